This is an optimization exercise on Yosys and OpenROAD, whose aim is small area, not a production implementation. Where RTL was checked, it was by simulation tests only, not by an equivalence proof against the original. Order is by start time. A run may have started before the one above it ended, and the first run may already hold edits. Some runs may be left out. An edit can pass the tests and still lose a function that they never use. Only the layout flow was run in runs 3 to 5, 9 and 23; the RTL was not checked for function there. No driver is modelled on the clock port, so clocking that relies on it looks cheaper here than on a real chip. No activity file was given, so power comes from the tool's default toggle rates.

**run.sh**
```bash
#!/bin/bash
# synth_recipe.tcl (not shown) runs the flow's synth.tcl, then flattens the netlist and writes it again
# the make line also repeats each setting of config.mk as NAME=value (left out here)
make -C /OpenROAD-flow-scripts/flow DESIGN_CONFIG=/design/flow/config.mk WORK_HOME=/design/flow/orfs CLKGATE_MAP_FILE= SYNTH_SCRIPT=/design/flow/synth_recipe.tcl finish
```
**design.v**
```verilog
`timescale 1ns/10ps
module fifo (data_i, write_i, read_i, full_o, empty_o, data_o, clk, rst_n);
parameter DWIDTH = 8, FDEPTH = 5;
input wire [DWIDTH-1:0] data_i;
input wire write_i, read_i;
output full_o, empty_o;
output reg [DWIDTH-1:0] data_o;
input wire clk, rst_n;
reg [2:0]j, n_j;
reg [DWIDTH-1:0] n_data;
reg [DWIDTH-1:0] mem [FDEPTH-1:0];
reg [DWIDTH-1:0] n_mem [FDEPTH-1:0];
assign empty_o = j == 0 ? 1 : 0;
assign full_o = j >= (FDEPTH) ? 1 : 0;
always@(*) begin
	n_j = j;
	data_o = 0;
	n_mem[0] = mem[0];
	n_mem[1] = mem[1];
	n_mem[2] = mem[2];
	n_mem[3] = mem[3];
	n_mem[4] = mem[4];
	if(write_i && read_i)begin
		data_o = mem[0];
		case(j)
			1:begin
				n_mem[0] = data_i;
				n_mem[1] = 0;
				n_mem[2] = 0;
				n_mem[3] = 0;
				n_mem[4] = 0;
			end
			2:begin
				n_mem[0] = mem[1];
				n_mem[1] = data_i;
				n_mem[2] = 0;
				n_mem[3] = 0;
				n_mem[4] = 0;
			end
			3:begin
				n_mem[0] = mem[1];
				n_mem[1] = mem[2];
				n_mem[2] = data_i;
				n_mem[3] = 0;
				n_mem[4] = 0;
			end
			4:begin
				n_mem[0] = mem[1];
				n_mem[1] = mem[2];
				n_mem[2] = mem[3];
				n_mem[3] = data_i;
				n_mem[4] = 0;
			end
			5:begin
				n_mem[0] = mem[1];
				n_mem[1] = mem[2];
				n_mem[2] = mem[3];
				n_mem[3] = mem[4];
				n_mem[4] = data_i;
			end
		endcase
		n_j = j;
	end
	else if(!write_i && read_i)begin
		data_o = mem[0];
		n_mem[0] = mem[1];
		n_mem[1] = mem[2];
		n_mem[2] = mem[3];
		n_mem[3] = mem[4];
		n_mem[4] = 0;
		n_j = j - 1;
	end
	else if(write_i && !read_i)begin
		data_o = 0;
		n_mem[j] = data_i;
		n_j = j + 1;
	end
end
always @(posedge clk, negedge rst_n) begin
	if(!rst_n) begin
		j <= 0;
		mem[0] <= 0;
		mem[1] <= 0;
		mem[2] <= 0;
		mem[3] <= 0;
		mem[4] <= 0;
	end
	else begin
		j <= n_j;
		mem[0] <= n_mem[0];
		mem[1] <= n_mem[1];
		mem[2] <= n_mem[2];
		mem[3] <= n_mem[3];
		mem[4] <= n_mem[4];
	end
end
endmodule
`timescale 1ns/10ps
module path(clk, rst_n, data1_i, data2_i, valid1_i, valid2_i, data_o, req_o, gnt_i, stop1_o, stop2_o, valid_o);
parameter DWIDTH = 8;
parameter FDEPTH = 5;
input clk;
input rst_n;
input [DWIDTH-1:0] data1_i;
input [DWIDTH-1:0] data2_i;
input valid1_i;
input valid2_i;
input gnt_i;
output req_o;
output reg stop1_o;
output reg stop2_o;
output reg [DWIDTH-1:0] data_o;
output reg valid_o;
wire [DWIDTH-1:0] fifo_o;
wire full, empty, valid_i, almost_full;
wire bypass;
wire read_i;
wire write_i;
wire [DWIDTH-1:0] data_i;
reg n_req_o;
reg n_stop1_o;
reg n_stop2_o;
reg [DWIDTH-1:0] n_data_o;
reg n_valid_o; 
reg [3:0]count;
reg [3:0]n_count;
reg switch,n_switch;
reg [DWIDTH-1:0]n_data_i;
assign valid_i = valid1_i || valid2_i;
assign bypass = empty && gnt_i && valid_i;
assign data_i = n_data_i;
assign read_i = !empty && gnt_i;
assign write_i = !bypass && ((!switch && valid1_i && !stop1_o) || (switch && valid2_i && !stop2_o));
assign req_o = !empty || bypass;
always@(*) begin
	n_data_o =  data_o;
	n_valid_o = valid_o;
	n_count = count;
	n_switch = switch;
	if(full && !read_i) begin
		stop1_o = 1;
		stop2_o = 1;
	end
	else begin
		if(switch)begin
			stop1_o = 1;
			stop2_o = 0;
		end
		else begin
			stop1_o = 0;
			stop2_o = 1;
		end
	end
	if(!switch && valid1_i && !stop1_o)begin
		n_data_i = data1_i;
		if(count == 9)begin
			n_count = 0;
			n_switch = 1;
		end
		else begin
			n_count = count + 1;
			n_switch = 0;
		end
	end
	else if(switch && valid2_i && !stop2_o)begin
		n_data_i = data2_i;
		if(count == 9)begin
			n_count = 0;
			n_switch = 0;
		end
		else begin
			n_count = count + 1;
			n_switch = 1;
		end
	end
	else begin
		n_data_i = 0;
		n_count = count;
		n_switch = switch;
	end
	if(bypass)begin
		n_data_o =  n_data_i;
		n_valid_o = 1;
	end
	else if(read_i)begin
		n_data_o = fifo_o;
		n_valid_o = 1;
	end
	else begin
		n_data_o = data_o;
		n_valid_o = 0;
	end
end
always@(posedge clk, negedge rst_n)	begin
    if (!rst_n) begin
		data_o <= 0;
		valid_o <= 0;
		count <= 0;
		switch <= 0;
	end else begin
		data_o <=  n_data_o;
		valid_o <= n_valid_o;
		count <= n_count;
		switch <= n_switch;
	end
end
fifo fifo_inst (.data_i(data_i), .write_i(write_i), .read_i(read_i),
                .full_o(full), .empty_o(empty),
                .data_o(fifo_o), .clk(clk), .rst_n(rst_n));
endmodule
```
**config.mk**
```make
export PLATFORM = sky130hd
export DESIGN_NAME = path
export DESIGN_NICKNAME = path
export VERILOG_FILES = /design/flow/design.v
export SDC_FILE = /design/flow/constraint.sdc
export NUM_CORES = 4
export LEC_CHECK = 0
export CAP_MARGIN = 20
export CORE_MARGIN = 2
export CORE_UTILIZATION = 40
export SLEW_MARGIN = 20
```
**constraint.sdc**
```tcl
create_clock -name core_clock -period 5.0 [get_ports {clk}]
set_input_delay 1.0000 -clock core_clock [delete_from_list [all_inputs] [get_ports {clk}]]
set_output_delay 1.0000 -clock core_clock [all_outputs]
set_load 0.01 [all_outputs]
```
==> run_summary.xml, run 1 <==
<?xml version="1.0" encoding="UTF-8"?>
<metrics>
  <group name="pwr">
    <metric name="leakage_power_summed_over_all_cells" unit="nW">1.59</metric>
    <metric name="max-vdd-ir-drop" unit="mV">0.247</metric>
    <metric name="cellPowerDensity" unit="nW/um^2">679</metric>
  </group>
  <group name="hold_path">
    <metric name="timing.hold.worst.class" unit="">register to register</metric>
  </group>
  <group name="global_route">
    <metric name="grt_first_pass_wirelength" unit="microns">13700</metric>
    <metric name="grt.overflow.total" unit="">0</metric>
    <metric name="grt_start_max_net_pins" unit="">40</metric>
    <metric name="grt_pass1_vias" unit="">2605</metric>
    <metric name="overall_global_routing_resource_usage" unit="%">19.7</metric>
    <metric name="antenna_found_initial" unit="">0</metric>
  </group>
  <group name="timing">
    <metric name="timing_hold_violations_final" unit="">0</metric>
    <metric name="setup_viol_count_final" unit="">0</metric>
    <metric name="fmax" unit="MHz">241</metric>
    <metric name="layout_min_cycle_time" unit="ns">4.15</metric>
    <metric name="grt_setup_unrepaired" unit="">no</metric>
    <metric name="drv_slew" unit="">0</metric>
    <metric name="finalClockSkew" unit="ns">0.00861</metric>
    <metric name="timing.hold.ws" unit="ns">0.492</metric>
    <metric name="total_negative_setup_slack" unit="ns">0</metric>
    <metric name="worst_slew_pin_slew" unit="ns">0.755</metric>
    <metric name="fin_crit_sh" unit="%">83.0</metric>
    <metric name="relSlewSlack" unit="%">49.6</metric>
  </group>
  <group name="layout">
    <metric name="syn2layout_area_growth" unit="%">14.5</metric>
    <metric name="drive_above_1_share" unit="%">12.1</metric>
    <metric name="multi_input_comb_area" unit="sq um">1820</metric>
    <metric name="ff_latch_area" unit="sq um">1430</metric>
    <metric name="antenna-diode-count" unit="">0</metric>
    <metric name="layout.cell_area.non_filler" unit="sq um">3910</metric>
    <metric name="final_nets" unit="">414</metric>
    <metric name="nFillCells" unit="">828</metric>
  </group>
  <group name="place">
    <metric name="port-buffer-count" unit="">32</metric>
    <metric name="post-dp-hpwl" unit="microns">6100</metric>
    <metric name="place_congestion" unit="">0.874</metric>
    <metric name="post_dp_cell_area" unit="sq um">3740</metric>
  </group>
  <group name="cts">
    <metric name="worst_skew_pair.late_latency" unit="ns">0.34</metric>
    <metric name="ctsHtreeMaxLevel" unit="">3</metric>
    <metric name="ctsHoldBuffers" unit="">0</metric>
    <metric name="clkTransAtPathRegs" unit="ns">0.06</metric>
    <metric name="tritoncts" unit="">built</metric>
    <metric name="cts-buffers-inserted" unit="">9</metric>
    <metric name="cts_buffer_depth" unit="">2</metric>
    <metric name="cts_num_sinks" unit="">57</metric>
    <metric name="cts_resized" unit="">0</metric>
    <metric name="root_buffer" unit="">sky130_fd_sc_hd__clkbuf_8</metric>
    <metric name="post-cts-setup-buffer-count" unit="">0</metric>
  </group>
  <group name="status">
    <metric name="status" unit="">complete, no violations</metric>
  </group>
  <group name="logic_synthesis">
    <metric name="synth_edf_count" unit="">0</metric>
    <metric name="synth.most_common_cell" unit="">sky130_fd_sc_hd__dfrtp_1</metric>
    <metric name="yosys-top-cells-area" unit="">sky130_fd_sc_hd__dfrtp_1, sky130_fd_sc_hd__nand3_1, sky130_fd_sc_hd__a22oi_4</metric>
    <metric name="ys_async_sr_fraction" unit="%">100</metric>
    <metric name="sequential_element_share_of_the_synthesized_area" unit="%">41.7</metric>
    <metric name="netlist_cell_types" unit="">52</metric>
    <metric name="synth_top_cell_by_area" unit="">sky130_fd_sc_hd__dfrtp_1</metric>
    <metric name="netlist_top_cells_count" unit="">sky130_fd_sc_hd__dfrtp_1, sky130_fd_sc_hd__nand2_1, sky130_fd_sc_hd__nand3_1</metric>
    <metric name="synthesis.instances" unit="">358</metric>
    <metric name="synth_seq_cells" unit="">57</metric>
    <metric name="ys_warn_count" unit="">4</metric>
    <metric name="post_synth_instance_area" unit="sq um">3420</metric>
    <metric name="synth-main-ff-cell" unit="">sky130_fd_sc_hd__dfrtp_1</metric>
    <metric name="synth_top_area_share" unit="%">41.7</metric>
    <metric name="synth.avg_cell_area" unit="sq um">9.55</metric>
  </group>
  <group name="floorplanning">
    <metric name="die_area" unit="sq um">9300</metric>
    <metric name="initial_core_utilization" unit="%">41.4</metric>
    <metric name="floorplan.die.width" unit="microns">96.4</metric>
    <metric name="core" unit="sq um">8260</metric>
    <metric name="placement_rows" unit="">33</metric>
    <metric name="io-pin-count" unit="">33</metric>
    <metric name="floorplan.die.height" unit="microns">96.4</metric>
  </group>
  <group name="setup_path">
    <metric name="worst-path-max-fanout" unit="">16</metric>
    <metric name="critical_path.slowest_cell" unit="">sky130_fd_sc_hd__clkdlybuf4s50_1</metric>
    <metric name="timing.critical_path.cells" unit="">clkdlybuf4s50_1, o21ai_0, or2_0, nand2_1, inv_1, ha_1, nor2_2, o21ai_1, and2_1, a31oi_1</metric>
    <metric name="timing.critical_path.to_type" unit="">register</metric>
    <metric name="timing.critical_path.required" unit="ns">5.20</metric>
    <metric name="critical_path_buf_inv_count" unit="">2</metric>
    <metric name="timing.setup.critical_path_class" unit="">input port to register</metric>
    <metric name="worst_setup_path_start_kind" unit="">input port</metric>
    <metric name="cp_top_family" unit="">simple AND/OR/NAND/NOR gates</metric>
    <metric name="critical-path-max-stage-delay" unit="ns">0.61</metric>
    <metric name="critical_path_arrival" unit="ns">4.35</metric>
  </group>
  <group name="route">
    <metric name="route.antenna.remaining_nets" unit="">0</metric>
    <metric name="detail_route.wl_per_cell" unit="microns">16.7</metric>
    <metric name="dr.first_iter.drc_count" unit="">272</metric>
    <metric name="drc_errors" unit="">0</metric>
    <metric name="drt-vias-per-instance" unit="">5.50</metric>
    <metric name="drt_pre_antenna_iters" unit="">5</metric>
    <metric name="num_vias" unit="">2718</metric>
    <metric name="drt-total-wl" unit="microns">8230</metric>
  </group>
  <group name="run">
    <metric name="max_cap_violations" unit="">0</metric>
  </group>
</metrics>
[cell families (layout without fill, tap and decap cells)]
family / after synthesis / count (layout) / synth area share (%)
compound gates: 114 / 114 / 26.8
buf+inv: 27 / 58 / 5.05
simple gates: 144 / 144 / 21.0
xor+xnor: 4 / 4 / 1.03
flops: 57 / 57 / 41.7
mux: 3 / 3 / 1.02
fa+ha+maj: 9 / 9 / 3.29
[sequential cells by signal, indices dropped and copies added, names as in the netlist]
register       flops
count              4
data_o             8
fifo_inst.j        3
fifo_inst.mem     40
switch             1
valid_o            1
[through the flow]
step	total power [mW]	cells	setup slack, ns	util [%]
2_1_floorplan	1.97	358	1.92	-
3_3_place_gp	2.25	478	0.746	45.3
3_5_place_dp	2.28	478	0.562	45.3
4_1_cts	2.67	494	0.889	47.4
5_1_grt	2.90	494	0.416	47.4
6_report	2.66	494	0.848	47.4
[path summary, 6_finish.rpt]
kind	startpoint	to	slack (ns)	cells after the start
worst max-delay path	valid1_i	fifo_inst.mem[1][4]	0.85	10
worst max register to register	fifo_inst.j[1]	fifo_inst.mem[1][4]	1.26	11
worst min-delay path	fifo_inst.mem[0][0]	data_o[0]	0.49	2
min in group asynchronous	rst_n	count[0]	0.59	1
max in group asynchronous	rst_n	fifo_inst.mem[2][2]	3.55	2
worst min register to register	fifo_inst.mem[0][0]	data_o[0]	0.49	2
[worst register-to-register path, delay by kind of cell (launching register included)]
kind	cells	cell delay [ns]
buf+inv	2	0.21
fa+ha+maj	2	0.78
flops	1	0.46
simple gates	4	1.26
compound gates	3	0.89
[area by class of cell]
type                    instances  share of cell area, %
clock buffers                  11                   3.61
well taps                     105                   3.36
inverters                       7                  0.671
multi-input cells             274                   46.5
clock inverters                 5                  0.799
flip-flops and latches         57                   36.4
repair buffers                 35                   8.63
[report_power, final]
part,internal [mW],total (mW),switching [mW]
Sequential,0.694,0.875,0.182
Combinational,0.565,1.41,0.840
Clock,0.191,0.379,0.187
[routing by layer]
layer	vias to the layer above	part of all wire (%)	wire length [microns]	track usage, %
met2	79	43	3530	29.1
met4	0	2.4	195	6.46
li1	1356	-	-	-
met1	1269	48	3990	28.3
met5	-	0	0	0
met3	14	6.2	508	5.04
[layout by cell type (no fill, tap or decap), types with 3 or more instances in the layout]
| cell | n |
|---|---|
| sky130_fd_sc_hd__dfrtp_1 | 57 |
| sky130_fd_sc_hd__nand2_1 | 38 |
| sky130_fd_sc_hd__nand3_1 | 37 |
| sky130_fd_sc_hd__clkdlybuf4s50_1 | 31 |
| sky130_fd_sc_hd__nor2_1 | 28 |
| sky130_fd_sc_hd__a21oi_1 | 26 |
| sky130_fd_sc_hd__a31oi_1 | 18 |
| sky130_fd_sc_hd__o21ai_1 | 16 |
| sky130_fd_sc_hd__a22oi_1 | 16 |
| sky130_fd_sc_hd__nand2b_1 | 14 |
| sky130_fd_sc_hd__clkbuf_8 | 10 |
| sky130_fd_sc_hd__a22o_1 | 9 |
| sky130_fd_sc_hd__ha_1 | 9 |
| sky130_fd_sc_hd__nand3b_1 | 8 |
| sky130_fd_sc_hd__a22oi_4 | 7 |
| sky130_fd_sc_hd__inv_1 | 6 |
| sky130_fd_sc_hd__a21oi_2 | 5 |
| sky130_fd_sc_hd__o21ai_0 | 5 |
| sky130_fd_sc_hd__xnor2_1 | 3 |
| sky130_fd_sc_hd__clkinv_2 | 3 |
| sky130_fd_sc_hd__buf_4 | 3 |
==> run 2, diff against run 1 <==
==> design.v (replaced) <==
`timescale 1ns/10ps
module path(clk, rst_n, data1_i, data2_i, valid1_i, valid2_i, data_o, req_o, gnt_i, stop1_o, stop2_o, valid_o);
input clk;
input rst_n;
input [7:0] data1_i;
input [7:0] data2_i;
input valid1_i;
input valid2_i;
input gnt_i;
output req_o;
output stop1_o;
output stop2_o;
output reg [7:0] data_o;
output reg valid_o;
reg [2:0] n;         
reg [3:0] count;     
reg sel;             
reg [7:0] mem0, mem1, mem2, mem3, mem4;
wire empty   = (n == 3'd0);
wire full    = (n == 3'd5);
wire read    = !empty && gnt_i;
wire blocked = full && !gnt_i;
wire vsel    = sel ? valid2_i : valid1_i;
wire accept  = vsel && !blocked;
wire bypass  = empty && gnt_i && (valid1_i || valid2_i);
wire write   = accept && !bypass;
wire [7:0] din = sel ? data2_i : data1_i;
assign stop1_o = blocked || sel;
assign stop2_o = blocked || !sel;
assign req_o   = !empty || bypass;
wire r1 = (n == 3'd1);
wire r2 = (n == 3'd2);
wire r3 = (n == 3'd3);
wire r4 = (n == 3'd4);
wire [7:0] oldest = ({8{r1}} & mem0) | ({8{r2}} & mem1) | ({8{r3}} & mem2)
                  | ({8{r4}} & mem3) | ({8{full}} & mem4);
always @(posedge clk) begin
	if (write) begin
		mem0 <= din;
		mem1 <= mem0;
		mem2 <= mem1;
		mem3 <= mem2;
		mem4 <= mem3;
	end
end
always @(posedge clk, negedge rst_n) begin
	if (!rst_n) begin
		n <= 3'd0;
		count <= 4'd0;
		sel <= 1'b0;
		data_o <= 8'd0;
		valid_o <= 1'b0;
	end else begin
		if (write && !read)
			n <= n + 3'd1;
		else if (read && !write)
			n <= n - 3'd1;
		if (accept) begin
			if (count == 4'd9) begin
				count <= 4'd0;
				sel <= !sel;
			end else
				count <= count + 4'd1;
		end
		valid_o <= bypass || read;
		if (bypass)
			data_o <= accept ? din : 8'd0;
		else if (read)
			data_o <= oldest;
	end
end
endmodule
==> run 2 against run 1 <==
Against the previous run: clock power is 35% higher; core utilization is 4.2 points higher; routed wire length is 38% lower; synthesized cell count is 49% lower; via count is 43% lower; die area is 26% lower; combinational power is 52% lower; largest cell class is now registers; largest power group is now registers; highest routed layer unchanged.
==> run_summary.xml, run 2 <==
<?xml version="1.0" encoding="UTF-8"?>
<metrics>
  <group name="global_route">
    <metric name="grt_start_max_net_pins" unit="">33</metric>
    <metric name="overall_global_routing_resource_usage" unit="%">16.3</metric>
    <metric name="grt_pass1_vias" unit="">1647</metric>
    <metric name="grt_first_pass_wirelength" unit="microns">8560</metric>
    <metric name="antenna_found_initial" unit="">0</metric>
    <metric name="grt.overflow.total" unit="">0</metric>
  </group>
  <group name="status">
    <metric name="status" unit="">complete, no violations</metric>
  </group>
  <group name="timing">
    <metric name="relSlewSlack" unit="%">42.5</metric>
    <metric name="worst_slew_pin_slew" unit="ns">0.859</metric>
    <metric name="grt_setup_unrepaired" unit="">no</metric>
    <metric name="layout_min_cycle_time" unit="ns">3.59</metric>
    <metric name="timing_hold_violations_final" unit="">0</metric>
    <metric name="fin_crit_sh" unit="%">71.8</metric>
    <metric name="finalClockSkew" unit="ns">0.00569</metric>
    <metric name="total_negative_setup_slack" unit="ns">0</metric>
    <metric name="setup_viol_count_final" unit="">0</metric>
    <metric name="timing.hold.ws" unit="ns">0.448</metric>
    <metric name="drv_slew" unit="">0</metric>
    <metric name="fmax" unit="MHz">279</metric>
  </group>
  <group name="setup_path">
    <metric name="ff_to_ff_start" unit="">n[1]</metric>
    <metric name="timing.critical_path.to_type" unit="">output pin</metric>
    <metric name="timing.critical_path.required" unit="ns">4.00</metric>
    <metric name="worst_setup_path_start_kind" unit="">input port</metric>
    <metric name="ff2ff_path_depth" unit="">8</metric>
    <metric name="reg2reg_setup_slack" unit="ns">2.42</metric>
    <metric name="rr_endpoint" unit="">n[2]</metric>
    <metric name="timing.setup.critical_path_class" unit="">input port to output pin</metric>
    <metric name="worst-path-max-fanout" unit="">7</metric>
    <metric name="critical_path_arrival" unit="ns">2.59</metric>
  </group>
  <group name="floorplanning">
    <metric name="placement_rows" unit="">28</metric>
    <metric name="core" unit="sq um">5990</metric>
    <metric name="die_area" unit="sq um">6900</metric>
    <metric name="floorplan.die.height" unit="microns">83.1</metric>
    <metric name="floorplan.die.width" unit="microns">83.1</metric>
    <metric name="io-pin-count" unit="">33</metric>
    <metric name="initial_core_utilization" unit="%">41.7</metric>
  </group>
  <group name="logic_synthesis">
    <metric name="synthesis.instances" unit="">183</metric>
    <metric name="ys_warn_count" unit="">1</metric>
    <metric name="synth_top_area_share" unit="%">48.0</metric>
    <metric name="synth-main-ff-cell" unit="">sky130_fd_sc_hd__edfxtp_1</metric>
    <metric name="netlist_cell_types" unit="">37</metric>
    <metric name="synth.avg_cell_area" unit="sq um">13.7</metric>
    <metric name="ys_async_sr_fraction" unit="%">29.8</metric>
    <metric name="synth_seq_cells" unit="">57</metric>
    <metric name="synth.most_common_cell" unit="">sky130_fd_sc_hd__edfxtp_1</metric>
    <metric name="yosys-top-cells-area" unit="">sky130_fd_sc_hd__edfxtp_1, sky130_fd_sc_hd__dfrtp_1, sky130_fd_sc_hd__ha_1</metric>
    <metric name="synth_edf_count" unit="">40</metric>
    <metric name="sequential_element_share_of_the_synthesized_area" unit="%">65.1</metric>
    <metric name="netlist_top_cells_count" unit="">sky130_fd_sc_hd__edfxtp_1, sky130_fd_sc_hd__a21oi_1, sky130_fd_sc_hd__dfrtp_1</metric>
    <metric name="synth_top_cell_by_area" unit="">sky130_fd_sc_hd__edfxtp_1</metric>
    <metric name="post_synth_instance_area" unit="sq um">2500</metric>
  </group>
  <group name="route">
    <metric name="drc_errors" unit="">0</metric>
    <metric name="dr.first_iter.drc_count" unit="">106</metric>
    <metric name="drt-vias-per-instance" unit="">5.24</metric>
    <metric name="num_vias" unit="">1557</metric>
    <metric name="drt-total-wl" unit="microns">5070</metric>
    <metric name="route.antenna.remaining_nets" unit="">0</metric>
    <metric name="drt_pre_antenna_iters" unit="">5</metric>
    <metric name="detail_route.wl_per_cell" unit="microns">17.1</metric>
  </group>
  <group name="layout">
    <metric name="nFillCells" unit="">527</metric>
    <metric name="drive_above_1_share" unit="%">11.7</metric>
    <metric name="antenna-diode-count" unit="">0</metric>
    <metric name="layout_commonest_cell" unit="">sky130_fd_sc_hd__edfxtp_1</metric>
    <metric name="syn2layout_area_growth" unit="%">23.7</metric>
    <metric name="layout_common_cells" unit="">sky130_fd_sc_hd__edfxtp_1, sky130_fd_sc_hd__clkdlybuf4s50_1, sky130_fd_sc_hd__a21oi_1, sky130_fd_sc_hd__dfrtp_1, sky130_fd_sc_hd__nand2_1</metric>
    <metric name="final_nets" unit="">245</metric>
  </group>
  <group name="cts">
    <metric name="cts_num_sinks" unit="">57</metric>
    <metric name="ctsHtreeMaxLevel" unit="">3</metric>
    <metric name="clkTransAtPathRegs" unit="ns">0.06</metric>
    <metric name="ctsHoldBuffers" unit="">0</metric>
    <metric name="post-cts-setup-buffer-count" unit="">0</metric>
    <metric name="cts_buffer_depth" unit="">2</metric>
    <metric name="root_buffer" unit="">sky130_fd_sc_hd__clkbuf_8</metric>
    <metric name="cts_resized" unit="">0</metric>
    <metric name="tritoncts" unit="">built</metric>
    <metric name="worst_skew_pair.late_latency" unit="ns">0.34</metric>
    <metric name="cts-buffers-inserted" unit="">9</metric>
  </group>
  <group name="hold_path">
    <metric name="timing.hold.worst.class" unit="">register to register</metric>
    <metric name="start_point_of_the_worst_hold_path" unit="">mem3[1]</metric>
    <metric name="holdPathEnd" unit="">mem4[1]</metric>
    <metric name="whs_path_cells" unit="">0</metric>
  </group>
  <group name="pwr">
    <metric name="seq_power_share" unit="%">43.8</metric>
    <metric name="switchingPower" unit="mW">0.704</metric>
    <metric name="clkPwrFrac" unit="%">24.1</metric>
    <metric name="cellPowerDensity" unit="nW/um^2">682</metric>
    <metric name="comb_power_share" unit="%">32.0</metric>
    <metric name="max-vdd-ir-drop" unit="mV">0.430</metric>
    <metric name="internal_power" unit="mW">1.41</metric>
    <metric name="leakage_power_summed_over_all_cells" unit="nW">1.20</metric>
    <metric name="switching_share" unit="%">33.4</metric>
  </group>
  <group name="place">
    <metric name="place_congestion" unit="">0.755</metric>
    <metric name="post-dp-hpwl" unit="microns">3310</metric>
    <metric name="port-buffer-count" unit="">32</metric>
  </group>
  <group name="run">
    <metric name="max_cap_violations" unit="">0</metric>
  </group>
</metrics>
[run 2: cell types whose count changed in the layout (fill, tap and decap cells not counted), moves of 24 or more]
cell / change
sky130_fd_sc_hd__edfxtp_1: +40
sky130_fd_sc_hd__nand3_1: -35
sky130_fd_sc_hd__nand2_1: -24
sky130_fd_sc_hd__dfrtp_1: -40
sky130_fd_sc_hd__nor2_1: -24
[run 2: how the worst max path moves through the flow]
| stage | start | endpoint | cells after the start |
|---|---|---|---|
| global placement | gnt_i | stop2_o | 4 |
| CTS | gnt_i | stop1_o | 4 |
| finish | gnt_i | stop1_o | 4 |
| detailed placement | gnt_i | stop1_o | 4 |
| global route | gnt_i | stop1_o | 4 |
| floorplan | gnt_i | n[2] | 7 |
[run 2: power groups by stage]
stage                     registers [mW]  clock network [mW]  logic (mW)
after detailed placement           0.935                   0       0.685
after global routing               0.959               0.539       0.763
after floorplan                    0.882                   0       0.505
after CTS                          0.927               0.520       0.688
final                              0.925               0.510       0.676
after global placement             0.927                   0       0.678
[run 2: metal layers]
layer | vias to the layer above | GRT usage, % | wire (microns)
met5 | - | 0 | 0
met4 | 0 | 5.37 | 40
met3 | 6 | 6.36 | 282
met2 | 45 | 25.7 | 2430
met1 | 746 | 20.8 | 2320
li1 | 760 | - | -
[run 2: layout make-up]
class | count | area, sq um | area share [%]
inverters | 13 | 48.8 | 1.58
clock inverters | 7 | 109 | 3.52
flip-flops and latches | 57 | 1630 | 52.6
repair buffers | 33 | 328 | 10.6
multi-input cells | 103 | 763 | 24.7
well taps | 75 | 93.8 | 3.03
clock buffers | 9 | 124 | 4.00
[run 2: through the flow]
stage | area, sq um | worst slack (ns) | instances | power [mW] | utilization [%]
global route | 3090 | 1.32 | 297 | 2.26 | 51.6
detailed placement | 2860 | 1.41 | 281 | 1.62 | 47.7
global placement | 2860 | 1.43 | 281 | 1.60 | 47.7
finish | 3090 | 1.41 | 297 | 2.11 | 51.6
floorplan | 2500 | 0.566 | 183 | 1.39 | -
CTS | 3090 | 1.40 | 297 | 2.14 | 51.6
[run 2: worst max-delay path, cell delays in order]
cell,delay [ns]
sky130_fd_sc_hd__clkdlybuf4s50_1,0.56
sky130_fd_sc_hd__nand3b_2,0.36
sky130_fd_sc_hd__nand2b_1,0.13
sky130_fd_sc_hd__clkdlybuf4s50_1,0.53
[run 2: cell families (layout without fill, tap and decap cells)]
group / Yosys count / after routing / synth area share, %
simple gates: 30 / 30 / 6.46
xor+xnor: 5 / 5 / 1.75
mux: 9 / 9 / 3.85
fa+ha+maj: 7 / 7 / 3.50
flops: 57 / 57 / 65.1
compound gates: 52 / 52 / 14.4
buf+inv: 23 / 62 / 5.00
==> run 3, diff against run 2 <==
--- a/design.v
+++ b/design.v
@@ -12,13 +12,13 @@
 output stop2_o;
 output reg [7:0] data_o;
 output reg valid_o;
-reg [2:0] n;         
+reg [4:0] v;         
 reg [3:0] count;     
 reg sel;             
 reg [7:0] mem0, mem1, mem2, mem3, mem4;
-wire empty   = (n == 3'd0);
-wire full    = (n == 3'd5);
-wire read    = !empty && gnt_i;
+wire empty   = !v[0];
+wire full    = v[4];
+wire read    = v[0] && gnt_i;
 wire blocked = full && !gnt_i;
 wire vsel    = sel ? valid2_i : valid1_i;
 wire accept  = vsel && !blocked;
@@ -27,13 +27,10 @@
 wire [7:0] din = sel ? data2_i : data1_i;
 assign stop1_o = blocked || sel;
 assign stop2_o = blocked || !sel;
-assign req_o   = !empty || bypass;
-wire r1 = (n == 3'd1);
-wire r2 = (n == 3'd2);
-wire r3 = (n == 3'd3);
-wire r4 = (n == 3'd4);
-wire [7:0] oldest = ({8{r1}} & mem0) | ({8{r2}} & mem1) | ({8{r3}} & mem2)
-                  | ({8{r4}} & mem3) | ({8{full}} & mem4);
+assign req_o   = v[0] || bypass;
+wire [7:0] oldest = ({8{v[0] & !v[1]}} & mem0) | ({8{v[1] & !v[2]}} & mem1)
+                  | ({8{v[2] & !v[3]}} & mem2) | ({8{v[3] & !v[4]}} & mem3)
+                  | ({8{v[4]}} & mem4);
 always @(posedge clk) begin
 	if (write) begin
 		mem0 <= din;
@@ -45,16 +42,16 @@
 end
 always @(posedge clk, negedge rst_n) begin
 	if (!rst_n) begin
-		n <= 3'd0;
+		v <= 5'd0;
 		count <= 4'd0;
 		sel <= 1'b0;
 		data_o <= 8'd0;
 		valid_o <= 1'b0;
 	end else begin
 		if (write && !read)
-			n <= n + 3'd1;
+			v <= {v[3:0], 1'b1};
 		else if (read && !write)
-			n <= n - 3'd1;
+			v <= {1'b0, v[4:1]};
 		if (accept) begin
 			if (count == 4'd9) begin
 				count <= 4'd0;
==> run 3 against run 2 <==
Against the previous run: critical path depth unchanged; core utilization down 0.99 points; via count down 4.4%; routed wire length down 1.8%; critical endpoint unchanged; sequential power shrank 5.9%; critical path type unchanged; highest routed layer unchanged; design area fell by 4.2%; count of clock-buffer cells in the layout grew 2; combinational power decreased by 28%; worst hold slack lost 0.0085 ns; largest power group unchanged.
==> run_summary.xml, run 3 <==
<?xml version="1.0" encoding="UTF-8"?>
<metrics>
  <group name="status">
    <metric name="status" unit="">complete, no violations</metric>
  </group>
  <group name="timing">
    <metric name="grt_setup_unrepaired" unit="">no</metric>
    <metric name="drv_slew" unit="">0</metric>
    <metric name="finalWorstSetupSlack" unit="ns">1.53</metric>
    <metric name="timing.hold.ws" unit="ns">0.440</metric>
    <metric name="layout_min_cycle_time" unit="ns">3.47</metric>
    <metric name="fmax" unit="MHz">288</metric>
    <metric name="relSlewSlack" unit="%">37.3</metric>
    <metric name="fin_crit_sh" unit="%">69.5</metric>
    <metric name="total_negative_setup_slack" unit="ns">0</metric>
    <metric name="finalClockSkew" unit="ns">0.00568</metric>
    <metric name="setup_viol_count_final" unit="">0</metric>
    <metric name="timing_hold_violations_final" unit="">0</metric>
    <metric name="worst_slew_pin_slew" unit="ns">0.938</metric>
  </group>
  <group name="cts">
    <metric name="worst_skew_pair.late_latency" unit="ns">0.33</metric>
    <metric name="root_buffer" unit="">sky130_fd_sc_hd__clkbuf_8</metric>
    <metric name="clkTransAtPathRegs" unit="ns">0.06</metric>
    <metric name="post-cts-setup-buffer-count" unit="">0</metric>
    <metric name="cts_resized" unit="">0</metric>
    <metric name="ctsHoldBuffers" unit="">0</metric>
    <metric name="cts_num_sinks" unit="">59</metric>
    <metric name="cts_buffer_depth" unit="">2</metric>
    <metric name="cts-buffers-inserted" unit="">9</metric>
    <metric name="ctsHtreeMaxLevel" unit="">3</metric>
    <metric name="tritoncts" unit="">built</metric>
  </group>
  <group name="route">
    <metric name="num_vias" unit="">1489</metric>
    <metric name="drt_pre_antenna_iters" unit="">5</metric>
    <metric name="drc_errors" unit="">0</metric>
    <metric name="dr.first_iter.drc_count" unit="">112</metric>
    <metric name="drt-vias-per-instance" unit="">5.34</metric>
    <metric name="route.antenna.remaining_nets" unit="">0</metric>
    <metric name="detail_route.wl_per_cell" unit="microns">17.8</metric>
    <metric name="drt-total-wl" unit="microns">4970</metric>
  </group>
  <group name="pwr">
    <metric name="cellPowerDensity" unit="nW/um^2">597</metric>
    <metric name="total_power" unit="mW">1.77</metric>
    <metric name="max-vdd-ir-drop" unit="mV">0.270</metric>
    <metric name="leakage_power_summed_over_all_cells" unit="nW">1.09</metric>
  </group>
  <group name="logic_synthesis">
    <metric name="synth_top_area_share" unit="%">50.1</metric>
    <metric name="synth.most_common_cell" unit="">sky130_fd_sc_hd__edfxtp_1</metric>
    <metric name="synthesis.instances" unit="">164</metric>
    <metric name="synth_seq_cells" unit="">59</metric>
    <metric name="yosys-top-cells-area" unit="">sky130_fd_sc_hd__edfxtp_1, sky130_fd_sc_hd__dfrtp_1, sky130_fd_sc_hd__mux2_2</metric>
    <metric name="synth-main-ff-cell" unit="">sky130_fd_sc_hd__edfxtp_1</metric>
    <metric name="post_synth_instance_area" unit="sq um">2400</metric>
    <metric name="netlist_top_cells_count" unit="">sky130_fd_sc_hd__edfxtp_1, sky130_fd_sc_hd__dfrtp_1, sky130_fd_sc_hd__nand2_1</metric>
    <metric name="sequential_element_share_of_the_synthesized_area" unit="%">69.9</metric>
    <metric name="synth_top_cell_by_area" unit="">sky130_fd_sc_hd__edfxtp_1</metric>
    <metric name="netlist_cell_types" unit="">28</metric>
    <metric name="synth_edf_count" unit="">40</metric>
    <metric name="ys_warn_count" unit="">1</metric>
    <metric name="ys_async_sr_fraction" unit="%">32.2</metric>
    <metric name="synth.avg_cell_area" unit="sq um">14.6</metric>
  </group>
  <group name="layout">
    <metric name="final_util" unit="%">50.6</metric>
    <metric name="layout.cell_area.non_filler" unit="sq um">2960</metric>
    <metric name="drive_above_1_share" unit="%">13.2</metric>
    <metric name="layout_common_cells" unit="">sky130_fd_sc_hd__edfxtp_1, sky130_fd_sc_hd__clkdlybuf4s50_1, sky130_fd_sc_hd__dfrtp_1</metric>
    <metric name="fin_cells" unit="">279</metric>
    <metric name="layout_commonest_cell" unit="">sky130_fd_sc_hd__edfxtp_1</metric>
    <metric name="syn2layout_area_growth" unit="%">23.5</metric>
    <metric name="antenna-diode-count" unit="">0</metric>
    <metric name="nFillCells" unit="">490</metric>
    <metric name="final_nets" unit="">221</metric>
  </group>
  <group name="global_route">
    <metric name="grt_pass1_vias" unit="">1569</metric>
    <metric name="grt.overflow.total" unit="">0</metric>
    <metric name="grt_start_max_net_pins" unit="">24</metric>
    <metric name="antenna_found_initial" unit="">0</metric>
    <metric name="overall_global_routing_resource_usage" unit="%">16.3</metric>
    <metric name="grt_first_pass_wirelength" unit="microns">7690</metric>
  </group>
  <group name="floorplanning">
    <metric name="io-pin-count" unit="">33</metric>
    <metric name="initial_core_utilization" unit="%">41.0</metric>
    <metric name="floorplan.die.height" unit="microns">81.4</metric>
    <metric name="placement_rows" unit="">28</metric>
    <metric name="core" unit="sq um">5850</metric>
    <metric name="die_area" unit="sq um">6630</metric>
    <metric name="floorplan.die.width" unit="microns">81.4</metric>
  </group>
  <group name="place">
    <metric name="post_dp_cell_area" unit="sq um">2780</metric>
    <metric name="post-place-cells" unit="">263</metric>
    <metric name="place_congestion" unit="">0.782</metric>
    <metric name="port-buffer-count" unit="">32</metric>
    <metric name="post-dp-hpwl" unit="microns">3350</metric>
    <metric name="post-place-ws" unit="ns">1.54</metric>
  </group>
  <group name="setup_path">
    <metric name="timing.critical_path.to_type" unit="">output pin</metric>
    <metric name="worst-path-max-fanout" unit="">6</metric>
    <metric name="critical_path_arrival" unit="ns">2.47</metric>
    <metric name="timing.setup.critical_path_class" unit="">input port to output pin</metric>
    <metric name="timing.critical_path.required" unit="ns">4.00</metric>
    <metric name="worst_setup_path_start_kind" unit="">input port</metric>
  </group>
  <group name="hold_path">
    <metric name="timing.hold.worst.class" unit="">register to register</metric>
  </group>
  <group name="run">
    <metric name="max_cap_violations" unit="">0</metric>
  </group>
</metrics>
-- run 3: cell types whose count changed after synthesis, sizes merged, moves of 5 or more --
cell    before  now
ha           7    1
a221o        0    8
a21oi       17   12
nor2b        2    9
a222oi       0    5
o221ai       7    0
mux2         2    9
a221oi       8    0
inv         13    3
-- run 3: per-layer routing --
layer / vias up / wire [microns] / track usage [%]
met5: - / 0 / 0
met4: 0 / 19 / 6.95
met3: 2 / 257 / 6.04
met2: 36 / 2530 / 26.0
met1: 746 / 2170 / 19.9
li1: 705 / - / -
-- run 3: where the power goes --
part	total, mW	leakage (nW)	internal [mW]	switching [mW]
Sequential	0.870	0.623	0.743	0.127
Clock	0.408	0.0971	0.228	0.179
Combinational	0.490	0.365	0.240	0.251
-- run 3: layout make-up --
| class | count | area, sq um | share of cell area (%) |
|---|---|---|---|
| Multi-Input combinational cell | 93 | 668 | 22.6 |
| Inverter | 3 | 11.3 | 0.380 |
| Sequential cell | 59 | 1680 | 56.6 |
| Clock buffer | 11 | 131 | 4.43 |
| Timing Repair Buffer | 33 | 328 | 11.1 |
| Tap cell | 75 | 93.8 | 3.17 |
| Clock inverter | 5 | 53.8 | 1.82 |
-- run 3: path summary, 6_finish.rpt --
kind	from	to	slack, ns	cells after the start
max in group asynchronous	rst_n	v[4]	3.24	1
max reg2reg	sel	v[2]	2.50	6
min in group asynchronous	rst_n	count[1]	1.19	1
min reg2reg	mem0[0]	mem1[0]	0.44	0
min	mem0[0]	mem1[0]	0.44	0
max	gnt_i	stop1_o	1.53	4
-- run 3: critical path: stages --
cell	delay (ns)
sky130_fd_sc_hd__clkdlybuf4s50_1	0.54
sky130_fd_sc_hd__nand2b_1	0.28
sky130_fd_sc_hd__nand2b_1	0.12
sky130_fd_sc_hd__clkdlybuf4s50_1	0.53
-- run 3: kinds of logic after synthesis --
group                    share of synthesized area, %
AO/OA/AOI/OAI                                    13.1
XOR/XNOR                                         1.10
adder cells (fa/ha/maj)                         0.522
buffers and inverters                            2.71
flip-flops                                       69.9
multiplexers                                     5.63
AND/OR/NAND/NOR                                  6.99
==> run 4, diff against run 3 <==
--- a/config.mk
+++ b/config.mk
@@ -8,4 +8,7 @@
 export CAP_MARGIN = 20
 export CORE_MARGIN = 2
 export CORE_UTILIZATION = 40
+export CTS_BUF_LIST = sky130_fd_sc_hd__clkbuf_4
+export CTS_CLUSTER_DIAMETER = 100
+export CTS_CLUSTER_SIZE = 30
 export SLEW_MARGIN = 20
==> run 4 against run 3 <==
Against the previous run: critical endpoint unchanged; clock skew grew 0.0075 ns; via count down 0.20%; largest cell class unchanged; still clean; combinational power is essentially flat.
==> run_summary.xml, run 4 <==
<?xml version="1.0" encoding="UTF-8"?>
<metrics>
  <group name="status">
    <metric name="status" unit="">complete, no violations</metric>
  </group>
  <group name="floorplanning">
    <metric name="core" unit="sq um">5850</metric>
    <metric name="placement_rows" unit="">28</metric>
    <metric name="floorplan.die.height" unit="microns">81.4</metric>
    <metric name="initial_core_utilization" unit="%">41.0</metric>
    <metric name="die_area" unit="sq um">6630</metric>
    <metric name="floorplan.die.width" unit="microns">81.4</metric>
    <metric name="io-pin-count" unit="">33</metric>
  </group>
  <group name="layout">
    <metric name="layout_common_cells" unit="">sky130_fd_sc_hd__edfxtp_1, sky130_fd_sc_hd__clkdlybuf4s50_1, sky130_fd_sc_hd__dfrtp_1</metric>
    <metric name="antenna-diode-count" unit="">0</metric>
    <metric name="syn2layout_area_growth" unit="%">21.5</metric>
    <metric name="final_nets" unit="">221</metric>
    <metric name="ff_latch_area" unit="sq um">1680</metric>
    <metric name="drive_above_1_share" unit="%">14.2</metric>
    <metric name="layout_commonest_cell" unit="">sky130_fd_sc_hd__edfxtp_1</metric>
    <metric name="nFillCells" unit="">488</metric>
    <metric name="multi_input_comb_area" unit="sq um">668</metric>
  </group>
  <group name="timing">
    <metric name="fin_crit_sh" unit="%">69.5</metric>
    <metric name="grt_setup_unrepaired" unit="">no</metric>
    <metric name="drv_slew" unit="">0</metric>
    <metric name="relSlewSlack" unit="%">36.7</metric>
    <metric name="worst_slew_pin_slew" unit="ns">0.947</metric>
    <metric name="total_negative_setup_slack" unit="ns">0</metric>
    <metric name="timing_hold_violations_final" unit="">0</metric>
    <metric name="timing.hold.ws" unit="ns">0.446</metric>
    <metric name="setup_viol_count_final" unit="">0</metric>
    <metric name="fmax" unit="MHz">288</metric>
    <metric name="finalClockSkew" unit="ns">0.0132</metric>
    <metric name="layout_min_cycle_time" unit="ns">3.47</metric>
  </group>
  <group name="cts">
    <metric name="worst_skew_pair.late_latency" unit="ns">0.39</metric>
    <metric name="ctsHtreeMaxLevel" unit="">3</metric>
    <metric name="cts_buffer_depth" unit="">2</metric>
    <metric name="post-cts-setup-buffer-count" unit="">0</metric>
    <metric name="cts-buffers-inserted" unit="">9</metric>
    <metric name="clkTransAtPathRegs" unit="ns">0.09</metric>
    <metric name="root_buffer" unit="">sky130_fd_sc_hd__clkbuf_4</metric>
    <metric name="cts_num_sinks" unit="">59</metric>
    <metric name="tritoncts" unit="">built</metric>
    <metric name="cts_resized" unit="">0</metric>
    <metric name="ctsHoldBuffers" unit="">0</metric>
  </group>
  <group name="setup_path">
    <metric name="rr_endpoint" unit="">v[2]</metric>
    <metric name="crit_start" unit="">gnt_i</metric>
    <metric name="timing.critical_path.required" unit="ns">4.00</metric>
    <metric name="worst-path-max-fanout" unit="">6</metric>
    <metric name="timing.setup.critical_path_class" unit="">input port to output pin</metric>
    <metric name="reg2reg_setup_slack" unit="ns">2.52</metric>
    <metric name="timing.critical_path.to_type" unit="">output pin</metric>
    <metric name="worst_setup_path_endpoint" unit="">stop1_o</metric>
    <metric name="ff_to_ff_start" unit="">sel</metric>
    <metric name="worst_setup_path_start_kind" unit="">input port</metric>
    <metric name="critical_path_arrival" unit="ns">2.47</metric>
    <metric name="ff2ff_path_depth" unit="">6</metric>
  </group>
  <group name="global_route">
    <metric name="grt.overflow.total" unit="">0</metric>
    <metric name="antenna_found_initial" unit="">0</metric>
    <metric name="grt_first_pass_wirelength" unit="microns">7670</metric>
    <metric name="grt_start_max_net_pins" unit="">24</metric>
    <metric name="overall_global_routing_resource_usage" unit="%">16.2</metric>
    <metric name="grt_pass1_vias" unit="">1569</metric>
  </group>
  <group name="pwr">
    <metric name="leakage_power_summed_over_all_cells" unit="nW">1.07</metric>
    <metric name="max-vdd-ir-drop" unit="mV">0.326</metric>
    <metric name="cellPowerDensity" unit="nW/um^2">579</metric>
  </group>
  <group name="logic_synthesis">
    <metric name="synth.avg_cell_area" unit="sq um">14.6</metric>
    <metric name="synth.most_common_cell" unit="">sky130_fd_sc_hd__edfxtp_1</metric>
    <metric name="yosys-top-cells-area" unit="">sky130_fd_sc_hd__edfxtp_1, sky130_fd_sc_hd__dfrtp_1, sky130_fd_sc_hd__mux2_2</metric>
    <metric name="ys_warn_count" unit="">1</metric>
    <metric name="netlist_top_cells_count" unit="">sky130_fd_sc_hd__edfxtp_1, sky130_fd_sc_hd__dfrtp_1, sky130_fd_sc_hd__nand2_1</metric>
    <metric name="synth_seq_cells" unit="">59</metric>
    <metric name="synth_top_cell_by_area" unit="">sky130_fd_sc_hd__edfxtp_1</metric>
    <metric name="synth_top_area_share" unit="%">50.1</metric>
    <metric name="synth-main-ff-cell" unit="">sky130_fd_sc_hd__edfxtp_1</metric>
    <metric name="sequential_element_share_of_the_synthesized_area" unit="%">69.9</metric>
    <metric name="ys_async_sr_fraction" unit="%">32.2</metric>
    <metric name="netlist_cell_types" unit="">28</metric>
    <metric name="synth_edf_count" unit="">40</metric>
    <metric name="synthesis.instances" unit="">164</metric>
    <metric name="post_synth_instance_area" unit="sq um">2400</metric>
  </group>
  <group name="place">
    <metric name="post-dp-hpwl" unit="microns">3350</metric>
    <metric name="port-buffer-count" unit="">32</metric>
    <metric name="place_congestion" unit="">0.782</metric>
  </group>
  <group name="route">
    <metric name="dr.first_iter.drc_count" unit="">102</metric>
    <metric name="num_vias" unit="">1486</metric>
    <metric name="drt_pre_antenna_iters" unit="">4</metric>
    <metric name="detail_route.wl_per_cell" unit="microns">17.8</metric>
    <metric name="route.antenna.remaining_nets" unit="">0</metric>
    <metric name="drc_errors" unit="">0</metric>
    <metric name="drt-vias-per-instance" unit="">5.33</metric>
    <metric name="drt-total-wl" unit="microns">4970</metric>
  </group>
  <group name="hold_path">
    <metric name="start_point_of_the_worst_hold_path" unit="">mem0[0]</metric>
    <metric name="timing.hold.worst.class" unit="">register to register</metric>
  </group>
  <group name="run">
    <metric name="max_cap_violations" unit="">0</metric>
  </group>
</metrics>
## run 4: cell count changes in the layout (fill, tap and decap cells not counted)
cell	change
sky130_fd_sc_hd__clkbuf_1	-2
sky130_fd_sc_hd__clkbuf_4	+11
sky130_fd_sc_hd__clkbuf_8	-9
## run 4: critical path, stage by stage
cell and delay [ns]:
sky130_fd_sc_hd__clkdlybuf4s50_1 0.54, sky130_fd_sc_hd__nand2b_1 0.28, sky130_fd_sc_hd__nand2b_1 0.12, sky130_fd_sc_hd__clkdlybuf4s50_1 0.53
## run 4: cell type report
cell class / instances / share of cell area, %
clock buffer: 11 / 2.83
clock inverter: 5 / 1.85
inverter: 3 / 0.386
tap: 75 / 3.22
timing repair buffer: 33 / 11.2
sequential: 59 / 57.5
multi-input combinational: 93 / 22.9
## run 4: how the worst min path moves through the flow
stage / endpoint / slack [ns] / depth (start not counted)
6_report: mem1[0] / 0.45 / 0
5_1_grt: mem1[0] / 0.46 / 0
4_1_cts: mem1[0] / 0.45 / 0
3_5_place_dp: mem1[0] / 0.43 / 0
3_3_place_gp: mem1[7] / 0.43 / 0
2_1_floorplan: mem1[0] / 0.42 / 0
## run 4: cell families after synthesis
group	synth area share, %
AND/OR/NAND/NOR	6.99
adder cells (fa/ha/maj)	0.522
multiplexers	5.63
buffers and inverters	2.71
XOR/XNOR	1.10
AO/OA/AOI/OAI	13.1
flip-flops	69.9
## run 4: where the power goes
part           internal, mW  leakage (nW)  total [mW]  switching, mW
logic                 0.240         0.365       0.490          0.251
registers             0.741         0.623       0.867          0.126
clock network         0.162        0.0806       0.330          0.168
total                  1.14          1.07        1.69          0.544
## run 4: per-layer routing
metal | vias up | share of wire, % | track usage (%)
li1 | 708 | - | -
met1 | 736 | 43 | 19.4
met2 | 40 | 51 | 26.1
met3 | 2 | 4.9 | 6.04
met4 | 0 | 0.42 | 6.78
met5 | - | 0 | 0
## run 4: per-stage QoR
stage / utilization [%] / cells / instance area (sq um) / worst slack [ns] / power [mW]
CTS: 49.8 / 279 / 2910 / 1.53 / 1.70
global route: 49.8 / 279 / 2910 / 1.47 / 1.79
floorplan: - / 164 / 2400 / 0.724 / 1.17
detailed placement: 47.5 / 263 / 2780 / 1.54 / 1.37
global placement: 47.5 / 263 / 2780 / 1.59 / 1.34
finish: 49.8 / 279 / 2910 / 1.53 / 1.69
==> run 5, diff against run 4 <==
==> flow/run.sh (new file) <==
#!/bin/bash
# The standard ORFS layout (standard.sh), with two changes to what it inserts:
#  - port buffers are the smallest buffer cell (buf_1) instead of clkdlybuf4s50_1;
#  - clock tree synthesis uses small clock buffers and inserts no dummy loads.
# The full make output goes to standard.log in this folder; ORFS's per-step
# logs stay under orfs/logs/.
set -euo pipefail
export BUFFER_PORTS_ARGS="-buffer_cell sky130_fd_sc_hd__buf_1"
export CTS_ARGS="-sink_clustering_enable -repair_clock_nets -dont_use_dummy_load -buf_list sky130_fd_sc_hd__clkbuf_4"
bash standard.sh > standard.log 2>&1
==> standard.sh (new file) <==
#!/bin/bash
# synth_recipe.tcl (not shown) runs the flow's synth.tcl, then flattens the netlist and writes it again
# the make line also repeats each setting of config.mk as NAME=value (left out here)
make -C /OpenROAD-flow-scripts/flow DESIGN_CONFIG=/design/flow/config.mk WORK_HOME=/design/flow/orfs CLKGATE_MAP_FILE= SYNTH_SCRIPT=/design/flow/synth_recipe.tcl "${@:-finish}"
--- a/config.mk
+++ b/config.mk
@@ -8,7 +8,4 @@
 export CAP_MARGIN = 20
 export CORE_MARGIN = 2
 export CORE_UTILIZATION = 40
-export CTS_BUF_LIST = sky130_fd_sc_hd__clkbuf_4
-export CTS_CLUSTER_DIAMETER = 100
-export CTS_CLUSTER_SIZE = 30
 export SLEW_MARGIN = 20
removed: run.sh
==> run 5 against run 4 <==
Against the previous run: design area shrank 9.2%; via count shrank 2.1%; synthesized cell count is the same; global-route usage grew 0.15 points; clock skew grew 0.0082 ns; largest cell class unchanged.
==> run_summary.xml, run 5 <==
<?xml version="1.0" encoding="UTF-8"?>
<metrics>
  <group name="logic_synthesis">
    <metric name="post_synth_instance_area" unit="sq um">2400</metric>
    <metric name="sequential_element_share_of_the_synthesized_area" unit="%">69.9</metric>
    <metric name="ys_warn_count" unit="">1</metric>
    <metric name="synth-main-ff-cell" unit="">sky130_fd_sc_hd__edfxtp_1</metric>
    <metric name="synthesis.instances" unit="">164</metric>
    <metric name="netlist_cell_types" unit="">28</metric>
    <metric name="synth_top_cell_by_area" unit="">sky130_fd_sc_hd__edfxtp_1</metric>
    <metric name="yosys-top-cells-area" unit="">sky130_fd_sc_hd__edfxtp_1, sky130_fd_sc_hd__dfrtp_1, sky130_fd_sc_hd__mux2_2</metric>
    <metric name="synth_edf_count" unit="">40</metric>
    <metric name="netlist_top_cells_count" unit="">sky130_fd_sc_hd__edfxtp_1, sky130_fd_sc_hd__dfrtp_1, sky130_fd_sc_hd__nand2_1</metric>
    <metric name="synth_top_area_share" unit="%">50.1</metric>
    <metric name="synth_seq_cells" unit="">59</metric>
    <metric name="ys_async_sr_fraction" unit="%">32.2</metric>
    <metric name="synth.avg_cell_area" unit="sq um">14.6</metric>
    <metric name="synth.most_common_cell" unit="">sky130_fd_sc_hd__edfxtp_1</metric>
  </group>
  <group name="cts">
    <metric name="worst_skew_pair.late_latency" unit="ns">0.38</metric>
    <metric name="cts-buffers-inserted" unit="">9</metric>
    <metric name="post-cts-setup-buffer-count" unit="">0</metric>
    <metric name="tritoncts" unit="">built</metric>
    <metric name="cts_resized" unit="">0</metric>
    <metric name="ctsHoldBuffers" unit="">0</metric>
    <metric name="cts_num_sinks" unit="">59</metric>
    <metric name="root_buffer" unit="">sky130_fd_sc_hd__clkbuf_4</metric>
    <metric name="ctsHtreeMaxLevel" unit="">3</metric>
    <metric name="clkTransAtPathRegs" unit="ns">0.09</metric>
    <metric name="cts_buffer_depth" unit="">2</metric>
  </group>
  <group name="floorplanning">
    <metric name="core" unit="sq um">5850</metric>
    <metric name="floorplan.die.width" unit="microns">81.4</metric>
    <metric name="die_area" unit="sq um">6630</metric>
    <metric name="placement_rows" unit="">28</metric>
    <metric name="io-pin-count" unit="">33</metric>
    <metric name="initial_core_utilization" unit="%">41.0</metric>
    <metric name="floorplan.die.height" unit="microns">81.4</metric>
  </group>
  <group name="layout">
    <metric name="syn2layout_area_growth" unit="%">10.3</metric>
    <metric name="final_nets" unit="">221</metric>
    <metric name="antenna-diode-count" unit="">0</metric>
    <metric name="layout_commonest_cell" unit="">sky130_fd_sc_hd__edfxtp_1</metric>
    <metric name="layout.cell_area.non_filler" unit="sq um">2650</metric>
    <metric name="final_util" unit="%">45.2</metric>
    <metric name="drive_above_1_share" unit="%">11.7</metric>
    <metric name="fin_cells" unit="">272</metric>
    <metric name="layout_common_cells" unit="">sky130_fd_sc_hd__edfxtp_1, sky130_fd_sc_hd__buf_1, sky130_fd_sc_hd__dfrtp_1</metric>
  </group>
  <group name="global_route">
    <metric name="overall_global_routing_resource_usage" unit="%">16.3</metric>
    <metric name="grt.overflow.total" unit="">0</metric>
    <metric name="antenna_found_initial" unit="">0</metric>
    <metric name="grt_first_pass_wirelength" unit="microns">7620</metric>
    <metric name="grt_pass1_vias" unit="">1483</metric>
    <metric name="grt_start_max_net_pins" unit="">41</metric>
  </group>
  <group name="timing">
    <metric name="finalWorstSetupSlack" unit="ns">2.28</metric>
    <metric name="relSlewSlack" unit="%">46.2</metric>
    <metric name="worst_slew_pin_slew" unit="ns">0.803</metric>
    <metric name="grt_setup_unrepaired" unit="">no</metric>
    <metric name="fin_crit_sh" unit="%">54.4</metric>
    <metric name="total_negative_setup_slack" unit="ns">0</metric>
    <metric name="drv_slew" unit="">0</metric>
    <metric name="setup_viol_count_final" unit="">0</metric>
    <metric name="finalClockSkew" unit="ns">0.0214</metric>
    <metric name="layout_min_cycle_time" unit="ns">2.72</metric>
    <metric name="timing.hold.ws" unit="ns">0.442</metric>
    <metric name="fmax" unit="MHz">368</metric>
    <metric name="timing_hold_violations_final" unit="">0</metric>
  </group>
  <group name="pwr">
    <metric name="max-vdd-ir-drop" unit="mV">0.282</metric>
    <metric name="total_power" unit="mW">1.51</metric>
    <metric name="leakage_power_summed_over_all_cells" unit="nW">0.947</metric>
    <metric name="cellPowerDensity" unit="nW/um^2">571</metric>
  </group>
  <group name="place">
    <metric name="port-buffer-count" unit="">32</metric>
    <metric name="post-place-ws" unit="ns">2.28</metric>
    <metric name="post_dp_cell_area" unit="sq um">2580</metric>
    <metric name="place_congestion" unit="">0.763</metric>
    <metric name="post-dp-hpwl" unit="microns">2970</metric>
    <metric name="post-place-cells" unit="">263</metric>
  </group>
  <group name="route">
    <metric name="route.antenna.remaining_nets" unit="">0</metric>
    <metric name="num_vias" unit="">1455</metric>
    <metric name="drc_errors" unit="">0</metric>
    <metric name="detail_route.wl_per_cell" unit="microns">16.7</metric>
    <metric name="dr.first_iter.drc_count" unit="">97</metric>
    <metric name="drt_pre_antenna_iters" unit="">4</metric>
    <metric name="drt-vias-per-instance" unit="">5.35</metric>
    <metric name="drt-total-wl" unit="microns">4530</metric>
  </group>
  <group name="setup_path">
    <metric name="timing.critical_path.required" unit="ns">4.00</metric>
    <metric name="ff2ff_path_depth" unit="">4</metric>
    <metric name="critical_path_arrival" unit="ns">1.72</metric>
    <metric name="reg2reg_setup_slack" unit="ns">2.93</metric>
    <metric name="worst-path-max-fanout" unit="">6</metric>
    <metric name="timing.setup.critical_path_class" unit="">input port to output pin</metric>
    <metric name="worst_setup_path_start_kind" unit="">input port</metric>
    <metric name="rr_endpoint" unit="">mem3[0]</metric>
    <metric name="timing.critical_path.to_type" unit="">output pin</metric>
    <metric name="ff_to_ff_start" unit="">sel</metric>
    <metric name="crit_start" unit="">gnt_i</metric>
  </group>
  <group name="status">
    <metric name="status" unit="">complete, no violations</metric>
  </group>
  <group name="hold_path">
    <metric name="timing.hold.worst.class" unit="">register to register</metric>
    <metric name="whs_path_cells" unit="">0</metric>
    <metric name="start_point_of_the_worst_hold_path" unit="">mem2[1]</metric>
    <metric name="holdPathEnd" unit="">mem3[1]</metric>
  </group>
  <group name="run">
    <metric name="max_cap_violations" unit="">0</metric>
  </group>
</metrics>
## run 5: cell counts after synthesis
No cell type changed its count.
## run 5: layout make-up
cell class / count / area, sq um
timing repair buffer: 33 / 129
tap: 75 / 93.8
sequential: 59 / 1680
clock buffer: 9 / 67.6
fill: 519 / 3200
inverter: 3 / 11.3
multi-input combinational: 93 / 668
## run 5: worst max-delay path by stage
stage                          to  slack, ns  cells after the start
after floorplan              v[1]       0.72                      7
after global placement    stop2_o       2.31                      4
after detailed placement  stop2_o       2.28                      4
after CTS                 stop2_o       2.28                      4
after global routing      stop2_o       2.19                      4
final                     stop2_o       2.28                      4
## run 5: cells by family (layout without fill, tap and decap cells)
| kind of cell | after synthesis | count (layout) | synth area share (%) |
|---|---|---|---|
| xor gates and xnor gates | 3 | 3 | 1.10 |
| AOI/OAI and AO/OA | 44 | 44 | 13.1 |
| muxes | 12 | 12 | 5.63 |
| DFF | 59 | 59 | 69.9 |
| buffers and inverters | 12 | 45 | 2.71 |
| adders and majority gates | 1 | 1 | 0.522 |
| and+or+nand+nor | 33 | 33 | 6.99 |
## run 5: worst max-delay path: stages
cell	delay, ns
sky130_fd_sc_hd__buf_1	0.26
sky130_fd_sc_hd__nand2b_1	0.24
sky130_fd_sc_hd__nand2_1	0.07
sky130_fd_sc_hd__buf_1	0.15
## run 5: routing by layer
metal	vias up	share of wire (%)	track usage, %
met5	-	0	0
met4	0	1.3	8.14
met3	6	3.3	4.62
met2	30	47	23.1
met1	723	49	23.0
li1	696	-	-
## run 5: power by group
part / internal (mW) / switching, mW / total [mW]
Clock: 0.0835 / 0.140 / 0.223
Combinational: 0.179 / 0.245 / 0.424
Sequential: 0.742 / 0.121 / 0.863
Total: 1.00 / 0.506 / 1.51
==> run 6, diff against run 5 <==
--- a/design.v
+++ b/design.v
@@ -31,6 +31,7 @@
 wire [7:0] oldest = ({8{v[0] & !v[1]}} & mem0) | ({8{v[1] & !v[2]}} & mem1)
                   | ({8{v[2] & !v[3]}} & mem2) | ({8{v[3] & !v[4]}} & mem3)
                   | ({8{v[4]}} & mem4);
+wire a0 = accept & count[0];
 always @(posedge clk) begin
 	if (write) begin
 		mem0 <= din;
@@ -52,13 +53,11 @@
 			v <= {v[3:0], 1'b1};
 		else if (read && !write)
 			v <= {1'b0, v[4:1]};
-		if (accept) begin
-			if (count == 4'd9) begin
-				count <= 4'd0;
-				sel <= !sel;
-			end else
-				count <= count + 4'd1;
-		end
+		count[0] <= count[0] ^ accept;
+		count[1] <= count[1] ^ (a0 & !count[3]);
+		count[2] <= count[2] ^ (a0 & count[1]);
+		count[3] <= count[3] ^ (a0 & ((count[1] & count[2]) | count[3]));
+		sel <= sel ^ (a0 & count[3]);
 		valid_o <= bypass || read;
 		if (bypass)
 			data_o <= accept ? din : 8'd0;
==> flow/run.sh (replaced) <==
#!/bin/bash
# The standard ORFS layout (standard.sh), with changes to what it inserts and sizes:
#  - port buffers are the smallest buffer cell (buf_1) instead of clkdlybuf4s50_1;
#  - clock tree synthesis uses small clock buffers and inserts no dummy loads;
#  - buffers from synthesis are removed, and gates off the critical paths downsized.
# The full make output goes to standard.log in this folder; ORFS's per-step
# logs stay under orfs/logs/.
set -euo pipefail
export BUFFER_PORTS_ARGS="-buffer_cell sky130_fd_sc_hd__buf_1"
export CTS_ARGS="-sink_clustering_enable -repair_clock_nets -dont_use_dummy_load -buf_list sky130_fd_sc_hd__clkbuf_4 -sink_clustering_size 30 -sink_clustering_max_diameter 200"
export REMOVE_ABC_BUFFERS=1
export RECOVER_POWER=100
bash standard.sh > standard.log 2>&1
==> run 6 against run 5 <==
Against the previous run: the layout now fails its checks (max-capacitance violations, max-slew violations); first-iteration DRC count rose by 27%; core utilization rose by 0.95 points; synthesized cell count fell by 6.7%; clock skew rose by 0.0043 ns; area after synthesis fell by 1.6%; die area fell by 1.5%; largest power group unchanged.
==> run_summary.xml, run 6 <==
<?xml version="1.0" encoding="UTF-8"?>
<metrics>
  <group name="status">
    <metric name="status" unit="">complete, but fails checks</metric>
    <metric name="check.faults" unit="">max-capacitance violations, max-slew violations</metric>
  </group>
  <group name="timing">
    <metric name="grt_setup_unrepaired" unit="">no</metric>
    <metric name="relSlewSlack" unit="%">-5.24</metric>
    <metric name="drv_slew" unit="">10</metric>
    <metric name="fmax" unit="MHz">310</metric>
    <metric name="finalWorstSetupSlack" unit="ns">1.77</metric>
    <metric name="timing.hold.ws" unit="ns">0.448</metric>
    <metric name="timing_hold_violations_final" unit="">0</metric>
    <metric name="total_negative_setup_slack" unit="ns">0</metric>
    <metric name="fin_crit_sh" unit="%">64.6</metric>
    <metric name="layout_min_cycle_time" unit="ns">3.23</metric>
    <metric name="finalClockSkew" unit="ns">0.0257</metric>
    <metric name="worst_slew_pin_slew" unit="ns">1.57</metric>
    <metric name="setup_viol_count_final" unit="">0</metric>
  </group>
  <group name="route">
    <metric name="dr.first_iter.drc_count" unit="">123</metric>
    <metric name="num_vias" unit="">1440</metric>
    <metric name="detail_route.wl_per_cell" unit="microns">19.2</metric>
    <metric name="drt-vias-per-instance" unit="">5.56</metric>
    <metric name="route.antenna.remaining_nets" unit="">0</metric>
    <metric name="drc_errors" unit="">0</metric>
    <metric name="drt_pre_antenna_iters" unit="">5</metric>
    <metric name="drt-total-wl" unit="microns">4980</metric>
  </group>
  <group name="pwr">
    <metric name="switchingPower" unit="mW">0.479</metric>
    <metric name="max-vdd-ir-drop" unit="mV">0.233</metric>
    <metric name="comb_power_share" unit="%">25.3</metric>
    <metric name="leakage_power_summed_over_all_cells" unit="nW">0.906</metric>
    <metric name="total_power" unit="mW">1.44</metric>
    <metric name="switching_share" unit="%">33.3</metric>
    <metric name="cellPowerDensity" unit="nW/um^2">556</metric>
    <metric name="seq_power_share" unit="%">58.6</metric>
    <metric name="clkPwrFrac" unit="%">16.1</metric>
    <metric name="internal_power" unit="mW">0.960</metric>
  </group>
  <group name="logic_synthesis">
    <metric name="synth.avg_cell_area" unit="sq um">15.4</metric>
    <metric name="ys_async_sr_fraction" unit="%">32.2</metric>
    <metric name="post_synth_instance_area" unit="sq um">2360</metric>
    <metric name="sequential_element_share_of_the_synthesized_area" unit="%">71.0</metric>
    <metric name="synth_seq_cells" unit="">59</metric>
    <metric name="synth_top_cell_by_area" unit="">sky130_fd_sc_hd__edfxtp_1</metric>
    <metric name="synth-main-ff-cell" unit="">sky130_fd_sc_hd__edfxtp_1</metric>
    <metric name="synth_edf_count" unit="">40</metric>
    <metric name="yosys-top-cells-area" unit="">sky130_fd_sc_hd__edfxtp_1, sky130_fd_sc_hd__dfrtp_1, sky130_fd_sc_hd__mux2_2</metric>
    <metric name="synth.most_common_cell" unit="">sky130_fd_sc_hd__edfxtp_1</metric>
    <metric name="netlist_cell_types" unit="">25</metric>
    <metric name="netlist_top_cells_count" unit="">sky130_fd_sc_hd__edfxtp_1, sky130_fd_sc_hd__dfrtp_1, sky130_fd_sc_hd__nand2_1</metric>
    <metric name="synthesis.instances" unit="">153</metric>
    <metric name="ys_warn_count" unit="">1</metric>
    <metric name="synth_top_area_share" unit="%">50.9</metric>
  </group>
  <group name="place">
    <metric name="post_dp_cell_area" unit="sq um">2530</metric>
    <metric name="post-place-ws" unit="ns">1.94</metric>
    <metric name="port-buffer-count" unit="">32</metric>
    <metric name="post-place-cells" unit="">250</metric>
    <metric name="place_congestion" unit="">0.709</metric>
    <metric name="post-dp-hpwl" unit="microns">3140</metric>
  </group>
  <group name="setup_path">
    <metric name="timing.critical_path.required" unit="ns">4.99</metric>
    <metric name="rr_endpoint" unit="">mem2[4]</metric>
    <metric name="ff_to_ff_start" unit="">sel</metric>
    <metric name="critical_path_arrival" unit="ns">3.22</metric>
    <metric name="timing.setup.critical_path_class" unit="">register to register</metric>
    <metric name="worst_setup_path_start_kind" unit="">register</metric>
    <metric name="timing.critical_path.to_type" unit="">register</metric>
    <metric name="reg2reg_setup_slack" unit="ns">1.77</metric>
    <metric name="ff2ff_path_depth" unit="">4</metric>
    <metric name="crit_start" unit="">sel</metric>
    <metric name="worst_setup_path_endpoint" unit="">mem2[4]</metric>
    <metric name="worst-path-max-fanout" unit="">25</metric>
  </group>
  <group name="cts">
    <metric name="worst_skew_pair.late_latency" unit="ns">0.40</metric>
    <metric name="ctsHoldBuffers" unit="">0</metric>
    <metric name="tritoncts" unit="">built</metric>
    <metric name="post-cts-setup-buffer-count" unit="">0</metric>
    <metric name="cts-buffers-inserted" unit="">9</metric>
    <metric name="cts_buffer_depth" unit="">2</metric>
    <metric name="clkTransAtPathRegs" unit="ns">0.09</metric>
    <metric name="cts_resized" unit="">0</metric>
    <metric name="cts_num_sinks" unit="">59</metric>
    <metric name="ctsHtreeMaxLevel" unit="">3</metric>
    <metric name="root_buffer" unit="">sky130_fd_sc_hd__clkbuf_4</metric>
  </group>
  <group name="global_route">
    <metric name="antenna_found_initial" unit="">0</metric>
    <metric name="overall_global_routing_resource_usage" unit="%">17.4</metric>
    <metric name="grt_first_pass_wirelength" unit="microns">7900</metric>
    <metric name="grt_pass1_vias" unit="">1511</metric>
    <metric name="grt_start_max_net_pins" unit="">26</metric>
    <metric name="grt.overflow.total" unit="">0</metric>
  </group>
  <group name="layout">
    <metric name="antenna-diode-count" unit="">0</metric>
    <metric name="syn2layout_area_growth" unit="%">9.70</metric>
    <metric name="final_nets" unit="">212</metric>
    <metric name="multi_input_comb_area" unit="sq um">621</metric>
    <metric name="fin_cells" unit="">259</metric>
    <metric name="layout_common_cells" unit="">sky130_fd_sc_hd__edfxtp_1, sky130_fd_sc_hd__buf_1, sky130_fd_sc_hd__dfrtp_1</metric>
    <metric name="final_util" unit="%">46.2</metric>
    <metric name="layout.cell_area.non_filler" unit="sq um">2590</metric>
    <metric name="drive_above_1_share" unit="%">6.95</metric>
    <metric name="layout_commonest_cell" unit="">sky130_fd_sc_hd__edfxtp_1</metric>
    <metric name="nFillCells" unit="">537</metric>
    <metric name="ff_latch_area" unit="sq um">1680</metric>
  </group>
  <group name="floorplanning">
    <metric name="core" unit="sq um">5610</metric>
    <metric name="die_area" unit="sq um">6530</metric>
    <metric name="placement_rows" unit="">27</metric>
    <metric name="io-pin-count" unit="">33</metric>
    <metric name="floorplan.die.height" unit="microns">80.8</metric>
    <metric name="floorplan.die.width" unit="microns">80.8</metric>
    <metric name="initial_core_utilization" unit="%">42.1</metric>
  </group>
  <group name="run">
    <metric name="max_cap_violations" unit="">1</metric>
  </group>
  <group name="hold_path">
    <metric name="timing.hold.worst.class" unit="">register to register</metric>
  </group>
</metrics>
## run 6: cell types whose count changed after synthesis, moves of 2 or more
| cell | previous run | this run |
|---|---|---|
| sky130_fd_sc_hd__buf_2 | 4 | 2 |
| sky130_fd_sc_hd__a21oi_1 | 12 | 7 |
| sky130_fd_sc_hd__a22oi_1 | 6 | 10 |
| sky130_fd_sc_hd__nor2b_1 | 9 | 3 |
| sky130_fd_sc_hd__nor3_1 | 2 | 0 |
| sky130_fd_sc_hd__nand2_1 | 16 | 13 |
## run 6: area by class of cell
type,count,area share (%)
multi-input cells,83,24.0
flip-flops and latches,59,64.7
well taps,72,3.48
repair buffers,33,4.78
clock buffers,9,2.61
inverters,3,0.435
## run 6: critical path, cell delays in order (launching register included)
cell and delay [ns]:
sky130_fd_sc_hd__dfrtp_1 0.76, sky130_fd_sc_hd__mux2i_1 0.21, sky130_fd_sc_hd__a21oi_1 0.21, sky130_fd_sc_hd__o21a_1 0.63, sky130_fd_sc_hd__clkbuf_1 1.02
## run 6: cells by family after synthesis
group	Yosys count	synth area share [%]
compound gates	42	13.5
flops	59	71.0
fa+ha+maj	2	1.06
mux	12	5.51
simple gates	24	5.35
xor+xnor	3	1.11
buf+inv	11	2.49
## run 6: power by group through the flow
stage | combinational [mW] | sequential, mW | clock, mW
floorplan | 0.255 | 0.824 | 0
global placement | 0.366 | 0.841 | 0
detailed placement | 0.380 | 0.850 | 0
CTS | 0.381 | 0.843 | 0.242
global route | 0.412 | 0.863 | 0.261
finish | 0.364 | 0.844 | 0.231
## run 6: per-layer routing
metal | wire [microns] | up-vias | GRT usage (%)
met4 | 53 | 0 | 6.27
met3 | 357 | 6 | 7.44
li1 | - | 665 | -
met1 | 2220 | 705 | 22.7
met2 | 2350 | 64 | 25.9
met5 | 0 | - | 0
## run 6: worst min path at each step
stage / endpoint / depth (start not counted) / startpoint
floorplan: mem1[6] / 0 / mem0[6]
global placement: mem3[7] / 0 / mem2[7]
detailed placement: mem3[7] / 0 / mem2[7]
CTS: mem3[7] / 0 / mem2[7]
global route: mem3[4] / 0 / mem2[4]
finish: mem3[1] / 0 / mem2[1]
==> run 7, diff against run 6 <==
--- a/flow/run.sh
+++ b/flow/run.sh
@@ -7,7 +7,7 @@
 # logs stay under orfs/logs/.
 set -euo pipefail
 export BUFFER_PORTS_ARGS="-buffer_cell sky130_fd_sc_hd__buf_1"
-export CTS_ARGS="-sink_clustering_enable -repair_clock_nets -dont_use_dummy_load -buf_list sky130_fd_sc_hd__clkbuf_4 -sink_clustering_size 30 -sink_clustering_max_diameter 200"
+export CTS_ARGS="-sink_clustering_enable -repair_clock_nets -dont_use_dummy_load -buf_list sky130_fd_sc_hd__clkbuf_8 -sink_clustering_size 64 -sink_clustering_max_diameter 500"
 export REMOVE_ABC_BUFFERS=1
 export RECOVER_POWER=100
 bash standard.sh > standard.log 2>&1
==> run 7 against run 6 <==
Against the previous run: still fails the layout checks on max-capacitance violations, max-slew violations; final cell count unchanged; worst hold slack better by 0.0012 ns; clock power is 37% higher; largest cell class unchanged; area after synthesis is the same; total power is 6.2% higher; via count rose by 1.7%; maximum frequency shrank 0.55%; register-to-register slack got worse by 0.02 ns; critical path depth stayed put; combinational power barely moved; synthesized cell count unchanged.
==> run_summary.xml, run 7 <==
<?xml version="1.0" encoding="UTF-8"?>
<metrics>
  <group name="floorplanning">
    <metric name="io-pin-count" unit="">33</metric>
    <metric name="core" unit="sq um">5610</metric>
    <metric name="floorplan.die.width" unit="microns">80.8</metric>
    <metric name="placement_rows" unit="">27</metric>
    <metric name="initial_core_utilization" unit="%">42.1</metric>
    <metric name="die_area" unit="sq um">6530</metric>
    <metric name="floorplan.die.height" unit="microns">80.8</metric>
  </group>
  <group name="timing">
    <metric name="grt_setup_unrepaired" unit="">no</metric>
    <metric name="total_negative_setup_slack" unit="ns">0</metric>
    <metric name="fmax" unit="MHz">308</metric>
    <metric name="fin_crit_sh" unit="%">64.9</metric>
    <metric name="setup_viol_count_final" unit="">0</metric>
    <metric name="relSlewSlack" unit="%">-9.33</metric>
    <metric name="layout_min_cycle_time" unit="ns">3.25</metric>
    <metric name="worst_slew_pin_slew" unit="ns">1.63</metric>
    <metric name="timing_hold_violations_final" unit="">0</metric>
    <metric name="finalClockSkew" unit="ns">0.0167</metric>
    <metric name="drv_slew" unit="">10</metric>
  </group>
  <group name="layout">
    <metric name="final_nets" unit="">212</metric>
    <metric name="nFillCells" unit="">530</metric>
    <metric name="layout.cell_area.non_filler" unit="sq um">2650</metric>
    <metric name="syn2layout_area_growth" unit="%">12.1</metric>
    <metric name="drive_above_1_share" unit="%">6.95</metric>
    <metric name="layout_common_cells" unit="">sky130_fd_sc_hd__edfxtp_1, sky130_fd_sc_hd__buf_1, sky130_fd_sc_hd__dfrtp_1</metric>
    <metric name="antenna-diode-count" unit="">0</metric>
    <metric name="layout_commonest_cell" unit="">sky130_fd_sc_hd__edfxtp_1</metric>
  </group>
  <group name="cts">
    <metric name="cts-buffers-inserted" unit="">9</metric>
    <metric name="root_buffer" unit="">sky130_fd_sc_hd__clkbuf_8</metric>
    <metric name="cts_num_sinks" unit="">59</metric>
    <metric name="cts_resized" unit="">0</metric>
    <metric name="cts_buffer_depth" unit="">2</metric>
    <metric name="clkTransAtPathRegs" unit="ns">0.07</metric>
    <metric name="post-cts-setup-buffer-count" unit="">0</metric>
    <metric name="tritoncts" unit="">built</metric>
    <metric name="ctsHoldBuffers" unit="">0</metric>
    <metric name="ctsHtreeMaxLevel" unit="">3</metric>
    <metric name="worst_skew_pair.late_latency" unit="ns">0.33</metric>
  </group>
  <group name="logic_synthesis">
    <metric name="synth_top_cell_by_area" unit="">sky130_fd_sc_hd__edfxtp_1</metric>
    <metric name="synth_top_area_share" unit="%">50.9</metric>
    <metric name="synth.avg_cell_area" unit="sq um">15.4</metric>
    <metric name="sequential_element_share_of_the_synthesized_area" unit="%">71.0</metric>
    <metric name="post_synth_instance_area" unit="sq um">2360</metric>
    <metric name="synthesis.instances" unit="">153</metric>
    <metric name="yosys-top-cells-area" unit="">sky130_fd_sc_hd__edfxtp_1, sky130_fd_sc_hd__dfrtp_1, sky130_fd_sc_hd__mux2_2</metric>
    <metric name="ys_async_sr_fraction" unit="%">32.2</metric>
    <metric name="netlist_cell_types" unit="">25</metric>
    <metric name="synth.most_common_cell" unit="">sky130_fd_sc_hd__edfxtp_1</metric>
    <metric name="netlist_top_cells_count" unit="">sky130_fd_sc_hd__edfxtp_1, sky130_fd_sc_hd__dfrtp_1, sky130_fd_sc_hd__nand2_1</metric>
    <metric name="synth_seq_cells" unit="">59</metric>
    <metric name="synth_edf_count" unit="">40</metric>
    <metric name="synth-main-ff-cell" unit="">sky130_fd_sc_hd__edfxtp_1</metric>
    <metric name="ys_warn_count" unit="">1</metric>
  </group>
  <group name="hold_path">
    <metric name="whs_path_cells" unit="">0</metric>
    <metric name="start_point_of_the_worst_hold_path" unit="">mem2[4]</metric>
    <metric name="timing.hold.worst.class" unit="">register to register</metric>
    <metric name="holdPathEnd" unit="">mem3[4]</metric>
  </group>
  <group name="setup_path">
    <metric name="ff2ff_path_depth" unit="">4</metric>
    <metric name="critical_path.slowest_cell" unit="">sky130_fd_sc_hd__clkbuf_1</metric>
    <metric name="critical-path-max-stage-delay" unit="ns">1.04</metric>
    <metric name="timing.critical_path.cells" unit="">mux2i_1, a21oi_1, o21a_1, clkbuf_1</metric>
    <metric name="ff_to_ff_start" unit="">sel</metric>
    <metric name="critical_path_arrival" unit="ns">3.17</metric>
    <metric name="reg2reg_setup_slack" unit="ns">1.75</metric>
    <metric name="timing.setup.critical_path_class" unit="">register to register</metric>
    <metric name="rr_endpoint" unit="">mem4[4]</metric>
    <metric name="worst-path-max-fanout" unit="">25</metric>
    <metric name="worst_setup_path_start_kind" unit="">register</metric>
    <metric name="timing.critical_path.required" unit="ns">4.93</metric>
    <metric name="timing.critical_path.to_type" unit="">register</metric>
  </group>
  <group name="route">
    <metric name="drt-vias-per-instance" unit="">5.65</metric>
    <metric name="detail_route.wl_per_cell" unit="microns">19.3</metric>
    <metric name="num_vias" unit="">1464</metric>
    <metric name="drt_pre_antenna_iters" unit="">5</metric>
    <metric name="drt-total-wl" unit="microns">5000</metric>
    <metric name="drc_errors" unit="">0</metric>
    <metric name="dr.first_iter.drc_count" unit="">130</metric>
    <metric name="route.antenna.remaining_nets" unit="">0</metric>
  </group>
  <group name="pwr">
    <metric name="leakage_power_summed_over_all_cells" unit="nW">0.929</metric>
    <metric name="clkPwrFrac" unit="%">20.7</metric>
    <metric name="internal_power" unit="mW">1.04</metric>
    <metric name="max-vdd-ir-drop" unit="mV">0.305</metric>
    <metric name="comb_power_share" unit="%">24.0</metric>
    <metric name="switchingPower" unit="mW">0.491</metric>
    <metric name="cellPowerDensity" unit="nW/um^2">578</metric>
    <metric name="total_power" unit="mW">1.53</metric>
    <metric name="seq_power_share" unit="%">55.3</metric>
    <metric name="switching_share" unit="%">32.1</metric>
  </group>
  <group name="global_route">
    <metric name="antenna_found_initial" unit="">0</metric>
    <metric name="grt_start_max_net_pins" unit="">26</metric>
    <metric name="grt_first_pass_wirelength" unit="microns">7910</metric>
    <metric name="grt.overflow.total" unit="">0</metric>
    <metric name="grt_pass1_vias" unit="">1527</metric>
    <metric name="overall_global_routing_resource_usage" unit="%">17.3</metric>
  </group>
  <group name="status">
    <metric name="check.faults" unit="">max-capacitance violations, max-slew violations</metric>
    <metric name="status" unit="">complete, but fails checks</metric>
  </group>
  <group name="place">
    <metric name="port-buffer-count" unit="">32</metric>
    <metric name="post_dp_cell_area" unit="sq um">2530</metric>
    <metric name="post-dp-hpwl" unit="microns">3140</metric>
    <metric name="place_congestion" unit="">0.709</metric>
  </group>
  <group name="run">
    <metric name="max_cap_violations" unit="">1</metric>
  </group>
</metrics>
-- run 7: power groups by stage --
stage,combinational [mW],clock [mW],sequential (mW)
floorplan,0.255,0,0.824
global placement,0.366,0,0.841
detailed placement,0.380,0,0.850
CTS,0.381,0.327,0.845
global route,0.411,0.348,0.865
finish,0.366,0.317,0.846
-- run 7: critical path: cells and delay by family, from the launching register on --
| family | cells | cell delay [ns] |
|---|---|---|
| AO/OA/AOI/OAI | 2 | 0.83 |
| buffers and inverters | 1 | 1.04 |
| flip-flops | 1 | 0.75 |
| multiplexers | 1 | 0.21 |
-- run 7: how the worst max path moves through the flow --
stage                     endpoint      from  slack [ns]  cells past startpoint
after global placement        v[3]     gnt_i        2.17                      7
after floorplan               v[3]  valid2_i        1.93                      6
after detailed placement      v[2]     gnt_i        1.94                      7
after CTS                     v[2]       sel        2.30                      6
after global routing       mem2[4]       sel        1.44                      4
final                      mem4[4]       sel        1.75                      4
-- run 7: kinds of logic (layout without fill, tap and decap cells) --
family                   Yosys count  in the layout  synth area share, %
adder cells (fa/ha/maj)            2              2                 1.06
flip-flops                        59             59                 71.0
XOR/XNOR                           3              3                 1.11
AO/OA/AOI/OAI                     42             42                 13.5
AND/OR/NAND/NOR                   24             24                 5.35
buffers and inverters             11             45                 2.49
multiplexers                      12             12                 5.51
-- run 7: metrics by stage --
stage,cells,utilization [%],hold slack [ns],setup WS [ns]
global route,259,47.2,0.450,1.44
finish,259,47.2,0.450,1.75
global placement,250,45.1,0.435,2.17
detailed placement,250,45.2,0.436,1.94
floorplan,145,-,0.425,1.93
CTS,259,47.4,0.443,2.30
-- run 7: metal layers --
| metal | up-vias | global-route usage [%] | part of all wire, % |
|---|---|---|---|
| met5 | - | 0 | 0 |
| met4 | 0 | 5.93 | 0.72 |
| met3 | 4 | 7.11 | 7.7 |
| met2 | 71 | 25.8 | 47 |
| met1 | 724 | 22.8 | 45 |
| li1 | 665 | - | - |
-- run 7: cell type report --
class                   instances  area, sq um  share of cell area, %
multi-input cells              83          621                   23.5
well taps                      72         90.1                   3.40
repair buffers                 33          124                   4.68
clock buffers                   9          124                   4.68
flip-flops and latches         59         1680                   63.4
inverters                       3         11.3                  0.426
==> run 8, diff against run 7 <==
==> flow/run.sh (replaced) <==
#!/bin/bash
# The standard ORFS layout (standard.sh), with changes to what it inserts:
#  - port buffers are the smallest buffer cell (buf_1) instead of clkdlybuf4s50_1;
#  - clock tree synthesis uses clkbuf_4 buffers and inserts no dummy loads;
#  - buffers that synthesis (ABC) inserted are removed at floorplan; the
#    resizer's repair_design puts back what slew and capacitance need.
# The full make output goes to standard.log in this folder; ORFS's per-step
# logs stay under orfs/logs/.
set -euo pipefail
export BUFFER_PORTS_ARGS="-buffer_cell sky130_fd_sc_hd__buf_1"
export CTS_ARGS="-sink_clustering_enable -repair_clock_nets -dont_use_dummy_load -buf_list sky130_fd_sc_hd__clkbuf_4"
export REMOVE_ABC_BUFFERS=1
bash standard.sh > standard.log 2>&1
==> run 8 against run 7 <==
Against the previous run: design area shrank 1.7%; via count decreased by 1.4%; the run now finishes clean; routed wire length fell by 0.44%; sequential power hardly changed; die area stayed put; register-to-register slack gained 0.58 ns; maximum frequency rose by 22%; largest power group unchanged; worst hold slack worse by 0.0013 ns; total power down 5.4%; non-clock buffer count unchanged; highest routed layer unchanged; count of clock-buffer cells in the layout did not move; first-iteration DRC count grew 3.1%.
==> run_summary.xml, run 8 <==
<?xml version="1.0" encoding="UTF-8"?>
<metrics>
  <group name="hold_path">
    <metric name="timing.hold.worst.class" unit="">register to register</metric>
  </group>
  <group name="floorplanning">
    <metric name="io-pin-count" unit="">33</metric>
    <metric name="placement_rows" unit="">27</metric>
    <metric name="floorplan.die.width" unit="microns">80.8</metric>
    <metric name="floorplan.die.height" unit="microns">80.8</metric>
    <metric name="initial_core_utilization" unit="%">42.1</metric>
    <metric name="die_area" unit="sq um">6530</metric>
    <metric name="core" unit="sq um">5610</metric>
  </group>
  <group name="logic_synthesis">
    <metric name="sequential_element_share_of_the_synthesized_area" unit="%">71.0</metric>
    <metric name="synth_top_cell_by_area" unit="">sky130_fd_sc_hd__edfxtp_1</metric>
    <metric name="synth.most_common_cell" unit="">sky130_fd_sc_hd__edfxtp_1</metric>
    <metric name="netlist_cell_types" unit="">25</metric>
    <metric name="ys_async_sr_fraction" unit="%">32.2</metric>
    <metric name="synth.avg_cell_area" unit="sq um">15.4</metric>
    <metric name="netlist_top_cells_count" unit="">sky130_fd_sc_hd__edfxtp_1, sky130_fd_sc_hd__dfrtp_1, sky130_fd_sc_hd__nand2_1</metric>
    <metric name="synth-main-ff-cell" unit="">sky130_fd_sc_hd__edfxtp_1</metric>
    <metric name="synth_edf_count" unit="">40</metric>
    <metric name="ys_warn_count" unit="">1</metric>
    <metric name="synth_seq_cells" unit="">59</metric>
    <metric name="yosys-top-cells-area" unit="">sky130_fd_sc_hd__edfxtp_1, sky130_fd_sc_hd__dfrtp_1, sky130_fd_sc_hd__mux2_2</metric>
    <metric name="post_synth_instance_area" unit="sq um">2360</metric>
    <metric name="synthesis.instances" unit="">153</metric>
    <metric name="synth_top_area_share" unit="%">50.9</metric>
  </group>
  <group name="timing">
    <metric name="setup_viol_count_final" unit="">0</metric>
    <metric name="fin_crit_sh" unit="%">53.4</metric>
    <metric name="layout_min_cycle_time" unit="ns">2.67</metric>
    <metric name="drv_slew" unit="">0</metric>
    <metric name="finalClockSkew" unit="ns">0.0268</metric>
    <metric name="worst_slew_pin_slew" unit="ns">0.947</metric>
    <metric name="timing_hold_violations_final" unit="">0</metric>
    <metric name="grt_setup_unrepaired" unit="">no</metric>
    <metric name="fmax" unit="MHz">375</metric>
    <metric name="relSlewSlack" unit="%">36.5</metric>
    <metric name="total_negative_setup_slack" unit="ns">0</metric>
  </group>
  <group name="setup_path">
    <metric name="timing.critical_path.to_type" unit="">register</metric>
    <metric name="timing.setup.critical_path_class" unit="">register to register</metric>
    <metric name="timing.critical_path.required" unit="ns">5.26</metric>
    <metric name="critical_path_arrival" unit="ns">2.93</metric>
    <metric name="worst-path-max-fanout" unit="">17</metric>
    <metric name="reg2reg_setup_slack" unit="ns">2.33</metric>
    <metric name="worst_setup_path_start_kind" unit="">register</metric>
  </group>
  <group name="pwr">
    <metric name="leakage_power_summed_over_all_cells" unit="nW">0.912</metric>
    <metric name="max-vdd-ir-drop" unit="mV">0.236</metric>
    <metric name="cellPowerDensity" unit="nW/um^2">556</metric>
  </group>
  <group name="layout">
    <metric name="drive_above_1_share" unit="%">12.3</metric>
    <metric name="final_nets" unit="">212</metric>
    <metric name="final_util" unit="%">46.4</metric>
    <metric name="syn2layout_area_growth" unit="%">10.1</metric>
    <metric name="antenna-diode-count" unit="">0</metric>
    <metric name="layout_common_cells" unit="">sky130_fd_sc_hd__edfxtp_1, sky130_fd_sc_hd__buf_1, sky130_fd_sc_hd__dfrtp_1</metric>
    <metric name="layout_commonest_cell" unit="">sky130_fd_sc_hd__edfxtp_1</metric>
  </group>
  <group name="global_route">
    <metric name="grt_pass1_vias" unit="">1511</metric>
    <metric name="antenna_found_initial" unit="">0</metric>
    <metric name="overall_global_routing_resource_usage" unit="%">17.4</metric>
    <metric name="grt_first_pass_wirelength" unit="microns">7900</metric>
    <metric name="grt.overflow.total" unit="">0</metric>
    <metric name="grt_start_max_net_pins" unit="">26</metric>
  </group>
  <group name="cts">
    <metric name="cts_resized" unit="">0</metric>
    <metric name="root_buffer" unit="">sky130_fd_sc_hd__clkbuf_4</metric>
    <metric name="cts_buffer_depth" unit="">2</metric>
    <metric name="clkTransAtPathRegs" unit="ns">0.09</metric>
    <metric name="worst_skew_pair.late_latency" unit="ns">0.40</metric>
    <metric name="cts-buffers-inserted" unit="">9</metric>
    <metric name="ctsHoldBuffers" unit="">0</metric>
    <metric name="post-cts-setup-buffer-count" unit="">0</metric>
    <metric name="cts_num_sinks" unit="">59</metric>
    <metric name="tritoncts" unit="">built</metric>
    <metric name="ctsHtreeMaxLevel" unit="">3</metric>
  </group>
  <group name="place">
    <metric name="port-buffer-count" unit="">32</metric>
    <metric name="place_congestion" unit="">0.709</metric>
    <metric name="post-dp-hpwl" unit="microns">3140</metric>
  </group>
  <group name="route">
    <metric name="num_vias" unit="">1443</metric>
    <metric name="wl_met1" unit="microns">2250</metric>
    <metric name="route.antenna.remaining_nets" unit="">0</metric>
    <metric name="drt-total-wl" unit="microns">4980</metric>
    <metric name="drt_pre_antenna_iters" unit="">5</metric>
    <metric name="met3_length" unit="microns">345</metric>
    <metric name="dr.first_iter.drc_count" unit="">134</metric>
    <metric name="drt-vias-per-instance" unit="">5.57</metric>
    <metric name="detail_route.wl_per_cell" unit="microns">19.2</metric>
    <metric name="drc_errors" unit="">0</metric>
    <metric name="wl_met2" unit="microns">2310</metric>
    <metric name="routed.top_layer" unit="">met4</metric>
  </group>
  <group name="status">
    <metric name="status" unit="">complete, no violations</metric>
  </group>
  <group name="run">
    <metric name="max_cap_violations" unit="">0</metric>
  </group>
</metrics>
==> run 8: changes by cell type in the layout (fill, tap and decap cells not counted), sizes merged <==
cell,before,now
clkbuf,11,9
buf,31,33
==> run 8: per-layer routing <==
layer,up-vias,track usage [%]
li1,665,-
met1,708,22.7
met2,61,25.9
met3,9,7.44
met4,0,6.27
met5,-,0
==> run 8: cell type report <==
| cell class | count | area, sq um |
|---|---|---|
| fillers | 535 | 3010 |
| flip-flops and latches | 59 | 1680 |
| clock buffers | 9 | 67.6 |
| multi-input cells | 83 | 626 |
| well taps | 72 | 90.1 |
| inverters | 3 | 11.3 |
| repair buffers | 33 | 129 |
==> run 8: logic make-up (layout without fill, tap and decap cells) <==
| kind of cell | after synthesis | count (layout) | share of synthesized area [%] |
|---|---|---|---|
| AOI/OAI and AO/OA | 42 | 42 | 13.5 |
| xor gates and xnor gates | 3 | 3 | 1.11 |
| adders and majority gates | 2 | 2 | 1.06 |
| buffers and inverters | 11 | 45 | 2.49 |
| DFF | 59 | 59 | 71.0 |
| muxes | 12 | 12 | 5.51 |
| and+or+nand+nor | 24 | 24 | 5.35 |
==> run 8: through the flow <==
step	hold slack (ns)	worst slack [ns]	power [mW]	cell area, sq um	instances
after floorplan	0.425	1.93	1.08	2310	145
after global placement	0.435	2.17	1.21	2530	250
after detailed placement	0.436	1.94	1.23	2530	250
after CTS	0.445	2.30	1.47	2600	259
after global routing	0.449	2.03	1.54	2600	259
final	0.448	2.33	1.45	2600	259
==> run 8: path summary, 6_finish.rpt <==
kind	start	end	cells past startpoint
worst min register to register	mem2[1]	mem3[1]	0
worst max-delay path	sel	v[1]	6
min in group asynchronous	rst_n	data_o[4]	1
max in group asynchronous	rst_n	data_o[6]	1
worst min-delay path	mem2[1]	mem3[1]	0
worst max register to register	sel	v[1]	6
==> run 8: critical path: stages, from the launching register on <==
cell	delay, ns
sky130_fd_sc_hd__dfrtp_1	0.76
sky130_fd_sc_hd__mux2i_1	0.21
sky130_fd_sc_hd__a21oi_1	0.21
sky130_fd_sc_hd__o21a_1	0.64
sky130_fd_sc_hd__ha_1	0.41
sky130_fd_sc_hd__mux2i_1	0.22
sky130_fd_sc_hd__o21ai_0	0.09
==> run 8: where the power goes <==
group / switching, mW / internal (mW) / leakage [nW] / total (mW)
Sequential: 0.119 / 0.723 / 0.626 / 0.843
Combinational: 0.213 / 0.160 / 0.245 / 0.372
Clock: 0.148 / 0.0835 / 0.0414 / 0.232
==> run 9, diff against run 8 <==
==> design.v (replaced) <==
`timescale 1ns/10ps
module path(clk, rst_n, data1_i, data2_i, valid1_i, valid2_i, data_o, req_o, gnt_i, stop1_o, stop2_o, valid_o);
input clk;
input rst_n;
input [7:0] data1_i;
input [7:0] data2_i;
input valid1_i;
input valid2_i;
input gnt_i;
output req_o;
output stop1_o;
output stop2_o;
output reg [7:0] data_o;
output reg valid_o;
reg [4:0] v;         
reg [3:0] count;     
reg sel;             
reg [7:0] mem0, mem1, mem2, mem3, mem4;
wire blocked = v[4] && !gnt_i;
wire vsel    = sel ? valid2_i : valid1_i;
wire accept  = vsel && !blocked;
wire anyv    = valid1_i || valid2_i;
wire [7:0] din = sel ? data2_i : data1_i;
assign stop1_o = blocked || sel;
assign stop2_o = blocked || !sel;
assign req_o   = v[0] || (gnt_i && anyv);
wire write = vsel && (v[0] ? (!v[4] || gnt_i) : !gnt_i);
wire up    = vsel && !gnt_i && !v[4];
wire down  = v[0] && gnt_i && !vsel;
wire s0 = gnt_i & v[0] & !v[1];
wire s1 = gnt_i & v[1] & !v[2];
wire s2 = gnt_i & v[2] & !v[3];
wire s3 = gnt_i & v[3] & !v[4];
wire s4 = gnt_i & v[4];
wire sb = gnt_i & !v[0] & vsel;
wire go = gnt_i && (v[0] || anyv);
wire [7:0] data_d = ({8{s0}} & mem0) | ({8{s1}} & mem1) | ({8{s2}} & mem2)
                  | ({8{s3}} & mem3) | ({8{s4}} & mem4) | ({8{sb}} & din)
                  | ({8{!go}} & data_o);
wire a0 = accept & count[0];
always @(posedge clk) begin
	if (write) begin
		mem0 <= din;
		mem1 <= mem0;
		mem2 <= mem1;
		mem3 <= mem2;
		mem4 <= mem3;
	end
end
always @(posedge clk, negedge rst_n) begin
	if (!rst_n) begin
		v <= 5'd0;
		count <= 4'd0;
		sel <= 1'b0;
		data_o <= 8'd0;
		valid_o <= 1'b0;
	end else begin
		v[0] <= (v[0] & !(down & !v[1])) | up;
		v[1] <= (v[1] & !(down & !v[2])) | (up & v[0]);
		v[2] <= (v[2] & !(down & !v[3])) | (up & v[1]);
		v[3] <= (v[3] & !(down & !v[4])) | (up & v[2]);
		v[4] <= (v[4] & !down) | (up & v[3]);
		count[0] <= count[0] ^ accept;
		count[1] <= count[1] ^ (a0 & !count[3]);
		count[2] <= count[2] ^ (a0 & count[1]);
		count[3] <= count[3] ^ (a0 & ((count[1] & count[2]) | count[3]));
		sel <= sel ^ (a0 & count[3]);
		valid_o <= go;
		data_o <= data_d;
	end
end
endmodule
==> flow/run.sh (replaced) <==
#!/bin/bash
# The standard ORFS layout (standard.sh), with changes to what it inserts and sizes:
#  - port buffers are the smallest buffer cell (buf_1) instead of clkdlybuf4s50_1;
#  - clock tree synthesis uses clkbuf_4 buffers and inserts no dummy loads;
#  - buffers that synthesis (ABC) inserted are removed at floorplan;
#  - before repair_design (3_4_place_resized), every gate is swapped for its
#    smallest drive strength (flow/downsize.tcl); repair_design and the later
#    timing repair size up what slew, capacitance and timing need.
# The full make output goes to standard.log in this folder; ORFS's per-step
# logs stay under orfs/logs/.
set -euo pipefail
export BUFFER_PORTS_ARGS="-buffer_cell sky130_fd_sc_hd__buf_1"
export CTS_ARGS="-sink_clustering_enable -repair_clock_nets -dont_use_dummy_load -buf_list sky130_fd_sc_hd__clkbuf_4"
export REMOVE_ABC_BUFFERS=1
export PRE_RESIZE_TCL="$PWD/flow/downsize.tcl"
bash standard.sh > standard.log 2>&1
==> flow/downsize.tcl (new file) <==
# PRE_RESIZE hook: swap every standard cell for the smallest-area cell of the
# same kind (the same name up to the drive-strength suffix), so that repair_design,
# which runs next, and the later timing repair size up only what needs it.
set ds_lib [lindex [get_libs *] 0]
set ds_block [ord::get_db_block]
set ds_db [ord::get_db]
set ds_swapped 0
foreach inst [$ds_block getInsts] {
  set master [$inst getMaster]
  if {[$master getType] ne "CORE"} { continue }
  set name [$master getName]
  if {![regexp {^(sky130_fd_sc_hd__.+)_([0-9]+)$} $name -> base drive]} { continue }
  if {[string match "*dfxtp*" $base] || [string match "*df*" $base] || [string match "*edf*" $base]} { continue }
  set best $name
  set best_area [expr {[$master getWidth] * [$master getHeight]}]
  foreach cand [$ds_db getLibs] {
    foreach m [$cand getMasters] {
      set mn [$m getName]
      if {![regexp "^[string map {+ \\+} $base]_(\[0-9\]+)\$" $mn]} { continue }
      set lc [get_lib_cells -quiet */$mn]
      if {$lc eq "" || [get_property $lc dont_use]} { continue }
      set a [expr {[$m getWidth] * [$m getHeight]}]
      if {$a < $best_area} { set best $mn; set best_area $a }
    }
  }
  if {$best ne $name} {
    replace_cell [$inst getName] $best
    incr ds_swapped
  }
}
puts "downsize.tcl: swapped $ds_swapped cells to smaller ones"
==> run 9 against run 8 <==
Against the previous run: global-route usage down 0.52 points; clock skew down 0.0020 ns; synthesized cell count up 5.9%; first-iteration DRC count up 31%; critical path type is now input port to output pin.
==> run_summary.xml, run 9 <==
<?xml version="1.0" encoding="UTF-8"?>
<metrics>
  <group name="layout">
    <metric name="layout_common_cells" unit="">sky130_fd_sc_hd__edfxtp_1, sky130_fd_sc_hd__buf_1, sky130_fd_sc_hd__dfrtp_1</metric>
    <metric name="nFillCells" unit="">535</metric>
    <metric name="layout_commonest_cell" unit="">sky130_fd_sc_hd__edfxtp_1</metric>
    <metric name="multi_input_comb_area" unit="sq um">633</metric>
    <metric name="final_util" unit="%">45.2</metric>
    <metric name="layout.cell_area.non_filler" unit="sq um">2640</metric>
    <metric name="ff_latch_area" unit="sq um">1680</metric>
    <metric name="fin_cells" unit="">274</metric>
    <metric name="antenna-diode-count" unit="">0</metric>
    <metric name="syn2layout_area_growth" unit="%">10.6</metric>
    <metric name="drive_above_1_share" unit="%">8.54</metric>
    <metric name="final_nets" unit="">223</metric>
  </group>
  <group name="timing">
    <metric name="grt_setup_unrepaired" unit="">no</metric>
    <metric name="total_negative_setup_slack" unit="ns">0</metric>
    <metric name="timing_hold_violations_final" unit="">0</metric>
    <metric name="finalClockSkew" unit="ns">0.0247</metric>
    <metric name="setup_viol_count_final" unit="">0</metric>
    <metric name="relSlewSlack" unit="%">26.9</metric>
    <metric name="finalWorstSetupSlack" unit="ns">1.72</metric>
    <metric name="worst_slew_pin_slew" unit="ns">1.09</metric>
    <metric name="drv_slew" unit="">0</metric>
    <metric name="fmax" unit="MHz">305</metric>
    <metric name="layout_min_cycle_time" unit="ns">3.28</metric>
    <metric name="fin_crit_sh" unit="%">65.6</metric>
    <metric name="timing.hold.ws" unit="ns">0.429</metric>
  </group>
  <group name="global_route">
    <metric name="grt_first_pass_wirelength" unit="microns">7870</metric>
    <metric name="overall_global_routing_resource_usage" unit="%">16.8</metric>
    <metric name="grt_pass1_vias" unit="">1465</metric>
    <metric name="antenna_found_initial" unit="">0</metric>
    <metric name="grt.overflow.total" unit="">0</metric>
    <metric name="grt_start_max_net_pins" unit="">24</metric>
  </group>
  <group name="pwr">
    <metric name="switching_share" unit="%">33.2</metric>
    <metric name="switchingPower" unit="mW">0.509</metric>
    <metric name="internal_power" unit="mW">1.02</metric>
    <metric name="seq_power_share" unit="%">58.9</metric>
    <metric name="cellPowerDensity" unit="nW/um^2">579</metric>
    <metric name="leakage_power_summed_over_all_cells" unit="nW">0.937</metric>
    <metric name="comb_power_share" unit="%">26.3</metric>
    <metric name="max-vdd-ir-drop" unit="mV">0.367</metric>
    <metric name="total_power" unit="mW">1.53</metric>
    <metric name="clkPwrFrac" unit="%">14.7</metric>
  </group>
  <group name="setup_path">
    <metric name="reg2reg_setup_slack" unit="ns">2.71</metric>
    <metric name="critical_path.slowest_cell" unit="">sky130_fd_sc_hd__buf_1</metric>
    <metric name="critical-path-max-stage-delay" unit="ns">0.68</metric>
    <metric name="critical_path_arrival" unit="ns">2.28</metric>
    <metric name="timing.setup.critical_path_class" unit="">input port to output pin</metric>
    <metric name="ff2ff_path_depth" unit="">5</metric>
    <metric name="timing.critical_path.cells" unit="">buf_1, nor2b_1, or2_2, buf_1</metric>
    <metric name="rr_endpoint" unit="">mem2[0]</metric>
    <metric name="cp_top_family" unit="">buffers and inverters</metric>
    <metric name="worst-path-max-fanout" unit="">19</metric>
    <metric name="timing.critical_path.required" unit="ns">4.00</metric>
    <metric name="critical_path_buf_inv_count" unit="">2</metric>
    <metric name="ff_to_ff_start" unit="">sel</metric>
    <metric name="worst_path_most_repeated_cell" unit="">sky130_fd_sc_hd__buf_1</metric>
    <metric name="timing.critical_path.to_type" unit="">output pin</metric>
    <metric name="worst_setup_path_start_kind" unit="">input port</metric>
  </group>
  <group name="hold_path">
    <metric name="whs_path_cells" unit="">0</metric>
    <metric name="start_point_of_the_worst_hold_path" unit="">mem1[2]</metric>
    <metric name="holdPathEnd" unit="">mem2[2]</metric>
    <metric name="timing.hold.worst.class" unit="">register to register</metric>
  </group>
  <group name="floorplanning">
    <metric name="floorplan.die.width" unit="microns">81.3</metric>
    <metric name="floorplan.die.height" unit="microns">81.3</metric>
    <metric name="core" unit="sq um">5850</metric>
    <metric name="die_area" unit="sq um">6610</metric>
    <metric name="initial_core_utilization" unit="%">40.9</metric>
    <metric name="placement_rows" unit="">28</metric>
    <metric name="io-pin-count" unit="">33</metric>
  </group>
  <group name="cts">
    <metric name="tritoncts" unit="">built</metric>
    <metric name="worst_skew_pair.late_latency" unit="ns">0.40</metric>
    <metric name="cts_buffer_depth" unit="">2</metric>
    <metric name="cts_num_sinks" unit="">59</metric>
    <metric name="cts-buffers-inserted" unit="">9</metric>
    <metric name="ctsHtreeMaxLevel" unit="">3</metric>
    <metric name="post-cts-setup-buffer-count" unit="">0</metric>
    <metric name="clkTransAtPathRegs" unit="ns">0.10</metric>
    <metric name="root_buffer" unit="">sky130_fd_sc_hd__clkbuf_4</metric>
    <metric name="cts_resized" unit="">0</metric>
    <metric name="ctsHoldBuffers" unit="">0</metric>
  </group>
  <group name="place">
    <metric name="post_dp_cell_area" unit="sq um">2580</metric>
    <metric name="post-place-ws" unit="ns">1.71</metric>
    <metric name="port-buffer-count" unit="">32</metric>
    <metric name="place_congestion" unit="">0.746</metric>
    <metric name="post-dp-hpwl" unit="microns">3110</metric>
    <metric name="post-place-cells" unit="">265</metric>
  </group>
  <group name="logic_synthesis">
    <metric name="synth.avg_cell_area" unit="sq um">14.8</metric>
    <metric name="post_synth_instance_area" unit="sq um">2390</metric>
    <metric name="synth.most_common_cell" unit="">sky130_fd_sc_hd__edfxtp_1</metric>
    <metric name="synth_compound_gate_area_share" unit="%">12.7</metric>
    <metric name="synth_top_cell_by_area" unit="">sky130_fd_sc_hd__edfxtp_1</metric>
    <metric name="synth_top_family_by_area" unit="">compound AO/OA/AOI/OAI gates</metric>
    <metric name="post_synth_fa_ha_maj_area_fraction" unit="%">0.523</metric>
    <metric name="netlist_cell_types" unit="">34</metric>
    <metric name="netlist_top_cells_count" unit="">sky130_fd_sc_hd__edfxtp_1, sky130_fd_sc_hd__dfrtp_1, sky130_fd_sc_hd__nand2_1</metric>
    <metric name="sequential_element_share_of_the_synthesized_area" unit="%">70.1</metric>
    <metric name="synth_xor_area_share" unit="%">1.10</metric>
    <metric name="synth_top_area_share" unit="%">50.2</metric>
    <metric name="synthesis.instances" unit="">162</metric>
    <metric name="synth-main-ff-cell" unit="">sky130_fd_sc_hd__edfxtp_1</metric>
    <metric name="synthMuxAreaShare" unit="%">5.29</metric>
    <metric name="synth_edf_count" unit="">40</metric>
    <metric name="post_synthesis_share_of_cell_area_spent_on_and_or_nand_and_nor_gates" unit="%">8.32</metric>
    <metric name="ys_async_sr_fraction" unit="%">32.2</metric>
    <metric name="ys_warn_count" unit="">1</metric>
    <metric name="synth_seq_cells" unit="">59</metric>
    <metric name="yosys-top-cells-area" unit="">sky130_fd_sc_hd__edfxtp_1, sky130_fd_sc_hd__dfrtp_1, sky130_fd_sc_hd__mux2_4</metric>
  </group>
  <group name="status">
    <metric name="status" unit="">complete, no violations</metric>
  </group>
  <group name="route">
    <metric name="num_vias" unit="">1507</metric>
    <metric name="drc_errors" unit="">0</metric>
    <metric name="route.antenna.remaining_nets" unit="">0</metric>
    <metric name="drt-total-wl" unit="microns">4870</metric>
    <metric name="dr.first_iter.drc_count" unit="">175</metric>
    <metric name="detail_route.wl_per_cell" unit="microns">17.8</metric>
    <metric name="drt_pre_antenna_iters" unit="">5</metric>
    <metric name="drt-vias-per-instance" unit="">5.50</metric>
  </group>
  <group name="run">
    <metric name="max_cap_violations" unit="">0</metric>
  </group>
</metrics>
[run 9: cell types whose count changed in the layout (fill, tap and decap cells not counted), sizes merged, moves of 2 or more]
cell	before	now
a21oi	7	5
nand2	14	16
a32oi	0	2
a32o	0	2
buf	33	35
nor2	1	4
mux2i	4	1
and3	0	2
a221o	8	0
nand3	0	7
a22o	0	7
a31oi	2	0
a22oi	10	6
[run 9: per-layer routing]
metal  share of wire (%)  wire (microns)  track usage (%)
met1                  47            2270             24.6
met5                   0               0                0
met2                  46            2250             23.1
met3                 4.8             232             3.44
met4                 2.3             114             9.83
[run 9: cell type report]
type / instances / area share (%)
inverters: 4 / 0.568
repair buffers: 35 / 5.96
clock buffers: 9 / 2.56
well taps: 75 / 3.55
multi-input cells: 92 / 23.9
flip-flops and latches: 59 / 63.4
[run 9: worst max-delay path by stage]
stage | depth (start not counted) | startpoint | slack (ns) | to
detailed placement | 4 | gnt_i | 1.71 | stop1_o
global placement | 4 | gnt_i | 1.71 | stop1_o
CTS | 4 | gnt_i | 1.71 | stop1_o
global route | 4 | gnt_i | 1.60 | stop1_o
floorplan | 3 | valid1_i | 2.40 | mem0[0]
finish | 4 | gnt_i | 1.72 | stop1_o
[run 9: cells by family after synthesis]
family,count (synthesis)
multiplexers,9
AO/OA/AOI/OAI,39
XOR/XNOR,3
adder cells (fa/ha/maj),1
buffers and inverters,11
flip-flops,59
AND/OR/NAND/NOR,40
[run 9: power by group through the flow]
stage               combinational (mW)  sequential (mW)  clock (mW)
floorplan                        0.277            0.886           0
detailed placement               0.406            0.914           0
finish                           0.403            0.902       0.226
CTS                              0.409            0.904       0.236
global route                     0.454            0.928       0.252
global placement                 0.402            0.918           0
==> run 10, diff against run 9 <==
==> design.v (replaced) <==
`timescale 1ns/10ps
module path(clk, rst_n, data1_i, data2_i, valid1_i, valid2_i, data_o, req_o, gnt_i, stop1_o, stop2_o, valid_o);
input clk;
input rst_n;
input [7:0] data1_i;
input [7:0] data2_i;
input valid1_i;
input valid2_i;
input gnt_i;
output req_o;
output stop1_o;
output stop2_o;
output reg [7:0] data_o;
output reg valid_o;
reg [4:0] v;         
reg [3:0] count;     
reg sel;             
reg [7:0] mem0, mem1, mem2, mem3, mem4;
wire empty   = !v[0];
wire full    = v[4];
wire read    = v[0] && gnt_i;
wire blocked = full && !gnt_i;
wire vsel    = sel ? valid2_i : valid1_i;
wire accept  = vsel && !blocked;
wire bypass  = empty && gnt_i && (valid1_i || valid2_i);
wire write   = accept && !bypass;
wire [7:0] din = sel ? data2_i : data1_i;
assign stop1_o = blocked || sel;
assign stop2_o = blocked || !sel;
assign req_o   = v[0] || bypass;
wire [7:0] oldest = ({8{v[0] & !v[1]}} & mem0) | ({8{v[1] & !v[2]}} & mem1)
                  | ({8{v[2] & !v[3]}} & mem2) | ({8{v[3] & !v[4]}} & mem3)
                  | ({8{v[4]}} & mem4);
wire a0 = accept & count[0];
always @(posedge clk) begin
	if (write) begin
		mem0 <= din;
		mem1 <= mem0;
		mem2 <= mem1;
		mem3 <= mem2;
		mem4 <= mem3;
	end
end
always @(posedge clk, negedge rst_n) begin
	if (!rst_n) begin
		v <= 5'd0;
		count <= 4'd0;
		sel <= 1'b0;
		data_o <= 8'd0;
		valid_o <= 1'b0;
	end else begin
		if (write && !read)
			v <= {v[3:0], 1'b1};
		else if (read && !write)
			v <= {1'b0, v[4:1]};
		count[0] <= count[0] ^ accept;
		count[1] <= count[1] ^ (a0 & !count[3]);
		count[2] <= count[2] ^ (a0 & count[1]);
		count[3] <= count[3] ^ (a0 & ((count[1] & count[2]) | count[3]));
		sel <= sel ^ (a0 & count[3]);
		valid_o <= bypass || read;
		if (bypass)
			data_o <= accept ? din : 8'd0;
		else if (read)
			data_o <= oldest;
	end
end
endmodule
==> flow/run.sh (replaced) <==
#!/bin/bash
# The standard ORFS layout (standard.sh), with changes to what it inserts:
#  - port buffers are the smallest buffer cell (buf_1) instead of clkdlybuf4s50_1;
#  - clock tree synthesis uses clkbuf_4 buffers and inserts no dummy loads;
#  - buffers that synthesis (ABC) inserted are removed at floorplan; the
#    resizer's repair_design puts back what slew and capacitance need.
# The full make output goes to standard.log in this folder; ORFS's per-step
# logs stay under orfs/logs/.
set -euo pipefail
export BUFFER_PORTS_ARGS="-buffer_cell sky130_fd_sc_hd__buf_1"
export CTS_ARGS="-sink_clustering_enable -repair_clock_nets -dont_use_dummy_load -buf_list sky130_fd_sc_hd__clkbuf_4"
export REMOVE_ABC_BUFFERS=1
bash standard.sh > standard.log 2>&1
--- a/config.mk
+++ b/config.mk
@@ -7,5 +7,5 @@
 export LEC_CHECK = 0
 export CAP_MARGIN = 20
 export CORE_MARGIN = 2
-export CORE_UTILIZATION = 40
+export CORE_UTILIZATION = 65
 export SLEW_MARGIN = 20
removed: flow/downsize.tcl
==> run 10 against run 9 <==
Against the previous run: count of clock-buffer cells in the layout did not move; synthesized cell count fell by 5.6%; first-iteration DRC count rose by 19%; design area fell by 2.9%; flip-flop and latch count did not move; register-to-register slack got worse by 0.57 ns; setup slack improved by 0.42 ns; non-clock buffer count fell by 2; die area fell by 38%; maximum frequency rose by 15%; routed wire length fell by 3.1%; critical endpoint is now v[3]; largest power group unchanged; highest routed layer unchanged.
==> run_summary.xml, run 10 <==
<?xml version="1.0" encoding="UTF-8"?>
<metrics>
  <group name="timing">
    <metric name="fmax" unit="MHz">350</metric>
    <metric name="total_negative_setup_slack" unit="ns">0</metric>
    <metric name="timing_hold_violations_final" unit="">0</metric>
    <metric name="finalClockSkew" unit="ns">0.0146</metric>
    <metric name="worst_slew_pin_slew" unit="ns">1.00</metric>
    <metric name="layout_min_cycle_time" unit="ns">2.86</metric>
    <metric name="relSlewSlack" unit="%">33.1</metric>
    <metric name="grt_setup_unrepaired" unit="">no</metric>
    <metric name="drv_slew" unit="">0</metric>
    <metric name="fin_crit_sh" unit="%">57.2</metric>
    <metric name="timing.hold.ws" unit="ns">0.461</metric>
    <metric name="setup_viol_count_final" unit="">0</metric>
  </group>
  <group name="floorplanning">
    <metric name="initial_core_utilization" unit="%">69.1</metric>
    <metric name="floorplan.die.width" unit="microns">64.3</metric>
    <metric name="core" unit="sq um">3420</metric>
    <metric name="io-pin-count" unit="">33</metric>
    <metric name="die_area" unit="sq um">4130</metric>
    <metric name="placement_rows" unit="">21</metric>
    <metric name="floorplan.die.height" unit="microns">64.3</metric>
  </group>
  <group name="layout">
    <metric name="fin_cells" unit="">233</metric>
    <metric name="layout_commonest_cell" unit="">sky130_fd_sc_hd__edfxtp_1</metric>
    <metric name="nFillCells" unit="">219</metric>
    <metric name="antenna-diode-count" unit="">0</metric>
    <metric name="syn2layout_area_growth" unit="%">8.74</metric>
    <metric name="layout_common_cells" unit="">sky130_fd_sc_hd__edfxtp_1, sky130_fd_sc_hd__buf_1, sky130_fd_sc_hd__dfrtp_1</metric>
    <metric name="drive_above_1_share" unit="%">12.3</metric>
    <metric name="final_nets" unit="">212</metric>
    <metric name="ff_latch_area" unit="sq um">1680</metric>
    <metric name="layout.cell_area.non_filler" unit="sq um">2570</metric>
    <metric name="multi_input_comb_area" unit="sq um">626</metric>
  </group>
  <group name="cts">
    <metric name="post-cts-setup-buffer-count" unit="">0</metric>
    <metric name="cts-buffers-inserted" unit="">9</metric>
    <metric name="root_buffer" unit="">sky130_fd_sc_hd__clkbuf_4</metric>
    <metric name="tritoncts" unit="">built</metric>
    <metric name="cts_buffer_depth" unit="">2</metric>
    <metric name="clkTransAtPathRegs" unit="ns">0.09</metric>
    <metric name="cts_num_sinks" unit="">59</metric>
    <metric name="ctsHoldBuffers" unit="">0</metric>
    <metric name="ctsHtreeMaxLevel" unit="">3</metric>
    <metric name="worst_skew_pair.late_latency" unit="ns">0.39</metric>
    <metric name="cts_resized" unit="">0</metric>
  </group>
  <group name="global_route">
    <metric name="grt_first_pass_wirelength" unit="microns">7670</metric>
    <metric name="grt_start_max_net_pins" unit="">23</metric>
    <metric name="grt_pass1_vias" unit="">1549</metric>
    <metric name="antenna_found_initial" unit="">0</metric>
    <metric name="overall_global_routing_resource_usage" unit="%">26.2</metric>
    <metric name="grt.overflow.total" unit="">0</metric>
  </group>
  <group name="logic_synthesis">
    <metric name="synth.avg_cell_area" unit="sq um">15.4</metric>
    <metric name="synthesis.instances" unit="">153</metric>
    <metric name="ys_warn_count" unit="">1</metric>
    <metric name="sequential_element_share_of_the_synthesized_area" unit="%">71.0</metric>
    <metric name="post_synth_instance_area" unit="sq um">2360</metric>
    <metric name="synth_seq_cells" unit="">59</metric>
    <metric name="netlist_cell_types" unit="">25</metric>
    <metric name="ys_async_sr_fraction" unit="%">32.2</metric>
    <metric name="netlist_top_cells_count" unit="">sky130_fd_sc_hd__edfxtp_1, sky130_fd_sc_hd__dfrtp_1, sky130_fd_sc_hd__nand2_1</metric>
    <metric name="synth.most_common_cell" unit="">sky130_fd_sc_hd__edfxtp_1</metric>
    <metric name="synth_edf_count" unit="">40</metric>
    <metric name="synth_top_area_share" unit="%">50.9</metric>
    <metric name="synth_top_cell_by_area" unit="">sky130_fd_sc_hd__edfxtp_1</metric>
    <metric name="yosys-top-cells-area" unit="">sky130_fd_sc_hd__edfxtp_1, sky130_fd_sc_hd__dfrtp_1, sky130_fd_sc_hd__mux2_2</metric>
    <metric name="synth-main-ff-cell" unit="">sky130_fd_sc_hd__edfxtp_1</metric>
  </group>
  <group name="route">
    <metric name="drc_errors" unit="">0</metric>
    <metric name="num_vias" unit="">1500</metric>
    <metric name="drt_pre_antenna_iters" unit="">5</metric>
    <metric name="route.antenna.remaining_nets" unit="">0</metric>
    <metric name="drt-vias-per-instance" unit="">6.44</metric>
    <metric name="dr.first_iter.drc_count" unit="">208</metric>
    <metric name="detail_route.wl_per_cell" unit="microns">20.3</metric>
    <metric name="drt-total-wl" unit="microns">4720</metric>
  </group>
  <group name="pwr">
    <metric name="max-vdd-ir-drop" unit="mV">0.317</metric>
    <metric name="cellPowerDensity" unit="nW/um^2">562</metric>
    <metric name="leakage_power_summed_over_all_cells" unit="nW">0.913</metric>
  </group>
  <group name="setup_path">
    <metric name="timing.critical_path.to_type" unit="">register</metric>
    <metric name="timing.setup.critical_path_class" unit="">register to register</metric>
    <metric name="critical_path_arrival" unit="ns">3.11</metric>
    <metric name="worst_setup_path_start_kind" unit="">register</metric>
    <metric name="timing.critical_path.required" unit="ns">5.25</metric>
    <metric name="worst-path-max-fanout" unit="">22</metric>
  </group>
  <group name="run">
    <metric name="max_cap_violations" unit="">0</metric>
  </group>
  <group name="place">
    <metric name="post-dp-hpwl" unit="microns">3060</metric>
    <metric name="place_congestion" unit="">0.734</metric>
    <metric name="port-buffer-count" unit="">32</metric>
    <metric name="post_dp_cell_area" unit="sq um">2500</metric>
    <metric name="post-place-cells" unit="">224</metric>
  </group>
  <group name="status">
    <metric name="status" unit="">complete, no violations</metric>
  </group>
  <group name="hold_path">
    <metric name="timing.hold.worst.class" unit="">register to register</metric>
  </group>
</metrics>
==> run 10: critical path, stage by stage (launching register included) <==
cell                      delay [ns]
sky130_fd_sc_hd__dfrtp_1        0.71
sky130_fd_sc_hd__mux2i_1        0.21
sky130_fd_sc_hd__a21oi_1        0.21
sky130_fd_sc_hd__o21a_1         0.83
sky130_fd_sc_hd__ha_1           0.43
sky130_fd_sc_hd__mux2i_1        0.21
sky130_fd_sc_hd__o21ai_0        0.10
==> run 10: final cells by class <==
type / count / share of cell area, %
Sequential cell: 59 / 65.3
Multi-Input combinational cell: 83 / 24.4
Timing Repair Buffer: 33 / 5.02
Clock buffer: 9 / 2.63
Tap cell: 46 / 2.24
Inverter: 3 / 0.439
==> run 10: per-layer routing <==
| metal | GRT usage [%] | wire [microns] | vias up |
|---|---|---|---|
| li1 | - | - | 669 |
| met1 | 33.5 | 1970 | 763 |
| met2 | 41.5 | 2420 | 63 |
| met3 | 10.6 | 285 | 5 |
| met4 | 7.98 | 48 | 0 |
| met5 | 0 | 0 | - |
==> run 10: cells by family (layout without fill, tap and decap cells) <==
group | Yosys count | in the layout | synth area share (%)
AOI/OAI and AO/OA | 42 | 42 | 13.5
buffers and inverters | 11 | 45 | 2.49
muxes | 12 | 12 | 5.51
adders and majority gates | 2 | 2 | 1.06
xor gates and xnor gates | 3 | 3 | 1.11
DFF | 59 | 59 | 71.0
and+or+nand+nor | 24 | 24 | 5.35
==> run 10: final timing paths <==
kind / start / endpoint / slack, ns / cells past startpoint
max in group asynchronous: rst_n / v[3] / 4.09 / 1
max: sel / v[3] / 2.14 / 6
min in group asynchronous: rst_n / count[1] / 0.56 / 1
min: mem0[3] / mem1[3] / 0.46 / 0
min reg2reg: mem0[3] / mem1[3] / 0.46 / 0
max reg2reg: sel / v[3] / 2.14 / 6
==> run 10: where the power goes <==
part | switching (mW) | internal (mW) | total (mW)
logic | 0.214 | 0.159 | 0.374
clock network | 0.143 | 0.0834 | 0.227
registers | 0.119 | 0.724 | 0.843
==> run 10: stage by stage <==
stage	total power, mW	setup WS, ns	utilization (%)
after floorplan	1.08	1.93	-
after global placement	1.20	1.98	73.2
after detailed placement	1.22	1.78	73.2
after CTS	1.45	2.17	75.1
after global routing	1.52	2.02	75.2
final	1.44	2.14	75.2
==> run 11, diff against run 10 <==
--- a/design.v
+++ b/design.v
@@ -1,3 +1,15 @@
+`timescale 1ns/10ps
+module dsel(s, m, d);
+input [6:0] s;
+input [6:0] m;
+output d;
+assign d = |(s & m);
+endmodule
+module vsel(up, down, hold, below, above, self, d);
+input up, down, hold, below, above, self;
+output d;
+assign d = (up & below) | (down & above) | (hold & self);
+endmodule
 `timescale 1ns/10ps
 module path(clk, rst_n, data1_i, data2_i, valid1_i, valid2_i, data_o, req_o, gnt_i, stop1_o, stop2_o, valid_o);
 input clk;
@@ -28,9 +40,30 @@
 assign stop1_o = blocked || sel;
 assign stop2_o = blocked || !sel;
 assign req_o   = v[0] || bypass;
-wire [7:0] oldest = ({8{v[0] & !v[1]}} & mem0) | ({8{v[1] & !v[2]}} & mem1)
-                  | ({8{v[2] & !v[3]}} & mem2) | ({8{v[3] & !v[4]}} & mem3)
-                  | ({8{v[4]}} & mem4);
+wire go = bypass || read;
+wire [6:0] dsel_s = {read & v[4], read & v[3] & !v[4], read & v[2] & !v[3],
+                     read & v[1] & !v[2], read & v[0] & !v[1], bypass & accept, !go};
+wire [7:0] data_d;
+genvar b;
+generate
+	for (b = 0; b < 8; b = b + 1) begin : bit_
+		dsel u_dsel (.s(dsel_s),
+		             .m({mem4[b], mem3[b], mem2[b], mem1[b], mem0[b], din[b], data_o[b]}),
+		             .d(data_d[b]));
+	end
+endgenerate
+wire up = write & !read;
+wire down = read & !write;
+wire hold = !(up | down);
+wire [4:0] v_d;
+assign v_d[0] = up | (down & v[1]) | (hold & v[0]);
+assign v_d[4] = (up & v[3]) | (hold & v[4]);
+generate
+	for (b = 1; b < 4; b = b + 1) begin : vbit_
+		vsel u_vsel (.up(up), .down(down), .hold(hold), .below(v[b - 1]),
+		             .above(v[b + 1]), .self(v[b]), .d(v_d[b]));
+	end
+endgenerate
 wire a0 = accept & count[0];
 always @(posedge clk) begin
 	if (write) begin
@@ -49,20 +82,14 @@
 		data_o <= 8'd0;
 		valid_o <= 1'b0;
 	end else begin
-		if (write && !read)
-			v <= {v[3:0], 1'b1};
-		else if (read && !write)
-			v <= {1'b0, v[4:1]};
+		v <= v_d;
 		count[0] <= count[0] ^ accept;
 		count[1] <= count[1] ^ (a0 & !count[3]);
 		count[2] <= count[2] ^ (a0 & count[1]);
 		count[3] <= count[3] ^ (a0 & ((count[1] & count[2]) | count[3]));
 		sel <= sel ^ (a0 & count[3]);
-		valid_o <= bypass || read;
-		if (bypass)
-			data_o <= accept ? din : 8'd0;
-		else if (read)
-			data_o <= oldest;
+		valid_o <= go;
+		data_o <= data_d;
 	end
 end
 endmodule
==> flow/run.sh (replaced) <==
#!/bin/bash
# The standard ORFS layout (standard.sh), with changes to what it inserts:
#  - port buffers are the smallest buffer cell (buf_1) instead of clkdlybuf4s50_1;
#  - clock tree synthesis uses clkbuf_4 buffers and inserts no dummy loads;
#    after CTS, flow/shrink.tcl shrinks clock buffers that can be smaller
#    while every flip-flop clock pin stays well under the slew limit;
#  - buffers that synthesis (ABC) inserted are removed at floorplan; the
#    resizer's repair_design puts back what slew and capacitance need.
# The full make output goes to standard.log in this folder; ORFS's per-step
# logs stay under orfs/logs/.
set -euo pipefail
export BUFFER_PORTS_ARGS="-buffer_cell sky130_fd_sc_hd__buf_1"
export CTS_ARGS="-sink_clustering_enable -repair_clock_nets -dont_use_dummy_load -buf_list sky130_fd_sc_hd__clkbuf_4"
export REMOVE_ABC_BUFFERS=1
export POST_CTS_TCL="$PWD/flow/shrink.tcl"
export CLK_SHRINK_CELLS="sky130_fd_sc_hd__clkbuf_1 sky130_fd_sc_hd__clkbuf_2"
export CLK_SHRINK_SLEW_PS=105
bash standard.sh > standard.log 2>&1
==> flow/shrink.tcl (new file) <==
# POST_CTS hook: shrink the clock buffers that CTS placed. Each clock buffer is
# tried at the smaller sizes in CLK_SHRINK_CELLS (smallest first); a size is kept
# if, with placement parasitics, every flip-flop clock pin stays under
# CLK_SHRINK_SLEW_PS and timing stays met.
set_propagated_clock [all_clocks]
proc cs_worst_clk_slew {} {
  estimate_parasitics -placement
  set w 0
  foreach pin [all_registers -clock_pins -edge_triggered] {
    foreach edge {rise fall} {
      foreach an {min max} {
        set sl [get_property $pin slew_${an}_$edge]
        set ps [expr {[sta::time_ui_sta $sl] * 1e12}]
        if {$ps > $w} { set w $ps }
      }
    }
  }
  return $w
}
proc cs_ok {} {
  if {[cs_worst_clk_slew] > $::env(CLK_SHRINK_SLEW_PS)} { return 0 }
  if {[sta::worst_slack_cmd max] < 0 || [sta::worst_slack_cmd min] < 0} { return 0 }
  if {[sta::max_slew_violation_count] > 0 || [sta::max_capacitance_violation_count] > 0} { return 0 }
  return 1
}
set cs_block [ord::get_db_block]
set cs_bufs {}
foreach inst [$cs_block getInsts] {
  if {[string match "clkbuf_*" [$inst getName]] && [string match "*clkbuf*" [[$inst getMaster] getName]]} {
    lappend cs_bufs $inst
  }
}
# leaves first, the root (clkbuf_0_*) last
set cs_bufs [lsort -decreasing -command {apply {{a b} {string compare [$a getName] [$b getName]}}} $cs_bufs]
puts "shrink.tcl: worst clock-pin slew before: [cs_worst_clk_slew] ps"
set cs_n 0
foreach inst $cs_bufs {
  set orig [[$inst getMaster] getName]
  foreach cell $::env(CLK_SHRINK_CELLS) {
    if {$cell eq $orig} { break }
    replace_cell [$inst getName] $cell
    if {[cs_ok]} {
      puts "shrink.tcl: [$inst getName] $orig -> $cell"
      incr cs_n
      break
    }
    replace_cell [$inst getName] $orig
  }
}
puts "shrink.tcl: shrank $cs_n of [llength $cs_bufs] clock buffers; worst clock-pin slew now [cs_worst_clk_slew] ps"
detailed_placement
--- a/config.mk
+++ b/config.mk
@@ -7,5 +7,6 @@
 export LEC_CHECK = 0
 export CAP_MARGIN = 20
 export CORE_MARGIN = 2
-export CORE_UTILIZATION = 65
+export CORE_UTILIZATION = 40
 export SLEW_MARGIN = 20
+export SYNTH_HIERARCHICAL = 1
==> run 11 against run 10 <==
Against the previous run: synthesized cell count shrank 8.5%; sequential share of layout area shrank 0.63 points; clock skew grew 0.041 ns; die area grew 54%; core utilization shrank 28 points; routed wire length grew 0.38%; critical endpoint is now stop1_o; non-clock buffer count grew 4; first-iteration DRC count shrank 31%.
==> run_summary.xml, run 11 <==
<?xml version="1.0" encoding="UTF-8"?>
<metrics>
  <group name="status">
    <metric name="status" unit="">complete, no violations</metric>
  </group>
  <group name="timing">
    <metric name="setup_viol_count_final" unit="">0</metric>
    <metric name="layout_min_cycle_time" unit="ns">2.73</metric>
    <metric name="fin_crit_sh" unit="%">54.6</metric>
    <metric name="finalWorstSetupSlack" unit="ns">2.27</metric>
    <metric name="worst_slew_pin_slew" unit="ns">0.777</metric>
    <metric name="fmax" unit="MHz">366</metric>
    <metric name="timing_hold_violations_final" unit="">0</metric>
    <metric name="total_negative_setup_slack" unit="ns">0</metric>
    <metric name="grt_setup_unrepaired" unit="">no</metric>
    <metric name="drv_slew" unit="">0</metric>
    <metric name="relSlewSlack" unit="%">48.0</metric>
    <metric name="finalClockSkew" unit="ns">0.0552</metric>
  </group>
  <group name="logic_synthesis">
    <metric name="ys_warn_count" unit="">7</metric>
    <metric name="post_synth_fa_ha_maj_area_fraction" unit="%">1.64</metric>
    <metric name="yosys-top-cells-area" unit="">sky130_fd_sc_hd__edfxtp_1, sky130_fd_sc_hd__dfrtp_1, sky130_fd_sc_hd__a22oi_1</metric>
    <metric name="netlist_cell_types" unit="">24</metric>
    <metric name="ys_async_sr_fraction" unit="%">32.2</metric>
    <metric name="synth_seq_cells" unit="">59</metric>
    <metric name="synth_top_cell_by_area" unit="">sky130_fd_sc_hd__edfxtp_1</metric>
    <metric name="synth_compound_gate_area_share" unit="%">11.7</metric>
    <metric name="synth_xor_area_share" unit="%">1.15</metric>
    <metric name="synth-main-ff-cell" unit="">sky130_fd_sc_hd__edfxtp_1</metric>
    <metric name="sequential_element_share_of_the_synthesized_area" unit="%">73.1</metric>
    <metric name="synth.avg_cell_area" unit="sq um">16.4</metric>
    <metric name="synthesis.instances" unit="">140</metric>
    <metric name="synth_edf_count" unit="">40</metric>
    <metric name="synth_top_area_share" unit="%">52.3</metric>
    <metric name="synth.most_common_cell" unit="">sky130_fd_sc_hd__edfxtp_1</metric>
    <metric name="post_synthesis_share_of_cell_area_spent_on_and_or_nand_and_nor_gates" unit="%">6.82</metric>
    <metric name="synthMuxAreaShare" unit="%">4.36</metric>
    <metric name="synth_top_family_by_area" unit="">compound AO/OA/AOI/OAI gates</metric>
    <metric name="post_synth_instance_area" unit="sq um">2290</metric>
    <metric name="netlist_top_cells_count" unit="">sky130_fd_sc_hd__edfxtp_1, sky130_fd_sc_hd__dfrtp_1, sky130_fd_sc_hd__a22oi_1</metric>
  </group>
  <group name="layout">
    <metric name="final_nets" unit="">211</metric>
    <metric name="multi_input_comb_area" unit="sq um">588</metric>
    <metric name="layout_commonest_cell" unit="">sky130_fd_sc_hd__edfxtp_1</metric>
    <metric name="antenna-diode-count" unit="">0</metric>
    <metric name="drive_above_1_share" unit="%">11.4</metric>
    <metric name="nFillCells" unit="">516</metric>
    <metric name="syn2layout_area_growth" unit="%">13.0</metric>
    <metric name="ff_latch_area" unit="sq um">1680</metric>
    <metric name="layout_common_cells" unit="">sky130_fd_sc_hd__edfxtp_1, sky130_fd_sc_hd__buf_1, sky130_fd_sc_hd__dfrtp_1</metric>
    <metric name="layout.cell_area.non_filler" unit="sq um">2590</metric>
  </group>
  <group name="setup_path">
    <metric name="worst_setup_path_start_kind" unit="">register</metric>
    <metric name="worst-path-max-fanout" unit="">12</metric>
    <metric name="reg2reg_setup_slack" unit="ns">2.43</metric>
    <metric name="ff_to_ff_start" unit="">sel</metric>
    <metric name="critical_path_buf_inv_count" unit="">1</metric>
    <metric name="timing.critical_path.to_type" unit="">output pin</metric>
    <metric name="critical_path_arrival" unit="ns">1.73</metric>
    <metric name="timing.critical_path.required" unit="ns">4.00</metric>
    <metric name="critical_path.slowest_cell" unit="">sky130_fd_sc_hd__dfrtp_1</metric>
    <metric name="timing.setup.critical_path_class" unit="">register to output pin</metric>
    <metric name="rr_endpoint" unit="">v[3]</metric>
    <metric name="cp_top_family" unit="">flip-flops</metric>
    <metric name="ff2ff_path_depth" unit="">6</metric>
    <metric name="timing.critical_path.cells" unit="">nand2b_1, buf_1</metric>
    <metric name="critical-path-max-stage-delay" unit="ns">0.76</metric>
  </group>
  <group name="floorplanning">
    <metric name="placement_rows" unit="">27</metric>
    <metric name="initial_core_utilization" unit="%">41.4</metric>
    <metric name="core" unit="sq um">5540</metric>
    <metric name="floorplan.die.height" unit="microns">79.7</metric>
    <metric name="die_area" unit="sq um">6360</metric>
    <metric name="floorplan.die.width" unit="microns">79.7</metric>
    <metric name="io-pin-count" unit="">33</metric>
  </group>
  <group name="route">
    <metric name="drt-total-wl" unit="microns">4740</metric>
    <metric name="drt-vias-per-instance" unit="">5.64</metric>
    <metric name="detail_route.wl_per_cell" unit="microns">18.4</metric>
    <metric name="drc_errors" unit="">0</metric>
    <metric name="drt_pre_antenna_iters" unit="">5</metric>
    <metric name="dr.first_iter.drc_count" unit="">144</metric>
    <metric name="route.antenna.remaining_nets" unit="">0</metric>
    <metric name="num_vias" unit="">1450</metric>
  </group>
  <group name="global_route">
    <metric name="overall_global_routing_resource_usage" unit="%">16.4</metric>
    <metric name="grt_first_pass_wirelength" unit="microns">7420</metric>
    <metric name="grt_pass1_vias" unit="">1449</metric>
    <metric name="antenna_found_initial" unit="">0</metric>
    <metric name="grt_start_max_net_pins" unit="">42</metric>
    <metric name="grt.overflow.total" unit="">0</metric>
  </group>
  <group name="place">
    <metric name="port-buffer-count" unit="">32</metric>
    <metric name="post_dp_cell_area" unit="sq um">2530</metric>
    <metric name="post-dp-hpwl" unit="microns">3070</metric>
    <metric name="post-place-ws" unit="ns">2.19</metric>
    <metric name="place_congestion" unit="">0.748</metric>
  </group>
  <group name="pwr">
    <metric name="cellPowerDensity" unit="nW/um^2">590</metric>
    <metric name="leakage_power_summed_over_all_cells" unit="nW">0.948</metric>
    <metric name="max-vdd-ir-drop" unit="mV">0.314</metric>
  </group>
  <group name="hold_path">
    <metric name="timing.hold.worst.class" unit="">input port to asynchronous set/reset pin</metric>
  </group>
  <group name="cts">
    <metric name="worst_skew_pair.late_latency" unit="ns">0.64</metric>
    <metric name="cts_num_sinks" unit="">59</metric>
    <metric name="tritoncts" unit="">built</metric>
    <metric name="clkTransAtPathRegs" unit="ns">0.10</metric>
  </group>
  <group name="run">
    <metric name="max_cap_violations" unit="">0</metric>
  </group>
</metrics>
-- run 11: cell count changes after synthesis, sizes merged, moves of 3 or more --
cell and change:
a222oi +5, a21oi -7, nand2 -9, nor2b -3
o21ai -5, nand3 +8, buf -3, mux2i -3
clkbuf -4, a22oi +6, a221o -7, nor3b +3
-- run 11: cell families after synthesis --
group,Yosys count
buffers and inverters,6
adders and majority gates,3
AOI/OAI and AO/OA,32
muxes,9
DFF,59
and+or+nand+nor,28
xor gates and xnor gates,3
-- run 11: through the flow --
step                std cells  hold slack [ns]  utilization [%]  power [mW]
floorplan                 139            0.426                -        1.16
global placement          248            0.430             45.7        1.29
detailed placement        248            0.441             45.7        1.33
global route              257            0.252             46.8        1.64
finish                    257            0.310             46.8        1.53
-- run 11: power breakdown --
group / internal, mW / switching [mW]
combinational: 0.174 / 0.229
clock: 0.0720 / 0.140
sequential: 0.776 / 0.138
total: 1.02 / 0.506
-- run 11: per-layer routing --
| metal | GRT usage [%] | vias up | part of all wire, % |
|---|---|---|---|
| li1 | - | 664 | - |
| met1 | 22.5 | 701 | 45 |
| met2 | 23.9 | 75 | 47 |
| met3 | 3.85 | 10 | 6.4 |
| met4 | 9.66 | 0 | 2.0 |
| met5 | 0 | - | 0 |
-- run 11: per-module statistics from Yosys, one instance, submodules excluded --
module | cells | copies in the design | cell area, sq um | flops+latches
dsel | 4 | 8 | 30.0 | 0
path | 102 | 1 | 2010 | 59
vsel | 2 | 3 | 13.8 | 0
-- run 11: worst max-delay path by stage --
stage	cells after the start	slack [ns]	from	endpoint
after global placement	7	2.32	gnt_i	v[1]
after detailed placement	7	2.19	gnt_i	v[2]
after global routing	2	2.13	sel	stop1_o
final	2	2.27	sel	stop1_o
after floorplan	5	2.18	valid2_i	v[1]
-- run 11: worst reg2reg max path: stages (launching register included) --
cell                       delay (ns)
sky130_fd_sc_hd__dfrtp_1         0.76
sky130_fd_sc_hd__mux2i_1         0.38
sky130_fd_sc_hd__and3b_1         0.22
sky130_fd_sc_hd__buf_4           0.28
sky130_fd_sc_hd__ha_1            0.34
sky130_fd_sc_hd__a222oi_1        0.36
sky130_fd_sc_hd__inv_1           0.07
-- run 11: cell type report --
| type | count | area share (%) |
|---|---|---|
| flip-flops and latches | 59 | 64.7 |
| well taps | 72 | 3.47 |
| repair buffers | 37 | 6.08 |
| inverters | 5 | 0.724 |
| clock buffers | 9 | 2.36 |
| multi-input cells | 75 | 22.7 |
==> run 12, diff against run 11 <==
--- a/design.v
+++ b/design.v
@@ -24,25 +24,30 @@
 output stop2_o;
 output reg [7:0] data_o;
 output reg valid_o;
-reg [4:0] v;         
+reg [2:0] j;         
 reg [3:0] count;     
 reg sel;             
 reg [7:0] mem0, mem1, mem2, mem3, mem4;
-wire empty   = !v[0];
-wire full    = v[4];
-wire read    = v[0] && gnt_i;
+wire n1 = j[0] & !j[1];
+wire n2 = j[1] & !j[2];
+wire n3 = j[2] & j[0];
+wire n4 = j[1] & !j[0];
+wire n5 = j[2] & !j[1];
+wire nz      = j[0] | j[2];
+wire full    = n5;
+wire read    = nz && gnt_i;
 wire blocked = full && !gnt_i;
 wire vsel    = sel ? valid2_i : valid1_i;
 wire accept  = vsel && !blocked;
-wire bypass  = empty && gnt_i && (valid1_i || valid2_i);
+wire bypass  = !nz && gnt_i && (valid1_i || valid2_i);
 wire write   = accept && !bypass;
 wire [7:0] din = sel ? data2_i : data1_i;
 assign stop1_o = blocked || sel;
 assign stop2_o = blocked || !sel;
-assign req_o   = v[0] || bypass;
+assign req_o   = nz || bypass;
 wire go = bypass || read;
-wire [6:0] dsel_s = {read & v[4], read & v[3] & !v[4], read & v[2] & !v[3],
-                     read & v[1] & !v[2], read & v[0] & !v[1], bypass & accept, !go};
+wire [6:0] dsel_s = {read & n5, read & n4, read & n3, read & n2, read & n1,
+                     bypass & accept, !go};
 wire [7:0] data_d;
 genvar b;
 generate
@@ -55,13 +60,13 @@
 wire up = write & !read;
 wire down = read & !write;
 wire hold = !(up | down);
-wire [4:0] v_d;
-assign v_d[0] = up | (down & v[1]) | (hold & v[0]);
-assign v_d[4] = (up & v[3]) | (hold & v[4]);
+wire [2:0] j_up = {j[1:0], !j[2]};
+wire [2:0] j_down = {!j[0], j[2:1]};
+wire [2:0] j_d;
 generate
-	for (b = 1; b < 4; b = b + 1) begin : vbit_
-		vsel u_vsel (.up(up), .down(down), .hold(hold), .below(v[b - 1]),
-		             .above(v[b + 1]), .self(v[b]), .d(v_d[b]));
+	for (b = 0; b < 3; b = b + 1) begin : jbit_
+		vsel u_vsel (.up(up), .down(down), .hold(hold), .below(j_up[b]),
+		             .above(j_down[b]), .self(j[b]), .d(j_d[b]));
 	end
 endgenerate
 wire a0 = accept & count[0];
@@ -76,13 +81,13 @@
 end
 always @(posedge clk, negedge rst_n) begin
 	if (!rst_n) begin
-		v <= 5'd0;
+		j <= 3'd0;
 		count <= 4'd0;
 		sel <= 1'b0;
 		data_o <= 8'd0;
 		valid_o <= 1'b0;
 	end else begin
-		v <= v_d;
+		j <= j_d;
 		count[0] <= count[0] ^ accept;
 		count[1] <= count[1] ^ (a0 & !count[3]);
 		count[2] <= count[2] ^ (a0 & count[1]);
==> run 12 against run 11 <==
Against the previous run: still clean; core utilization shrank 0.11 points; first-iteration DRC count rose by 11%; design area shrank 1.4%; via count down 0.55%; sequential power decreased by 3.5%; clock skew fell by 0.028 ns; global-route usage up 0.80 points; count of clock-buffer cells in the layout is the same; non-clock buffer count shrank 2; critical path type is now input port to output pin; critical endpoint is now stop2_o; largest power group unchanged.
==> run_summary.xml, run 12 <==
<?xml version="1.0" encoding="UTF-8"?>
<metrics>
  <group name="setup_path">
    <metric name="critical_path.slowest_cell" unit="">sky130_fd_sc_hd__nor3b_4</metric>
    <metric name="timing.critical_path.required" unit="ns">4.00</metric>
    <metric name="critical_path_buf_inv_count" unit="">2</metric>
    <metric name="worst-path-max-fanout" unit="">7</metric>
    <metric name="critical-path-max-stage-delay" unit="ns">0.35</metric>
    <metric name="worst_setup_path_start_kind" unit="">input port</metric>
    <metric name="timing.critical_path.cells" unit="">buf_1, nor3b_4, nand2b_1, buf_1</metric>
    <metric name="timing.setup.critical_path_class" unit="">input port to output pin</metric>
    <metric name="worst_path_most_repeated_cell" unit="">sky130_fd_sc_hd__buf_1</metric>
    <metric name="critical_path_arrival" unit="ns">1.85</metric>
    <metric name="cp_top_family" unit="">simple AND/OR/NAND/NOR gates</metric>
    <metric name="timing.critical_path.to_type" unit="">output pin</metric>
  </group>
  <group name="timing">
    <metric name="relSlewSlack" unit="%">40.3</metric>
    <metric name="finalClockSkew" unit="ns">0.0270</metric>
    <metric name="fin_crit_sh" unit="%">57.1</metric>
    <metric name="worst_slew_pin_slew" unit="ns">0.893</metric>
    <metric name="timing_hold_violations_final" unit="">0</metric>
    <metric name="layout_min_cycle_time" unit="ns">2.85</metric>
    <metric name="setup_viol_count_final" unit="">0</metric>
    <metric name="drv_slew" unit="">0</metric>
    <metric name="fmax" unit="MHz">350</metric>
    <metric name="grt_setup_unrepaired" unit="">no</metric>
    <metric name="total_negative_setup_slack" unit="ns">0</metric>
  </group>
  <group name="route">
    <metric name="drt_pre_antenna_iters" unit="">5</metric>
    <metric name="num_vias" unit="">1442</metric>
    <metric name="drt-total-wl" unit="microns">4760</metric>
    <metric name="drc_errors" unit="">0</metric>
    <metric name="route.antenna.remaining_nets" unit="">0</metric>
    <metric name="detail_route.wl_per_cell" unit="microns">18.6</metric>
    <metric name="dr.first_iter.drc_count" unit="">160</metric>
    <metric name="drt-vias-per-instance" unit="">5.63</metric>
  </group>
  <group name="floorplanning">
    <metric name="floorplan.die.height" unit="microns">79.1</metric>
    <metric name="floorplan.die.width" unit="microns">79.1</metric>
    <metric name="placement_rows" unit="">27</metric>
    <metric name="initial_core_utilization" unit="%">41.2</metric>
    <metric name="io-pin-count" unit="">33</metric>
    <metric name="core" unit="sq um">5470</metric>
    <metric name="die_area" unit="sq um">6250</metric>
  </group>
  <group name="logic_synthesis">
    <metric name="post_synth_instance_area" unit="sq um">2250</metric>
    <metric name="synth.most_common_cell" unit="">sky130_fd_sc_hd__edfxtp_1</metric>
    <metric name="synth_edf_count" unit="">40</metric>
    <metric name="synth_top_cell_by_area" unit="">sky130_fd_sc_hd__edfxtp_1</metric>
    <metric name="netlist_cell_types" unit="">25</metric>
    <metric name="ys_async_sr_fraction" unit="%">29.8</metric>
    <metric name="synth.avg_cell_area" unit="sq um">16.0</metric>
    <metric name="yosys-top-cells-area" unit="">sky130_fd_sc_hd__edfxtp_1, sky130_fd_sc_hd__dfrtp_1, sky130_fd_sc_hd__a22oi_1</metric>
    <metric name="synthesis.instances" unit="">141</metric>
    <metric name="ys_warn_count" unit="">7</metric>
    <metric name="synth_top_area_share" unit="%">53.3</metric>
    <metric name="netlist_top_cells_count" unit="">sky130_fd_sc_hd__edfxtp_1, sky130_fd_sc_hd__dfrtp_1, sky130_fd_sc_hd__a22oi_1</metric>
    <metric name="sequential_element_share_of_the_synthesized_area" unit="%">72.2</metric>
    <metric name="synth_seq_cells" unit="">57</metric>
    <metric name="synth-main-ff-cell" unit="">sky130_fd_sc_hd__edfxtp_1</metric>
  </group>
  <group name="place">
    <metric name="port-buffer-count" unit="">32</metric>
    <metric name="post-place-cells" unit="">247</metric>
    <metric name="post-dp-hpwl" unit="microns">3120</metric>
    <metric name="place_congestion" unit="">0.799</metric>
  </group>
  <group name="global_route">
    <metric name="antenna_found_initial" unit="">0</metric>
    <metric name="grt.overflow.total" unit="">0</metric>
    <metric name="grt_start_max_net_pins" unit="">26</metric>
    <metric name="grt_pass1_vias" unit="">1492</metric>
    <metric name="grt_first_pass_wirelength" unit="microns">7730</metric>
    <metric name="overall_global_routing_resource_usage" unit="%">17.2</metric>
  </group>
  <group name="pwr">
    <metric name="max-vdd-ir-drop" unit="mV">0.253</metric>
    <metric name="leakage_power_summed_over_all_cells" unit="nW">0.922</metric>
    <metric name="cellPowerDensity" unit="nW/um^2">591</metric>
    <metric name="total_power" unit="mW">1.51</metric>
  </group>
  <group name="layout">
    <metric name="ff_latch_area" unit="sq um">1630</metric>
    <metric name="syn2layout_area_growth" unit="%">13.4</metric>
    <metric name="nFillCells" unit="">517</metric>
    <metric name="final_util" unit="%">46.7</metric>
    <metric name="antenna-diode-count" unit="">0</metric>
    <metric name="final_nets" unit="">210</metric>
    <metric name="drive_above_1_share" unit="%">13.6</metric>
    <metric name="multi_input_comb_area" unit="sq um">609</metric>
    <metric name="layout_common_cells" unit="">sky130_fd_sc_hd__edfxtp_1, sky130_fd_sc_hd__buf_1, sky130_fd_sc_hd__dfrtp_1</metric>
    <metric name="fin_cells" unit="">256</metric>
    <metric name="layout_commonest_cell" unit="">sky130_fd_sc_hd__edfxtp_1</metric>
  </group>
  <group name="hold_path">
    <metric name="timing.hold.worst.class" unit="">register to register</metric>
  </group>
  <group name="cts">
    <metric name="cts_num_sinks" unit="">57</metric>
    <metric name="tritoncts" unit="">built</metric>
    <metric name="clkTransAtPathRegs" unit="ns">0.09</metric>
    <metric name="worst_skew_pair.late_latency" unit="ns">0.37</metric>
  </group>
  <group name="run">
    <metric name="max_cap_violations" unit="">0</metric>
  </group>
  <group name="status">
    <metric name="status" unit="">complete, no violations</metric>
  </group>
</metrics>
## run 12: changes by cell type in the layout (fill, tap and decap cells not counted), moves of 2 or more
cell	change
sky130_fd_sc_hd__nor2_1	+4
sky130_fd_sc_hd__buf_4	-2
sky130_fd_sc_hd__clkbuf_2	+2
sky130_fd_sc_hd__dfrtp_1	-2
sky130_fd_sc_hd__nand2b_1	-2
sky130_fd_sc_hd__nor3b_1	-2
sky130_fd_sc_hd__o21ai_2	+2
## run 12: path summary, 6_finish.rpt
path                               from  endpoint  slack, ns  cells after the start
worst min-delay path            mem3[0]   mem4[0]       0.45                      0
min in group asynchronous         rst_n  count[3]       0.58                      1
worst min register to register  mem3[0]   mem4[0]       0.45                      0
worst max-delay path              gnt_i   stop2_o       2.15                      4
max in group asynchronous         rst_n      j[0]       4.07                      1
worst max register to register      sel   mem1[0]       2.32                      3
## run 12: cell type report
class / count / share of cell area (%)
clock buffers: 9 / 2.45
repair buffers: 35 / 5.63
flip-flops and latches: 57 / 63.7
well taps: 72 / 3.53
inverters: 6 / 0.881
multi-input cells: 77 / 23.8
## run 12: layer usage
layer,track usage (%),up-vias,wire (microns)
met1,22.8,716,1950
met5,0,-,0
li1,-,656,-
met2,26.4,68,2370
met3,6.48,2,406
met4,5.34,0,24
## run 12: power breakdown
| group | total [mW] | internal [mW] | leakage, nW | switching, mW |
|---|---|---|---|---|
| clock | 0.212 | 0.0757 | 0.0405 | 0.136 |
| sequential | 0.881 | 0.746 | 0.592 | 0.135 |
| combinational | 0.416 | 0.175 | 0.290 | 0.241 |
| total | 1.51 | 0.997 | 0.922 | 0.512 |
## run 12: kinds of logic (layout without fill, tap and decap cells)
| group | Yosys count | count (layout) | share of synthesized area [%] |
|---|---|---|---|
| buf+inv | 7 | 50 | 1.33 |
| fa+ha+maj | 3 | 3 | 1.67 |
| flops | 57 | 57 | 72.2 |
| mux | 9 | 9 | 4.44 |
| xor+xnor | 3 | 3 | 1.17 |
| compound gates | 34 | 34 | 12.6 |
| simple gates | 28 | 28 | 6.61 |
## run 12: stage by stage
step | setup WS, ns | area (sq um) | hold WS (ns)
2_1_floorplan | -0.0679 | 2250 | 0.426
3_3_place_gp | 2.14 | 2490 | 0.434
3_5_place_dp | 2.00 | 2490 | 0.436
5_1_grt | 2.05 | 2550 | 0.467
6_report | 2.15 | 2550 | 0.449
## run 12: Yosys stat by module (local to each module, per instance)
| module | cells | cell area (sq um) |
|---|---|---|
| path | 103 | 1970 |
| vsel | 2 | 13.8 |
| dsel | 4 | 30.0 |
==> run 13, diff against run 12 <==
--- a/config.mk
+++ b/config.mk
@@ -8,5 +8,6 @@
 export CAP_MARGIN = 20
 export CORE_MARGIN = 2
 export CORE_UTILIZATION = 40
+export GPL_TIMING_DRIVEN = 0
 export SLEW_MARGIN = 20
 export SYNTH_HIERARCHICAL = 1
==> run 13 against run 12 <==
Against the previous run: die area stayed put; global-route usage rose by 0.22 points; critical path depth unchanged; total power increased by 1.2%; first-iteration DRC count fell by 28%; count of clock-buffer cells in the layout is the same; flip-flop and latch count did not move; highest routed layer unchanged.
==> run_summary.xml, run 13 <==
<?xml version="1.0" encoding="UTF-8"?>
<metrics>
  <group name="route">
    <metric name="drt_pre_antenna_iters" unit="">4</metric>
    <metric name="route.antenna.remaining_nets" unit="">0</metric>
    <metric name="drt-vias-per-instance" unit="">5.61</metric>
    <metric name="drt-total-wl" unit="microns">4800</metric>
    <metric name="detail_route.wl_per_cell" unit="microns">18.7</metric>
    <metric name="drc_errors" unit="">0</metric>
    <metric name="dr.first_iter.drc_count" unit="">116</metric>
    <metric name="num_vias" unit="">1436</metric>
  </group>
  <group name="floorplanning">
    <metric name="floorplan.die.width" unit="microns">79.1</metric>
    <metric name="initial_core_utilization" unit="%">41.2</metric>
    <metric name="io-pin-count" unit="">33</metric>
    <metric name="core" unit="sq um">5470</metric>
    <metric name="placement_rows" unit="">27</metric>
    <metric name="floorplan.die.height" unit="microns">79.1</metric>
    <metric name="die_area" unit="sq um">6250</metric>
  </group>
  <group name="setup_path">
    <metric name="ff_to_ff_start" unit="">sel</metric>
    <metric name="timing.critical_path.required" unit="ns">4.00</metric>
    <metric name="reg2reg_setup_slack" unit="ns">2.62</metric>
    <metric name="worst_setup_path_start_kind" unit="">input port</metric>
    <metric name="worst-path-max-fanout" unit="">7</metric>
    <metric name="timing.setup.critical_path_class" unit="">input port to output pin</metric>
    <metric name="timing.critical_path.to_type" unit="">output pin</metric>
    <metric name="rr_endpoint" unit="">j[2]</metric>
    <metric name="ff2ff_path_depth" unit="">5</metric>
    <metric name="crit_start" unit="">gnt_i</metric>
    <metric name="worst_setup_path_endpoint" unit="">stop2_o</metric>
    <metric name="critical_path_arrival" unit="ns">1.89</metric>
  </group>
  <group name="timing">
    <metric name="layout_min_cycle_time" unit="ns">2.89</metric>
    <metric name="fin_crit_sh" unit="%">57.8</metric>
    <metric name="worst_slew_pin_slew" unit="ns">0.740</metric>
    <metric name="drv_slew" unit="">0</metric>
    <metric name="finalWorstSetupSlack" unit="ns">2.11</metric>
    <metric name="finalClockSkew" unit="ns">0.0150</metric>
    <metric name="timing.hold.ws" unit="ns">0.277</metric>
    <metric name="fmax" unit="MHz">346</metric>
    <metric name="relSlewSlack" unit="%">50.5</metric>
    <metric name="grt_setup_unrepaired" unit="">no</metric>
    <metric name="timing_hold_violations_final" unit="">0</metric>
    <metric name="setup_viol_count_final" unit="">0</metric>
  </group>
  <group name="pwr">
    <metric name="total_power" unit="mW">1.53</metric>
    <metric name="cellPowerDensity" unit="nW/um^2">592</metric>
    <metric name="leakage_power_summed_over_all_cells" unit="nW">0.925</metric>
    <metric name="max-vdd-ir-drop" unit="mV">0.237</metric>
  </group>
  <group name="logic_synthesis">
    <metric name="synth_top_cell_by_area" unit="">sky130_fd_sc_hd__edfxtp_1</metric>
    <metric name="sequential_element_share_of_the_synthesized_area" unit="%">72.2</metric>
    <metric name="synth_seq_cells" unit="">57</metric>
    <metric name="netlist_cell_types" unit="">25</metric>
    <metric name="synth_edf_count" unit="">40</metric>
    <metric name="synth.avg_cell_area" unit="sq um">16.0</metric>
    <metric name="synth_top_area_share" unit="%">53.3</metric>
    <metric name="synth-main-ff-cell" unit="">sky130_fd_sc_hd__edfxtp_1</metric>
    <metric name="yosys-top-cells-area" unit="">sky130_fd_sc_hd__edfxtp_1, sky130_fd_sc_hd__dfrtp_1, sky130_fd_sc_hd__a22oi_1</metric>
    <metric name="post_synth_instance_area" unit="sq um">2250</metric>
    <metric name="ys_async_sr_fraction" unit="%">29.8</metric>
    <metric name="synthesis.instances" unit="">141</metric>
    <metric name="ys_warn_count" unit="">7</metric>
    <metric name="netlist_top_cells_count" unit="">sky130_fd_sc_hd__edfxtp_1, sky130_fd_sc_hd__dfrtp_1, sky130_fd_sc_hd__a22oi_1</metric>
    <metric name="synth.most_common_cell" unit="">sky130_fd_sc_hd__edfxtp_1</metric>
  </group>
  <group name="layout">
    <metric name="drive_above_1_share" unit="%">14.1</metric>
    <metric name="layout_common_cells" unit="">sky130_fd_sc_hd__edfxtp_1, sky130_fd_sc_hd__buf_1, sky130_fd_sc_hd__dfrtp_1</metric>
    <metric name="antenna-diode-count" unit="">0</metric>
    <metric name="layout_commonest_cell" unit="">sky130_fd_sc_hd__edfxtp_1</metric>
    <metric name="nFillCells" unit="">516</metric>
    <metric name="multi_input_comb_area" unit="sq um">621</metric>
    <metric name="syn2layout_area_growth" unit="%">14.4</metric>
    <metric name="ff_latch_area" unit="sq um">1630</metric>
    <metric name="final_nets" unit="">210</metric>
  </group>
  <group name="cts">
    <metric name="tritoncts" unit="">built</metric>
    <metric name="cts_num_sinks" unit="">57</metric>
    <metric name="clkTransAtPathRegs" unit="ns">0.09</metric>
    <metric name="worst_skew_pair.late_latency" unit="ns">0.67</metric>
  </group>
  <group name="place">
    <metric name="place_congestion" unit="">0.798</metric>
    <metric name="post-dp-hpwl" unit="microns">3220</metric>
    <metric name="port-buffer-count" unit="">32</metric>
    <metric name="post-place-ws" unit="ns">2.13</metric>
  </group>
  <group name="global_route">
    <metric name="antenna_found_initial" unit="">0</metric>
    <metric name="gr-usage-met2" unit="%">26.2</metric>
    <metric name="grtUsageMet3" unit="%">6.82</metric>
    <metric name="grt.overflow.total" unit="">0</metric>
    <metric name="grt_pass1_vias" unit="">1515</metric>
    <metric name="grt_first_pass_wirelength" unit="microns">7910</metric>
    <metric name="grt-busiest-layer" unit="">met2</metric>
    <metric name="grt_start_max_net_pins" unit="">18</metric>
    <metric name="overall_global_routing_resource_usage" unit="%">17.4</metric>
    <metric name="grt.met1_usage" unit="%">23.3</metric>
  </group>
  <group name="hold_path">
    <metric name="timing.hold.worst.class" unit="">input port to asynchronous set/reset pin</metric>
  </group>
  <group name="run">
    <metric name="max_cap_violations" unit="">0</metric>
  </group>
  <group name="status">
    <metric name="status" unit="">complete, no violations</metric>
  </group>
</metrics>
==> run 13: final cells by class <==
| class | instances | area share, % |
|---|---|---|
| clock buffers | 9 | 2.47 |
| inverters | 6 | 0.873 |
| multi-input cells | 77 | 24.1 |
| repair buffers | 35 | 6.02 |
| well taps | 72 | 3.49 |
| flip-flops and latches | 57 | 63.1 |
==> run 13: kinds of logic after synthesis <==
| family | after synthesis | synth area share, % |
|---|---|---|
| and+or+nand+nor | 28 | 6.61 |
| buffers and inverters | 7 | 1.33 |
| xor gates and xnor gates | 3 | 1.17 |
| AOI/OAI and AO/OA | 34 | 12.6 |
| adders and majority gates | 3 | 1.67 |
| muxes | 9 | 4.44 |
| DFF | 57 | 72.2 |
==> run 13: Yosys stat by module (local to each module, per instance) <==
module,cell area (sq um),cells,flip-flops and latches,times used
path,1970,103,57,1
dsel,30.0,4,0,8
vsel,13.8,2,0,3
==> run 13: metrics by stage <==
| stage | area (sq um) | std cells | setup TNS [ns] | utilization [%] |
|---|---|---|---|---|
| floorplan | 2250 | 140 | -0.202 | - |
| global placement | 2460 | 244 | -45.25 | 44.9 |
| detailed placement | 2510 | 247 | 0 | 45.9 |
| global route | 2580 | 256 | 0 | 47.1 |
| finish | 2580 | 256 | 0 | 47.1 |
==> run 13: how the worst min path moves through the flow <==
stage,cells past startpoint,start,end,slack [ns]
floorplan,0,mem1[0],mem2[0],0.43
global placement,0,mem1[3],mem2[3],0.43
detailed placement,0,mem0[0],mem1[0],0.44
global route,1,rst_n,count[3],0.19
finish,1,rst_n,count[0],0.28
==> run 13: layer usage <==
| layer | vias to the layer above | part of all wire (%) | routed length [microns] |
|---|---|---|---|
| met5 | - | 0 | 0 |
| met4 | 0 | 1.3 | 62 |
| met3 | 6 | 6.5 | 311 |
| met2 | 55 | 48 | 2320 |
| met1 | 717 | 44 | 2110 |
| li1 | 658 | - | - |
==> run 13: critical path, stage by stage <==
cell	delay, ns
sky130_fd_sc_hd__buf_1	0.20
sky130_fd_sc_hd__nor3b_4	0.37
sky130_fd_sc_hd__nand2b_1	0.15
sky130_fd_sc_hd__buf_1	0.16
==> run 13: power by group <==
part	switching [mW]	leakage [nW]	internal [mW]
Sequential	0.136	0.592	0.745
Clock	0.137	0.0380	0.0757
Combinational	0.248	0.295	0.185
==> run 14, diff against run 13 <==
==> config.mk (replaced) <==
export PLATFORM = sky130hd
export DESIGN_NAME = path
export DESIGN_NICKNAME = path
export VERILOG_FILES = /design/flow/design.v
export SDC_FILE = /design/flow/constraint.sdc
export NUM_CORES = 4
export LEC_CHECK = 0
export CAP_MARGIN = 10
export CORE_MARGIN = 2
export CORE_UTILIZATION = 40
export SLEW_MARGIN = 10
export SYNTH_HIERARCHICAL = 1
==> run 14 against run 13 <==
Against the previous run: sequential share of layout area is 0.62 points higher; combinational power shrank 4%; die area unchanged; still clean; synthesized cell count unchanged.
==> run_summary.xml, run 14 <==
<?xml version="1.0" encoding="UTF-8"?>
<metrics>
  <group name="status">
    <metric name="status" unit="">complete, no violations</metric>
  </group>
  <group name="layout">
    <metric name="nFillCells" unit="">518</metric>
    <metric name="layout_commonest_cell" unit="">sky130_fd_sc_hd__edfxtp_1</metric>
    <metric name="layout_common_cells" unit="">sky130_fd_sc_hd__edfxtp_1, sky130_fd_sc_hd__buf_1, sky130_fd_sc_hd__dfrtp_1</metric>
    <metric name="syn2layout_area_growth" unit="%">13.3</metric>
    <metric name="layout.cell_area.non_filler" unit="sq um">2550</metric>
    <metric name="drive_above_1_share" unit="%">13.0</metric>
    <metric name="antenna-diode-count" unit="">0</metric>
    <metric name="final_nets" unit="">210</metric>
  </group>
  <group name="floorplanning">
    <metric name="core" unit="sq um">5470</metric>
    <metric name="die_area" unit="sq um">6250</metric>
    <metric name="floorplan.die.width" unit="microns">79.1</metric>
    <metric name="placement_rows" unit="">27</metric>
    <metric name="floorplan.die.height" unit="microns">79.1</metric>
    <metric name="initial_core_utilization" unit="%">41.2</metric>
    <metric name="io-pin-count" unit="">33</metric>
  </group>
  <group name="timing">
    <metric name="fmax" unit="MHz">350</metric>
    <metric name="finalClockSkew" unit="ns">0.0270</metric>
    <metric name="worst_slew_pin_slew" unit="ns">1.05</metric>
    <metric name="drv_slew" unit="">0</metric>
    <metric name="grt_setup_unrepaired" unit="">no</metric>
    <metric name="relSlewSlack" unit="%">29.7</metric>
    <metric name="setup_viol_count_final" unit="">0</metric>
    <metric name="timing_hold_violations_final" unit="">0</metric>
    <metric name="finalWorstSetupSlack" unit="ns">2.15</metric>
    <metric name="fin_crit_sh" unit="%">57.1</metric>
    <metric name="layout_min_cycle_time" unit="ns">2.85</metric>
  </group>
  <group name="logic_synthesis">
    <metric name="synth_xor_area_share" unit="%">1.17</metric>
    <metric name="sequential_element_share_of_the_synthesized_area" unit="%">72.2</metric>
    <metric name="synth_top_area_share" unit="%">53.3</metric>
    <metric name="synth.most_common_cell" unit="">sky130_fd_sc_hd__edfxtp_1</metric>
    <metric name="synthesis.instances" unit="">141</metric>
    <metric name="synth_seq_cells" unit="">57</metric>
    <metric name="post_synth_fa_ha_maj_area_fraction" unit="%">1.67</metric>
    <metric name="netlist_top_cells_count" unit="">sky130_fd_sc_hd__edfxtp_1, sky130_fd_sc_hd__dfrtp_1, sky130_fd_sc_hd__a22oi_1</metric>
    <metric name="synth_compound_gate_area_share" unit="%">12.6</metric>
    <metric name="synthMuxAreaShare" unit="%">4.44</metric>
    <metric name="synth_top_family_by_area" unit="">compound AO/OA/AOI/OAI gates</metric>
    <metric name="post_synthesis_share_of_cell_area_spent_on_and_or_nand_and_nor_gates" unit="%">6.61</metric>
    <metric name="synth.avg_cell_area" unit="sq um">16.0</metric>
    <metric name="synth_top_cell_by_area" unit="">sky130_fd_sc_hd__edfxtp_1</metric>
    <metric name="ys_warn_count" unit="">7</metric>
    <metric name="post_synth_instance_area" unit="sq um">2250</metric>
    <metric name="synth_edf_count" unit="">40</metric>
    <metric name="netlist_cell_types" unit="">25</metric>
    <metric name="yosys-top-cells-area" unit="">sky130_fd_sc_hd__edfxtp_1, sky130_fd_sc_hd__dfrtp_1, sky130_fd_sc_hd__a22oi_1</metric>
    <metric name="synth-main-ff-cell" unit="">sky130_fd_sc_hd__edfxtp_1</metric>
    <metric name="ys_async_sr_fraction" unit="%">29.8</metric>
  </group>
  <group name="setup_path">
    <metric name="ff2ff_path_depth" unit="">3</metric>
    <metric name="reg2reg_setup_slack" unit="ns">2.32</metric>
    <metric name="rr_endpoint" unit="">mem1[0]</metric>
    <metric name="critical_path.slowest_cell" unit="">sky130_fd_sc_hd__nor3b_4</metric>
    <metric name="worst_setup_path_start_kind" unit="">input port</metric>
    <metric name="timing.critical_path.cells" unit="">buf_1, nor3b_4, nand2b_1, buf_1</metric>
    <metric name="ff_to_ff_start" unit="">sel</metric>
    <metric name="critical-path-max-stage-delay" unit="ns">0.35</metric>
    <metric name="critical_path_arrival" unit="ns">1.85</metric>
    <metric name="timing.setup.critical_path_class" unit="">input port to output pin</metric>
    <metric name="worst_path_most_repeated_cell" unit="">sky130_fd_sc_hd__buf_1</metric>
    <metric name="timing.critical_path.to_type" unit="">output pin</metric>
    <metric name="worst-path-max-fanout" unit="">7</metric>
    <metric name="timing.critical_path.required" unit="ns">4.00</metric>
  </group>
  <group name="hold_path">
    <metric name="start_point_of_the_worst_hold_path" unit="">mem3[0]</metric>
    <metric name="timing.hold.worst.class" unit="">register to register</metric>
    <metric name="holdPathEnd" unit="">mem4[0]</metric>
    <metric name="whs_path_cells" unit="">0</metric>
  </group>
  <group name="cts">
    <metric name="worst_skew_pair.late_latency" unit="ns">0.37</metric>
    <metric name="tritoncts" unit="">built</metric>
    <metric name="clkTransAtPathRegs" unit="ns">0.09</metric>
    <metric name="cts_num_sinks" unit="">57</metric>
  </group>
  <group name="global_route">
    <metric name="antenna_found_initial" unit="">0</metric>
    <metric name="overall_global_routing_resource_usage" unit="%">17.2</metric>
    <metric name="grt_start_max_net_pins" unit="">26</metric>
    <metric name="grt_first_pass_wirelength" unit="microns">7730</metric>
    <metric name="grt.overflow.total" unit="">0</metric>
    <metric name="grt_pass1_vias" unit="">1492</metric>
  </group>
  <group name="pwr">
    <metric name="max-vdd-ir-drop" unit="mV">0.253</metric>
    <metric name="cellPowerDensity" unit="nW/um^2">591</metric>
    <metric name="leakage_power_summed_over_all_cells" unit="nW">0.919</metric>
    <metric name="total_power" unit="mW">1.51</metric>
  </group>
  <group name="route">
    <metric name="drc_errors" unit="">0</metric>
    <metric name="drt-vias-per-instance" unit="">5.63</metric>
    <metric name="num_vias" unit="">1442</metric>
    <metric name="dr.first_iter.drc_count" unit="">160</metric>
    <metric name="drt_pre_antenna_iters" unit="">5</metric>
    <metric name="drt-total-wl" unit="microns">4760</metric>
    <metric name="route.antenna.remaining_nets" unit="">0</metric>
    <metric name="detail_route.wl_per_cell" unit="microns">18.6</metric>
  </group>
  <group name="place">
    <metric name="post_dp_cell_area" unit="sq um">2490</metric>
    <metric name="post-dp-hpwl" unit="microns">3120</metric>
    <metric name="port-buffer-count" unit="">32</metric>
    <metric name="place_congestion" unit="">0.799</metric>
    <metric name="post-place-ws" unit="ns">2.00</metric>
  </group>
  <group name="run">
    <metric name="max_cap_violations" unit="">0</metric>
  </group>
</metrics>
-- run 14: cell counts after synthesis --
No cell type changed its count.
-- run 14: how the worst max path moves through the flow --
stage	endpoint	slack, ns	startpoint	cells past startpoint
2_1_floorplan	j[1]	-0.07	valid2_i	5
3_3_place_gp	mem4[4]	2.14	gnt_i	4
3_5_place_dp	mem0[4]	2.00	gnt_i	4
5_1_grt	stop2_o	2.05	gnt_i	4
6_report	stop2_o	2.15	gnt_i	4
-- run 14: report_power, final --
part | switching, mW | internal (mW)
combinational | 0.241 | 0.175
sequential | 0.135 | 0.746
clock | 0.136 | 0.0757
total | 0.512 | 0.996
-- run 14: modules after synthesis (local to each module, per instance) --
module | flops+latches | cells inside | copies in the design
dsel | 0 | 4 | 8
path | 57 | 103 | 1
vsel | 0 | 2 | 3
-- run 14: stage by stage --
step | std cells | setup TNS (ns) | hold WS, ns | utilization (%)
floorplan | 140 | -0.202 | 0.426 | -
global placement | 247 | 0 | 0.434 | 45.5
detailed placement | 247 | 0 | 0.436 | 45.5
global route | 256 | 0 | 0.467 | 46.7
finish | 256 | 0 | 0.449 | 46.7
-- run 14: final cells by class --
type / count / area [sq um] / share of cell area (%)
well taps: 72 / 90.1 / 3.53
inverters: 6 / 22.5 / 0.882
repair buffers: 35 / 143 / 5.59
multi-input cells: 77 / 609 / 23.9
clock buffers: 9 / 62.6 / 2.45
flip-flops and latches: 57 / 1630 / 63.7
-- run 14: per-layer routing --
metal | global-route usage (%) | vias to the layer above | wire, microns | share of wire, %
met2 | 26.4 | 68 | 2370 | 50
met1 | 22.8 | 716 | 1960 | 41
li1 | - | 656 | - | -
met5 | 0 | - | 0 | 0
met4 | 5.34 | 0 | 24 | 0.50
met3 | 6.48 | 2 | 406 | 8.5
-- run 14: worst max-delay path, delay by kind of cell --
kind,cells,cell delay (ns)
buffers and inverters,2,0.35
and+or+nand+nor,2,0.50
-- run 14: cells by family after synthesis --
| kind of cell | Yosys count |
|---|---|
| adder cells (fa/ha/maj) | 3 |
| XOR/XNOR | 3 |
| multiplexers | 9 |
| flip-flops | 57 |
| buffers and inverters | 7 |
| AO/OA/AOI/OAI | 34 |
| AND/OR/NAND/NOR | 28 |
==> run 15, diff against run 14 <==
--- a/config.mk
+++ b/config.mk
@@ -5,8 +5,8 @@
 export SDC_FILE = /design/flow/constraint.sdc
 export NUM_CORES = 4
 export LEC_CHECK = 0
-export CAP_MARGIN = 10
+export CAP_MARGIN = 5
 export CORE_MARGIN = 2
 export CORE_UTILIZATION = 40
-export SLEW_MARGIN = 10
+export SLEW_MARGIN = 5
 export SYNTH_HIERARCHICAL = 1
==> run 15 against run 14 <==
Against the previous run: flip-flop and latch count stayed put; count of clock-buffer cells in the layout did not move; via count is the same; area after synthesis is the same; worst hold slack is the same; routed wire length unchanged; combinational power about the same; first-iteration DRC count did not move; critical path depth did not move; design area unchanged; global-route usage stayed put; critical endpoint unchanged; highest routed layer unchanged.
==> run_summary.xml, run 15 <==
<?xml version="1.0" encoding="UTF-8"?>
<metrics>
  <group name="route">
    <metric name="dr.first_iter.drc_count" unit="">160</metric>
    <metric name="drc_errors" unit="">0</metric>
    <metric name="drt-vias-per-instance" unit="">5.63</metric>
    <metric name="num_vias" unit="">1442</metric>
    <metric name="drt_pre_antenna_iters" unit="">5</metric>
    <metric name="detail_route.wl_per_cell" unit="microns">18.6</metric>
    <metric name="route.antenna.remaining_nets" unit="">0</metric>
    <metric name="drt-total-wl" unit="microns">4760</metric>
  </group>
  <group name="timing">
    <metric name="fmax" unit="MHz">350</metric>
    <metric name="relSlewSlack" unit="%">29.7</metric>
    <metric name="layout_min_cycle_time" unit="ns">2.85</metric>
    <metric name="setup_viol_count_final" unit="">0</metric>
    <metric name="drv_slew" unit="">0</metric>
    <metric name="grt_setup_unrepaired" unit="">no</metric>
    <metric name="finalClockSkew" unit="ns">0.0270</metric>
    <metric name="finalWorstSetupSlack" unit="ns">2.15</metric>
    <metric name="worst_slew_pin_slew" unit="ns">1.05</metric>
    <metric name="fin_crit_sh" unit="%">57.1</metric>
    <metric name="total_negative_setup_slack" unit="ns">0</metric>
    <metric name="timing_hold_violations_final" unit="">0</metric>
  </group>
  <group name="logic_synthesis">
    <metric name="post_synth_instance_area" unit="sq um">2250</metric>
    <metric name="netlist_cell_types" unit="">25</metric>
    <metric name="sequential_element_share_of_the_synthesized_area" unit="%">72.2</metric>
    <metric name="synth.most_common_cell" unit="">sky130_fd_sc_hd__edfxtp_1</metric>
    <metric name="synth_top_area_share" unit="%">53.3</metric>
    <metric name="ys_async_sr_fraction" unit="%">29.8</metric>
    <metric name="yosys-top-cells-area" unit="">sky130_fd_sc_hd__edfxtp_1, sky130_fd_sc_hd__dfrtp_1, sky130_fd_sc_hd__a22oi_1</metric>
    <metric name="ys_warn_count" unit="">7</metric>
    <metric name="synth_top_cell_by_area" unit="">sky130_fd_sc_hd__edfxtp_1</metric>
    <metric name="synth-main-ff-cell" unit="">sky130_fd_sc_hd__edfxtp_1</metric>
    <metric name="synth_edf_count" unit="">40</metric>
    <metric name="synth_seq_cells" unit="">57</metric>
    <metric name="synth.avg_cell_area" unit="sq um">16.0</metric>
    <metric name="netlist_top_cells_count" unit="">sky130_fd_sc_hd__edfxtp_1, sky130_fd_sc_hd__dfrtp_1, sky130_fd_sc_hd__a22oi_1</metric>
    <metric name="synthesis.instances" unit="">141</metric>
  </group>
  <group name="global_route">
    <metric name="overall_global_routing_resource_usage" unit="%">17.2</metric>
    <metric name="antenna_found_initial" unit="">0</metric>
    <metric name="grt.overflow.total" unit="">0</metric>
    <metric name="grt_start_max_net_pins" unit="">26</metric>
    <metric name="grt_first_pass_wirelength" unit="microns">7730</metric>
    <metric name="grt_pass1_vias" unit="">1492</metric>
  </group>
  <group name="setup_path">
    <metric name="worst_setup_path_start_kind" unit="">input port</metric>
    <metric name="rr_endpoint" unit="">mem1[0]</metric>
    <metric name="timing.critical_path.required" unit="ns">4.00</metric>
    <metric name="timing.setup.critical_path_class" unit="">input port to output pin</metric>
    <metric name="ff_to_ff_start" unit="">sel</metric>
    <metric name="worst_path_most_repeated_cell" unit="">sky130_fd_sc_hd__buf_1</metric>
    <metric name="critical_path_buf_inv_count" unit="">2</metric>
    <metric name="timing.critical_path.to_type" unit="">output pin</metric>
    <metric name="worst_setup_path_endpoint" unit="">stop2_o</metric>
    <metric name="critical_path_arrival" unit="ns">1.85</metric>
    <metric name="reg2reg_setup_slack" unit="ns">2.32</metric>
    <metric name="cp_top_family" unit="">simple AND/OR/NAND/NOR gates</metric>
    <metric name="cp_num_cells" unit="">4</metric>
    <metric name="worst-path-max-fanout" unit="">7</metric>
    <metric name="critical_path.slowest_cell" unit="">sky130_fd_sc_hd__nor3b_4</metric>
    <metric name="crit_start" unit="">gnt_i</metric>
    <metric name="ff2ff_path_depth" unit="">3</metric>
    <metric name="timing.critical_path.cells" unit="">buf_1, nor3b_4, nand2b_1, buf_1</metric>
    <metric name="critical-path-max-stage-delay" unit="ns">0.35</metric>
  </group>
  <group name="cts">
    <metric name="clkTransAtPathRegs" unit="ns">0.09</metric>
    <metric name="worst_skew_pair.late_latency" unit="ns">0.37</metric>
    <metric name="cts_num_sinks" unit="">57</metric>
    <metric name="tritoncts" unit="">built</metric>
  </group>
  <group name="run">
    <metric name="max_cap_violations" unit="">0</metric>
  </group>
  <group name="layout">
    <metric name="layout_commonest_cell" unit="">sky130_fd_sc_hd__edfxtp_1</metric>
    <metric name="final_nets" unit="">210</metric>
    <metric name="drive_above_1_share" unit="%">13.0</metric>
    <metric name="syn2layout_area_growth" unit="%">13.3</metric>
    <metric name="layout_common_cells" unit="">sky130_fd_sc_hd__edfxtp_1, sky130_fd_sc_hd__buf_1, sky130_fd_sc_hd__dfrtp_1</metric>
    <metric name="nFillCells" unit="">518</metric>
    <metric name="antenna-diode-count" unit="">0</metric>
  </group>
  <group name="floorplanning">
    <metric name="io-pin-count" unit="">33</metric>
    <metric name="die_area" unit="sq um">6250</metric>
    <metric name="core" unit="sq um">5470</metric>
    <metric name="initial_core_utilization" unit="%">41.2</metric>
    <metric name="placement_rows" unit="">27</metric>
    <metric name="floorplan.die.width" unit="microns">79.1</metric>
    <metric name="floorplan.die.height" unit="microns">79.1</metric>
  </group>
  <group name="pwr">
    <metric name="cellPowerDensity" unit="nW/um^2">591</metric>
    <metric name="leakage_power_summed_over_all_cells" unit="nW">0.919</metric>
    <metric name="max-vdd-ir-drop" unit="mV">0.253</metric>
    <metric name="total_power" unit="mW">1.51</metric>
  </group>
  <group name="place">
    <metric name="post-dp-hpwl" unit="microns">3120</metric>
    <metric name="port-buffer-count" unit="">32</metric>
    <metric name="place_congestion" unit="">0.799</metric>
    <metric name="post-place-ws" unit="ns">2.00</metric>
  </group>
  <group name="status">
    <metric name="status" unit="">complete, no violations</metric>
  </group>
  <group name="hold_path">
    <metric name="timing.hold.worst.class" unit="">register to register</metric>
  </group>
</metrics>
## run 15: cell counts after synthesis
No cell type changed its count.
## run 15: routing by layer
layer  track usage, %  part of all wire [%]
met5                0                     0
met4             5.34                  0.50
met2             26.4                    50
met3             6.48                   8.5
met1             22.8                    41
## run 15: cell families (layout without fill, tap and decap cells)
logic type | Yosys count | count (layout) | synth area share (%)
simple gates | 28 | 28 | 6.61
fa+ha+maj | 3 | 3 | 1.67
compound gates | 34 | 34 | 12.6
flops | 57 | 57 | 72.2
mux | 9 | 9 | 4.44
buf+inv | 7 | 50 | 1.33
xor+xnor | 3 | 3 | 1.17
## run 15: cell type report
class | count | area, sq um | area share (%)
Clock buffer | 9 | 62.6 | 2.45
Inverter | 6 | 22.5 | 0.882
Multi-Input combinational cell | 77 | 609 | 23.9
Sequential cell | 57 | 1630 | 63.7
Tap cell | 72 | 90.1 | 3.53
Timing Repair Buffer | 35 | 143 | 5.59
## run 15: metrics by stage
stage / hold slack (ns) / area [sq um] / utilization [%] / std cells
final: 0.449 / 2550 / 46.7 / 256
after global routing: 0.467 / 2550 / 46.7 / 256
after detailed placement: 0.436 / 2490 / 45.5 / 247
after global placement: 0.434 / 2490 / 45.5 / 247
after floorplan: 0.426 / 2250 / - / 140
## run 15: worst min path at each step
| stage | slack, ns | start | cells past startpoint | endpoint |
|---|---|---|---|---|
| detailed placement | 0.44 | mem2[4] | 0 | mem3[4] |
| global placement | 0.43 | mem2[0] | 0 | mem3[0] |
| floorplan | 0.43 | mem1[0] | 0 | mem2[0] |
| global route | 0.47 | mem0[7] | 0 | mem1[7] |
| finish | 0.45 | mem3[0] | 0 | mem4[0] |
## run 15: power by group
group          internal, mW  total [mW]  switching [mW]
Clock                0.0757       0.212           0.136
Combinational         0.175       0.416           0.241
Sequential            0.746       0.881           0.135
## run 15: Yosys stat by module, one instance, submodules excluded
module | copies in the design | flops+latches | cells inside | area (sq um)
path | 1 | 57 | 103 | 1970
dsel | 8 | 0 | 4 | 30.0
vsel | 3 | 0 | 2 | 13.8
==> run 16, diff against run 15 <==
--- a/flow/run.sh
+++ b/flow/run.sh
@@ -5,13 +5,16 @@
 #    after CTS, flow/shrink.tcl shrinks clock buffers that can be smaller
 #    while every flip-flop clock pin stays well under the slew limit;
 #  - buffers that synthesis (ABC) inserted are removed at floorplan; the
-#    resizer's repair_design puts back what slew and capacitance need.
+#    resizer's repair_design puts back what slew and capacitance need;
+#  - before CTS, flow/recover.tcl downsizes gates with timing slack to spare
+#    and repairs slew and capacitance again.
 # The full make output goes to standard.log in this folder; ORFS's per-step
 # logs stay under orfs/logs/.
 set -euo pipefail
 export BUFFER_PORTS_ARGS="-buffer_cell sky130_fd_sc_hd__buf_1"
 export CTS_ARGS="-sink_clustering_enable -repair_clock_nets -dont_use_dummy_load -buf_list sky130_fd_sc_hd__clkbuf_4"
 export REMOVE_ABC_BUFFERS=1
+export PRE_CTS_TCL="$PWD/flow/recover.tcl"
 export POST_CTS_TCL="$PWD/flow/shrink.tcl"
 export CLK_SHRINK_CELLS="sky130_fd_sc_hd__clkbuf_1 sky130_fd_sc_hd__clkbuf_2"
 export CLK_SHRINK_SLEW_PS=105
==> flow/recover.tcl (new file) <==
# PRE_CTS hook: area recovery after placement. The resizer downsizes gates
# that have timing slack to spare (repair_timing -recover_power), then
# repair_design fixes any slew or capacitance this leaves over the usual margins,
# and detailed placement legalises the result.
set_dont_use $::env(DONT_USE_CELLS)
estimate_parasitics -placement
repair_timing -recover_power 100 -verbose
set rc_slew 20
set rc_cap 20
if {[info exists ::env(SLEW_MARGIN)] && $::env(SLEW_MARGIN) ne ""} { set rc_slew $::env(SLEW_MARGIN) }
if {[info exists ::env(CAP_MARGIN)] && $::env(CAP_MARGIN) ne ""} { set rc_cap $::env(CAP_MARGIN) }
repair_design -verbose -slew_margin $rc_slew -cap_margin $rc_cap
detailed_placement
estimate_parasitics -placement
--- a/config.mk
+++ b/config.mk
@@ -5,8 +5,8 @@
 export SDC_FILE = /design/flow/constraint.sdc
 export NUM_CORES = 4
 export LEC_CHECK = 0
-export CAP_MARGIN = 5
+export CAP_MARGIN = 20
 export CORE_MARGIN = 2
 export CORE_UTILIZATION = 40
-export SLEW_MARGIN = 5
+export SLEW_MARGIN = 20
 export SYNTH_HIERARCHICAL = 1
==> run 16 against run 15 <==
Against the previous run: still clean; routed wire length is essentially flat; sequential share of layout area grew 0.38 points; flip-flop and latch count is the same; total power shrank 0.94%; core utilization shrank 0.27 points; setup slack lost 0.27 ns; critical endpoint unchanged.
==> run_summary.xml, run 16 <==
<?xml version="1.0" encoding="UTF-8"?>
<metrics>
  <group name="timing">
    <metric name="drv_slew" unit="">0</metric>
    <metric name="worst_slew_pin_slew" unit="ns">0.918</metric>
    <metric name="timing.hold.ws" unit="ns">0.334</metric>
    <metric name="fin_crit_sh" unit="%">62.5</metric>
    <metric name="layout_min_cycle_time" unit="ns">3.13</metric>
    <metric name="fmax" unit="MHz">320</metric>
    <metric name="finalClockSkew" unit="ns">0.0217</metric>
    <metric name="relSlewSlack" unit="%">38.6</metric>
    <metric name="grt_setup_unrepaired" unit="">no</metric>
    <metric name="timing_hold_violations_final" unit="">0</metric>
    <metric name="total_negative_setup_slack" unit="ns">0</metric>
    <metric name="setup_viol_count_final" unit="">0</metric>
  </group>
  <group name="layout">
    <metric name="drive_above_1_share" unit="%">10.3</metric>
    <metric name="antenna-diode-count" unit="">0</metric>
    <metric name="final_nets" unit="">210</metric>
    <metric name="layout_common_cells" unit="">sky130_fd_sc_hd__edfxtp_1, sky130_fd_sc_hd__buf_1, sky130_fd_sc_hd__dfrtp_1</metric>
    <metric name="syn2layout_area_growth" unit="%">12.7</metric>
    <metric name="layout_commonest_cell" unit="">sky130_fd_sc_hd__edfxtp_1</metric>
    <metric name="fin_cells" unit="">256</metric>
  </group>
  <group name="place">
    <metric name="port-buffer-count" unit="">32</metric>
    <metric name="post-place-cells" unit="">247</metric>
    <metric name="place_congestion" unit="">0.799</metric>
    <metric name="post-dp-hpwl" unit="microns">3120</metric>
  </group>
  <group name="logic_synthesis">
    <metric name="synth-main-ff-cell" unit="">sky130_fd_sc_hd__edfxtp_1</metric>
    <metric name="synth_edf_count" unit="">40</metric>
    <metric name="yosys-top-cells-area" unit="">sky130_fd_sc_hd__edfxtp_1, sky130_fd_sc_hd__dfrtp_1, sky130_fd_sc_hd__a22oi_1</metric>
    <metric name="ys_warn_count" unit="">7</metric>
    <metric name="netlist_top_cells_count" unit="">sky130_fd_sc_hd__edfxtp_1, sky130_fd_sc_hd__dfrtp_1, sky130_fd_sc_hd__a22oi_1</metric>
    <metric name="synth_top_cell_by_area" unit="">sky130_fd_sc_hd__edfxtp_1</metric>
    <metric name="synthesis.instances" unit="">141</metric>
    <metric name="synth.most_common_cell" unit="">sky130_fd_sc_hd__edfxtp_1</metric>
    <metric name="netlist_cell_types" unit="">25</metric>
    <metric name="synth_top_area_share" unit="%">53.3</metric>
    <metric name="post_synth_instance_area" unit="sq um">2250</metric>
    <metric name="synth.avg_cell_area" unit="sq um">16.0</metric>
    <metric name="ys_async_sr_fraction" unit="%">29.8</metric>
    <metric name="sequential_element_share_of_the_synthesized_area" unit="%">72.2</metric>
    <metric name="synth_seq_cells" unit="">57</metric>
  </group>
  <group name="setup_path">
    <metric name="critical_path_buf_inv_count" unit="">2</metric>
    <metric name="timing.setup.critical_path_class" unit="">input port to output pin</metric>
    <metric name="critical_path_arrival" unit="ns">2.13</metric>
    <metric name="cp_top_family" unit="">simple AND/OR/NAND/NOR gates</metric>
    <metric name="timing.critical_path.cells" unit="">clkbuf_1, nor3b_1, nand2b_1, buf_1</metric>
    <metric name="critical_path.slowest_cell" unit="">sky130_fd_sc_hd__nor3b_1</metric>
    <metric name="worst-path-max-fanout" unit="">7</metric>
    <metric name="worst_setup_path_start_kind" unit="">input port</metric>
    <metric name="critical-path-max-stage-delay" unit="ns">0.61</metric>
    <metric name="timing.critical_path.required" unit="ns">4.00</metric>
    <metric name="timing.critical_path.to_type" unit="">output pin</metric>
  </group>
  <group name="cts">
    <metric name="worst_skew_pair.late_latency" unit="ns">0.61</metric>
    <metric name="tritoncts" unit="">built</metric>
    <metric name="clkTransAtPathRegs" unit="ns">0.10</metric>
    <metric name="cts_num_sinks" unit="">57</metric>
  </group>
  <group name="route">
    <metric name="num_vias" unit="">1426</metric>
    <metric name="dr.first_iter.drc_count" unit="">130</metric>
    <metric name="drc_errors" unit="">0</metric>
    <metric name="drt-total-wl" unit="microns">4750</metric>
    <metric name="drt-vias-per-instance" unit="">5.57</metric>
    <metric name="route.antenna.remaining_nets" unit="">0</metric>
    <metric name="drt_pre_antenna_iters" unit="">4</metric>
    <metric name="detail_route.wl_per_cell" unit="microns">18.6</metric>
  </group>
  <group name="floorplanning">
    <metric name="core" unit="sq um">5470</metric>
    <metric name="floorplan.die.height" unit="microns">79.1</metric>
    <metric name="placement_rows" unit="">27</metric>
    <metric name="initial_core_utilization" unit="%">41.2</metric>
    <metric name="floorplan.die.width" unit="microns">79.1</metric>
    <metric name="die_area" unit="sq um">6250</metric>
    <metric name="io-pin-count" unit="">33</metric>
  </group>
  <group name="pwr">
    <metric name="max-vdd-ir-drop" unit="mV">0.298</metric>
    <metric name="total_power" unit="mW">1.49</metric>
    <metric name="clkPwrFrac" unit="%">13.8</metric>
    <metric name="cellPowerDensity" unit="nW/um^2">589</metric>
    <metric name="switching_share" unit="%">33.8</metric>
    <metric name="switchingPower" unit="mW">0.505</metric>
    <metric name="comb_power_share" unit="%">27.3</metric>
    <metric name="leakage_power_summed_over_all_cells" unit="nW">0.914</metric>
    <metric name="internal_power" unit="mW">0.990</metric>
    <metric name="seq_power_share" unit="%">58.9</metric>
  </group>
  <group name="global_route">
    <metric name="grt_pass1_vias" unit="">1471</metric>
    <metric name="grt.overflow.total" unit="">0</metric>
    <metric name="overall_global_routing_resource_usage" unit="%">17.4</metric>
    <metric name="grt_start_max_net_pins" unit="">26</metric>
    <metric name="antenna_found_initial" unit="">0</metric>
    <metric name="grt_first_pass_wirelength" unit="microns">7760</metric>
  </group>
  <group name="run">
    <metric name="max_cap_violations" unit="">0</metric>
  </group>
  <group name="hold_path">
    <metric name="timing.hold.worst.class" unit="">input port to asynchronous set/reset pin</metric>
  </group>
  <group name="status">
    <metric name="status" unit="">complete, no violations</metric>
  </group>
</metrics>
-- run 16: area by class of cell --
cell class | count | area, sq um
Inverter | 6 | 22.5
Multi-Input combinational cell | 77 | 594
Tap cell | 72 | 90.1
Clock buffer | 9 | 63.8
Timing Repair Buffer | 35 | 141
Sequential cell | 57 | 1630
Fill cell | 530 | 2930
-- run 16: modules after synthesis (local to each module, per instance) --
module | cell area, sq um | times used | cells | flip-flops and latches
dsel | 30.0 | 8 | 4 | 0
path | 1970 | 1 | 103 | 57
vsel | 13.8 | 3 | 2 | 0
-- run 16: power by group through the flow --
stage | registers [mW] | logic [mW] | clock network, mW
3_3_place_gp | 0.878 | 0.405 | 0
6_report | 0.881 | 0.408 | 0.206
2_1_floorplan | 0.870 | 0.272 | 0
5_1_grt | 0.908 | 0.455 | 0.248
3_5_place_dp | 0.891 | 0.421 | 0
-- run 16: through the flow --
stage / utilization (%) / setup slack, ns / instance area [sq um]
floorplan: - / -0.0679 / 2250
global placement: 45.5 / 2.14 / 2490
detailed placement: 45.5 / 2.00 / 2490
global route: 46.4 / 1.56 / 2540
finish: 46.4 / 1.87 / 2540
-- run 16: worst reg2reg max path, stage by stage (launching register included) --
cell	delay, ns
sky130_fd_sc_hd__dfrtp_1	0.77
sky130_fd_sc_hd__mux2i_1	0.31
sky130_fd_sc_hd__a211oi_4	0.83
sky130_fd_sc_hd__clkbuf_2	0.63
-- run 16: worst paths after layout --
| kind | endpoint | slack, ns | cells after the start | start |
|---|---|---|---|---|
| min in group core_clock | mem4[6] | 0.45 | 0 | mem3[6] |
| max in group asynchronous | j[0] | 4.30 | 1 | rst_n |
| worst min-delay path | count[2] | 0.33 | 1 | rst_n |
| worst max-delay path | stop2_o | 1.87 | 4 | gnt_i |
| worst min register to register | mem4[6] | 0.45 | 0 | mem3[6] |
| worst max register to register | mem4[3] | 2.07 | 3 | sel |
-- run 16: cells by family after synthesis --
| kind of cell | count (synthesis) | synth area share [%] |
|---|---|---|
| AND/OR/NAND/NOR | 28 | 6.61 |
| buffers and inverters | 7 | 1.33 |
| AO/OA/AOI/OAI | 34 | 12.6 |
| XOR/XNOR | 3 | 1.17 |
| multiplexers | 9 | 4.44 |
| adder cells (fa/ha/maj) | 3 | 1.67 |
| flip-flops | 57 | 72.2 |
-- run 16: layer usage --
layer	part of all wire [%]	global-route usage, %
met5	0	0
met4	0.46	6.90
met3	5.9	6.48
met2	50	26.0
met1	43	23.2
==> run 17, diff against run 16 <==
--- a/config.mk
+++ b/config.mk
@@ -7,6 +7,6 @@
 export LEC_CHECK = 0
 export CAP_MARGIN = 20
 export CORE_MARGIN = 2
-export CORE_UTILIZATION = 40
+export CORE_UTILIZATION = 60
 export SLEW_MARGIN = 20
 export SYNTH_HIERARCHICAL = 1
==> run 17 against run 16 <==
Against the previous run: still clean on timing, DRC and antenna; sequential share of layout area rose by 0.64 points; die area fell by 32%; via count rose by 1.6%; worst hold slack gained 0.12 ns; total power is essentially flat; core utilization is 23 points higher; combinational power grew 2%; sequential power is 0.6% lower; critical path depth did not move; global-route usage up 6.5 points; routed wire length decreased by 7.2%; maximum frequency down 2.0%; critical path type unchanged; largest power group unchanged.
==> run_summary.xml, run 17 <==
<?xml version="1.0" encoding="UTF-8"?>
<metrics>
  <group name="layout">
    <metric name="antenna-diode-count" unit="">0</metric>
    <metric name="layout_common_cells" unit="">sky130_fd_sc_hd__edfxtp_1, sky130_fd_sc_hd__buf_1, sky130_fd_sc_hd__dfrtp_1</metric>
    <metric name="layout.cell_area.non_filler" unit="sq um">2510</metric>
    <metric name="multi_input_comb_area" unit="sq um">594</metric>
    <metric name="drive_above_1_share" unit="%">10.3</metric>
    <metric name="final_nets" unit="">210</metric>
    <metric name="syn2layout_area_growth" unit="%">11.5</metric>
    <metric name="layout_commonest_cell" unit="">sky130_fd_sc_hd__edfxtp_1</metric>
    <metric name="fin_cells" unit="">232</metric>
    <metric name="final_util" unit="%">69.2</metric>
    <metric name="nFillCells" unit="">266</metric>
    <metric name="ff_latch_area" unit="sq um">1630</metric>
  </group>
  <group name="hold_path">
    <metric name="holdPathEnd" unit="">mem4[7]</metric>
    <metric name="whs_path_cells" unit="">0</metric>
    <metric name="start_point_of_the_worst_hold_path" unit="">mem3[7]</metric>
    <metric name="timing.hold.worst.class" unit="">register to register</metric>
  </group>
  <group name="floorplanning">
    <metric name="floorplan.die.height" unit="microns">65.3</metric>
    <metric name="floorplan.die.width" unit="microns">65.3</metric>
    <metric name="io-pin-count" unit="">33</metric>
    <metric name="initial_core_utilization" unit="%">62.0</metric>
    <metric name="die_area" unit="sq um">4260</metric>
    <metric name="placement_rows" unit="">22</metric>
    <metric name="core" unit="sq um">3630</metric>
  </group>
  <group name="setup_path">
    <metric name="crit_start" unit="">gnt_i</metric>
    <metric name="reg2reg_setup_slack" unit="ns">2.50</metric>
    <metric name="rr_endpoint" unit="">data_o[5]</metric>
    <metric name="worst_setup_path_start_kind" unit="">input port</metric>
    <metric name="timing.critical_path.to_type" unit="">output pin</metric>
    <metric name="worst-path-max-fanout" unit="">7</metric>
    <metric name="timing.critical_path.cells" unit="">clkbuf_1, nor3b_1, nand2b_1, buf_1</metric>
    <metric name="timing.setup.critical_path_class" unit="">input port to output pin</metric>
    <metric name="critical_path.slowest_cell" unit="">sky130_fd_sc_hd__nor3b_1</metric>
    <metric name="timing.critical_path.required" unit="ns">4.00</metric>
    <metric name="cp_top_family" unit="">simple AND/OR/NAND/NOR gates</metric>
    <metric name="critical_path_buf_inv_count" unit="">2</metric>
    <metric name="critical_path_arrival" unit="ns">2.19</metric>
    <metric name="critical-path-max-stage-delay" unit="ns">0.69</metric>
    <metric name="ff2ff_path_depth" unit="">5</metric>
    <metric name="ff_to_ff_start" unit="">sel</metric>
  </group>
  <group name="route">
    <metric name="drc_errors" unit="">0</metric>
    <metric name="drt-total-wl" unit="microns">4410</metric>
    <metric name="detail_route.wl_per_cell" unit="microns">19.0</metric>
    <metric name="num_vias" unit="">1449</metric>
    <metric name="drt_pre_antenna_iters" unit="">6</metric>
    <metric name="route.antenna.remaining_nets" unit="">0</metric>
    <metric name="drt-vias-per-instance" unit="">6.25</metric>
    <metric name="dr.first_iter.drc_count" unit="">160</metric>
    <metric name="met3_length" unit="microns">292</metric>
    <metric name="wl_met2" unit="microns">2160</metric>
    <metric name="routed.top_layer" unit="">met4</metric>
    <metric name="wl_met1" unit="microns">1870</metric>
  </group>
  <group name="timing">
    <metric name="grt_setup_unrepaired" unit="">no</metric>
    <metric name="finalClockSkew" unit="ns">0.0282</metric>
    <metric name="fmax" unit="MHz">314</metric>
    <metric name="drv_slew" unit="">0</metric>
    <metric name="setup_viol_count_final" unit="">0</metric>
    <metric name="finalWorstSetupSlack" unit="ns">1.81</metric>
    <metric name="worst_slew_pin_slew" unit="ns">1.09</metric>
    <metric name="fin_crit_sh" unit="%">63.8</metric>
    <metric name="timing_hold_violations_final" unit="">0</metric>
    <metric name="layout_min_cycle_time" unit="ns">3.19</metric>
    <metric name="relSlewSlack" unit="%">27.3</metric>
  </group>
  <group name="logic_synthesis">
    <metric name="ys_warn_count" unit="">7</metric>
    <metric name="ys_async_sr_fraction" unit="%">29.8</metric>
    <metric name="synth.most_common_cell" unit="">sky130_fd_sc_hd__edfxtp_1</metric>
    <metric name="synth_top_area_share" unit="%">53.3</metric>
    <metric name="synth.avg_cell_area" unit="sq um">16.0</metric>
    <metric name="netlist_cell_types" unit="">25</metric>
    <metric name="synth-main-ff-cell" unit="">sky130_fd_sc_hd__edfxtp_1</metric>
    <metric name="synth_seq_cells" unit="">57</metric>
    <metric name="synthesis.instances" unit="">141</metric>
    <metric name="netlist_top_cells_count" unit="">sky130_fd_sc_hd__edfxtp_1, sky130_fd_sc_hd__dfrtp_1, sky130_fd_sc_hd__a22oi_1</metric>
    <metric name="synth_edf_count" unit="">40</metric>
    <metric name="yosys-top-cells-area" unit="">sky130_fd_sc_hd__edfxtp_1, sky130_fd_sc_hd__dfrtp_1, sky130_fd_sc_hd__a22oi_1</metric>
    <metric name="post_synth_instance_area" unit="sq um">2250</metric>
    <metric name="sequential_element_share_of_the_synthesized_area" unit="%">72.2</metric>
    <metric name="synth_top_cell_by_area" unit="">sky130_fd_sc_hd__edfxtp_1</metric>
  </group>
  <group name="global_route">
    <metric name="grt_start_max_net_pins" unit="">31</metric>
    <metric name="grt_first_pass_wirelength" unit="microns">7250</metric>
    <metric name="antenna_found_initial" unit="">0</metric>
    <metric name="overall_global_routing_resource_usage" unit="%">23.9</metric>
    <metric name="grt.overflow.total" unit="">0</metric>
    <metric name="grt_pass1_vias" unit="">1452</metric>
  </group>
  <group name="pwr">
    <metric name="total_power" unit="mW">1.49</metric>
    <metric name="max-vdd-ir-drop" unit="mV">0.286</metric>
    <metric name="leakage_power_summed_over_all_cells" unit="nW">0.916</metric>
    <metric name="cellPowerDensity" unit="nW/um^2">594</metric>
  </group>
  <group name="place">
    <metric name="post-dp-hpwl" unit="microns">2970</metric>
    <metric name="post-place-cells" unit="">222</metric>
    <metric name="port-buffer-count" unit="">32</metric>
    <metric name="place_congestion" unit="">0.739</metric>
    <metric name="post-place-ws" unit="ns">2.14</metric>
    <metric name="post_dp_cell_area" unit="sq um">2450</metric>
  </group>
  <group name="cts">
    <metric name="tritoncts" unit="">built</metric>
    <metric name="worst_skew_pair.late_latency" unit="ns">0.43</metric>
    <metric name="cts_num_sinks" unit="">57</metric>
    <metric name="clkTransAtPathRegs" unit="ns">0.09</metric>
  </group>
  <group name="status">
    <metric name="status" unit="">complete, no violations</metric>
  </group>
  <group name="run">
    <metric name="max_cap_violations" unit="">0</metric>
  </group>
</metrics>
## run 17: cell counts after synthesis
No cell type changed its count.
## run 17: worst reg2reg max path, cell delays in order (launching register included)
cell and delay (ns):
sky130_fd_sc_hd__dfrtp_1 0.70, sky130_fd_sc_hd__mux2i_1 0.29, sky130_fd_sc_hd__nor4_1 0.92, sky130_fd_sc_hd__clkbuf_1 0.30, sky130_fd_sc_hd__a222oi_1 0.10, sky130_fd_sc_hd__nand3_1 0.11
## run 17: how the worst max path moves through the flow
stage,endpoint,cells past startpoint
2_1_floorplan,j[1],5
3_3_place_gp,stop2_o,4
3_5_place_dp,stop2_o,4
5_1_grt,stop2_o,4
6_report,stop2_o,4
## run 17: final cells by class
type | count | area share [%]
Inverter | 6 | 0.896
Clock buffer | 9 | 2.39
Multi-Input combinational cell | 77 | 23.6
Sequential cell | 57 | 64.7
Timing Repair Buffer | 35 | 5.97
Tap cell | 48 | 2.39
## run 17: cells by family after synthesis
logic type	Yosys count	synth area share, %
flip-flops	57	72.2
multiplexers	9	4.44
XOR/XNOR	3	1.17
buffers and inverters	7	1.33
AND/OR/NAND/NOR	28	6.61
AO/OA/AOI/OAI	34	12.6
adder cells (fa/ha/maj)	3	1.67
## run 17: Yosys stat by module (local to each module, per instance)
module | cells | area, sq um | copies in the design
vsel | 2 | 13.8 | 3
dsel | 4 | 30.0 | 8
path | 103 | 1970 | 1
## run 17: power breakdown
group          leakage [nW]  total (mW)  internal [mW]  switching [mW]
clock network        0.0401       0.201         0.0706           0.130
registers             0.592       0.876          0.745           0.131
logic                 0.284       0.416          0.176           0.240
total                 0.916        1.49          0.991           0.502
## run 17: routing by layer
metal,track usage (%),vias up
met4,13.3,0
met2,37.4,59
met5,0,-
li1,-,660
met1,31.6,722
met3,4.97,8
## run 17: per-stage QoR
stage / setup TNS (ns) / hold WS (ns)
final: 0 / 0.451
after detailed placement: 0 / 0.442
after global routing: 0 / 0.472
after global placement: 0 / 0.433
after floorplan: -0.202 / 0.426
==> run 18, diff against run 17 <==
--- a/design.v
+++ b/design.v
@@ -3,7 +3,16 @@
 input [6:0] s;
 input [6:0] m;
 output d;
-assign d = |(s & m);
+wire lo_n, hi_n;
+aoi3 u_lo (.s(s[2:0]), .m(m[2:0]), .y_n(lo_n));
+aoi3 u_hi (.s(s[5:3]), .m(m[5:3]), .y_n(hi_n));
+assign d = !(lo_n & hi_n) | (s[6] & m[6]);
+endmodule
+module aoi3(s, m, y_n);
+input [2:0] s;
+input [2:0] m;
+output y_n;
+assign y_n = !(|(s & m));
 endmodule
 module vsel(up, down, hold, below, above, self, d);
 input up, down, hold, below, above, self;
--- a/config.mk
+++ b/config.mk
@@ -7,6 +7,6 @@
 export LEC_CHECK = 0
 export CAP_MARGIN = 20
 export CORE_MARGIN = 2
-export CORE_UTILIZATION = 60
+export CORE_UTILIZATION = 40
 export SLEW_MARGIN = 20
 export SYNTH_HIERARCHICAL = 1
==> run 18 against run 17 <==
Against the previous run: critical path depth is the same; combinational power is essentially flat; still clean on timing, DRC and antenna; largest power group unchanged; global-route usage shrank 6.7 points.
==> run_summary.xml, run 18 <==
<?xml version="1.0" encoding="UTF-8"?>
<metrics>
  <group name="status">
    <metric name="status" unit="">complete, no violations</metric>
  </group>
  <group name="setup_path">
    <metric name="rr_endpoint" unit="">mem2[1]</metric>
    <metric name="timing.critical_path.required" unit="ns">4.00</metric>
    <metric name="timing.setup.critical_path_class" unit="">input port to output pin</metric>
    <metric name="worst_setup_path_start_kind" unit="">input port</metric>
    <metric name="timing.critical_path.to_type" unit="">output pin</metric>
    <metric name="critical_path_buf_inv_count" unit="">2</metric>
    <metric name="worst-path-max-fanout" unit="">7</metric>
    <metric name="critical_path.slowest_cell" unit="">sky130_fd_sc_hd__nor3b_1</metric>
    <metric name="critical_path_arrival" unit="ns">2.19</metric>
    <metric name="cp_top_family" unit="">simple AND/OR/NAND/NOR gates</metric>
    <metric name="timing.critical_path.cells" unit="">clkbuf_1, nor3b_1, nand2b_1, buf_1</metric>
    <metric name="ff2ff_path_depth" unit="">3</metric>
    <metric name="reg2reg_setup_slack" unit="ns">2.09</metric>
    <metric name="ff_to_ff_start" unit="">sel</metric>
    <metric name="critical-path-max-stage-delay" unit="ns">0.68</metric>
  </group>
  <group name="logic_synthesis">
    <metric name="synthMuxAreaShare" unit="%">4.46</metric>
    <metric name="synth_top_cell_by_area" unit="">sky130_fd_sc_hd__edfxtp_1</metric>
    <metric name="netlist_top_cells_count" unit="">sky130_fd_sc_hd__edfxtp_1, sky130_fd_sc_hd__a222oi_1, sky130_fd_sc_hd__dfrtp_1</metric>
    <metric name="synth.avg_cell_area" unit="sq um">15.9</metric>
    <metric name="yosys-top-cells-area" unit="">sky130_fd_sc_hd__edfxtp_1, sky130_fd_sc_hd__dfrtp_1, sky130_fd_sc_hd__a222oi_1</metric>
    <metric name="synth.most_common_cell" unit="">sky130_fd_sc_hd__edfxtp_1</metric>
    <metric name="synth_seq_cells" unit="">57</metric>
    <metric name="synth_edf_count" unit="">40</metric>
    <metric name="ys_async_sr_fraction" unit="%">29.8</metric>
    <metric name="post_synth_fa_ha_maj_area_fraction" unit="%">1.67</metric>
    <metric name="sequential_element_share_of_the_synthesized_area" unit="%">72.5</metric>
    <metric name="post_synthesis_share_of_cell_area_spent_on_and_or_nand_and_nor_gates" unit="%">7.98</metric>
    <metric name="post_synth_instance_area" unit="sq um">2240</metric>
    <metric name="synth-main-ff-cell" unit="">sky130_fd_sc_hd__edfxtp_1</metric>
    <metric name="ys_warn_count" unit="">7</metric>
    <metric name="synth_xor_area_share" unit="%">1.17</metric>
    <metric name="netlist_cell_types" unit="">24</metric>
    <metric name="synth_top_family_by_area" unit="">compound AO/OA/AOI/OAI gates</metric>
    <metric name="synthesis.instances" unit="">141</metric>
    <metric name="synth_top_area_share" unit="%">53.5</metric>
    <metric name="synth_compound_gate_area_share" unit="%">10.9</metric>
  </group>
  <group name="timing">
    <metric name="layout_min_cycle_time" unit="ns">3.19</metric>
    <metric name="relSlewSlack" unit="%">35.5</metric>
    <metric name="grt_setup_unrepaired" unit="">no</metric>
    <metric name="timing_hold_violations_final" unit="">0</metric>
    <metric name="finalWorstSetupSlack" unit="ns">1.81</metric>
    <metric name="finalClockSkew" unit="ns">0.0316</metric>
    <metric name="setup_viol_count_final" unit="">0</metric>
    <metric name="fin_crit_sh" unit="%">63.8</metric>
    <metric name="worst_slew_pin_slew" unit="ns">0.965</metric>
    <metric name="fmax" unit="MHz">313</metric>
    <metric name="drv_slew" unit="">0</metric>
  </group>
  <group name="run">
    <metric name="max_cap_violations" unit="">0</metric>
  </group>
  <group name="floorplanning">
    <metric name="floorplan.die.width" unit="microns">78.9</metric>
    <metric name="placement_rows" unit="">27</metric>
    <metric name="io-pin-count" unit="">33</metric>
    <metric name="die_area" unit="sq um">6220</metric>
    <metric name="initial_core_utilization" unit="%">41.0</metric>
    <metric name="core" unit="sq um">5470</metric>
    <metric name="floorplan.die.height" unit="microns">78.9</metric>
  </group>
  <group name="cts">
    <metric name="worst_skew_pair.late_latency" unit="ns">0.43</metric>
    <metric name="cts_num_sinks" unit="">57</metric>
    <metric name="clkTransAtPathRegs" unit="ns">0.09</metric>
    <metric name="tritoncts" unit="">built</metric>
  </group>
  <group name="pwr">
    <metric name="leakage_power_summed_over_all_cells" unit="nW">0.919</metric>
    <metric name="cellPowerDensity" unit="nW/um^2">592</metric>
    <metric name="max-vdd-ir-drop" unit="mV">0.310</metric>
  </group>
  <group name="route">
    <metric name="drt-vias-per-instance" unit="">5.51</metric>
    <metric name="drc_errors" unit="">0</metric>
    <metric name="num_vias" unit="">1411</metric>
    <metric name="drt_pre_antenna_iters" unit="">4</metric>
    <metric name="drt-total-wl" unit="microns">4890</metric>
    <metric name="route.antenna.remaining_nets" unit="">0</metric>
    <metric name="dr.first_iter.drc_count" unit="">209</metric>
    <metric name="detail_route.wl_per_cell" unit="microns">19.1</metric>
  </group>
  <group name="place">
    <metric name="port-buffer-count" unit="">32</metric>
    <metric name="place_congestion" unit="">0.760</metric>
    <metric name="post-dp-hpwl" unit="microns">3140</metric>
    <metric name="post-place-ws" unit="ns">1.93</metric>
    <metric name="post-place-cells" unit="">247</metric>
  </group>
  <group name="global_route">
    <metric name="antenna_found_initial" unit="">0</metric>
    <metric name="grt.overflow.total" unit="">0</metric>
    <metric name="grt_start_max_net_pins" unit="">24</metric>
    <metric name="grt_pass1_vias" unit="">1475</metric>
    <metric name="overall_global_routing_resource_usage" unit="%">17.2</metric>
    <metric name="grt_first_pass_wirelength" unit="microns">7720</metric>
  </group>
  <group name="layout">
    <metric name="drive_above_1_share" unit="%">10.3</metric>
    <metric name="final_util" unit="%">46.2</metric>
    <metric name="syn2layout_area_growth" unit="%">12.7</metric>
    <metric name="final_nets" unit="">210</metric>
    <metric name="layout_commonest_cell" unit="">sky130_fd_sc_hd__edfxtp_1</metric>
    <metric name="layout_common_cells" unit="">sky130_fd_sc_hd__edfxtp_1, sky130_fd_sc_hd__buf_1, sky130_fd_sc_hd__a222oi_1</metric>
    <metric name="fin_cells" unit="">256</metric>
    <metric name="antenna-diode-count" unit="">0</metric>
  </group>
  <group name="hold_path">
    <metric name="whs_path_cells" unit="">0</metric>
    <metric name="timing.hold.worst.class" unit="">register to register</metric>
    <metric name="start_point_of_the_worst_hold_path" unit="">mem0[0]</metric>
    <metric name="holdPathEnd" unit="">mem1[0]</metric>
  </group>
</metrics>
-- run 18: layout make-up --
type | instances | area [sq um]
Sequential cell | 57 | 1630
Tap cell | 72 | 90.1
Inverter | 6 | 22.5
Timing Repair Buffer | 35 | 141
Clock buffer | 9 | 62.6
Fill cell | 522 | 2950
Multi-Input combinational cell | 77 | 584
-- run 18: Yosys stat by module, one instance, submodules excluded --
module,flops+latches,times used
dsel,0,8
vsel,0,3
aoi3,0,16
path,57,1
-- run 18: metal layers --
metal  GRT usage, %  vias to the layer above  share of wire (%)
met5              0                        -                  0
met4           8.79                        0               0.74
met3           4.43                        4                7.0
met2           26.4                       60                 49
met1           22.8                      690                 44
li1               -                      657                  -
-- run 18: cells by family (layout without fill, tap and decap cells) --
logic type,count (synthesis),in the layout
flip-flops,57,57
AND/OR/NAND/NOR,36,36
AO/OA/AOI/OAI,26,26
multiplexers,9,9
buffers and inverters,7,50
adder cells (fa/ha/maj),3,3
XOR/XNOR,3,3
-- run 18: how the worst max path moves through the flow --
stage	startpoint	endpoint	slack (ns)	cells after the start
after detailed placement	gnt_i	mem0[3]	1.93	4
after global placement	gnt_i	mem4[3]	2.07	4
final	gnt_i	stop2_o	1.81	4
after global routing	gnt_i	stop2_o	1.72	4
after floorplan	valid2_i	j[1]	-0.07	5
-- run 18: worst register-to-register path, cell delays in order (launching register included) --
cell,delay [ns]
sky130_fd_sc_hd__dfrtp_1,0.75
sky130_fd_sc_hd__mux2i_1,0.31
sky130_fd_sc_hd__a211oi_4,0.86
sky130_fd_sc_hd__clkbuf_2,0.62
-- run 18: report_power, final --
group	internal, mW	switching, mW	total [mW]
clock network	0.0746	0.131	0.205
logic	0.166	0.247	0.413
registers	0.747	0.131	0.878
total	0.988	0.509	1.50
-- run 18: metrics by stage --
step	setup TNS [ns]	hold slack (ns)	cell area, sq um	total power [mW]
floorplan	-0.202	0.425	2240	1.14
global placement	0	0.432	2480	1.28
detailed placement	0	0.432	2480	1.31
global route	0	0.463	2530	1.60
finish	0	0.451	2530	1.50
==> run 19, diff against run 18 <==
--- a/design.v
+++ b/design.v
@@ -49,14 +49,14 @@
 wire vsel    = sel ? valid2_i : valid1_i;
 wire accept  = vsel && !blocked;
 wire bypass  = !nz && gnt_i && (valid1_i || valid2_i);
-wire write   = accept && !bypass;
+wire write   = vsel && (nz ? !blocked : !gnt_i);
 wire [7:0] din = sel ? data2_i : data1_i;
 assign stop1_o = blocked || sel;
 assign stop2_o = blocked || !sel;
-assign req_o   = nz || bypass;
-wire go = bypass || read;
-wire [6:0] dsel_s = {read & n5, read & n4, read & n3, read & n2, read & n1,
-                     bypass & accept, !go};
+assign req_o   = nz || (gnt_i && (valid1_i || valid2_i));
+wire go = gnt_i && (nz || valid1_i || valid2_i);
+wire [6:0] dsel_s = {gnt_i & n5, gnt_i & n4, gnt_i & n3, gnt_i & n2, gnt_i & n1,
+                     gnt_i & !nz & vsel, !go};
 wire [7:0] data_d;
 genvar b;
 generate
@@ -66,8 +66,8 @@
 		             .d(data_d[b]));
 	end
 endgenerate
-wire up = write & !read;
-wire down = read & !write;
+wire up = vsel & !gnt_i & !full;
+wire down = nz & gnt_i & !vsel;
 wire hold = !(up | down);
 wire [2:0] j_up = {j[1:0], !j[2]};
 wire [2:0] j_down = {!j[0], j[2:1]};
==> run 19 against run 18 <==
Against the previous run: die area fell by 0.90%; still clean; first-iteration DRC count decreased by 10%; clock skew grew 0.011 ns; largest cell class unchanged; clock power about the same.
==> run_summary.xml, run 19 <==
<?xml version="1.0" encoding="UTF-8"?>
<metrics>
  <group name="setup_path">
    <metric name="timing.setup.critical_path_class" unit="">input port to output pin</metric>
    <metric name="timing.critical_path.to_type" unit="">output pin</metric>
    <metric name="reg2reg_setup_slack" unit="ns">2.76</metric>
    <metric name="worst-path-max-fanout" unit="">9</metric>
    <metric name="ff_to_ff_start" unit="">sel</metric>
    <metric name="worst_setup_path_start_kind" unit="">input port</metric>
    <metric name="timing.critical_path.required" unit="ns">4.00</metric>
    <metric name="critical_path_arrival" unit="ns">1.82</metric>
    <metric name="worst_setup_path_endpoint" unit="">stop1_o</metric>
    <metric name="crit_start" unit="">gnt_i</metric>
    <metric name="rr_endpoint" unit="">mem2[5]</metric>
    <metric name="ff2ff_path_depth" unit="">5</metric>
  </group>
  <group name="route">
    <metric name="num_vias" unit="">1393</metric>
    <metric name="drc_errors" unit="">0</metric>
    <metric name="detail_route.wl_per_cell" unit="microns">18.1</metric>
    <metric name="drt-total-wl" unit="microns">4610</metric>
    <metric name="route.antenna.remaining_nets" unit="">0</metric>
    <metric name="drt-vias-per-instance" unit="">5.46</metric>
    <metric name="dr.first_iter.drc_count" unit="">188</metric>
    <metric name="drt_pre_antenna_iters" unit="">5</metric>
  </group>
  <group name="pwr">
    <metric name="seq_power_share" unit="%">59.1</metric>
    <metric name="switchingPower" unit="mW">0.495</metric>
    <metric name="cellPowerDensity" unit="nW/um^2">592</metric>
    <metric name="leakage_power_summed_over_all_cells" unit="nW">0.902</metric>
    <metric name="max-vdd-ir-drop" unit="mV">0.285</metric>
    <metric name="internal_power" unit="mW">0.989</metric>
    <metric name="total_power" unit="mW">1.48</metric>
    <metric name="switching_share" unit="%">33.3</metric>
    <metric name="comb_power_share" unit="%">27.2</metric>
    <metric name="clkPwrFrac" unit="%">13.7</metric>
  </group>
  <group name="status">
    <metric name="status" unit="">complete, no violations</metric>
  </group>
  <group name="logic_synthesis">
    <metric name="synth_seq_cells" unit="">57</metric>
    <metric name="synth_top_cell_by_area" unit="">sky130_fd_sc_hd__edfxtp_1</metric>
    <metric name="yosys-top-cells-area" unit="">sky130_fd_sc_hd__edfxtp_1, sky130_fd_sc_hd__dfrtp_1, sky130_fd_sc_hd__a222oi_1</metric>
    <metric name="synth_top_area_share" unit="%">54.1</metric>
    <metric name="netlist_cell_types" unit="">22</metric>
    <metric name="synthesis.instances" unit="">141</metric>
    <metric name="synth.avg_cell_area" unit="sq um">15.8</metric>
    <metric name="ys_async_sr_fraction" unit="%">29.8</metric>
    <metric name="synth.most_common_cell" unit="">sky130_fd_sc_hd__edfxtp_1</metric>
    <metric name="synth_edf_count" unit="">40</metric>
    <metric name="synth-main-ff-cell" unit="">sky130_fd_sc_hd__edfxtp_1</metric>
    <metric name="post_synth_instance_area" unit="sq um">2220</metric>
    <metric name="netlist_top_cells_count" unit="">sky130_fd_sc_hd__edfxtp_1, sky130_fd_sc_hd__a222oi_1, sky130_fd_sc_hd__dfrtp_1</metric>
    <metric name="sequential_element_share_of_the_synthesized_area" unit="%">73.2</metric>
    <metric name="ys_warn_count" unit="">7</metric>
  </group>
  <group name="global_route">
    <metric name="overall_global_routing_resource_usage" unit="%">16.3</metric>
    <metric name="grt_pass1_vias" unit="">1449</metric>
    <metric name="grt.overflow.total" unit="">0</metric>
    <metric name="antenna_found_initial" unit="">0</metric>
    <metric name="grt_first_pass_wirelength" unit="microns">7370</metric>
    <metric name="grt_start_max_net_pins" unit="">29</metric>
  </group>
  <group name="floorplanning">
    <metric name="initial_core_utilization" unit="%">40.9</metric>
    <metric name="core" unit="sq um">5440</metric>
    <metric name="placement_rows" unit="">27</metric>
    <metric name="die_area" unit="sq um">6170</metric>
    <metric name="floorplan.die.height" unit="microns">78.5</metric>
    <metric name="io-pin-count" unit="">33</metric>
    <metric name="floorplan.die.width" unit="microns">78.5</metric>
  </group>
  <group name="cts">
    <metric name="cts_num_sinks" unit="">57</metric>
    <metric name="worst_skew_pair.late_latency" unit="ns">0.61</metric>
    <metric name="tritoncts" unit="">built</metric>
    <metric name="clkTransAtPathRegs" unit="ns">0.09</metric>
  </group>
  <group name="timing">
    <metric name="finalWorstSetupSlack" unit="ns">2.18</metric>
    <metric name="timing.hold.ws" unit="ns">0.338</metric>
    <metric name="drv_slew" unit="">0</metric>
    <metric name="grt_setup_unrepaired" unit="">no</metric>
    <metric name="setup_viol_count_final" unit="">0</metric>
    <metric name="finalClockSkew" unit="ns">0.0428</metric>
    <metric name="worst_slew_pin_slew" unit="ns">0.736</metric>
    <metric name="fmax" unit="MHz">355</metric>
    <metric name="timing_hold_violations_final" unit="">0</metric>
    <metric name="layout_min_cycle_time" unit="ns">2.82</metric>
    <metric name="fin_crit_sh" unit="%">56.3</metric>
    <metric name="relSlewSlack" unit="%">50.7</metric>
    <metric name="total_negative_setup_slack" unit="ns">0</metric>
  </group>
  <group name="place">
    <metric name="port-buffer-count" unit="">32</metric>
    <metric name="post-dp-hpwl" unit="microns">3000</metric>
    <metric name="post-place-ws" unit="ns">2.19</metric>
    <metric name="post-place-cells" unit="">244</metric>
    <metric name="place_congestion" unit="">0.834</metric>
    <metric name="post_dp_cell_area" unit="sq um">2430</metric>
  </group>
  <group name="layout">
    <metric name="layout_common_cells" unit="">sky130_fd_sc_hd__edfxtp_1, sky130_fd_sc_hd__buf_1, sky130_fd_sc_hd__a222oi_1</metric>
    <metric name="layout_commonest_cell" unit="">sky130_fd_sc_hd__edfxtp_1</metric>
    <metric name="drive_above_1_share" unit="%">10.4</metric>
    <metric name="syn2layout_area_growth" unit="%">12.8</metric>
    <metric name="fin_cells" unit="">255</metric>
    <metric name="final_util" unit="%">46.1</metric>
    <metric name="nFillCells" unit="">501</metric>
    <metric name="final_nets" unit="">207</metric>
    <metric name="layout.cell_area.non_filler" unit="sq um">2510</metric>
    <metric name="antenna-diode-count" unit="">0</metric>
  </group>
  <group name="hold_path">
    <metric name="timing.hold.worst.class" unit="">input port to asynchronous set/reset pin</metric>
  </group>
  <group name="run">
    <metric name="max_cap_violations" unit="">0</metric>
  </group>
</metrics>
run 19: power groups by stage:
stage                     sequential [mW]  combinational (mW)  clock [mW]
after floorplan                     0.863               0.264           0
after global routing                0.900               0.448       0.236
final                               0.877               0.404       0.203
after global placement              0.874               0.383           0
after detailed placement            0.890               0.400           0
run 19: layout make-up:
type                    count  area (sq um)  area share [%]
well taps                  72          90.1            3.59
flip-flops and latches     57          1630            64.9
multi-input cells          76           552            22.0
clock buffers               9          61.3            2.45
repair buffers             35           154            6.14
inverters                   6          22.5           0.899
run 19: worst max-delay path, stage by stage:
cell	delay, ns
sky130_fd_sc_hd__clkbuf_1	0.28
sky130_fd_sc_hd__nor3b_1	0.12
sky130_fd_sc_hd__or2_2	0.29
sky130_fd_sc_hd__buf_1	0.13
run 19: logic make-up (layout without fill, tap and decap cells):
logic type	count (synthesis)	count (layout)	share of synthesized area, %
buffers and inverters	8	50	1.58
flip-flops	57	57	73.2
AO/OA/AOI/OAI	22	22	9.74
AND/OR/NAND/NOR	41	41	9.07
multiplexers	9	9	4.67
adder cells (fa/ha/maj)	1	1	0.563
XOR/XNOR	3	3	1.18
run 19: worst min path at each step:
stage,to,cells after the start,from
2_1_floorplan,mem2[0],0,mem1[0]
3_3_place_gp,mem1[7],0,mem0[7]
3_5_place_dp,mem3[0],0,mem2[0]
5_1_grt,data_o[4],1,rst_n
6_report,data_o[5],1,rst_n
run 19: modules after synthesis (local to each module, per instance):
module / flops+latches / cells inside
vsel: 0 / 2
path: 57 / 103
dsel: 0 / 2
aoi3: 0 / 1
run 19: metal layers:
layer	track usage [%]	up-vias	share of wire (%)
li1	-	651	-
met1	21.1	691	43
met2	25.6	49	50
met3	3.56	2	6.5
met4	8.42	0	0.41
met5	0	-	0
==> run 20, diff against run 19 <==
--- a/flow/run.sh
+++ b/flow/run.sh
@@ -7,6 +7,7 @@
 #  - buffers that synthesis (ABC) inserted are removed at floorplan; the
 #    resizer's repair_design puts back what slew and capacitance need;
 #  - before CTS, flow/recover.tcl downsizes gates with timing slack to spare
+#    (not the drivers of nets with many loads)
 #    and repairs slew and capacitance again.
 # The full make output goes to standard.log in this folder; ORFS's per-step
 # logs stay under orfs/logs/.
==> flow/recover.tcl (replaced) <==
# PRE_CTS hook: area recovery after placement. The resizer downsizes gates
# that have timing slack to spare (repair_timing -recover_power), then
# repair_design fixes any slew or capacitance this leaves over the usual margins,
# and detailed placement legalises the result. Drivers of nets with more than
# RECOVER_MAX_FANOUT loads are left alone (dont_touch while recovering), since
# shrinking them only makes repair_design buffer their nets.
set_dont_use $::env(DONT_USE_CELLS)
estimate_parasitics -placement
set rc_max_fanout 6
if {[info exists ::env(RECOVER_MAX_FANOUT)]} { set rc_max_fanout $::env(RECOVER_MAX_FANOUT) }
set rc_kept {}
foreach net [[ord::get_db_block] getNets] {
  if {[$net getSigType] ne "SIGNAL"} { continue }
  set loads 0
  set drv ""
  foreach it [$net getITerms] {
    if {[$it isOutputSignal]} { set drv [$it getInst] } else { incr loads }
  }
  if {$drv ne "" && $loads > $rc_max_fanout} { lappend rc_kept [$drv getName] }
}
set rc_kept [lsort -unique $rc_kept]
if {[llength $rc_kept]} { set_dont_touch [get_cells $rc_kept] }
repair_timing -recover_power 100 -verbose
if {[llength $rc_kept]} { unset_dont_touch [get_cells $rc_kept] }
set rc_slew 20
set rc_cap 20
if {[info exists ::env(SLEW_MARGIN)] && $::env(SLEW_MARGIN) ne ""} { set rc_slew $::env(SLEW_MARGIN) }
if {[info exists ::env(CAP_MARGIN)] && $::env(CAP_MARGIN) ne ""} { set rc_cap $::env(CAP_MARGIN) }
repair_design -verbose -slew_margin $rc_slew -cap_margin $rc_cap
detailed_placement
estimate_parasitics -placement
puts "recover.tcl: kept [llength $rc_kept] high-fanout drivers: $rc_kept"
==> run 20 against run 19 <==
Against the previous run: critical endpoint unchanged; still clean on timing, DRC and antenna; largest power group unchanged; total power fell by 0.99%; area after synthesis is the same; flip-flop and latch count did not move; sequential share of layout area increased by 0.65 points; largest cell class unchanged; synthesized cell count is the same; maximum frequency is 0.31% lower.
==> run_summary.xml, run 20 <==
<?xml version="1.0" encoding="UTF-8"?>
<metrics>
  <group name="layout">
    <metric name="layout_common_cells" unit="">sky130_fd_sc_hd__edfxtp_1, sky130_fd_sc_hd__buf_1, sky130_fd_sc_hd__a222oi_1</metric>
    <metric name="antenna-diode-count" unit="">0</metric>
    <metric name="drive_above_1_share" unit="%">9.39</metric>
    <metric name="final_nets" unit="">205</metric>
    <metric name="syn2layout_area_growth" unit="%">11.7</metric>
    <metric name="layout_commonest_cell" unit="">sky130_fd_sc_hd__edfxtp_1</metric>
  </group>
  <group name="setup_path">
    <metric name="worst-path-max-fanout" unit="">9</metric>
    <metric name="critical-path-max-stage-delay" unit="ns">0.29</metric>
    <metric name="worst_setup_path_endpoint" unit="">stop1_o</metric>
    <metric name="cp_top_family" unit="">buffers and inverters</metric>
    <metric name="ff2ff_path_depth" unit="">4</metric>
    <metric name="timing.critical_path.cells" unit="">buf_1, nor3b_1, or2_2, buf_1</metric>
    <metric name="critical_path_arrival" unit="ns">1.82</metric>
    <metric name="timing.critical_path.to_type" unit="">output pin</metric>
    <metric name="critical_path_buf_inv_count" unit="">2</metric>
    <metric name="crit_start" unit="">gnt_i</metric>
    <metric name="ff_to_ff_start" unit="">sel</metric>
    <metric name="worst_path_most_repeated_cell" unit="">sky130_fd_sc_hd__buf_1</metric>
    <metric name="cp_num_cells" unit="">4</metric>
    <metric name="reg2reg_setup_slack" unit="ns">2.85</metric>
    <metric name="worst_setup_path_start_kind" unit="">input port</metric>
    <metric name="timing.critical_path.required" unit="ns">4.00</metric>
    <metric name="timing.setup.critical_path_class" unit="">input port to output pin</metric>
    <metric name="rr_endpoint" unit="">mem4[3]</metric>
    <metric name="critical_path.slowest_cell" unit="">sky130_fd_sc_hd__buf_1</metric>
  </group>
  <group name="global_route">
    <metric name="grt_pass1_vias" unit="">1420</metric>
    <metric name="antenna_found_initial" unit="">0</metric>
    <metric name="grt.overflow.total" unit="">0</metric>
    <metric name="overall_global_routing_resource_usage" unit="%">16.2</metric>
    <metric name="grt_start_max_net_pins" unit="">41</metric>
    <metric name="grt_first_pass_wirelength" unit="microns">7330</metric>
  </group>
  <group name="run">
    <metric name="max_cap_violations" unit="">0</metric>
  </group>
  <group name="status">
    <metric name="status" unit="">complete, no violations</metric>
  </group>
  <group name="timing">
    <metric name="fmax" unit="MHz">354</metric>
    <metric name="relSlewSlack" unit="%">29.2</metric>
    <metric name="finalClockSkew" unit="ns">0.0432</metric>
    <metric name="setup_viol_count_final" unit="">0</metric>
    <metric name="worst_slew_pin_slew" unit="ns">1.05</metric>
    <metric name="total_negative_setup_slack" unit="ns">0</metric>
    <metric name="layout_min_cycle_time" unit="ns">2.82</metric>
    <metric name="fin_crit_sh" unit="%">56.5</metric>
    <metric name="timing_hold_violations_final" unit="">0</metric>
    <metric name="grt_setup_unrepaired" unit="">no</metric>
    <metric name="drv_slew" unit="">0</metric>
  </group>
  <group name="cts">
    <metric name="clkTransAtPathRegs" unit="ns">0.09</metric>
    <metric name="tritoncts" unit="">built</metric>
    <metric name="cts_num_sinks" unit="">57</metric>
    <metric name="worst_skew_pair.late_latency" unit="ns">0.60</metric>
  </group>
  <group name="logic_synthesis">
    <metric name="sequential_element_share_of_the_synthesized_area" unit="%">73.2</metric>
    <metric name="ys_warn_count" unit="">7</metric>
    <metric name="synth.avg_cell_area" unit="sq um">15.8</metric>
    <metric name="synth.most_common_cell" unit="">sky130_fd_sc_hd__edfxtp_1</metric>
    <metric name="synth_seq_cells" unit="">57</metric>
    <metric name="netlist_top_cells_count" unit="">sky130_fd_sc_hd__edfxtp_1, sky130_fd_sc_hd__a222oi_1, sky130_fd_sc_hd__dfrtp_1</metric>
    <metric name="yosys-top-cells-area" unit="">sky130_fd_sc_hd__edfxtp_1, sky130_fd_sc_hd__dfrtp_1, sky130_fd_sc_hd__a222oi_1</metric>
    <metric name="synth_top_cell_by_area" unit="">sky130_fd_sc_hd__edfxtp_1</metric>
    <metric name="synthesis.instances" unit="">141</metric>
    <metric name="post_synth_instance_area" unit="sq um">2220</metric>
    <metric name="netlist_cell_types" unit="">22</metric>
    <metric name="synth-main-ff-cell" unit="">sky130_fd_sc_hd__edfxtp_1</metric>
    <metric name="synth_top_area_share" unit="%">54.1</metric>
    <metric name="synth_edf_count" unit="">40</metric>
    <metric name="ys_async_sr_fraction" unit="%">29.8</metric>
  </group>
  <group name="pwr">
    <metric name="cellPowerDensity" unit="nW/um^2">592</metric>
    <metric name="total_power" unit="mW">1.47</metric>
    <metric name="leakage_power_summed_over_all_cells" unit="nW">0.889</metric>
    <metric name="max-vdd-ir-drop" unit="mV">0.361</metric>
  </group>
  <group name="place">
    <metric name="post-dp-hpwl" unit="microns">3000</metric>
    <metric name="port-buffer-count" unit="">32</metric>
    <metric name="place_congestion" unit="">0.834</metric>
  </group>
  <group name="floorplanning">
    <metric name="io-pin-count" unit="">33</metric>
    <metric name="core" unit="sq um">5440</metric>
    <metric name="placement_rows" unit="">27</metric>
    <metric name="initial_core_utilization" unit="%">40.9</metric>
    <metric name="floorplan.die.height" unit="microns">78.5</metric>
    <metric name="floorplan.die.width" unit="microns">78.5</metric>
    <metric name="die_area" unit="sq um">6170</metric>
  </group>
  <group name="route">
    <metric name="drc_errors" unit="">0</metric>
    <metric name="num_vias" unit="">1412</metric>
    <metric name="dr.first_iter.drc_count" unit="">197</metric>
    <metric name="drt_pre_antenna_iters" unit="">4</metric>
    <metric name="detail_route.wl_per_cell" unit="microns">18.0</metric>
    <metric name="route.antenna.remaining_nets" unit="">0</metric>
    <metric name="drt-total-wl" unit="microns">4560</metric>
    <metric name="drt-vias-per-instance" unit="">5.58</metric>
  </group>
  <group name="hold_path">
    <metric name="timing.hold.worst.class" unit="">input port to asynchronous set/reset pin</metric>
  </group>
</metrics>
run 20: through the flow:
step / util, % / cells / hold slack, ns / setup WS [ns] / instance area [sq um]
2_1_floorplan: - / 139 / 0.425 / 2.38 / 2210
3_5_place_dp: 44.6 / 244 / 0.435 / 2.19 / 2430
6_report: 45.6 / 253 / 0.342 / 2.18 / 2480
3_3_place_gp: 44.6 / 244 / 0.432 / 2.24 / 2430
5_1_grt: 45.6 / 253 / 0.278 / 2.12 / 2480
run 20: Yosys stat by module, one instance, submodules excluded:
module,flip-flops and latches,cells,copies in the design
dsel,0,2,8
path,57,103,1
vsel,0,2,3
aoi3,0,1,16
run 20: how the worst min path moves through the flow:
stage / to / from / slack (ns)
finish: data_o[2] / rst_n / 0.34
global route: data_o[4] / rst_n / 0.28
detailed placement: mem3[0] / mem2[0] / 0.44
global placement: mem1[7] / mem0[7] / 0.43
floorplan: mem2[0] / mem1[0] / 0.43
run 20: area by class of cell:
cell class                      instances  area [sq um]
Fill cell                             504          2960
Sequential cell                        57          1630
Multi-Input combinational cell         76           552
Timing Repair Buffer                   33           129
Tap cell                               72          90.1
Clock buffer                            9          61.3
Inverter                                6          22.5
run 20: power by group:
part | switching [mW] | total, mW | internal, mW
sequential | 0.128 | 0.877 | 0.749
clock | 0.132 | 0.204 | 0.0719
combinational | 0.231 | 0.388 | 0.158
run 20: routing by layer:
layer | global-route usage [%] | up-vias | part of all wire, %
met5 | 0 | - | 0
met2 | 25.7 | 57 | 50
li1 | - | 648 | -
met3 | 3.56 | 6 | 5.6
met1 | 21.1 | 701 | 43
met4 | 7.89 | 0 | 1.2
run 20: kinds of logic (layout without fill, tap and decap cells):
| logic type | after synthesis | in the layout | share of synthesized area [%] |
|---|---|---|---|
| buffers and inverters | 8 | 48 | 1.58 |
| AOI/OAI and AO/OA | 22 | 22 | 9.74 |
| xor gates and xnor gates | 3 | 3 | 1.18 |
| adders and majority gates | 1 | 1 | 0.563 |
| and+or+nand+nor | 41 | 41 | 9.07 |
| muxes | 9 | 9 | 4.67 |
| DFF | 57 | 57 | 73.2 |
==> run 21, diff against run 20 <==
--- a/design.v
+++ b/design.v
@@ -37,6 +37,7 @@
 reg [3:0] count;     
 reg sel;             
 reg [7:0] mem0, mem1, mem2, mem3, mem4;
+genvar b;
 wire n1 = j[0] & !j[1];
 wire n2 = j[1] & !j[2];
 wire n3 = j[2] & j[0];
@@ -49,8 +50,14 @@
 wire vsel    = sel ? valid2_i : valid1_i;
 wire accept  = vsel && !blocked;
 wire bypass  = !nz && gnt_i && (valid1_i || valid2_i);
-wire write   = vsel && (nz ? !blocked : !gnt_i);
-wire [7:0] din = sel ? data2_i : data1_i;
+wire [2:0] m0_s = {accept & sel, accept & !sel, !accept};
+wire [7:0] mem0_d_n;
+generate
+	for (b = 0; b < 8; b = b + 1) begin : m0bit_
+		aoi3 u_m0 (.s(m0_s), .m({data2_i[b], data1_i[b], mem0[b]}), .y_n(mem0_d_n[b]));
+	end
+endgenerate
+wire [7:0] mem0_d = ~mem0_d_n;
 assign stop1_o = blocked || sel;
 assign stop2_o = blocked || !sel;
 assign req_o   = nz || (gnt_i && (valid1_i || valid2_i));
@@ -58,11 +65,10 @@
 wire [6:0] dsel_s = {gnt_i & n5, gnt_i & n4, gnt_i & n3, gnt_i & n2, gnt_i & n1,
                      gnt_i & !nz & vsel, !go};
 wire [7:0] data_d;
-genvar b;
 generate
 	for (b = 0; b < 8; b = b + 1) begin : bit_
 		dsel u_dsel (.s(dsel_s),
-		             .m({mem4[b], mem3[b], mem2[b], mem1[b], mem0[b], din[b], data_o[b]}),
+		             .m({mem4[b], mem3[b], mem2[b], mem1[b], mem0[b], mem0_d[b], data_o[b]}),
 		             .d(data_d[b]));
 	end
 endgenerate
@@ -80,8 +86,8 @@
 endgenerate
 wire a0 = accept & count[0];
 always @(posedge clk) begin
-	if (write) begin
-		mem0 <= din;
+	mem0 <= mem0_d;
+	if (accept) begin
 		mem1 <= mem0;
 		mem2 <= mem1;
 		mem3 <= mem2;
==> run 21 against run 20 <==
Against the previous run: still clean; clock power fell by 2%; clock skew rose by 0.017 ns; via count up 9.4%; critical path type is now register to output pin; largest cell class unchanged.
==> run_summary.xml, run 21 <==
<?xml version="1.0" encoding="UTF-8"?>
<metrics>
  <group name="logic_synthesis">
    <metric name="yosys-top-cells-area" unit="">sky130_fd_sc_hd__edfxtp_1, sky130_fd_sc_hd__dfrtp_1, sky130_fd_sc_hd__a222oi_1</metric>
    <metric name="netlist_top_cells_count" unit="">sky130_fd_sc_hd__edfxtp_1, sky130_fd_sc_hd__a222oi_1, sky130_fd_sc_hd__dfrtp_1</metric>
    <metric name="synth_top_area_share" unit="%">44.5</metric>
    <metric name="ys_warn_count" unit="">7</metric>
    <metric name="synthesis.instances" unit="">151</metric>
    <metric name="synth-main-ff-cell" unit="">sky130_fd_sc_hd__edfxtp_1</metric>
    <metric name="ys_async_sr_fraction" unit="%">29.8</metric>
    <metric name="synth_top_cell_by_area" unit="">sky130_fd_sc_hd__edfxtp_1</metric>
    <metric name="sequential_element_share_of_the_synthesized_area" unit="%">71.7</metric>
    <metric name="synth_edf_count" unit="">32</metric>
    <metric name="synth.avg_cell_area" unit="sq um">14.3</metric>
    <metric name="netlist_cell_types" unit="">20</metric>
    <metric name="synth.most_common_cell" unit="">sky130_fd_sc_hd__edfxtp_1</metric>
    <metric name="post_synth_instance_area" unit="sq um">2160</metric>
    <metric name="synth_seq_cells" unit="">57</metric>
  </group>
  <group name="timing">
    <metric name="fmax" unit="MHz">350</metric>
    <metric name="setup_viol_count_final" unit="">0</metric>
    <metric name="drv_slew" unit="">0</metric>
    <metric name="timing_hold_violations_final" unit="">0</metric>
    <metric name="relSlewSlack" unit="%">45.7</metric>
    <metric name="layout_min_cycle_time" unit="ns">2.86</metric>
    <metric name="finalClockSkew" unit="ns">0.0600</metric>
    <metric name="fin_crit_sh" unit="%">57.2</metric>
    <metric name="total_negative_setup_slack" unit="ns">0</metric>
    <metric name="worst_slew_pin_slew" unit="ns">0.811</metric>
    <metric name="grt_setup_unrepaired" unit="">no</metric>
  </group>
  <group name="floorplanning">
    <metric name="placement_rows" unit="">26</metric>
    <metric name="die_area" unit="sq um">6000</metric>
    <metric name="floorplan.die.height" unit="microns">77.4</metric>
    <metric name="initial_core_utilization" unit="%">42.0</metric>
    <metric name="core" unit="sq um">5140</metric>
    <metric name="io-pin-count" unit="">33</metric>
    <metric name="floorplan.die.width" unit="microns">77.4</metric>
  </group>
  <group name="route">
    <metric name="drt_pre_antenna_iters" unit="">6</metric>
    <metric name="route.antenna.remaining_nets" unit="">0</metric>
    <metric name="drc_errors" unit="">0</metric>
    <metric name="detail_route.wl_per_cell" unit="microns">18.7</metric>
    <metric name="num_vias" unit="">1545</metric>
    <metric name="drt-vias-per-instance" unit="">5.85</metric>
    <metric name="dr.first_iter.drc_count" unit="">256</metric>
    <metric name="drt-total-wl" unit="microns">4930</metric>
  </group>
  <group name="global_route">
    <metric name="grt_pass1_vias" unit="">1641</metric>
    <metric name="overall_global_routing_resource_usage" unit="%">18.0</metric>
    <metric name="antenna_found_initial" unit="">0</metric>
    <metric name="grt_start_max_net_pins" unit="">23</metric>
    <metric name="grt_first_pass_wirelength" unit="microns">7990</metric>
    <metric name="grt.overflow.total" unit="">0</metric>
  </group>
  <group name="setup_path">
    <metric name="critical_path_arrival" unit="ns">1.86</metric>
    <metric name="ff2ff_path_depth" unit="">6</metric>
    <metric name="reg2reg_setup_slack" unit="ns">2.78</metric>
    <metric name="timing.setup.critical_path_class" unit="">register to output pin</metric>
    <metric name="rr_endpoint" unit="">data_o[0]</metric>
    <metric name="critical-path-max-stage-delay" unit="ns">0.44</metric>
    <metric name="critical_path.slowest_cell" unit="">sky130_fd_sc_hd__dfrtp_1</metric>
    <metric name="timing.critical_path.cells" unit="">nand2b_1, nor2_1, or2_1, buf_1</metric>
    <metric name="ff_to_ff_start" unit="">sel</metric>
    <metric name="crit_start" unit="">j[1]</metric>
    <metric name="worst_setup_path_start_kind" unit="">register</metric>
    <metric name="timing.critical_path.required" unit="ns">4.00</metric>
    <metric name="worst_setup_path_endpoint" unit="">stop1_o</metric>
    <metric name="timing.critical_path.to_type" unit="">output pin</metric>
    <metric name="worst-path-max-fanout" unit="">6</metric>
  </group>
  <group name="place">
    <metric name="post-dp-hpwl" unit="microns">3290</metric>
    <metric name="place_congestion" unit="">0.791</metric>
    <metric name="port-buffer-count" unit="">32</metric>
  </group>
  <group name="layout">
    <metric name="antenna-diode-count" unit="">0</metric>
    <metric name="syn2layout_area_growth" unit="%">13.6</metric>
    <metric name="layout_commonest_cell" unit="">sky130_fd_sc_hd__edfxtp_1</metric>
    <metric name="drive_above_1_share" unit="%">7.73</metric>
    <metric name="layout_common_cells" unit="">sky130_fd_sc_hd__edfxtp_1, sky130_fd_sc_hd__buf_1, sky130_fd_sc_hd__a222oi_1</metric>
    <metric name="final_nets" unit="">218</metric>
  </group>
  <group name="pwr">
    <metric name="total_power" unit="mW">1.52</metric>
    <metric name="cellPowerDensity" unit="nW/um^2">619</metric>
    <metric name="seq_power_share" unit="%">58.2</metric>
    <metric name="switching_share" unit="%">34.6</metric>
    <metric name="internal_power" unit="mW">0.992</metric>
    <metric name="comb_power_share" unit="%">28.6</metric>
    <metric name="max-vdd-ir-drop" unit="mV">0.238</metric>
    <metric name="leakage_power_summed_over_all_cells" unit="nW">0.951</metric>
    <metric name="clkPwrFrac" unit="%">13.2</metric>
    <metric name="switchingPower" unit="mW">0.525</metric>
  </group>
  <group name="run">
    <metric name="max_cap_violations" unit="">0</metric>
  </group>
  <group name="cts">
    <metric name="tritoncts" unit="">built</metric>
    <metric name="cts_num_sinks" unit="">57</metric>
    <metric name="clkTransAtPathRegs" unit="ns">0.10</metric>
    <metric name="worst_skew_pair.late_latency" unit="ns">0.67</metric>
  </group>
  <group name="status">
    <metric name="status" unit="">complete, no violations</metric>
  </group>
  <group name="hold_path">
    <metric name="timing.hold.worst.class" unit="">input port to asynchronous set/reset pin</metric>
  </group>
</metrics>
-- run 21: cell types whose count changed in the layout (fill, tap and decap cells not counted), sizes merged, moves of 2 or more --
cell	before	now
inv	6	16
a222oi	19	27
dfxtp	0	8
edfxtp	40	32
mux2	8	0
and2	2	0
buf	32	34
nand2	15	13
nor4	0	2
-- run 21: per-layer routing --
metal / part of all wire (%) / routed length [microns] / vias to the layer above / GRT usage [%]
li1: - / - / 692 / -
met1: 41 / 2010 / 767 / 20.8
met2: 47 / 2340 / 72 / 26.9
met3: 8.7 / 427 / 14 / 8.84
met4: 3.1 / 155 / 0 / 11.1
met5: 0 / 0 / - / 0
-- run 21: area by class of cell --
class                           instances  area (sq um)
Timing Repair Buffer                   35           148
Multi-Input combinational cell         77           549
Inverter                               16          60.1
Sequential cell                        57          1550
Tap cell                               70          87.6
Fill cell                             477          2690
Clock buffer                            9          58.8
-- run 21: critical path: cells and delay by family (launching register included) --
kind,cells,cell delay [ns]
simple gates,3,0.62
flops,1,0.44
buf+inv,1,0.14
-- run 21: power groups by stage --
stage | sequential, mW | combinational [mW] | clock, mW
floorplan | 0.867 | 0.280 | 0
global placement | 0.878 | 0.416 | 0
detailed placement | 0.890 | 0.433 | 0
global route | 0.909 | 0.482 | 0.232
finish | 0.883 | 0.434 | 0.200
-- run 21: per-stage QoR --
step	setup WS, ns	cells	hold WS [ns]	utilization (%)	instance area [sq um]
floorplan	1.75	150	0.425	-	2150
global placement	1.96	254	0.432	46.3	2380
detailed placement	1.98	254	0.435	46.3	2380
global route	1.91	264	0.196	47.7	2450
finish	2.14	264	0.274	47.7	2450
-- run 21: cell families (layout without fill, tap and decap cells) --
family | count (synthesis) | after routing | share of synthesized area, %
buffers and inverters | 17 | 60 | 3.02
DFF | 57 | 57 | 71.7
muxes | 1 | 1 | 0.638
and+or+nand+nor | 41 | 41 | 9.16
adders and majority gates | 1 | 1 | 0.580
AOI/OAI and AO/OA | 31 | 31 | 13.7
xor gates and xnor gates | 3 | 3 | 1.22
-- run 21: how the worst min path moves through the flow --
| stage | slack [ns] | endpoint | cells after the start | startpoint |
|---|---|---|---|---|
| detailed placement | 0.44 | mem4[5] | 0 | mem3[5] |
| floorplan | 0.43 | mem2[0] | 0 | mem1[0] |
| finish | 0.27 | count[2] | 1 | rst_n |
| global route | 0.20 | count[1] | 1 | rst_n |
| global placement | 0.43 | mem4[2] | 0 | mem3[2] |
-- run 21: Yosys stat by module (local to each module, per instance) --
| module | area, sq um | times used | flip-flops and latches |
|---|---|---|---|
| path | 1810 | 1 | 57 |
| vsel | 13.8 | 3 | 0 |
| aoi3 | 10.0 | 24 | 0 |
| dsel | 8.76 | 8 | 0 |
==> run 22, diff against run 21 <==
--- a/config.mk
+++ b/config.mk
@@ -8,5 +8,6 @@
 export CAP_MARGIN = 20
 export CORE_MARGIN = 2
 export CORE_UTILIZATION = 40
+export GPL_TIMING_DRIVEN = 0
 export SLEW_MARGIN = 20
 export SYNTH_HIERARCHICAL = 1
==> run 22 against run 21 <==
Against the previous run: first-iteration DRC count fell by 16%; sequential share of layout area fell by 0.61 points; sequential power barely moved; maximum frequency rose by 0.38%; clock skew fell by 0.0068 ns; critical path depth did not move; final cell count fell by 0.38%; total power rose by 1.5%; area after synthesis did not move; die area did not move; critical path type is now input port to output pin.
==> run_summary.xml, run 22 <==
<?xml version="1.0" encoding="UTF-8"?>
<metrics>
  <group name="layout">
    <metric name="syn2layout_area_growth" unit="%">14.7</metric>
    <metric name="nFillCells" unit="">500</metric>
    <metric name="final_util" unit="%">48.1</metric>
    <metric name="final_nets" unit="">217</metric>
    <metric name="drive_above_1_share" unit="%">8.29</metric>
    <metric name="ff_latch_area" unit="sq um">1550</metric>
    <metric name="antenna-diode-count" unit="">0</metric>
    <metric name="layout.cell_area.non_filler" unit="sq um">2470</metric>
    <metric name="multi_input_comb_area" unit="sq um">561</metric>
    <metric name="layout_commonest_cell" unit="">sky130_fd_sc_hd__edfxtp_1</metric>
    <metric name="layout_common_cells" unit="">sky130_fd_sc_hd__edfxtp_1, sky130_fd_sc_hd__buf_1, sky130_fd_sc_hd__a222oi_1</metric>
    <metric name="fin_cells" unit="">263</metric>
  </group>
  <group name="place">
    <metric name="port-buffer-count" unit="">32</metric>
    <metric name="post-place-cells" unit="">254</metric>
    <metric name="post_dp_cell_area" unit="sq um">2410</metric>
    <metric name="post-dp-hpwl" unit="microns">3400</metric>
    <metric name="place_congestion" unit="">0.836</metric>
  </group>
  <group name="global_route">
    <metric name="grt-busiest-layer" unit="">met2</metric>
    <metric name="grtUsageMet3" unit="%">5.47</metric>
    <metric name="overall_global_routing_resource_usage" unit="%">18.6</metric>
    <metric name="grt.met1_usage" unit="%">22.4</metric>
    <metric name="gr-usage-met2" unit="%">28.5</metric>
    <metric name="grt_first_pass_wirelength" unit="microns">8190</metric>
    <metric name="grt_start_max_net_pins" unit="">18</metric>
    <metric name="grt.overflow.total" unit="">0</metric>
    <metric name="grt_pass1_vias" unit="">1600</metric>
    <metric name="antenna_found_initial" unit="">0</metric>
  </group>
  <group name="pwr">
    <metric name="cellPowerDensity" unit="nW/um^2">623</metric>
    <metric name="clkPwrFrac" unit="%">13.8</metric>
    <metric name="total_power" unit="mW">1.54</metric>
    <metric name="internal_power" unit="mW">1.01</metric>
    <metric name="switching_share" unit="%">34.7</metric>
    <metric name="comb_power_share" unit="%">28.9</metric>
    <metric name="seq_power_share" unit="%">57.2</metric>
    <metric name="switchingPower" unit="mW">0.534</metric>
    <metric name="max-vdd-ir-drop" unit="mV">0.230</metric>
    <metric name="leakage_power_summed_over_all_cells" unit="nW">0.958</metric>
  </group>
  <group name="route">
    <metric name="dr.first_iter.drc_count" unit="">216</metric>
    <metric name="route.antenna.remaining_nets" unit="">0</metric>
    <metric name="num_vias" unit="">1547</metric>
    <metric name="detail_route.wl_per_cell" unit="microns">19.3</metric>
    <metric name="drc_errors" unit="">0</metric>
    <metric name="drt-total-wl" unit="microns">5080</metric>
    <metric name="drt_pre_antenna_iters" unit="">5</metric>
    <metric name="drt-vias-per-instance" unit="">5.88</metric>
  </group>
  <group name="setup_path">
    <metric name="timing.setup.critical_path_class" unit="">input port to output pin</metric>
    <metric name="reg2reg_setup_slack" unit="ns">2.80</metric>
    <metric name="ff2ff_path_depth" unit="">6</metric>
    <metric name="worst_path_most_repeated_cell" unit="">sky130_fd_sc_hd__buf_1</metric>
    <metric name="critical-path-max-stage-delay" unit="ns">0.30</metric>
    <metric name="timing.critical_path.to_type" unit="">output pin</metric>
    <metric name="crit_start" unit="">gnt_i</metric>
    <metric name="critical_path_arrival" unit="ns">1.85</metric>
    <metric name="rr_endpoint" unit="">data_o[6]</metric>
    <metric name="worst-path-max-fanout" unit="">9</metric>
    <metric name="ff_to_ff_start" unit="">sel</metric>
    <metric name="critical_path.slowest_cell" unit="">sky130_fd_sc_hd__buf_1</metric>
    <metric name="timing.critical_path.cells" unit="">buf_1, nor2_1, or2_1, buf_1</metric>
    <metric name="timing.critical_path.required" unit="ns">4.00</metric>
    <metric name="worst_setup_path_endpoint" unit="">stop1_o</metric>
    <metric name="worst_setup_path_start_kind" unit="">input port</metric>
  </group>
  <group name="logic_synthesis">
    <metric name="post_synth_instance_area" unit="sq um">2160</metric>
    <metric name="synth_top_cell_by_area" unit="">sky130_fd_sc_hd__edfxtp_1</metric>
    <metric name="synth.most_common_cell" unit="">sky130_fd_sc_hd__edfxtp_1</metric>
    <metric name="netlist_cell_types" unit="">20</metric>
    <metric name="sequential_element_share_of_the_synthesized_area" unit="%">71.7</metric>
    <metric name="synth-main-ff-cell" unit="">sky130_fd_sc_hd__edfxtp_1</metric>
    <metric name="synth_seq_cells" unit="">57</metric>
    <metric name="ys_async_sr_fraction" unit="%">29.8</metric>
    <metric name="synth_top_area_share" unit="%">44.5</metric>
    <metric name="ys_warn_count" unit="">7</metric>
    <metric name="synthesis.instances" unit="">151</metric>
    <metric name="yosys-top-cells-area" unit="">sky130_fd_sc_hd__edfxtp_1, sky130_fd_sc_hd__dfrtp_1, sky130_fd_sc_hd__a222oi_1</metric>
    <metric name="netlist_top_cells_count" unit="">sky130_fd_sc_hd__edfxtp_1, sky130_fd_sc_hd__a222oi_1, sky130_fd_sc_hd__dfrtp_1</metric>
    <metric name="synth_edf_count" unit="">32</metric>
    <metric name="synth.avg_cell_area" unit="sq um">14.3</metric>
  </group>
  <group name="floorplanning">
    <metric name="initial_core_utilization" unit="%">42.0</metric>
    <metric name="floorplan.die.height" unit="microns">77.4</metric>
    <metric name="io-pin-count" unit="">33</metric>
    <metric name="die_area" unit="sq um">6000</metric>
    <metric name="core" unit="sq um">5140</metric>
    <metric name="placement_rows" unit="">26</metric>
    <metric name="floorplan.die.width" unit="microns">77.4</metric>
  </group>
  <group name="cts">
    <metric name="tritoncts" unit="">built</metric>
    <metric name="clkTransAtPathRegs" unit="ns">0.09</metric>
    <metric name="cts_num_sinks" unit="">57</metric>
    <metric name="worst_skew_pair.late_latency" unit="ns">0.46</metric>
  </group>
  <group name="hold_path">
    <metric name="timing.hold.worst.class" unit="">register to register</metric>
    <metric name="whs_path_cells" unit="">0</metric>
  </group>
  <group name="run">
    <metric name="max_cap_violations" unit="">0</metric>
  </group>
  <group name="timing">
    <metric name="layout_min_cycle_time" unit="ns">2.85</metric>
    <metric name="grt_setup_unrepaired" unit="">no</metric>
    <metric name="worst_slew_pin_slew" unit="ns">0.886</metric>
    <metric name="fmax" unit="MHz">351</metric>
    <metric name="fin_crit_sh" unit="%">57.0</metric>
    <metric name="setup_viol_count_final" unit="">0</metric>
    <metric name="drv_slew" unit="">0</metric>
    <metric name="relSlewSlack" unit="%">40.7</metric>
    <metric name="total_negative_setup_slack" unit="ns">0</metric>
    <metric name="finalClockSkew" unit="ns">0.0532</metric>
    <metric name="timing_hold_violations_final" unit="">0</metric>
  </group>
  <group name="status">
    <metric name="status" unit="">complete, no violations</metric>
  </group>
</metrics>
-- run 22: kinds of logic (layout without fill, tap and decap cells) --
logic type | Yosys count | in the layout | synth area share, %
flip-flops | 57 | 57 | 71.7
AND/OR/NAND/NOR | 41 | 41 | 9.16
AO/OA/AOI/OAI | 31 | 31 | 13.7
buffers and inverters | 17 | 59 | 3.02
XOR/XNOR | 3 | 3 | 1.22
adder cells (fa/ha/maj) | 1 | 1 | 0.580
multiplexers | 1 | 1 | 0.638
-- run 22: layout make-up --
cell class	count	share of cell area, %
Clock buffer	9	2.53
Inverter	16	2.43
Timing Repair Buffer	34	6.32
Tap cell	70	3.54
Sequential cell	57	62.5
Multi-Input combinational cell	77	22.7
-- run 22: worst min path at each step --
stage | slack, ns | from | to
3_5_place_dp | 0.44 | mem3[0] | mem4[0]
6_report | 0.40 | mem3[2] | mem4[2]
5_1_grt | 0.42 | mem3[2] | mem4[2]
3_3_place_gp | 0.43 | mem1[5] | mem2[5]
2_1_floorplan | 0.43 | mem1[0] | mem2[0]
-- run 22: Yosys stat by module (local to each module, per instance) --
module  cells  times used  cell area [sq um]
vsel        2           3               13.8
aoi3        1          24               10.0
dsel        2           8               8.76
path      105           1               1810
-- run 22: power by group through the flow --
stage,Combinational (mW),Sequential [mW],Clock (mW)
3_3_place_gp,0.410,0.880,0
2_1_floorplan,0.280,0.867,0
3_5_place_dp,0.454,0.892,0
5_1_grt,0.497,0.907,0.242
6_report,0.446,0.882,0.213
-- run 22: metrics by stage --
| stage | hold slack (ns) | setup slack [ns] |
|---|---|---|
| floorplan | 0.425 | 1.75 |
| global placement | 0.429 | 0.835 |
| detailed placement | 0.436 | 2.11 |
| global route | 0.418 | 2.08 |
| finish | 0.401 | 2.15 |
-- run 22: critical path: cells and delay by family --
kind | cells | cell delay (ns)
buf+inv | 2 | 0.43
simple gates | 2 | 0.42
-- run 22: per-layer routing --
metal | up-vias | share of wire [%]
li1 | 689 | -
met3 | 9 | 7.9
met1 | 772 | 39
met4 | 0 | 2.2
met5 | - | 0
met2 | 77 | 51
==> run 23, diff against run 22 <==
--- a/design.v
+++ b/design.v
@@ -18,6 +18,11 @@
 input up, down, hold, below, above, self;
 output d;
 assign d = (up & below) | (down & above) | (hold & self);
+endmodule
+module acc(vsel, full, gnt, accept);
+input vsel, full, gnt;
+output accept;
+assign accept = vsel & !(full & !gnt);
 endmodule
 `timescale 1ns/10ps
 module path(clk, rst_n, data1_i, data2_i, valid1_i, valid2_i, data_o, req_o, gnt_i, stop1_o, stop2_o, valid_o);
@@ -85,11 +90,16 @@
 	end
 endgenerate
 wire a0 = accept & count[0];
+wire shift_lo, shift_hi;
+acc u_acc_lo (.vsel(vsel), .full(full), .gnt(gnt_i), .accept(shift_lo));
+acc u_acc_hi (.vsel(vsel), .full(full), .gnt(gnt_i), .accept(shift_hi));
 always @(posedge clk) begin
 	mem0 <= mem0_d;
-	if (accept) begin
+	if (shift_lo) begin
 		mem1 <= mem0;
 		mem2 <= mem1;
+	end
+	if (shift_hi) begin
 		mem3 <= mem2;
 		mem4 <= mem3;
 	end
--- a/config.mk
+++ b/config.mk
@@ -8,6 +8,5 @@
 export CAP_MARGIN = 20
 export CORE_MARGIN = 2
 export CORE_UTILIZATION = 40
-export GPL_TIMING_DRIVEN = 0
 export SLEW_MARGIN = 20
 export SYNTH_HIERARCHICAL = 1
==> run 23 against run 22 <==
Against the previous run: total power shrank 1.1%; clock skew grew 0.0097 ns; largest power group unchanged; still clean; synthesized cell count grew 3.3%; sequential share of layout area is the same; routed wire length shrank 3.9%; via count shrank 1.9%.
==> run_summary.xml, run 23 <==
<?xml version="1.0" encoding="UTF-8"?>
<metrics>
  <group name="status">
    <metric name="status" unit="">complete, no violations</metric>
  </group>
  <group name="logic_synthesis">
    <metric name="yosys-top-cells-area" unit="">sky130_fd_sc_hd__edfxtp_1, sky130_fd_sc_hd__dfrtp_1, sky130_fd_sc_hd__a222oi_1</metric>
    <metric name="synth_top_cell_by_area" unit="">sky130_fd_sc_hd__edfxtp_1</metric>
    <metric name="netlist_top_cells_count" unit="">sky130_fd_sc_hd__edfxtp_1, sky130_fd_sc_hd__a222oi_1, sky130_fd_sc_hd__inv_1</metric>
    <metric name="netlist_cell_types" unit="">22</metric>
    <metric name="synth_edf_count" unit="">32</metric>
    <metric name="synth-main-ff-cell" unit="">sky130_fd_sc_hd__edfxtp_1</metric>
    <metric name="synthesis.instances" unit="">156</metric>
    <metric name="sequential_element_share_of_the_synthesized_area" unit="%">71.1</metric>
    <metric name="ys_async_sr_fraction" unit="%">29.8</metric>
    <metric name="post_synth_instance_area" unit="sq um">2180</metric>
    <metric name="synth.most_common_cell" unit="">sky130_fd_sc_hd__edfxtp_1</metric>
    <metric name="synth.avg_cell_area" unit="sq um">13.9</metric>
    <metric name="synth_seq_cells" unit="">57</metric>
    <metric name="synth_top_area_share" unit="%">44.2</metric>
    <metric name="ys_warn_count" unit="">7</metric>
  </group>
  <group name="hold_path">
    <metric name="timing.hold.worst.class" unit="">input port to asynchronous set/reset pin</metric>
  </group>
  <group name="pwr">
    <metric name="max-vdd-ir-drop" unit="mV">0.274</metric>
    <metric name="switchingPower" unit="mW">0.523</metric>
    <metric name="seq_power_share" unit="%">57.7</metric>
    <metric name="total_power" unit="mW">1.52</metric>
    <metric name="leakage_power_summed_over_all_cells" unit="nW">0.976</metric>
    <metric name="switching_share" unit="%">34.4</metric>
    <metric name="clkPwrFrac" unit="%">13.5</metric>
    <metric name="cellPowerDensity" unit="nW/um^2">616</metric>
    <metric name="internal_power" unit="mW">1.00</metric>
    <metric name="comb_power_share" unit="%">28.8</metric>
  </group>
  <group name="timing">
    <metric name="fin_crit_sh" unit="%">57.1</metric>
    <metric name="grt_setup_unrepaired" unit="">no</metric>
    <metric name="worst_slew_pin_slew" unit="ns">0.768</metric>
    <metric name="drv_slew" unit="">0</metric>
    <metric name="total_negative_setup_slack" unit="ns">0</metric>
    <metric name="relSlewSlack" unit="%">48.6</metric>
    <metric name="fmax" unit="MHz">351</metric>
    <metric name="timing_hold_violations_final" unit="">0</metric>
    <metric name="layout_min_cycle_time" unit="ns">2.85</metric>
    <metric name="finalClockSkew" unit="ns">0.0629</metric>
    <metric name="setup_viol_count_final" unit="">0</metric>
  </group>
  <group name="route">
    <metric name="drt-vias-per-instance" unit="">5.60</metric>
    <metric name="drt_pre_antenna_iters" unit="">6</metric>
    <metric name="drt-total-wl" unit="microns">4890</metric>
    <metric name="num_vias" unit="">1517</metric>
    <metric name="route.antenna.remaining_nets" unit="">0</metric>
    <metric name="detail_route.wl_per_cell" unit="microns">18.0</metric>
    <metric name="drc_errors" unit="">0</metric>
    <metric name="dr.first_iter.drc_count" unit="">187</metric>
  </group>
  <group name="layout">
    <metric name="final_nets" unit="">225</metric>
    <metric name="multi_input_comb_area" unit="sq um">544</metric>
    <metric name="layout_commonest_cell" unit="">sky130_fd_sc_hd__edfxtp_1</metric>
    <metric name="layout_common_cells" unit="">sky130_fd_sc_hd__edfxtp_1, sky130_fd_sc_hd__buf_1, sky130_fd_sc_hd__a222oi_1</metric>
    <metric name="nFillCells" unit="">476</metric>
    <metric name="ff_latch_area" unit="sq um">1550</metric>
    <metric name="syn2layout_area_growth" unit="%">13.7</metric>
    <metric name="drive_above_1_share" unit="%">7.96</metric>
    <metric name="antenna-diode-count" unit="">0</metric>
    <metric name="fin_cells" unit="">271</metric>
    <metric name="final_util" unit="%">47.8</metric>
  </group>
  <group name="global_route">
    <metric name="antenna_found_initial" unit="">0</metric>
    <metric name="grt_start_max_net_pins" unit="">18</metric>
    <metric name="grt.overflow.total" unit="">0</metric>
    <metric name="grt_pass1_vias" unit="">1557</metric>
    <metric name="overall_global_routing_resource_usage" unit="%">17.5</metric>
    <metric name="grt_first_pass_wirelength" unit="microns">7800</metric>
  </group>
  <group name="cts">
    <metric name="cts_num_sinks" unit="">57</metric>
    <metric name="worst_skew_pair.late_latency" unit="ns">0.65</metric>
    <metric name="clkTransAtPathRegs" unit="ns">0.10</metric>
    <metric name="tritoncts" unit="">built</metric>
  </group>
  <group name="setup_path">
    <metric name="ff_to_ff_start" unit="">j[1]</metric>
    <metric name="timing.critical_path.cells" unit="">buf_1, nor2_1, or2_2, buf_1</metric>
    <metric name="critical_path_arrival" unit="ns">1.85</metric>
    <metric name="critical-path-max-stage-delay" unit="ns">0.32</metric>
    <metric name="critical_path.slowest_cell" unit="">sky130_fd_sc_hd__buf_1</metric>
    <metric name="timing.critical_path.required" unit="ns">4.00</metric>
    <metric name="crit_start" unit="">gnt_i</metric>
    <metric name="worst-path-max-fanout" unit="">13</metric>
    <metric name="timing.setup.critical_path_class" unit="">input port to output pin</metric>
    <metric name="worst_path_most_repeated_cell" unit="">sky130_fd_sc_hd__buf_1</metric>
    <metric name="timing.critical_path.to_type" unit="">output pin</metric>
    <metric name="worst_setup_path_start_kind" unit="">input port</metric>
  </group>
  <group name="place">
    <metric name="place_congestion" unit="">0.858</metric>
    <metric name="post-dp-hpwl" unit="microns">3320</metric>
    <metric name="port-buffer-count" unit="">32</metric>
    <metric name="post-place-cells" unit="">262</metric>
  </group>
  <group name="floorplanning">
    <metric name="placement_rows" unit="">26</metric>
    <metric name="die_area" unit="sq um">6050</metric>
    <metric name="initial_core_utilization" unit="%">42.1</metric>
    <metric name="floorplan.die.height" unit="microns">77.8</metric>
    <metric name="core" unit="sq um">5170</metric>
    <metric name="floorplan.die.width" unit="microns">77.8</metric>
    <metric name="io-pin-count" unit="">33</metric>
  </group>
  <group name="run">
    <metric name="max_cap_violations" unit="">0</metric>
  </group>
</metrics>
## run 23: power by group through the flow
stage	clock network [mW]	registers (mW)	logic, mW
floorplan	0	0.864	0.285
global placement	0	0.873	0.435
detailed placement	0	0.889	0.451
global route	0.232	0.904	0.493
finish	0.205	0.879	0.439
## run 23: final cells by class
class	count	area share, %
Inverter	20	3.03
Sequential cell	57	62.5
Clock buffer	9	2.48
Multi-Input combinational cell	78	22.0
Tap cell	70	3.54
Timing Repair Buffer	37	6.42
## run 23: Yosys stat by module, one instance, submodules excluded
module / flip-flops and latches / cells inside / copies in the design / cell area [sq um]
acc: 0 / 2 / 2 / 11.3
dsel: 0 / 2 / 8 / 8.76
aoi3: 0 / 1 / 24 / 10.0
path: 57 / 106 / 1 / 1800
vsel: 0 / 2 / 3 / 13.8
## run 23: critical path: cells and delay by family
kind / cells / cell delay [ns]
buffers and inverters: 2 / 0.45
AND/OR/NAND/NOR: 2 / 0.40
## run 23: logic make-up (layout without fill, tap and decap cells)
group | Yosys count | count (layout) | share of synthesized area, %
muxes | 1 | 1 | 0.460
AOI/OAI and AO/OA | 34 | 34 | 14.4
adders and majority gates | 1 | 1 | 0.575
and+or+nand+nor | 39 | 39 | 8.57
DFF | 57 | 57 | 71.1
xor gates and xnor gates | 3 | 3 | 1.21
buffers and inverters | 21 | 66 | 3.68
## run 23: through the flow
stage	hold slack (ns)	setup slack, ns	instance area (sq um)
global placement	0.433	2.21	2420
global route	0.286	2.05	2470
floorplan	0.425	2.57	2170
finish	0.282	2.15	2470
detailed placement	0.434	2.16	2420
## run 23: final timing paths
check / endpoint / slack, ns / depth (start not counted)
worst max-delay path: stop1_o / 2.15 / 4
worst min-delay path: data_o[4] / 0.28 / 1
worst max register to register: data_o[3] / 2.97 / 7
worst min register to register: data_o[4] / 0.41 / 2
max in group asynchronous: sel / 4.38 / 1
min in group core_clock: data_o[4] / 0.41 / 2
## run 23: layer usage
| layer | share of wire [%] | track usage [%] | vias to the layer above | routed length [microns] |
|---|---|---|---|---|
| met1 | 40 | 22.5 | 726 | 1960 |
| li1 | - | - | 708 | - |
| met5 | 0 | 0 | - | 0 |
| met2 | 48 | 28.3 | 73 | 2360 |
| met3 | 9.4 | 3.26 | 10 | 460 |
| met4 | 2.0 | 9.11 | 0 | 99 |

## what the ideal ports hide
The results above use ideal ports. As a check the final layouts listed here were re-extracted and re-timed, cells and wires unchanged.
Step 1 assumes that a clkbuf_16 drives the clock port and a buf_2 every other input.
Step 2 times the ports against the registers' clock, not the clock port: input delays grow and output delays shrink by t, the midpoint of the rising clock arrivals with the driver on.
Three values: ideal ports, drivers, drivers and shift; two values: the first two.
| run | t (ns) | slack for setup (ns) | worst setup path at the end | cell pins on the clock port's net |
|---|---|---|---|---|
| run 1 | 0.369 | 0.848 / 0.858 / 0.489 | input to register | 1 |
| run 2 | 0.360 | 1.410 / 1.389 / 1.389 | input to output | 1 |
| run 3 | 0.356 | 1.527 / 1.506 / 1.506 | input to output | 1 |
| run 4 | 0.410 | 1.525 / 1.505 / 1.505 | input to output | 1 |
| run 5 | 0.393 | 2.281 / 2.260 / 2.260 | input to output | 1 |
| run 6 | 0.407 | 1.772 / 1.772 / 1.441 | input to register | 1 |
| run 7 | 0.347 | 1.755 / 1.755 / 1.418 | input to register | 1 |
| run 8 | 0.406 | 2.330 / 2.330 / 1.963 | input to register | 1 |
| run 9 | 0.407 | 1.720 / 1.694 / 1.694 | input to output | 1 |
| run 10 | 0.409 | 2.141 / 2.141 / 1.759 | input to register | 1 |
| run 11 | 0.639 | 2.270 / 2.243 / 2.166 | input to register | 1 |
| run 12 | 0.381 | 2.145 / 2.126 / 2.022 | input to register | 1 |
| run 13 | 0.691 | 2.108 / 2.087 / 2.087 | input to output | 1 |
| run 14 | 0.381 | 2.145 / 2.126 / 2.022 | input to register | 1 |
| run 15 | 0.381 | 2.145 / 2.126 / 2.022 | input to register | 1 |
| run 16 | 0.622 | 1.875 / 1.855 / 1.801 | input to register | 1 |
| run 17 | 0.443 | 1.811 / 1.784 / 1.784 | input to output | 1 |
| run 18 | 0.435 | 1.809 / 1.789 / 1.770 | input to register | 1 |
| run 19 | 0.611 | 2.184 / 2.155 / 2.155 | input to output | 1 |
| run 20 | 0.603 | 2.175 / 2.149 / 2.149 | input to output | 1 |
| run 21 | 0.666 | 2.140 / 2.115 / 2.059 | input to register | 1 |
| run 22 | 0.457 | 2.151 / 2.114 / 2.062 | input to register | 1 |
| run 23 | 0.645 | 2.147 / 2.126 / 2.126 | input to output | 1 |
The setup slack of run 10, which loses most, moves by 0.000 ns with the drivers and by -0.382 ns with both steps.
